Context: an optimization exercise on an open-source flow, tuned for small area. The choices shown serve that exercise and are no tape-out recipe. Function was checked by simulation only, so behaviour that the tests miss may differ from the original. Runs are listed by start time; runs that overlapped did not see each other's results, and the first one shown may already differ from the original design. The series may have gaps, and a smaller design here may also do less where the tests do not look. No activity file was given, so power comes from the tool's default toggle rates.

==> design.v <==
`timescale 1ns / 1ps
module ADD(
    input [7:0] A,
    input [7:0] B,
    output reg [7:0] Y
    );
	always @(*) begin
		Y <= A + B;
	end
endmodule
`timescale 1ns / 1ps
module ALU(
    input [7:0] A,
    input [7:0] B,
    input ALUOP,
    output [7:0] Y
    );
	assign Y = (ALUOP == 1) ? A + B : 8'b00000000;
endmodule
`timescale 1ns / 1ps
module BCD7(
    input [3:0] A,
    output [6:0] Y
    );
	assign Y = (A == 4'b0000) ? 7'b0111111 :
				  (A == 4'b0001) ? 7'b0000110 :
				  (A == 4'b0010) ? 7'b1011011 :
				  (A == 4'b0011) ? 7'b1001111 :
				  (A == 4'b0100) ? 7'b1100110 :
				  (A == 4'b0101) ? 7'b1101101 :
				  (A == 4'b0110) ? 7'b1111101 :
				  (A == 4'b0111) ? 7'b0000111 :
				  (A == 4'b1000) ? 7'b1111111 :
				  (A == 4'b1001) ? 7'b1101111 :
				  (A == 4'b1010) ? 7'b1110111 :
				  (A == 4'b1011) ? 7'b1111100 :
				  (A == 4'b1100) ? 7'b0111001 :
				  (A == 4'b1101) ? 7'b1011110 :
				  (A == 4'b1110) ? 7'b1111001 : 7'b1110001;
endmodule
`timescale 1ns / 1ps
module CTRL(
    input [1:0] A,
    output RegDst,
    output RegWrite,
    output ALUSrc,
    output Branch,
    output MemRead,
    output MemWrite,
    output MemtoReg,
    output ALUOP
    );
	reg [7:0] out;
	always @(A) begin
		case(A)
			4'b00 : out <= 8'b11000001;
			4'b01 : out <= 8'b01101011;
			4'b10 : out <= 8'b00100101;
			4'b11 : out <= 8'b00010000;
		endcase
	end
	assign RegDst = out[7];
	assign RegWrite = out[6];
   assign ALUSrc = out[5];
   assign Branch = out[4];
   assign MemRead = out[3];
   assign MemWrite = out[2];
   assign MemtoReg = out[1];
	assign ALUOP = out[0];
endmodule
`timescale 1ns / 1ps
module MEM(
    input [7:0] AD,
    input [7:0] WD,
	 input MW,
	 input MR,
	 input RESET,
	 input CLK,
    output [7:0] RD
    );
	reg [7:0] mem [0:31];
	integer i;
	always @(posedge CLK or posedge RESET) begin
		if(RESET == 1) begin
			for(i = 0; i < 32; i = i + 1) begin
				if(i < 16) mem[i] <= i;
				else mem[i] <= 16 - i;
			end
		end
		else if(MW == 1) begin
			mem[AD[4:0]] <= WD;
		end
	end
	assign RD = (MR == 0) ? 8'b00000000 : mem[AD[4:0]];
endmodule
`timescale 1ns / 1ps
module MUX2(
    input [1:0] A,
    input [1:0] B,
    input S,
    output [1:0] Y
    );
	assign Y = (S == 0) ? A : B;
endmodule
`timescale 1ns / 1ps
module MUX8(
    input [7:0] A,
    input [7:0] B,
    input S,
    output [7:0] Y
    );
	assign Y = (S == 0) ? A : B;
endmodule
`timescale 1ns / 1ps
module Output(
    input [7:0] WD,
    input [1:0] Ins,
    output reg [6:0] Seg1,
    output reg [6:0] Seg2,
    output reg [6:0] Seg3,
    output reg [6:0] Seg4,
    output reg [6:0] Seg5
    );
	wire [6:0] tmp1, tmp2;
	BCD7 B1(WD[7:4], tmp1);
	BCD7 B2(WD[3:0], tmp2);
	always @(*) begin
		if(Ins == 2'b10) begin
			Seg1 <= 7'b1101101;
			Seg2 <= 7'b1111000;
			Seg3 <= 7'b0111111;
			Seg4 <= 7'b1110000;
			Seg5 <= 7'b1111001;
		end
		else if(Ins == 2'b11) begin
			Seg1 <= 7'b0001110;
			Seg2 <= 7'b0111110;
			Seg3 <= 7'b0110111;
			Seg4 <= 7'b0110111;
			Seg5 <= 7'b1110011;
		end
		else begin
			Seg1 <= tmp1;
			Seg2 <= tmp2;
			Seg3 <= 7'b0000000;
			Seg4 <= 7'b0000000;
			Seg5 <= 7'b0000000;
		end
	end		  
endmodule
`timescale 1ns / 1ps
module PC(
    input [7:0] A,
	 input RESET,
	 input CLK,
    output reg [7:0] Y
    );
	always @(posedge CLK or posedge RESET) begin
		if(RESET == 1) Y <= 8'b00000000;
		else Y <= A;
	end
endmodule
`timescale 1ns / 1ps
module Register(
    input [1:0] R1,
    input [1:0] R2,
    input [1:0] W,
	 input [7:0] WD,
	 input RW,
    input CLK,
	 input RESET,
    output [7:0] RD1,
    output [7:0] RD2,
    output [7:0] Y
    );
	integer i;
	reg [7:0] mem [0:3];
	always @(posedge CLK or posedge RESET) begin
		if(RESET == 1) begin
			for(i = 0; i < 4; i = i + 1) mem[i] <= 8'b00000000;
		end
		else if(RW == 1) begin
			mem[W] <= WD;
		end
	end
	assign RD1 = mem[R1];
	assign RD2 = mem[R2];
	assign Y = WD;
endmodule
`timescale 1ns / 1ps
module SignEx(
    input [1:0] A,
    output [7:0] Y
    );
	assign Y = {{6{A[1]}}, A};
endmodule
`timescale 1ns / 1ps
module CPU(
    input [7:0] Ins,
	 input RESET,
	 input sCLK,
    output [6:0] SEG1,
    output [6:0] SEG2,
    output [6:0] SEG3,
    output [6:0] SEG4,
    output [6:0] SEG5,
    output [7:0] ADD
    );
	wire CLK;
	wire RegDst, RegWrite, ALUSrc, Branch, MemRead, MemWrite, MemtoReg, ALUOP;
	wire [1:0] WriteReg;
	wire [7:0] ReadData1;
	wire [7:0] ReadData2;
	wire [7:0] WriteData;
	wire [7:0] Data3;
	wire [7:0] Out;
	wire [7:0] SignExtend;
	wire [7:0] ALUResult;
	wire [7:0] MemoryRead;
	wire [7:0] PPC, OPC, JPC, NPC;
	assign ADD = PPC;
	assign CLK = sCLK;
	CTRL C(Ins[7:6], RegDst, RegWrite, ALUSrc, Branch, MemRead, MemWrite, MemtoReg, ALUOP);
	MUX2 M1(Ins[3:2], Ins[1:0], RegDst, WriteReg);
	Register R(Ins[5:4], Ins[3:2], WriteReg, WriteData, RegWrite, CLK, RESET, ReadData1, ReadData2, Out);
	SignEx S(Ins[1:0], SignExtend);
	MUX8 M2(ReadData2, SignExtend, ALUSrc, Data3);
	ALU A1(ReadData1, Data3, ALUOP, ALUResult);
	MEM M3(ALUResult, ReadData2, MemWrite, MemRead, RESET, CLK, MemoryRead);
	MUX8 M4(ALUResult, MemoryRead, MemtoReg, WriteData);
	PC P(NPC, RESET, CLK, PPC);
	ADD A2(PPC, 8'b00000001, OPC);
	ADD A3(OPC, SignExtend, JPC);
	MUX8 M5(OPC, JPC, Branch, NPC);
	Output O(Out, Ins[7:6], SEG1, SEG2, SEG3, SEG4, SEG5);
endmodule
==> run.sh <==
#!/bin/bash
# synth_recipe.tcl (not shown) runs the flow's synth.tcl, then flattens the netlist and writes it again
# the make line also repeats each setting of config.mk as NAME=value (left out here)
make -C /OpenROAD-flow-scripts/flow DESIGN_CONFIG=/design/flow/config.mk WORK_HOME=/design/flow/orfs CLKGATE_MAP_FILE= SYNTH_SCRIPT=/design/flow/synth_recipe.tcl finish
==> config.mk <==
export PLATFORM = sky130hd
export DESIGN_NAME = CPU
export DESIGN_NICKNAME = CPU
export VERILOG_FILES = /design/flow/design.v
export SDC_FILE = /design/flow/constraint.sdc
export NUM_CORES = 4
export LEC_CHECK = 0
export CAP_MARGIN = 20
export CORE_MARGIN = 2
export CORE_UTILIZATION = 40
export SLEW_MARGIN = 20
==> constraint.sdc <==
create_clock -name core_clock -period 11.0 [get_ports {sCLK}]
set_input_delay 2.2000 -clock core_clock [delete_from_list [all_inputs] [get_ports {sCLK}]]
set_output_delay 2.2000 -clock core_clock [all_outputs]
set_load 0.01 [all_outputs]
==> results.txt, run 1 <==
# TYPE chip_impl_metric gauge
chip_impl_metric{name="cts_inserted_buffers",unit=""} 35
chip_impl_metric{name="synth.ff_latch_count",unit=""} 296
chip_impl_metric{name="worst_slack",unit="ns"} 0.227
chip_impl_metric{name="overall_fraction_of_global_route_tracks_in_use",unit="%"} 27.5
chip_impl_metric{name="routed_wirelength",unit="mm"} 55.7
chip_impl_metric{name="gp_congestion",unit=""} 0.995
chip_impl_info{name="critical_path.cell_chain",value="clkdlybuf4s50_1 > inv_1 > ha_1 > o21ai_0 > ha_1 > inv_1 > fa_2 > buf_12 > and3b_1 > a22oi_1 > nor4_1 > o22ai_1 > o211ai_1 > nor4_2 > nand4_1 > o22a_1 > nand2_1 > o21ai_0 > a211oi_1 > clkdlybuf4s50_1"} 1
chip_impl_metric{name="max_slew.worst_pin.slew",unit="ns"} 0.999
chip_impl_info{name="timing.setup.critical_path_class",value="in -> out"} 1
chip_impl_metric{name="final_hold_viol_count",unit=""} 0
chip_impl_metric{name="maxSlewViolCount",unit=""} 0
chip_impl_info{name="cp_top_family",value="compound AO/OA/AOI/OAI gates"} 1
chip_impl_metric{name="cells_after_synthesis",unit=""} 1688
chip_impl_metric{name="synth-edff-count",unit=""} 0
chip_impl_metric{name="utilization_after_layout",unit="%"} 46.2
chip_impl_metric{name="antennaDiodeCount",unit=""} 0
chip_impl_metric{name="holdBufCountCts",unit=""} 0
chip_impl_metric{name="clock_tree.buffer_depth",unit=""} 3
chip_impl_metric{name="clkSlewWorstSetupHoldPaths",unit="ns"} 0.05
chip_impl_metric{name="synth_largest_type_area_fraction",unit="%"} 27.4
chip_impl_metric{name="hold_path_depth",unit=""} 2
chip_impl_info{name="netlist.top_cell.by_area",value="sky130_fd_sc_hd__dfrtp_1"} 1
chip_impl_metric{name="cp_data_arrival_time",unit="ns"} 8.57
chip_impl_metric{name="syn_area_cell",unit="um^2"} 9.30
chip_impl_metric{name="max-slew-margin-rel",unit="%"} 33.4
chip_impl_info{name="min_path_type",value="reg -> reg"} 1
chip_impl_metric{name="placement.cell_area",unit="um^2"} 16700
chip_impl_metric{name="reg2reg_depth",unit=""} 18
chip_impl_info{name="dominantRegCellSynth",value="sky130_fd_sc_hd__dfrtp_1"} 1
chip_impl_metric{name="htree_num_levels",unit=""} 2
chip_impl_info{name="netlist_top_cells_area",value="sky130_fd_sc_hd__dfrtp_1, sky130_fd_sc_hd__dfstp_2, sky130_fd_sc_hd__o21ai_0, sky130_fd_sc_hd__nand2_1, sky130_fd_sc_hd__clkbuf_1"} 1
chip_impl_metric{name="start_util",unit="%"} 40.5
chip_impl_metric{name="synth.yosys.warnings",unit=""} 8
chip_impl_metric{name="grt_antenna_before_repair",unit=""} 0
chip_impl_metric{name="crit_path_max_fanout",unit=""} 13
chip_impl_info{name="outcome",value="complete, no violations"} 1
chip_impl_info{name="critical_path.slowest_cell",value="sky130_fd_sc_hd__fa_2"} 1
chip_impl_info{name="crit_path_end_kind",value="output port"} 1
chip_impl_metric{name="sequential_cell_area_fraction_in_the_yosys_report",unit="%"} 48.2
chip_impl_metric{name="setup_viol",unit=""} 0
chip_impl_metric{name="pre_cts_ws",unit="ns"} 0.181
chip_impl_metric{name="count_of_buffering_cells_on_the_critical_path_with_inverters_included",unit=""} 5
chip_impl_metric{name="via_count_of_the_first_global_routing_pass",unit=""} 13000
chip_impl_metric{name="layout_cell_share_with_drive_strength_beyond_1",unit="%"} 20.6
chip_impl_info{name="ctsRootBufferMaster",value="sky130_fd_sc_hd__clkbuf_16"} 1
chip_impl_metric{name="core.rowCount",unit=""} 72
chip_impl_metric{name="detailedRoute.firstPassIterationCount",unit=""} 7
chip_impl_info{name="setup_repair_after_global_routing_missed_its_margin",value="no"} 1
chip_impl_metric{name="post_drt_via_cell_ratio",unit=""} 5.92
chip_impl_info{name="start_kind",value="primary input"} 1
chip_impl_metric{name="finish.net_count",unit=""} 1737
chip_impl_info{name="tritoncts_clock_tree",value="built"} 1
chip_impl_metric{name="clkLatencyLatePin",unit="ns"} 0.57
chip_impl_metric{name="routed_via_count",unit=""} 13300
chip_impl_metric{name="wire_per_inst",unit="um"} 24.8
chip_impl_metric{name="antenna_violating_nets_left",unit=""} 0
chip_impl_metric{name="placement.io_buffers",unit=""} 49
chip_impl_metric{name="worst_path_largest_cell_delay",unit="ns"} 0.64
chip_impl_metric{name="grt_max_degree",unit=""} 84
chip_impl_metric{name="clock-skew-final",unit="ns"} 0.0232
chip_impl_metric{name="post-route-drc-count",unit=""} 0
chip_impl_metric{name="layout_area_overhead",unit="%"} 13.9
chip_impl_metric{name="layout_worst_path_cycle_share",unit="%"} 97.9
chip_impl_metric{name="finish.instance_area",unit="um^2"} 17900
chip_impl_metric{name="grt_pass1_wl",unit="mm"} 84.6
chip_impl_metric{name="critPathRequiredTime",unit="ns"} 8.80
chip_impl_metric{name="distinct_cells_synth",unit=""} 107
chip_impl_metric{name="fmax",unit="MHz"} 92.8
chip_impl_metric{name="clock_sinks",unit=""} 296
chip_impl_metric{name="globalRoute.totalOverflow",unit=""} 0
chip_impl_metric{name="fp.dieW",unit="um"} 202
chip_impl_metric{name="min_period",unit="ns"} 10.77
chip_impl_metric{name="totalNegativeSetupSlack",unit="ns"} 0
chip_impl_metric{name="num_io_pins",unit=""} 53
chip_impl_metric{name="max-cap-violations",unit=""} 0
chip_impl_metric{name="die_h",unit="um"} 202
chip_impl_metric{name="detail_route.iter0.violations",unit=""} 1385
chip_impl_metric{name="synth_async_sr_flop_share",unit="%"} 100
chip_impl_metric{name="syn_area",unit="um^2"} 15700
chip_impl_metric{name="worst-path-stages",unit=""} 20
chip_impl_metric{name="die_area",unit="um^2"} 40900
chip_impl_metric{name="slack_of_the_worst_reg_to_reg_path",unit="ns"} 5.74
chip_impl_metric{name="core_area",unit="um^2"} 38700
chip_impl_metric{name="detailedPlacementHpwl",unit="mm"} 38.4
## kinds of logic (layout without fill, tap and decap cells)
| group | after synthesis | count (layout) | synth area share, % |
|---|---|---|---|
| simple gates | 587 | 588 | 17.1 |
| mux | 59 | 59 | 4.73 |
| compound gates | 527 | 527 | 20.9 |
| other cells | 1 | 3 | 0.0239 |
| flops | 296 | 296 | 48.2 |
| fa+ha+maj | 23 | 23 | 1.93 |
| xor+xnor | 25 | 25 | 1.61 |
| buf+inv | 170 | 209 | 5.45 |
## state kept, by name (all words and copies together) (netlist names)
register	flops
R.mem	32
M3.mem	256
P.Y	8
## worst reg2reg max path, stage by stage, from the launching register on
cell and delay [ns]:
sky130_fd_sc_hd__dfrtp_1 0.35, sky130_fd_sc_hd__inv_1 0.06, sky130_fd_sc_hd__o21ai_0 0.21, sky130_fd_sc_hd__o21ai_2 0.09
sky130_fd_sc_hd__o21ai_0 0.17, sky130_fd_sc_hd__ha_1 0.27, sky130_fd_sc_hd__inv_1 0.09, sky130_fd_sc_hd__fa_2 0.64
sky130_fd_sc_hd__buf_12 0.23, sky130_fd_sc_hd__and3b_1 0.44, sky130_fd_sc_hd__a22oi_1 0.34, sky130_fd_sc_hd__nor4_1 0.08
sky130_fd_sc_hd__o22ai_1 0.36, sky130_fd_sc_hd__o211ai_1 0.22, sky130_fd_sc_hd__nor4_2 0.32, sky130_fd_sc_hd__nand4_1 0.32
sky130_fd_sc_hd__o22a_1 0.44, sky130_fd_sc_hd__buf_4 0.23, sky130_fd_sc_hd__mux2_2 0.27
## final timing paths
path,from,end
setup reg to reg,R.mem[0][0],R.mem[0][6]
hold reg to reg,M3.mem[2][4],M3.mem[2][4]
setup / recovery,Ins[6],SEG1[0]
hold / removal,M3.mem[2][4],M3.mem[2][4]
min in group asynchronous,RESET,M3.mem[7][3]
max in group asynchronous,RESET,M3.mem[31][3]
## Yosys cell counts, types with 11 or more instances
| master | instances |
|---|---|
| sky130_fd_sc_hd__buf_6 | 12 |
| sky130_fd_sc_hd__nor2_1 | 55 |
| sky130_fd_sc_hd__a211oi_1 | 12 |
| sky130_fd_sc_hd__xnor2_1 | 17 |
| sky130_fd_sc_hd__inv_1 | 21 |
| sky130_fd_sc_hd__buf_2 | 18 |
| sky130_fd_sc_hd__a22oi_1 | 20 |
| sky130_fd_sc_hd__a22o_1 | 12 |
| sky130_fd_sc_hd__o21ai_0 | 300 |
| sky130_fd_sc_hd__nand2_1 | 355 |
| sky130_fd_sc_hd__ha_1 | 21 |
| sky130_fd_sc_hd__mux2_2 | 28 |
| sky130_fd_sc_hd__dfrtp_1 | 172 |
| sky130_fd_sc_hd__nand3_1 | 47 |
| sky130_fd_sc_hd__a32oi_1 | 20 |
| sky130_fd_sc_hd__and3_1 | 12 |
| sky130_fd_sc_hd__nand4_1 | 19 |
| sky130_fd_sc_hd__clkbuf_1 | 84 |
| sky130_fd_sc_hd__dfstp_2 | 124 |
| sky130_fd_sc_hd__nor3_1 | 17 |
| sky130_fd_sc_hd__a21oi_1 | 51 |
| sky130_fd_sc_hd__buf_4 | 28 |
| sky130_fd_sc_hd__mux2i_1 | 21 |
| sky130_fd_sc_hd__nor4_1 | 11 |
## cells in the final DEF, fill, tap and decap left out, types with 10 or more instances in the layout
master	n
sky130_fd_sc_hd__dfrtp_1	172
sky130_fd_sc_hd__o21ai_0	292
sky130_fd_sc_hd__a211oi_1	12
sky130_fd_sc_hd__nand3_1	47
sky130_fd_sc_hd__and3_1	12
sky130_fd_sc_hd__ha_1	19
sky130_fd_sc_hd__nand2_1	355
sky130_fd_sc_hd__nand4_1	19
sky130_fd_sc_hd__mux2i_1	21
sky130_fd_sc_hd__inv_1	20
sky130_fd_sc_hd__a21oi_1	51
sky130_fd_sc_hd__buf_4	73
sky130_fd_sc_hd__xnor2_1	17
sky130_fd_sc_hd__nor2_1	55
sky130_fd_sc_hd__a22oi_1	20
sky130_fd_sc_hd__nor4_1	10
sky130_fd_sc_hd__a32oi_1	20
sky130_fd_sc_hd__nor3_1	16
sky130_fd_sc_hd__a22o_1	12
sky130_fd_sc_hd__clkbuf_16	35
sky130_fd_sc_hd__dfstp_2	124
sky130_fd_sc_hd__a32o_1	10
sky130_fd_sc_hd__clkdlybuf4s50_1	49
sky130_fd_sc_hd__mux2_2	28
## cell type report
| type | count | area [um^2] |
|---|---|---|
| Timing Repair Buffer | 124 | 1070 |
| Multi-Input combinational cell | 1225 | 7360 |
| Clock inverter | 14 | 166 |
| Tap cell | 518 | 648 |
| Clock buffer | 49 | 988 |
| Fill cell | 3731 | 20900 |
| Inverter | 22 | 90.1 |
| Sequential cell | 296 | 7560 |
## stage by stage
stage,std cells,hold WS (ns)
after floorplan,1690,0.441
after global placement,2184,0.458
after detailed placement,2184,0.467
after CTS,2247,0.480
after global routing,2248,0.495
final,2248,0.475
## metal layers
layer | GRT usage, % | vias up | part of all wire [%]
met3 | 6.09 | 143 | 8.3
met1 | 39.1 | 6581 | 44
li1 | - | 6015 | -
met5 | 0 | - | 0
met4 | 10.7 | 0 | 3.8
met2 | 40.8 | 577 | 43
## what timing repair did
item | 4_1_cts | 5_1_grt
setup buffers | 0 | 0
resized for setup | 0 | 3
setup endpoints to repair | 0 | 13
Power of run 1 is not shown: the default activity estimate is doubtful for this run.
==> inputs of run 2 (changes only) <==
==> design.v (replaced) <==
`timescale 1ns / 1ps
module CPU(
    input [7:0] Ins,
    input RESET,
    input sCLK,
    output [6:0] SEG1,
    output [6:0] SEG2,
    output [6:0] SEG3,
    output [6:0] SEG4,
    output [6:0] SEG5,
    output [7:0] ADD
    );
	wire [1:0] op = Ins[7:6];
	wire [1:0] rs = Ins[5:4];
	wire [1:0] rt = Ins[3:2];
	wire [1:0] rd = Ins[1:0];
	wire [7:0] imm = {{6{Ins[1]}}, Ins[1:0]};
	wire is_add   = (op == 2'b00);
	wire is_load  = (op == 2'b01);
	wire is_store = (op == 2'b10);
	wire is_jump  = (op == 2'b11);
	reg [7:0] pc;
	wire [7:0] off = is_jump ? {{6{Ins[1] & ~Ins[0]}}, Ins[1] ^ Ins[0], ~Ins[0]} : 8'd1;
	always @(posedge sCLK or posedge RESET)
		if (RESET) pc <= 8'd0;
		else pc <= pc + off;
	assign ADD = pc;
	reg [7:0] r [0:3];
	wire [7:0] A = r[rs];
	wire [7:0] B = r[rt];
	wire [7:0] sum = A + (is_add ? B : imm);
	wire [4:0] addr = sum[4:0];
	reg [7:0] m [0:31];
	reg [31:0] mv;
	wire [7:0] init = addr[4] ? (8'd0 - {4'd0, addr[3:0]}) : {4'd0, addr[3:0]};
	wire [31:0] dec = 32'd1 << addr;
	wire [31:0] sv = dec & mv;
	wire hit = |sv;
	reg [7:0] md;
	integer k;
	always @(*) begin
		md = 8'd0;
		for (k = 0; k < 32; k = k + 1)
			md = md | ({8{sv[k]}} & m[k]);
	end
	wire [7:0] mrd = hit ? md : init;
	always @(posedge sCLK)
		for (k = 0; k < 32; k = k + 1)
			if (is_store & dec[k]) m[k] <= B;
	integer i;
	always @(posedge sCLK or posedge RESET)
		if (RESET) mv <= 32'd0;
		else if (is_store) mv <= mv | dec;
	wire [7:0] W = is_load ? mrd : sum;
	wire [1:0] wr = is_load ? rt : rd;
	always @(posedge sCLK or posedge RESET)
		if (RESET) begin
			r[0] <= 8'd0; r[1] <= 8'd0; r[2] <= 8'd0; r[3] <= 8'd0;
		end else if (is_add | is_load)
			r[wr] <= W;
	function [6:0] hex7(input [3:0] h);
		case (h)
			4'h0: hex7 = 7'b0111111; 4'h1: hex7 = 7'b0000110;
			4'h2: hex7 = 7'b1011011; 4'h3: hex7 = 7'b1001111;
			4'h4: hex7 = 7'b1100110; 4'h5: hex7 = 7'b1101101;
			4'h6: hex7 = 7'b1111101; 4'h7: hex7 = 7'b0000111;
			4'h8: hex7 = 7'b1111111; 4'h9: hex7 = 7'b1101111;
			4'hA: hex7 = 7'b1110111; 4'hB: hex7 = 7'b1111100;
			4'hC: hex7 = 7'b0111001; 4'hD: hex7 = 7'b1011110;
			4'hE: hex7 = 7'b1111001; default: hex7 = 7'b1110001;
		endcase
	endfunction
	assign SEG1 = is_store ? 7'b1101101 : is_jump ? 7'b0001110 : hex7(W[7:4]);
	assign SEG2 = is_store ? 7'b1111000 : is_jump ? 7'b0111110 : hex7(W[3:0]);
	assign SEG3 = is_store ? 7'b0111111 : is_jump ? 7'b0110111 : 7'b0000000;
	assign SEG4 = is_store ? 7'b1110000 : is_jump ? 7'b0110111 : 7'b0000000;
	assign SEG5 = is_store ? 7'b1111001 : is_jump ? 7'b1110011 : 7'b0000000;
endmodule
==> run 2 against run 1 <==
Compared with the run above: still clean; synthesized cell count is 29% lower; critical path depth up 3; synthesized area down 3.7%; sequential cell count is 32 higher; worst setup slack better by 0.056 ns.
==> results.txt, run 2 <==
# TYPE chip_impl_metric gauge
chip_impl_metric{name="routedLengthMet1",unit="mm"} 20.1
chip_impl_metric{name="start_util",unit="%"} 40.3
chip_impl_metric{name="cells_after_synthesis",unit=""} 1201
chip_impl_metric{name="worst_path_largest_cell_delay",unit="ns"} 0.63
chip_impl_info{name="cpMostUsedCell",value="sky130_fd_sc_hd__nand2_1"} 1
chip_impl_metric{name="detail_route.iter0.violations",unit=""} 1476
chip_impl_info{name="min_path_type",value="reg -> reg"} 1
chip_impl_metric{name="die_area",unit="um^2"} 39400
chip_impl_metric{name="clock_tree.buffer_depth",unit=""} 3
chip_impl_metric{name="min_period",unit="ns"} 10.72
chip_impl_metric{name="clkLatencyLatePin",unit="ns"} 0.54
chip_impl_metric{name="via_count_of_the_first_global_routing_pass",unit=""} 11000
chip_impl_metric{name="grt_antenna_before_repair",unit=""} 0
chip_impl_info{name="dominantRegCellSynth",value="sky130_fd_sc_hd__edfxtp_1"} 1
chip_impl_metric{name="synth-edff-count",unit=""} 256
chip_impl_metric{name="htree_num_levels",unit=""} 2
chip_impl_metric{name="cts_inserted_buffers",unit=""} 36
chip_impl_metric{name="final_hold_viol_count",unit=""} 0
chip_impl_info{name="outcome",value="complete, no violations"} 1
chip_impl_metric{name="distinct_cells_synth",unit=""} 89
chip_impl_metric{name="grt_max_degree",unit=""} 51
chip_impl_metric{name="layout_cell_share_with_drive_strength_beyond_1",unit="%"} 15.6
chip_impl_metric{name="synth.ff_latch_count",unit=""} 328
chip_impl_metric{name="area.sequential",unit="um^2"} 9490
chip_impl_metric{name="core.rowCount",unit=""} 71
chip_impl_info{name="setup_repair_after_global_routing_missed_its_margin",value="no"} 1
chip_impl_metric{name="layout_area_overhead",unit="%"} 17.2
chip_impl_metric{name="detailroute.wirelength.met3",unit="mm"} 5.68
chip_impl_info{name="critical_path.cell_chain",value="clkdlybuf4s50_1 > buf_4 > mux4_2 > nand2_1 > nand2_1 > ha_1 > xor2_2 > buf_4 > ha_1 > buf_4 > nand2_1 > mux2i_1 > and3_1 > a32oi_1 > and3_1 > and4_1 > a31oi_4 > inv_2 > ha_1 > nand2_1 > nor2_1 > a211oi_1 > clkdlybuf4s50_1"} 1
chip_impl_metric{name="max-slew-margin-rel",unit="%"} 21.0
chip_impl_metric{name="syn_area",unit="um^2"} 15100
chip_impl_info{name="reg.largest.list",value="m: 256 flops, mv: 32 flops, r: 32 flops"} 1
chip_impl_metric{name="count_of_buffering_cells_on_the_critical_path_with_inverters_included",unit=""} 6
chip_impl_info{name="cp_top_family",value="buffers and inverters"} 1
chip_impl_metric{name="detailedPlacementHpwl",unit="mm"} 33.9
chip_impl_metric{name="met2_wirelength",unit="mm"} 22.2
chip_impl_metric{name="sequential_cell_area_fraction_in_the_yosys_report",unit="%"} 62.8
chip_impl_metric{name="routed_via_count",unit=""} 11200
chip_impl_metric{name="num-fill-cells",unit=""} 3432
chip_impl_info{name="crit_path_end_kind",value="output port"} 1
chip_impl_info{name="layout_common_cells",value="sky130_fd_sc_hd__edfxtp_1, sky130_fd_sc_hd__nand2_1, sky130_fd_sc_hd__dfrtp_1"} 1
chip_impl_metric{name="max-cap-violations",unit=""} 0
chip_impl_metric{name="synth.yosys.warnings",unit=""} 3
chip_impl_metric{name="crit_path_max_fanout",unit=""} 13
chip_impl_metric{name="multi_input_comb_area",unit="um^2"} 5120
chip_impl_info{name="ctsRootBufferMaster",value="sky130_fd_sc_hd__clkbuf_16"} 1
chip_impl_metric{name="maxSlewViolCount",unit=""} 0
chip_impl_metric{name="finish.net_count",unit=""} 1317
chip_impl_metric{name="largest_reg_flops",unit=""} 256
chip_impl_metric{name="totalNegativeSetupSlack",unit="ns"} 0
chip_impl_metric{name="synth_async_sr_flop_share",unit="%"} 22.0
chip_impl_metric{name="die_h",unit="um"} 198
chip_impl_metric{name="syn_area_cell",unit="um^2"} 12.6
chip_impl_info{name="maxUsedRoutingLayer",value="met4"} 1
chip_impl_metric{name="layout_worst_path_cycle_share",unit="%"} 97.4
chip_impl_info{name="yosys.cell_count.top_type",value="sky130_fd_sc_hd__edfxtp_1"} 1
chip_impl_metric{name="fmax",unit="MHz"} 93.3
chip_impl_metric{name="wire_per_inst",unit="um"} 27.5
chip_impl_metric{name="detailedRoute.firstPassIterationCount",unit=""} 6
chip_impl_metric{name="setup_viol",unit=""} 0
chip_impl_metric{name="holdBufCountCts",unit=""} 0
chip_impl_info{name="synth_commonest_cells",value="sky130_fd_sc_hd__edfxtp_1, sky130_fd_sc_hd__nand2_1, sky130_fd_sc_hd__dfrtp_1, sky130_fd_sc_hd__nor2_1, sky130_fd_sc_hd__o21ai_0"} 1
chip_impl_metric{name="globalRoute.totalOverflow",unit=""} 0
chip_impl_metric{name="routed_wirelength",unit="mm"} 50.0
chip_impl_metric{name="clkSlewWorstSetupHoldPaths",unit="ns"} 0.05
chip_impl_metric{name="core_area",unit="um^2"} 37500
chip_impl_metric{name="grt_pass1_wl",unit="mm"} 73.7
chip_impl_info{name="register_containing_the_most_flip_flops_in_the_final_layout",value="m"} 1
chip_impl_metric{name="critPathRequiredTime",unit="ns"} 8.80
chip_impl_metric{name="fp.dieW",unit="um"} 198
chip_impl_metric{name="antennaDiodeCount",unit=""} 0
chip_impl_metric{name="gp_congestion",unit=""} 0.975
chip_impl_info{name="timing.setup.critical_path_class",value="in -> out"} 1
chip_impl_metric{name="cp_data_arrival_time",unit="ns"} 8.52
chip_impl_info{name="tritoncts_clock_tree",value="built"} 1
chip_impl_info{name="start_kind",value="primary input"} 1
chip_impl_info{name="mostFrequentLayoutCell",value="sky130_fd_sc_hd__edfxtp_1"} 1
chip_impl_metric{name="placement.io_buffers",unit=""} 49
chip_impl_metric{name="clock-skew-final",unit="ns"} 0.0242
chip_impl_metric{name="post-route-drc-count",unit=""} 0
chip_impl_metric{name="num_io_pins",unit=""} 53
chip_impl_metric{name="synth_largest_type_area_fraction",unit="%"} 50.8
chip_impl_info{name="netlist_top_cells_area",value="sky130_fd_sc_hd__edfxtp_1, sky130_fd_sc_hd__dfrtp_1, sky130_fd_sc_hd__nand2_1, sky130_fd_sc_hd__ha_1, sky130_fd_sc_hd__mux4_2"} 1
chip_impl_metric{name="max_slew.worst_pin.slew",unit="ns"} 1.18
chip_impl_metric{name="overall_fraction_of_global_route_tracks_in_use",unit="%"} 25.8
chip_impl_info{name="netlist.top_cell.by_area",value="sky130_fd_sc_hd__edfxtp_1"} 1
chip_impl_metric{name="antenna_violating_nets_left",unit=""} 0
chip_impl_metric{name="post_drt_via_cell_ratio",unit=""} 6.18
chip_impl_metric{name="clock_sinks",unit=""} 328
chip_impl_info{name="critical_path.slowest_cell",value="sky130_fd_sc_hd__clkdlybuf4s50_1"} 1
==> run 2: cell count changes in the layout (fill, tap and decap cells not counted), sizes merged, moves of 100 or more <==
cell / before / now
o21ai: 305 / 55
dfrtp: 172 / 72
edfxtp: 0 / 256
nand2: 358 / 130
dfstp: 124 / 0
==> run 2: stage by stage <==
| stage | hold WS (ns) | worst slack [ns] | utilization (%) | instance area (um^2) | instances |
|---|---|---|---|---|---|
| 2_1_floorplan | 0.430 | 0.987 | - | 15100 | 1203 |
| 3_3_place_gp | 0.444 | 0.167 | 43.7 | 16400 | 1743 |
| 3_5_place_dp | 0.445 | 0.181 | 43.7 | 16400 | 1743 |
| 4_1_cts | 0.458 | 0.156 | 47.1 | 17600 | 1809 |
| 5_1_grt | 0.465 | 0.0277 | 47.3 | 17700 | 1815 |
| 6_report | 0.459 | 0.283 | 47.3 | 17700 | 1815 |
==> run 2: area by class of cell <==
cell class,instances,area share [%]
sequential,328,53.5
multi-input combinational,752,28.9
timing repair buffer,124,6.23
clock buffer,56,5.97
tap,511,3.61
clock inverter,10,1.08
inverter,34,0.727
==> run 2: metal layers <==
| layer | up-vias | GRT usage [%] |
|---|---|---|
| li1 | 4727 | - |
| met1 | 5596 | 36.0 |
| met2 | 742 | 39.3 |
| met3 | 150 | 6.27 |
| met4 | 0 | 9.62 |
| met5 | - | 0 |
==> run 2: worst paths after layout <==
path,endpoint,slack (ns),from,depth (start not counted)
worst max-delay path,SEG1[4],0.28,Ins[2],23
worst min-delay path,mv[29],0.46,mv[29],1
worst max register to register,r[3][7],5.57,r[3][0],19
worst min register to register,mv[29],0.46,mv[29],1
max in group asynchronous,r[1][1],7.85,RESET,3
min in group asynchronous,pc[7],2.06,RESET,2
==> run 2: cell families (layout without fill, tap and decap cells) <==
logic type                 Yosys count  in the layout  share of synthesized area (%)
adders and majority gates           31             31                           2.66
xor gates and xnor gates            17             17                           1.03
buffers and inverters              123            224                           3.68
other                                1              3                         0.0248
muxes                               25             25                           2.98
and+or+nand+nor                    398            398                           13.1
DFF                                328            328                           62.8
AOI/OAI and AO/OA                  278            278                           13.7
==> run 2: what timing repair did <==
action / in CTS / in global routing
endpoints found under the setup margin: 0 / 13
gates resized for setup: 0 / 4
setup buffers: 0 / 5
Power of run 2 is not shown: the default activity estimate is doubtful for this run.
==> inputs of run 3 (changes only) <==
--- a/config.mk
+++ b/config.mk
@@ -9,3 +9,4 @@
 export CORE_MARGIN = 2
 export CORE_UTILIZATION = 40
+export CTS_BUF_LIST = sky130_fd_sc_hd__clkbuf_4
 export SLEW_MARGIN = 20
==> run 3 against run 2 <==
Compared with the run above: still clean on timing, DRC and antenna; register-to-register slack lost 0.09 ns; via count up 3.3%; sequential share of layout area is 0.13 points higher.
==> results.txt, run 3 <==
# TYPE chip_impl_metric gauge
chip_impl_metric{name="layout_area_overhead",unit="%"} 17.0
chip_impl_metric{name="clock-skew-final",unit="ns"} 0.0709
chip_impl_metric{name="sequential_cell_area_fraction_in_the_yosys_report",unit="%"} 62.8
chip_impl_info{name="crit_path_end_kind",value="output port"} 1
chip_impl_metric{name="detailedPlacementHpwl",unit="mm"} 33.9
chip_impl_metric{name="cts_inserted_buffers",unit=""} 87
chip_impl_metric{name="grt_max_degree",unit=""} 51
chip_impl_metric{name="post-route-drc-count",unit=""} 0
chip_impl_info{name="min_path_type",value="reg -> reg"} 1
chip_impl_metric{name="max-cap-violations",unit=""} 0
chip_impl_metric{name="wire_per_inst",unit="um"} 26.4
chip_impl_metric{name="die_area",unit="um^2"} 39400
chip_impl_metric{name="detailedRoute.firstPassIterationCount",unit=""} 6
chip_impl_metric{name="globalRoute.totalOverflow",unit=""} 0
chip_impl_metric{name="hold_path_depth",unit=""} 1
chip_impl_metric{name="clkSlewWorstSetupHoldPaths",unit="ns"} 0.06
chip_impl_metric{name="core.rowCount",unit=""} 71
chip_impl_metric{name="antenna_violating_nets_left",unit=""} 0
chip_impl_metric{name="largest_reg_flops",unit=""} 256
chip_impl_info{name="outcome",value="complete, no violations"} 1
chip_impl_metric{name="critPathRequiredTime",unit="ns"} 8.80
chip_impl_metric{name="overall_fraction_of_global_route_tracks_in_use",unit="%"} 26.1
chip_impl_info{name="reg.largest.list",value="m: 256 flops, mv: 32 flops, r: 32 flops"} 1
chip_impl_metric{name="via_count_of_the_first_global_routing_pass",unit=""} 11400
chip_impl_metric{name="synth-edff-count",unit=""} 256
chip_impl_metric{name="synth_async_sr_flop_share",unit="%"} 22.0
chip_impl_metric{name="grt_pass1_wl",unit="mm"} 74.4
chip_impl_metric{name="slack_of_the_worst_reg_to_reg_path",unit="ns"} 5.48
chip_impl_metric{name="totalNegativeSetupSlack",unit="ns"} 0
chip_impl_info{name="dominantRegCellSynth",value="sky130_fd_sc_hd__edfxtp_1"} 1
chip_impl_metric{name="worst_hold_slack",unit="ns"} 0.459
chip_impl_metric{name="fp.dieW",unit="um"} 198
chip_impl_metric{name="layout_worst_path_cycle_share",unit="%"} 97.4
chip_impl_metric{name="max-slew-margin-rel",unit="%"} 22.0
chip_impl_info{name="yosys.cell_count.top_type",value="sky130_fd_sc_hd__edfxtp_1"} 1
chip_impl_metric{name="grt_antenna_before_repair",unit=""} 2
chip_impl_metric{name="syn_area",unit="um^2"} 15100
chip_impl_metric{name="synth.ff_latch_count",unit=""} 328
chip_impl_metric{name="start_util",unit="%"} 40.3
chip_impl_metric{name="routed_via_count",unit=""} 11600
chip_impl_metric{name="crit_path_max_fanout",unit=""} 11
chip_impl_metric{name="clkLatencyLatePin",unit="ns"} 0.80
chip_impl_info{name="layout_common_cells",value="sky130_fd_sc_hd__edfxtp_1, sky130_fd_sc_hd__clkbuf_4, sky130_fd_sc_hd__nand2_1"} 1
chip_impl_metric{name="max_slew.worst_pin.slew",unit="ns"} 1.17
chip_impl_metric{name="clock_sinks",unit=""} 328
chip_impl_metric{name="final_hold_viol_count",unit=""} 0
chip_impl_info{name="synth_commonest_cells",value="sky130_fd_sc_hd__edfxtp_1, sky130_fd_sc_hd__nand2_1, sky130_fd_sc_hd__dfrtp_1, sky130_fd_sc_hd__nor2_1, sky130_fd_sc_hd__o21ai_0"} 1
chip_impl_info{name="mostFrequentLayoutCell",value="sky130_fd_sc_hd__edfxtp_1"} 1
chip_impl_metric{name="setup_viol",unit=""} 0
chip_impl_info{name="timing.setup.critical_path_class",value="in -> out"} 1
chip_impl_metric{name="placement.io_buffers",unit=""} 49
chip_impl_metric{name="maxSlewViolCount",unit=""} 0
chip_impl_metric{name="num_io_pins",unit=""} 53
chip_impl_metric{name="detail_route.iter0.violations",unit=""} 1577
chip_impl_metric{name="htree_num_levels",unit=""} 3
chip_impl_metric{name="synth.yosys.warnings",unit=""} 3
chip_impl_metric{name="fmax",unit="MHz"} 93.3
chip_impl_metric{name="pre_cts_ws",unit="ns"} 0.181
chip_impl_metric{name="syn_area_cell",unit="um^2"} 12.6
chip_impl_info{name="netlist.top_cell.by_area",value="sky130_fd_sc_hd__edfxtp_1"} 1
chip_impl_metric{name="finish.net_count",unit=""} 1368
chip_impl_metric{name="reg2reg_depth",unit=""} 20
chip_impl_metric{name="utilization_after_layout",unit="%"} 47.2
chip_impl_metric{name="worst_slack",unit="ns"} 0.282
chip_impl_metric{name="routed_wirelength",unit="mm"} 50.5
chip_impl_metric{name="distinct_cells_synth",unit=""} 89
chip_impl_metric{name="min_period",unit="ns"} 10.72
chip_impl_metric{name="synth_largest_type_area_fraction",unit="%"} 50.8
chip_impl_metric{name="num-fill-cells",unit=""} 3510
chip_impl_info{name="register_containing_the_most_flip_flops_in_the_final_layout",value="m"} 1
chip_impl_info{name="setup_repair_after_global_routing_missed_its_margin",value="no"} 1
chip_impl_metric{name="die_h",unit="um"} 198
chip_impl_metric{name="core_area",unit="um^2"} 37500
chip_impl_info{name="ctsRootBufferMaster",value="sky130_fd_sc_hd__clkbuf_4"} 1
chip_impl_info{name="netlist_top_cells_area",value="sky130_fd_sc_hd__edfxtp_1, sky130_fd_sc_hd__dfrtp_1, sky130_fd_sc_hd__nand2_1, sky130_fd_sc_hd__ha_1, sky130_fd_sc_hd__mux4_2"} 1
chip_impl_metric{name="clock_tree.buffer_depth",unit=""} 3
chip_impl_info{name="start_kind",value="primary input"} 1
chip_impl_info{name="tritoncts_clock_tree",value="built"} 1
chip_impl_metric{name="gp_congestion",unit=""} 0.975
chip_impl_metric{name="layout_cell_share_with_drive_strength_beyond_1",unit="%"} 21.6
chip_impl_metric{name="cells_after_synthesis",unit=""} 1201
chip_impl_metric{name="cp_data_arrival_time",unit="ns"} 8.52
chip_impl_metric{name="post_drt_via_cell_ratio",unit=""} 6.06
-- run 3: cell counts after synthesis --
No cell type changed its count.
-- run 3: layout make-up --
| type | instances | area [um^2] | share of cell area, % |
|---|---|---|---|
| Sequential cell | 328 | 9490 | 53.7 |
| Timing Repair Buffer | 124 | 1100 | 6.24 |
| Clock inverter | 21 | 149 | 0.842 |
| Clock buffer | 141 | 1060 | 5.99 |
| Inverter | 34 | 129 | 0.729 |
| Tap cell | 511 | 639 | 3.62 |
| Multi-Input combinational cell | 752 | 5110 | 28.9 |
| Antenna cell | 1 | 2.50 | 0.0142 |
-- run 3: cell families (layout without fill, tap and decap cells) --
family                     after synthesis  after routing  share of synthesized area [%]
AOI/OAI and AO/OA                      278            278                           13.7
muxes                                   25             25                           2.98
DFF                                    328            328                           62.8
and+or+nand+nor                        398            398                           13.1
buffers and inverters                  123            320                           3.68
xor gates and xnor gates                17             17                           1.03
other                                    1              4                         0.0248
adders and majority gates               31             31                           2.66
-- run 3: path summary, 6_finish.rpt --
path                          from       to
setup / recovery            Ins[2]  SEG1[4]
hold / removal              mv[29]   mv[29]
setup reg to reg           r[0][0]  r[3][7]
hold reg to reg             mv[29]   mv[29]
max in group asynchronous    RESET   mv[24]
min in group asynchronous    RESET    mv[2]
-- run 3: routing by layer --
| metal | part of all wire, % | GRT usage, % |
|---|---|---|
| met2 | 45 | 39.3 |
| met4 | 4.3 | 11.2 |
| met3 | 12 | 6.60 |
| met1 | 39 | 36.1 |
| met5 | 0 | 0 |
-- run 3: what timing repair did --
action | 4_1_cts | 5_1_grt
endpoints found under the setup margin | 0 | 13
gates resized for setup | 0 | 3
buffers inserted | 0 | 5
hold buffers | 0 | 0
-- run 3: metrics by stage --
step	std cells	area [um^2]
2_1_floorplan	1203	15100
6_report	1912	17700
5_1_grt	1912	17700
4_1_cts	1905	17600
3_3_place_gp	1743	16400
3_5_place_dp	1743	16400
-- run 3: worst max-delay path, cell delays in order --
cell and delay (ns):
sky130_fd_sc_hd__clkdlybuf4s50_1 0.50, sky130_fd_sc_hd__mux4_2 0.52, sky130_fd_sc_hd__nand2_1 0.07, sky130_fd_sc_hd__o21ai_0 0.08, sky130_fd_sc_hd__ha_1 0.26, sky130_fd_sc_hd__inv_1 0.10, sky130_fd_sc_hd__fa_1 0.48, sky130_fd_sc_hd__inv_1 0.12
sky130_fd_sc_hd__ha_1 0.49, sky130_fd_sc_hd__buf_4 0.25, sky130_fd_sc_hd__and2_1 0.34, sky130_fd_sc_hd__nand2_1 0.11, sky130_fd_sc_hd__a2111oi_0 0.47, sky130_fd_sc_hd__buf_4 0.21, sky130_fd_sc_hd__a31oi_1 0.04, sky130_fd_sc_hd__o311ai_0 0.14
sky130_fd_sc_hd__a211oi_1 0.17, sky130_fd_sc_hd__o211a_1 0.19, sky130_fd_sc_hd__o221ai_2 0.37, sky130_fd_sc_hd__nand2_1 0.36, sky130_fd_sc_hd__a211oi_1 0.39, sky130_fd_sc_hd__clkdlybuf4s50_1 0.64
Power of run 3 is not shown: the default activity estimate is doubtful for this run.
==> inputs of run 4 (changes only) <==
==> flow/run.sh (new file) <==
#!/bin/bash
# Standard ORFS flow with: no CTS dummy loads and smaller clock buffers,
# smallest buffer on the ports, and power (size) recovery after global route.
set -euo pipefail
CTSBUF=${CTSBUF:-sky130_fd_sc_hd__clkbuf_4}
bash standard.sh \
  "CTS_ARGS=-sink_clustering_enable -repair_clock_nets -dont_use_dummy_load -buf_list $CTSBUF" \
  "BUFFER_PORTS_ARGS=-buffer_cell sky130_fd_sc_hd__buf_1" \
  RECOVER_POWER=100 \
  finish > make_finish.log 2>&1
==> standard.sh (new file) <==
#!/bin/bash
# synth_recipe.tcl (not shown) runs the flow's synth.tcl, then flattens the netlist and writes it again
# the make line also repeats each setting of config.mk as NAME=value (left out here)
make -C /OpenROAD-flow-scripts/flow DESIGN_CONFIG=/design/flow/config.mk WORK_HOME=/design/flow/orfs CLKGATE_MAP_FILE= SYNTH_SCRIPT=/design/flow/synth_recipe.tcl "${@:-finish}"
--- a/config.mk
+++ b/config.mk
@@ -6,7 +6,6 @@
 export NUM_CORES = 4
 export LEC_CHECK = 0
-export CAP_MARGIN = 20
+export CAP_MARGIN = 0
 export CORE_MARGIN = 2
 export CORE_UTILIZATION = 40
-export CTS_BUF_LIST = sky130_fd_sc_hd__clkbuf_4
-export SLEW_MARGIN = 20
+export SLEW_MARGIN = 0
removed: run.sh
==> run 4 against run 3 <==
Compared with the run above: the layout now fails its checks (max-capacitance violations, max-slew violations); sequential share of layout area up 3.8 points; synthesized cell count unchanged; sequential cell count did not move; count of clock-buffer cells in the layout decreased by 56; via count decreased by 4.2%; critical endpoint is now SEG1[0].
==> results.txt, run 4 <==
# TYPE chip_impl_metric gauge
chip_impl_info{name="outcome",value="complete, but fails checks"} 1
chip_impl_info{name="so_faults",value="max-capacitance violations, max-slew violations"} 1
chip_impl_info{name="timing.setup.critical_path_class",value="in -> out"} 1
chip_impl_info{name="min_path_type",value="reg -> reg"} 1
chip_impl_metric{name="grt_pass1_wl",unit="mm"} 72.6
chip_impl_metric{name="layout_worst_path_cycle_share",unit="%"} 96.7
chip_impl_metric{name="grt_max_degree",unit=""} 54
chip_impl_metric{name="syn_area_cell",unit="um^2"} 12.6
chip_impl_metric{name="pre_cts_ws",unit="ns"} 0.444
chip_impl_metric{name="num_io_pins",unit=""} 53
chip_impl_info{name="dominantRegCellSynth",value="sky130_fd_sc_hd__edfxtp_1"} 1
chip_impl_metric{name="placement.io_buffers",unit=""} 49
chip_impl_metric{name="synth.ff_latch_count",unit=""} 328
chip_impl_info{name="layout_common_cells",value="sky130_fd_sc_hd__edfxtp_1, sky130_fd_sc_hd__nand2_1, sky130_fd_sc_hd__clkbuf_4"} 1
chip_impl_metric{name="grt_antenna_before_repair",unit=""} 2
chip_impl_info{name="setup_repair_after_global_routing_missed_its_margin",value="no"} 1
chip_impl_metric{name="layout_cell_share_with_drive_strength_beyond_1",unit="%"} 14.8
chip_impl_metric{name="clkSlewWorstSetupHoldPaths",unit="ns"} 0.06
chip_impl_metric{name="cp_data_arrival_time",unit="ns"} 8.44
chip_impl_metric{name="max-cap-violations",unit=""} 7
chip_impl_info{name="start_kind",value="primary input"} 1
chip_impl_metric{name="synth_async_sr_flop_share",unit="%"} 22.0
chip_impl_metric{name="worst_slack",unit="ns"} 0.362
chip_impl_metric{name="slack_of_the_worst_reg_to_reg_path",unit="ns"} 5.15
chip_impl_info{name="ctsRootBufferMaster",value="sky130_fd_sc_hd__clkbuf_4"} 1
chip_impl_metric{name="num-fill-cells",unit=""} 3551
chip_impl_metric{name="globalRoute.totalOverflow",unit=""} 0
chip_impl_metric{name="detailedRoute.firstPassIterationCount",unit=""} 8
chip_impl_metric{name="synth_largest_type_area_fraction",unit="%"} 50.8
chip_impl_metric{name="clock_sinks",unit=""} 328
chip_impl_info{name="combinational_family_with_the_most_area_after_synthesis",value="compound AO/OA/AOI/OAI gates"} 1
chip_impl_info{name="reg.largest.list",value="m: 256 flops, mv: 32 flops, r: 32 flops"} 1
chip_impl_info{name="register_containing_the_most_flip_flops_in_the_final_layout",value="m"} 1
chip_impl_info{name="synth_commonest_cells",value="sky130_fd_sc_hd__edfxtp_1, sky130_fd_sc_hd__nand2_1, sky130_fd_sc_hd__dfrtp_1, sky130_fd_sc_hd__nor2_1, sky130_fd_sc_hd__o21ai_0"} 1
chip_impl_info{name="crit_path_end_kind",value="output port"} 1
chip_impl_metric{name="cells_after_synthesis",unit=""} 1201
chip_impl_metric{name="finish.net_count",unit=""} 1344
chip_impl_metric{name="crit_path_max_fanout",unit=""} 10
chip_impl_metric{name="syn_area",unit="um^2"} 15100
chip_impl_metric{name="synth.yosys.warnings",unit=""} 3
chip_impl_info{name="worst_hold_path.endpoint",value="mv[22]"} 1
chip_impl_metric{name="synth-edff-count",unit=""} 256
chip_impl_metric{name="die_area",unit="um^2"} 39400
chip_impl_info{name="worst_r2r_startpoint",value="r[3][3]"} 1
chip_impl_metric{name="core_area",unit="um^2"} 37500
chip_impl_info{name="hold_path.startpoint",value="mv[22]"} 1
chip_impl_info{name="tritoncts_clock_tree",value="built"} 1
chip_impl_info{name="yosys.cell_count.top_type",value="sky130_fd_sc_hd__edfxtp_1"} 1
chip_impl_metric{name="max-slew-margin-rel",unit="%"} -98.6
chip_impl_metric{name="critPathRequiredTime",unit="ns"} 8.80
chip_impl_metric{name="layout_area_overhead",unit="%"} 9.18
chip_impl_metric{name="post-route-drc-count",unit=""} 0
chip_impl_info{name="worst_r2r_endpoint",value="r[2][7]"} 1
chip_impl_metric{name="largest_reg_flops",unit=""} 256
chip_impl_metric{name="distinct_cells_synth",unit=""} 89
chip_impl_info{name="netlist_top_cells_area",value="sky130_fd_sc_hd__edfxtp_1, sky130_fd_sc_hd__dfrtp_1, sky130_fd_sc_hd__nand2_1, sky130_fd_sc_hd__ha_1, sky130_fd_sc_hd__mux4_2"} 1
chip_impl_metric{name="hold_path_depth",unit=""} 1
chip_impl_metric{name="routed_wirelength",unit="mm"} 49.7
chip_impl_metric{name="synth-xor-area-share",unit="%"} 1.03
chip_impl_metric{name="multi_input_comb_area",unit="um^2"} 5070
chip_impl_metric{name="clkLatencyLatePin",unit="ns"} 0.75
chip_impl_metric{name="area.sequential",unit="um^2"} 9490
chip_impl_metric{name="synth_compound_area_share",unit="%"} 13.7
chip_impl_metric{name="die_h",unit="um"} 198
chip_impl_metric{name="fmax",unit="MHz"} 94.0
chip_impl_metric{name="core.rowCount",unit=""} 71
chip_impl_metric{name="overall_fraction_of_global_route_tracks_in_use",unit="%"} 25.7
chip_impl_metric{name="reg2reg_depth",unit=""} 14
chip_impl_metric{name="max_slew.worst_pin.slew",unit="ns"} 2.98
chip_impl_metric{name="gp_congestion",unit=""} 0.956
chip_impl_metric{name="post_drt_via_cell_ratio",unit=""} 6.12
chip_impl_metric{name="final_hold_viol_count",unit=""} 0
chip_impl_metric{name="detailedPlacementHpwl",unit="mm"} 34.0
chip_impl_metric{name="min_period",unit="ns"} 10.64
chip_impl_metric{name="sequential_cell_area_fraction_in_the_yosys_report",unit="%"} 62.8
chip_impl_info{name="mostFrequentLayoutCell",value="sky130_fd_sc_hd__edfxtp_1"} 1
chip_impl_metric{name="synth_simple_gate_area_share",unit="%"} 13.1
chip_impl_metric{name="detail_route.iter0.violations",unit=""} 1256
chip_impl_metric{name="htree_num_levels",unit=""} 3
chip_impl_metric{name="clock_tree.buffer_depth",unit=""} 3
chip_impl_metric{name="clock-skew-final",unit="ns"} 0.0823
chip_impl_metric{name="totalNegativeSetupSlack",unit="ns"} 0
chip_impl_metric{name="start_util",unit="%"} 40.3
chip_impl_metric{name="fp.dieW",unit="um"} 198
chip_impl_info{name="netlist.top_cell.by_area",value="sky130_fd_sc_hd__edfxtp_1"} 1
chip_impl_metric{name="synth_mux_area_share",unit="%"} 2.98
chip_impl_metric{name="wire_per_inst",unit="um"} 27.4
chip_impl_metric{name="routed_via_count",unit=""} 11100
chip_impl_metric{name="maxSlewViolCount",unit=""} 240
chip_impl_metric{name="setup_viol",unit=""} 0
chip_impl_metric{name="via_count_of_the_first_global_routing_pass",unit=""} 11000
chip_impl_metric{name="antenna_violating_nets_left",unit=""} 0
chip_impl_metric{name="cts_setup_buffers",unit=""} 0
chip_impl_metric{name="cts_inserted_buffers",unit=""} 85
chip_impl_metric{name="synth-adder-area-share",unit="%"} 2.66
[run 4: cell counts after synthesis]
Identical to the previous run, type by type.
[run 4: final cells by class]
type / count / share of cell area [%]
Tap cell: 511 / 3.87
Sequential cell: 328 / 57.5
Clock buffer: 85 / 3.87
Timing Repair Buffer: 102 / 3.28
Inverter: 34 / 0.781
Antenna cell: 1 / 0.0152
Multi-Input combinational cell: 752 / 30.7
[run 4: through the flow]
step | util (%) | cells | instance area [um^2] | hold slack, ns
after floorplan | - | 1203 | 15100 | 0.430
after global placement | 42.5 | 1727 | 15900 | 0.445
after detailed placement | 42.5 | 1727 | 15900 | 0.447
after CTS | 44.2 | 1812 | 16600 | 0.462
after global routing | 44.0 | 1813 | 16500 | 0.475
final | 44.0 | 1813 | 16500 | 0.461
[run 4: what timing repair did]
action                     4_1_cts  5_1_grt
gates resized for setup          0        1
setup endpoints to repair        0        1
hold buffers                     0        0
[run 4: logic make-up after synthesis]
kind of cell / count (synthesis)
flip-flops: 328
multiplexers: 25
AND/OR/NAND/NOR: 398
other: 1
adder cells (fa/ha/maj): 31
XOR/XNOR: 17
buffers and inverters: 123
AO/OA/AOI/OAI: 278
[run 4: layer usage]
metal	global-route usage (%)	vias up	wire (um)
li1	-	4790	-
met4	12.1	0	2270
met1	34.0	5498	20000
met2	39.3	668	22600
met5	0	-	0
met3	7.07	137	4850
[run 4: worst max-delay path by stage]
stage	from	endpoint	slack [ns]	cells after the start
after floorplan	Ins[2]	SEG2[2]	0.99	25
after global placement	Ins[2]	SEG1[0]	0.41	20
after detailed placement	Ins[2]	SEG2[6]	0.44	25
after CTS	Ins[2]	SEG2[6]	0.42	25
after global routing	Ins[7]	SEG2[6]	0.09	26
final	Ins[3]	SEG1[0]	0.36	21
[run 4: worst max-delay path, stage by stage]
cell                        delay (ns)
sky130_fd_sc_hd__clkbuf_1         0.35
sky130_fd_sc_hd__clkbuf_1         0.32
sky130_fd_sc_hd__mux4_2           0.27
sky130_fd_sc_hd__nand2_1          0.05
sky130_fd_sc_hd__nand2_1          0.09
sky130_fd_sc_hd__ha_1             0.34
sky130_fd_sc_hd__a21oi_1          0.19
sky130_fd_sc_hd__xnor2_1          1.10
sky130_fd_sc_hd__nor3_1           0.43
sky130_fd_sc_hd__a32oi_1          0.38
sky130_fd_sc_hd__a31oi_1          0.18
sky130_fd_sc_hd__nor4_1           0.69
sky130_fd_sc_hd__and4_1           0.46
sky130_fd_sc_hd__a31oi_4          0.16
sky130_fd_sc_hd__inv_1            0.29
sky130_fd_sc_hd__ha_1             0.24
sky130_fd_sc_hd__inv_1            0.04
sky130_fd_sc_hd__o21ai_0          0.24
sky130_fd_sc_hd__o2bb2ai_1        0.15
sky130_fd_sc_hd__a21oi_1          0.10
sky130_fd_sc_hd__buf_1            0.14
Power of run 4 is not shown: the default activity estimate is doubtful for this run.
==> inputs of run 5 (changes only) <==
--- a/flow/run.sh
+++ b/flow/run.sh
@@ -3,5 +3,5 @@
 # smallest buffer on the ports, and power (size) recovery after global route.
 set -euo pipefail
-CTSBUF=${CTSBUF:-sky130_fd_sc_hd__clkbuf_4}
+CTSBUF=${CTSBUF:-sky130_fd_sc_hd__clkbuf_8}
 bash standard.sh \
   "CTS_ARGS=-sink_clustering_enable -repair_clock_nets -dont_use_dummy_load -buf_list $CTSBUF" \
--- a/config.mk
+++ b/config.mk
@@ -6,6 +6,6 @@
 export NUM_CORES = 4
 export LEC_CHECK = 0
-export CAP_MARGIN = 0
+export CAP_MARGIN = 20
 export CORE_MARGIN = 2
 export CORE_UTILIZATION = 40
-export SLEW_MARGIN = 0
+export SLEW_MARGIN = 20
==> run 5 against run 4 <==
Compared with the run above: still fails the layout checks on max-capacitance violations, max-slew violations; maximum frequency down 1.1%; synthesized cell count unchanged; first-iteration DRC count up 9.6%; non-clock buffer count up 1; synthesized area unchanged; core utilization up 0.36 points; sequential cell count unchanged; cell count down 1.7%; count of clock-buffer cells in the layout down 30; hold slack about the same; clock skew down 0.035 ns; critical path depth down 3.
==> results.txt, run 5 <==
# TYPE chip_impl_metric gauge
chip_impl_metric{name="cp_data_arrival_time",unit="ns"} 8.56
chip_impl_metric{name="finish.net_count",unit=""} 1315
chip_impl_metric{name="layout_cell_share_with_drive_strength_beyond_1",unit="%"} 13.0
chip_impl_metric{name="htree_num_levels",unit=""} 2
chip_impl_metric{name="via_count_of_the_first_global_routing_pass",unit=""} 10700
chip_impl_metric{name="holdBufCountCts",unit=""} 0
chip_impl_metric{name="clkLatencyLatePin",unit="ns"} 0.61
chip_impl_metric{name="overall_fraction_of_global_route_tracks_in_use",unit="%"} 25.6
chip_impl_metric{name="final_hold_viol_count",unit=""} 0
chip_impl_metric{name="gp_congestion",unit=""} 0.956
chip_impl_metric{name="max-slew-margin-rel",unit="%"} -98.9
chip_impl_metric{name="max_slew.worst_pin.slew",unit="ns"} 2.98
chip_impl_metric{name="syn_area_cell",unit="um^2"} 12.6
chip_impl_metric{name="detailedPlacementHpwl",unit="mm"} 34.1
chip_impl_info{name="outcome",value="complete, but fails checks"} 1
chip_impl_metric{name="cts_setup_buffers",unit=""} 0
chip_impl_metric{name="synth.ff_latch_count",unit=""} 328
chip_impl_info{name="reg.largest.list",value="m: 256 flops, mv: 32 flops, r: 32 flops"} 1
chip_impl_info{name="ctsRootBufferMaster",value="sky130_fd_sc_hd__clkbuf_8"} 1
chip_impl_metric{name="antenna_violating_nets_left",unit=""} 0
chip_impl_metric{name="worst_path_largest_cell_delay",unit="ns"} 0.77
chip_impl_metric{name="globalRoute.totalOverflow",unit=""} 0
chip_impl_metric{name="area.sequential",unit="um^2"} 9490
chip_impl_metric{name="core.rowCount",unit=""} 71
chip_impl_metric{name="num-fill-cells",unit=""} 3547
chip_impl_metric{name="cts_repair_resize_count",unit=""} 0
chip_impl_metric{name="grt_antenna_before_repair",unit=""} 0
chip_impl_info{name="register_containing_the_most_flip_flops_in_the_final_layout",value="m"} 1
chip_impl_info{name="timing.setup.critical_path_class",value="in -> out"} 1
chip_impl_metric{name="synth.yosys.warnings",unit=""} 3
chip_impl_info{name="cpMostUsedCell",value="sky130_fd_sc_hd__nand2_1"} 1
chip_impl_metric{name="critPathRequiredTime",unit="ns"} 8.80
chip_impl_info{name="netlist.top_cell.by_area",value="sky130_fd_sc_hd__edfxtp_1"} 1
chip_impl_info{name="so_faults",value="max-capacitance violations, max-slew violations"} 1
chip_impl_metric{name="start_util",unit="%"} 40.3
chip_impl_metric{name="clock-skew-final",unit="ns"} 0.0469
chip_impl_info{name="tritoncts_clock_tree",value="built"} 1
chip_impl_metric{name="core_area",unit="um^2"} 37500
chip_impl_info{name="cp_top_family",value="compound AO/OA/AOI/OAI gates"} 1
chip_impl_metric{name="synth_async_sr_flop_share",unit="%"} 22.0
chip_impl_metric{name="totalNegativeSetupSlack",unit="ns"} 0
chip_impl_metric{name="setup_viol",unit=""} 0
chip_impl_metric{name="min_period",unit="ns"} 10.76
chip_impl_metric{name="fp.dieW",unit="um"} 198
chip_impl_info{name="layout_common_cells",value="sky130_fd_sc_hd__edfxtp_1, sky130_fd_sc_hd__nand2_1, sky130_fd_sc_hd__dfrtp_1"} 1
chip_impl_metric{name="routed_via_count",unit=""} 10900
chip_impl_metric{name="max-cap-violations",unit=""} 7
chip_impl_metric{name="clock_tree.buffer_depth",unit=""} 3
chip_impl_info{name="mostFrequentLayoutCell",value="sky130_fd_sc_hd__edfxtp_1"} 1
chip_impl_info{name="critical_path.slowest_cell",value="sky130_fd_sc_hd__nor4b_1"} 1
chip_impl_metric{name="maxSlewViolCount",unit=""} 240
chip_impl_metric{name="crit_path_max_fanout",unit=""} 22
chip_impl_metric{name="post-route-drc-count",unit=""} 0
chip_impl_metric{name="distinct_cells_synth",unit=""} 89
chip_impl_metric{name="num_io_pins",unit=""} 53
chip_impl_metric{name="layout_area_overhead",unit="%"} 10.1
chip_impl_info{name="critical_path.cell_chain",value="clkbuf_1 > buf_4 > mux4_2 > nand2_1 > nand2_1 > ha_1 > nor2_1 > o21ba_1 > nor2_4 > o21ai_0 > a22o_1 > nor4b_1 > o211ai_1 > a22oi_1 > clkbuf_2 > a21oi_1 > a211oi_1 > buf_1"} 1
chip_impl_info{name="crit_path_end_kind",value="output port"} 1
chip_impl_metric{name="die_area",unit="um^2"} 39400
chip_impl_metric{name="cts_inserted_buffers",unit=""} 55
chip_impl_metric{name="fmax",unit="MHz"} 92.9
chip_impl_info{name="min_path_type",value="reg -> reg"} 1
chip_impl_metric{name="multi_input_comb_area",unit="um^2"} 5090
chip_impl_metric{name="cells_after_synthesis",unit=""} 1201
chip_impl_metric{name="placement.io_buffers",unit=""} 49
chip_impl_metric{name="grt_max_degree",unit=""} 54
chip_impl_metric{name="sequential_cell_area_fraction_in_the_yosys_report",unit="%"} 62.8
chip_impl_metric{name="detail_route.iter0.violations",unit=""} 1377
chip_impl_info{name="synth_commonest_cells",value="sky130_fd_sc_hd__edfxtp_1, sky130_fd_sc_hd__nand2_1, sky130_fd_sc_hd__dfrtp_1, sky130_fd_sc_hd__nor2_1, sky130_fd_sc_hd__o21ai_0"} 1
chip_impl_metric{name="routed_wirelength",unit="mm"} 49.6
chip_impl_metric{name="clock_sinks",unit=""} 328
chip_impl_metric{name="synth-edff-count",unit=""} 256
chip_impl_info{name="setup_repair_after_global_routing_missed_its_margin",value="no"} 1
chip_impl_info{name="yosys.cell_count.top_type",value="sky130_fd_sc_hd__edfxtp_1"} 1
chip_impl_metric{name="grt_pass1_wl",unit="mm"} 72.4
chip_impl_metric{name="die_h",unit="um"} 198
chip_impl_metric{name="synth_largest_type_area_fraction",unit="%"} 50.8
chip_impl_info{name="start_kind",value="primary input"} 1
chip_impl_metric{name="layout_worst_path_cycle_share",unit="%"} 97.8
chip_impl_metric{name="wire_per_inst",unit="um"} 27.8
chip_impl_metric{name="count_of_buffering_cells_on_the_critical_path_with_inverters_included",unit=""} 4
chip_impl_metric{name="post_drt_via_cell_ratio",unit=""} 6.13
chip_impl_metric{name="largest_reg_flops",unit=""} 256
chip_impl_metric{name="syn_area",unit="um^2"} 15100
chip_impl_info{name="dominantRegCellSynth",value="sky130_fd_sc_hd__edfxtp_1"} 1
chip_impl_metric{name="clkSlewWorstSetupHoldPaths",unit="ns"} 0.06
chip_impl_metric{name="detailedRoute.firstPassIterationCount",unit=""} 8
chip_impl_metric{name="antennaDiodeCount",unit=""} 0
chip_impl_info{name="netlist_top_cells_area",value="sky130_fd_sc_hd__edfxtp_1, sky130_fd_sc_hd__dfrtp_1, sky130_fd_sc_hd__nand2_1, sky130_fd_sc_hd__ha_1, sky130_fd_sc_hd__mux4_2"} 1
[run 5: cell counts after synthesis]
No cell type changed its count.
[run 5: final cells by class]
class	count	share of cell area, %
Multi-Input combinational cell	752	30.6
Sequential cell	328	57.0
Timing Repair Buffer	103	3.23
Tap cell	511	3.84
Clock buffer	55	4.55
Inverter	34	0.774
[run 5: worst register-to-register path: cells and delay by family, from the launching register on]
kind	cells	cell delay (ns)
AO/OA/AOI/OAI	7	1.91
adder cells (fa/ha/maj)	3	1.16
AND/OR/NAND/NOR	3	0.97
buffers and inverters	3	0.74
multiplexers	1	0.48
flip-flops	1	0.39
[run 5: logic make-up (layout without fill, tap and decap cells)]
group / after synthesis / count (layout) / share of synthesized area [%]
buffers and inverters: 123 / 192 / 3.68
XOR/XNOR: 17 / 17 / 1.03
AND/OR/NAND/NOR: 398 / 398 / 13.1
adder cells (fa/ha/maj): 31 / 31 / 2.66
AO/OA/AOI/OAI: 278 / 278 / 13.7
multiplexers: 25 / 25 / 2.98
flip-flops: 328 / 328 / 62.8
other: 1 / 3 / 0.0248
[run 5: worst paths after layout]
path,slack (ns),endpoint,cells after the start,start
setup / recovery,0.24,SEG1[4],18,Ins[2]
hold / removal,0.46,mv[9],1,mv[9]
setup reg to reg,5.26,r[3][7],17,r[3][0]
hold reg to reg,0.46,mv[9],1,mv[9]
max in group asynchronous,5.60,pc[2],3,RESET
min in group asynchronous,1.96,mv[29],2,RESET
[run 5: layer usage]
layer | GRT usage (%) | vias up | wire length, um
met1 | 34.8 | 5500 | 20000
met3 | 5.29 | 118 | 4650
met4 | 10.3 | 0 | 2290
met5 | 0 | - | 0
met2 | 40.3 | 619 | 22700
li1 | - | 4696 | -
[run 5: stage by stage]
| stage | cell area, um^2 | setup slack, ns | std cells | hold slack (ns) | utilization, % |
|---|---|---|---|---|---|
| 5_1_grt | 16600 | 0.0202 | 1783 | 0.464 | 44.4 |
| 4_1_cts | 16700 | 0.449 | 1783 | 0.458 | 44.6 |
| 3_5_place_dp | 16000 | 0.443 | 1728 | 0.445 | 42.6 |
| 3_3_place_gp | 15900 | 0.408 | 1727 | 0.445 | 42.5 |
| 2_1_floorplan | 15100 | 0.987 | 1203 | 0.430 | - |
| 6_report | 16600 | 0.241 | 1783 | 0.460 | 44.4 |
Power of run 5 is not shown: the default activity estimate is doubtful for this run.
==> inputs of run 6 (changes only) <==
==> flow/run.sh (replaced) <==
#!/bin/bash
# Standard ORFS flow with: no CTS dummy loads and smaller clock buffers,
# smallest buffer on the ports, and power (size) recovery after global route.
set -euo pipefail
EXTRA_ARGS=""
HERE=$(pwd)
CTSBUF=${CTSBUF:-sky130_fd_sc_hd__clkbuf_8}
bash standard.sh \
  "CTS_ARGS=-sink_clustering_enable -repair_clock_nets -dont_use_dummy_load -buf_list $CTSBUF" \
  "PRE_RESIZE_TCL=$HERE/flow/pre_resize.tcl" \
  RECOVER_POWER=100 \
  $EXTRA_ARGS finish > make_finish.log 2>&1
==> flow/pre_resize.tcl (new file) <==
# Shrink the port buffers that buffer_ports inserted to the smallest buffer.
foreach inst [get_cells -quiet {input* output*}] {
  set name [get_full_name $inst]
  set master [get_property $inst ref_name]
  if {[string match "sky130_fd_sc_hd__*buf*" $master] && $master ne "sky130_fd_sc_hd__buf_1"} {
    replace_cell $name sky130_fd_sc_hd__buf_1
  }
}
==> run 6 against run 5 <==
Compared with the run above: still fails the layout checks on max-capacitance violations, max-slew violations; global-route usage is 0.30 points higher; die area stayed put; highest routed layer is now met5; maximum frequency is 2.4% higher; sequential cell count stayed put; critical path type unchanged; sequential share of layout area is 0.43 points lower; cell count is 0.95% higher; routed wire length is 0.97% higher; count of clock-buffer cells in the layout stayed put.
==> results.txt, run 6 <==
# TYPE chip_impl_metric gauge
chip_impl_metric{name="max_slew.worst_pin.slew",unit="ns"} 2.85
chip_impl_metric{name="clock_tree.buffer_depth",unit=""} 3
chip_impl_info{name="dominantRegCellSynth",value="sky130_fd_sc_hd__edfxtp_1"} 1
chip_impl_metric{name="core_area",unit="um^2"} 37500
chip_impl_info{name="tritoncts_clock_tree",value="built"} 1
chip_impl_metric{name="antenna_violating_nets_left",unit=""} 0
chip_impl_metric{name="setup_viol",unit=""} 0
chip_impl_metric{name="synth_largest_type_area_fraction",unit="%"} 50.8
chip_impl_metric{name="detailedRoute.firstPassIterationCount",unit=""} 6
chip_impl_metric{name="crit_path_max_fanout",unit=""} 15
chip_impl_info{name="crit_path_end_kind",value="output port"} 1
chip_impl_metric{name="syn_area_cell",unit="um^2"} 12.6
chip_impl_metric{name="grt_antenna_before_repair",unit=""} 1
chip_impl_metric{name="distinct_cells_synth",unit=""} 89
chip_impl_metric{name="antennaDiodeCount",unit=""} 0
chip_impl_metric{name="detailedPlacementHpwl",unit="mm"} 33.8
chip_impl_metric{name="gp_congestion",unit=""} 0.975
chip_impl_metric{name="synth.ff_latch_count",unit=""} 328
chip_impl_metric{name="num_io_pins",unit=""} 53
chip_impl_metric{name="die_h",unit="um"} 198
chip_impl_metric{name="synth-edff-count",unit=""} 256
chip_impl_metric{name="critPathRequiredTime",unit="ns"} 8.80
chip_impl_info{name="worst_hold_path.endpoint",value="mv[29]"} 1
chip_impl_info{name="reg.largest.list",value="m: 256 flops, mv: 32 flops, r: 32 flops"} 1
chip_impl_metric{name="sequential_cell_area_fraction_in_the_yosys_report",unit="%"} 62.8
chip_impl_metric{name="fp.dieW",unit="um"} 198
chip_impl_metric{name="final-instance-count-excl-fill",unit=""} 1800
chip_impl_metric{name="cells_after_synthesis",unit=""} 1201
chip_impl_metric{name="grt_pass1_wl",unit="mm"} 73.2
chip_impl_metric{name="clock_sinks",unit=""} 328
chip_impl_info{name="worst_r2r_startpoint",value="r[3][0]"} 1
chip_impl_metric{name="worst_hold_slack",unit="ns"} 0.456
chip_impl_metric{name="start_util",unit="%"} 40.3
chip_impl_metric{name="num-fill-cells",unit=""} 3533
chip_impl_metric{name="hold_path_depth",unit=""} 1
chip_impl_metric{name="clock-skew-final",unit="ns"} 0.0851
chip_impl_metric{name="reg2reg_depth",unit=""} 15
chip_impl_metric{name="post-route-drc-count",unit=""} 0
chip_impl_metric{name="synth.yosys.warnings",unit=""} 3
chip_impl_info{name="timing.setup.critical_path_class",value="in -> out"} 1
chip_impl_metric{name="final_hold_viol_count",unit=""} 0
chip_impl_metric{name="globalRoute.totalOverflow",unit=""} 0
chip_impl_info{name="worst_r2r_endpoint",value="r[2][2]"} 1
chip_impl_info{name="setup_repair_after_global_routing_missed_its_margin",value="no"} 1
chip_impl_metric{name="largest_reg_flops",unit=""} 256
chip_impl_metric{name="holdBufCountCts",unit=""} 0
chip_impl_metric{name="cts_setup_buffers",unit=""} 0
chip_impl_info{name="yosys.cell_count.top_type",value="sky130_fd_sc_hd__edfxtp_1"} 1
chip_impl_metric{name="cts_inserted_buffers",unit=""} 55
chip_impl_metric{name="max-slew-margin-rel",unit="%"} -90.1
chip_impl_info{name="outcome",value="complete, but fails checks"} 1
chip_impl_metric{name="overall_fraction_of_global_route_tracks_in_use",unit="%"} 25.9
chip_impl_metric{name="utilization_after_layout",unit="%"} 44.7
chip_impl_metric{name="synth_async_sr_flop_share",unit="%"} 22.0
chip_impl_info{name="ctsRootBufferMaster",value="sky130_fd_sc_hd__clkbuf_8"} 1
chip_impl_metric{name="routed_via_count",unit=""} 11200
chip_impl_info{name="start_kind",value="primary input"} 1
chip_impl_info{name="min_path_type",value="reg -> reg"} 1
chip_impl_metric{name="dp_cells",unit=""} 1743
chip_impl_metric{name="detail_route.iter0.violations",unit=""} 1463
chip_impl_info{name="layout_common_cells",value="sky130_fd_sc_hd__edfxtp_1, sky130_fd_sc_hd__nand2_1, sky130_fd_sc_hd__dfrtp_1"} 1
chip_impl_metric{name="grt_max_degree",unit=""} 51
chip_impl_metric{name="clkLatencyLatePin",unit="ns"} 0.63
chip_impl_metric{name="placement.io_buffers",unit=""} 49
chip_impl_metric{name="min_period",unit="ns"} 10.51
chip_impl_metric{name="cts_repair_resize_count",unit=""} 0
chip_impl_metric{name="totalNegativeSetupSlack",unit="ns"} 0
chip_impl_metric{name="layout_worst_path_cycle_share",unit="%"} 95.6
chip_impl_metric{name="maxSlewViolCount",unit=""} 240
chip_impl_metric{name="fmax",unit="MHz"} 95.1
chip_impl_info{name="netlist_top_cells_area",value="sky130_fd_sc_hd__edfxtp_1, sky130_fd_sc_hd__dfrtp_1, sky130_fd_sc_hd__nand2_1, sky130_fd_sc_hd__ha_1, sky130_fd_sc_hd__mux4_2"} 1
chip_impl_metric{name="htree_num_levels",unit=""} 2
chip_impl_metric{name="finish.net_count",unit=""} 1332
chip_impl_metric{name="clkSlewWorstSetupHoldPaths",unit="ns"} 0.05
chip_impl_info{name="register_containing_the_most_flip_flops_in_the_final_layout",value="m"} 1
chip_impl_metric{name="cp_data_arrival_time",unit="ns"} 8.31
chip_impl_metric{name="syn_area",unit="um^2"} 15100
chip_impl_info{name="mostFrequentLayoutCell",value="sky130_fd_sc_hd__edfxtp_1"} 1
chip_impl_info{name="synth_commonest_cells",value="sky130_fd_sc_hd__edfxtp_1, sky130_fd_sc_hd__nand2_1, sky130_fd_sc_hd__dfrtp_1, sky130_fd_sc_hd__nor2_1, sky130_fd_sc_hd__o21ai_0"} 1
chip_impl_metric{name="via_count_of_the_first_global_routing_pass",unit=""} 11000
chip_impl_info{name="hold_path.startpoint",value="mv[29]"} 1
chip_impl_info{name="so_faults",value="max-capacitance violations, max-slew violations"} 1
chip_impl_metric{name="wire_per_inst",unit="um"} 27.8
chip_impl_metric{name="core.rowCount",unit=""} 71
chip_impl_metric{name="routed_wirelength",unit="mm"} 50.1
chip_impl_info{name="netlist.top_cell.by_area",value="sky130_fd_sc_hd__edfxtp_1"} 1
chip_impl_metric{name="layout_cell_share_with_drive_strength_beyond_1",unit="%"} 13.6
chip_impl_metric{name="post_drt_via_cell_ratio",unit=""} 6.23
chip_impl_info{name="launching_element_of_the_worst_setup_path",value="Ins[3]"} 1
chip_impl_metric{name="layout_area_overhead",unit="%"} 10.9
chip_impl_metric{name="slack_of_the_worst_reg_to_reg_path",unit="ns"} 5.30
chip_impl_metric{name="max-cap-violations",unit=""} 7
chip_impl_metric{name="die_area",unit="um^2"} 39400
-- run 6: cell count changes in the layout (fill, tap and decap cells not counted), sizes merged --
| cell | before | now |
|---|---|---|
| buf | 87 | 103 |
| clkbuf | 71 | 72 |
-- run 6: routing by layer --
layer  global-route usage, %  up-vias  share of wire, %
met5                   0.128        -             0.026
met4                    11.4        2               4.3
met3                    6.82      152                12
met2                    39.0      734                44
met1                    35.3     5594                40
li1                        -     4726                 -
-- run 6: how the worst max path moves through the flow --
stage / to / slack, ns / cells after the start
2_1_floorplan: SEG2[2] / 0.99 / 25
3_3_place_gp: SEG2[0] / 0.17 / 24
3_5_place_dp: SEG2[0] / 0.91 / 24
4_1_cts: SEG2[0] / 0.89 / 24
5_1_grt: SEG2[6] / 0.26 / 26
6_report: SEG2[2] / 0.49 / 20
-- run 6: layout make-up --
cell class | count | area, um^2 | share of cell area, %
flip-flops and latches | 328 | 9490 | 56.6
multi-input cells | 752 | 5070 | 30.2
clock buffers | 55 | 757 | 4.51
repair buffers | 120 | 691 | 4.12
well taps | 511 | 639 | 3.81
inverters | 34 | 129 | 0.768
-- run 6: critical path, stage by stage --
cell	delay, ns
sky130_fd_sc_hd__buf_1	0.10
sky130_fd_sc_hd__clkbuf_1	0.51
sky130_fd_sc_hd__mux4_2	0.41
sky130_fd_sc_hd__nand2_1	0.08
sky130_fd_sc_hd__nand2_1	0.06
sky130_fd_sc_hd__ha_1	0.32
sky130_fd_sc_hd__a211oi_1	0.34
sky130_fd_sc_hd__o21ba_1	0.59
sky130_fd_sc_hd__nor2_1	0.38
sky130_fd_sc_hd__buf_4	0.32
sky130_fd_sc_hd__and3_1	0.25
sky130_fd_sc_hd__a22o_1	0.25
sky130_fd_sc_hd__a211oi_1	0.57
sky130_fd_sc_hd__a41oi_1	0.32
sky130_fd_sc_hd__a211oi_2	0.29
sky130_fd_sc_hd__clkbuf_1	0.52
sky130_fd_sc_hd__or2_2	0.26
sky130_fd_sc_hd__nor2_1	0.04
sky130_fd_sc_hd__or3_1	0.32
sky130_fd_sc_hd__buf_1	0.14
-- run 6: cells by family (layout without fill, tap and decap cells) --
group	Yosys count	after routing	share of synthesized area, %
compound gates	278	278	13.7
other cells	1	3	0.0248
flops	328	328	62.8
simple gates	398	398	13.1
fa+ha+maj	31	31	2.66
mux	25	25	2.98
xor+xnor	17	17	1.03
buf+inv	123	209	3.68
-- run 6: per-stage QoR --
step	area, um^2	setup WS (ns)
floorplan	15100	0.987
global placement	16400	0.167
detailed placement	16100	0.913
CTS	16800	0.894
global route	16800	0.258
finish	16800	0.489
Power of run 6 is not shown: the default activity estimate is doubtful for this run.
==> inputs of run 7 (changes only) <==
==> flow/run.sh (replaced) <==
#!/bin/bash
# Own layout flow: the standard synthesis, then the logic between the
# flip-flops re-mapped for area (flow/resynth.tcl, flip-flops untouched), then
# the standard ORFS flow with smaller port and clock buffers.
# Each tool's output goes to a log file of its own in this folder.
set -euo pipefail
HERE=$(pwd)
R=$HERE/orfs/results/sky130hd/CPU/base
CTSBUF=${CTSBUF:-sky130_fd_sc_hd__clkbuf_8}
VARS=(
  "CTS_ARGS=-sink_clustering_enable -repair_clock_nets -dont_use_dummy_load -buf_list $CTSBUF"
  "PRE_RESIZE_TCL=$HERE/flow/pre_resize.tcl"
)
bash standard.sh "${VARS[@]}" synth > make_synth.log 2>&1
cp $R/1_2_yosys.v $HERE/standard_synth.v
printf 'set_driving_cell sky130_fd_sc_hd__buf_1\nset_load 5\n' > $HERE/abc.constr
LIB=$FLOW_HOME/platforms/sky130hd/lib/sky130_fd_sc_hd__tt_025C_1v80.lib \
IN=$HERE/standard_synth.v OUT=$R/1_2_yosys.v TOP=$FLOW_TOP \
ABC_SCRIPT=$HERE/flow/area.abc ABC_CONSTR=$HERE/abc.constr STAT=$HERE/resynth_stat.txt \
  yosys -c $HERE/flow/resynth.tcl > resynth.log 2>&1
rm -f $R/1_synth.odb $R/1_synth.sdc
bash standard.sh "${VARS[@]}" finish > make_finish.log 2>&1
==> flow/area.abc (new file) <==
strash
dch
&get -n
&st
&dch
&nf -R 1000 -p
&st
&syn2
&dch
&nf -R 1000 -p
&put
topo
stime -c
==> flow/resynth.tcl (new file) <==
# Re-map the combinational logic of the standard synthesis netlist for area.
# The flip-flops (and their instance names) are kept as they are: every
# sequential cell is a black box here, so only the logic between them changes.
yosys -import
set lib $::env(LIB)
read_liberty -ignore_miss_func $lib
read_verilog $::env(IN)
hierarchy -top $::env(TOP)
set f [open $lib r]; set txt [read $f]; close $f
foreach {- m} [regexp -all -inline {cell\s*\(\s*"?(sky130_fd_sc_hd__\w+)"?\s*\)} $txt] {
  if {[regexp {__(s?e?df|dl|sdl)} $m]} { blackbox $m }
}
flatten
opt_clean -purge
techmap
opt -fast
set dont_use {}
foreach c {sky130_fd_sc_hd__lpflow_bleeder_1 sky130_fd_sc_hd__lpflow_clkbufkapwr_1 sky130_fd_sc_hd__lpflow_clkbufkapwr_16 sky130_fd_sc_hd__lpflow_clkbufkapwr_2 sky130_fd_sc_hd__lpflow_clkbufkapwr_4 sky130_fd_sc_hd__lpflow_clkbufkapwr_8 sky130_fd_sc_hd__lpflow_clkinvkapwr_1 sky130_fd_sc_hd__lpflow_clkinvkapwr_16 sky130_fd_sc_hd__lpflow_clkinvkapwr_2 sky130_fd_sc_hd__lpflow_clkinvkapwr_4 sky130_fd_sc_hd__lpflow_clkinvkapwr_8 sky130_fd_sc_hd__lpflow_decapkapwr_12 sky130_fd_sc_hd__lpflow_decapkapwr_3 sky130_fd_sc_hd__lpflow_decapkapwr_4 sky130_fd_sc_hd__lpflow_decapkapwr_6 sky130_fd_sc_hd__lpflow_decapkapwr_8 sky130_fd_sc_hd__lpflow_inputiso0n_1 sky130_fd_sc_hd__lpflow_inputiso0p_1 sky130_fd_sc_hd__lpflow_inputiso1n_1 sky130_fd_sc_hd__lpflow_inputiso1p_1 sky130_fd_sc_hd__lpflow_inputisolatch_1 sky130_fd_sc_hd__lpflow_isobufsrc_1 sky130_fd_sc_hd__lpflow_isobufsrc_16 sky130_fd_sc_hd__lpflow_isobufsrc_2 sky130_fd_sc_hd__lpflow_isobufsrc_4 sky130_fd_sc_hd__lpflow_isobufsrc_8 sky130_fd_sc_hd__lpflow_isobufsrckapwr_16 sky130_fd_sc_hd__lpflow_lsbuf_lh_hl_isowell_tap_1 sky130_fd_sc_hd__lpflow_lsbuf_lh_hl_isowell_tap_2 sky130_fd_sc_hd__lpflow_lsbuf_lh_hl_isowell_tap_4 sky130_fd_sc_hd__lpflow_lsbuf_lh_isowell_4 sky130_fd_sc_hd__lpflow_lsbuf_lh_isowell_tap_1 sky130_fd_sc_hd__lpflow_lsbuf_lh_isowell_tap_2 sky130_fd_sc_hd__lpflow_lsbuf_lh_isowell_tap_4 sky130_fd_sc_hd__probe_p_8 sky130_fd_sc_hd__probec_p_8} { lappend dont_use -dont_use $c }
abc -liberty $lib {*}$dont_use -script $::env(ABC_SCRIPT) -constr $::env(ABC_CONSTR)
read_liberty -lib -overwrite $lib
opt_clean -purge
hilomap -singleton -hicell sky130_fd_sc_hd__conb_1 HI -locell sky130_fd_sc_hd__conb_1 LO
insbuf -buf sky130_fd_sc_hd__buf_1 A X
opt_clean -purge
check -assert
tee -o $::env(STAT) stat -liberty $lib
write_verilog -noattr -nohex -nodec $::env(OUT)
==> run 7 against run 6 <==
Compared with the run above: the run now finishes clean; hold slack improved by 0.013 ns; count of clock-buffer cells in the layout fell by 3; clock skew fell by 0.0075 ns; sequential cell count did not move; core utilization rose by 1.5 points; synthesized area fell by 8.9%; routed wire length fell by 17%; global-route usage fell by 2.6 points; non-clock buffer count fell by 9; cell count fell by 9.6%; critical path type unchanged; largest cell class unchanged.
==> results.txt, run 7 <==
# TYPE chip_impl_metric gauge
chip_impl_metric{name="comb_power_share",unit="%"} 46.1
chip_impl_metric{name="totalNegativeSetupSlack",unit="ns"} 0
chip_impl_metric{name="cts_repair_resize_count",unit=""} 0
chip_impl_metric{name="grt_antenna_before_repair",unit=""} 0
chip_impl_metric{name="core_area",unit="um^2"} 33700
chip_impl_info{name="launching_element_of_the_worst_setup_path",value="Ins[2]"} 1
chip_impl_metric{name="placement.io_buffers",unit=""} 49
chip_impl_metric{name="placement.cell_area",unit="um^2"} 14900
chip_impl_metric{name="gp_congestion",unit=""} 0.910
chip_impl_metric{name="clock_tree.buffer_depth",unit=""} 3
chip_impl_metric{name="critPathRequiredTime",unit="ns"} 8.80
chip_impl_metric{name="max-slew-margin-rel",unit="%"} 27.2
chip_impl_metric{name="overall_fraction_of_global_route_tracks_in_use",unit="%"} 23.2
chip_impl_metric{name="max_slew.worst_pin.slew",unit="ns"} 1.09
chip_impl_metric{name="clkSlewWorstSetupHoldPaths",unit="ns"} 0.05
chip_impl_metric{name="share_seq_of_total_power",unit="%"} 36.3
chip_impl_metric{name="die_area",unit="um^2"} 35900
chip_impl_metric{name="detail_route.iter0.violations",unit=""} 1184
chip_impl_info{name="outcome",value="complete, no violations"} 1
chip_impl_metric{name="start_util",unit="%"} 40.9
chip_impl_metric{name="grt_max_degree",unit=""} 73
chip_impl_metric{name="max-cap-violations",unit=""} 0
chip_impl_info{name="min_path_type",value="reg -> reg"} 1
chip_impl_metric{name="die_h",unit="um"} 190
chip_impl_metric{name="count_of_buffering_cells_on_the_critical_path_with_inverters_included",unit=""} 6
chip_impl_metric{name="crit_path_max_fanout",unit=""} 14
chip_impl_metric{name="largest_reg_flops",unit=""} 256
chip_impl_metric{name="ir_worst_vdd",unit="V"} 0.000156
chip_impl_metric{name="cellPowerDensity",unit="nW/um^2"} 310
chip_impl_metric{name="routed_wirelength",unit="mm"} 41.6
chip_impl_info{name="reg.largest.list",value="m: 256 flops, mv: 32 flops, r: 32 flops"} 1
chip_impl_metric{name="layout_cell_share_with_drive_strength_beyond_1",unit="%"} 11.4
chip_impl_metric{name="routed_via_count",unit=""} 9759
chip_impl_metric{name="antenna_violating_nets_left",unit=""} 0
chip_impl_info{name="setup_repair_after_global_routing_missed_its_margin",value="no"} 1
chip_impl_metric{name="num_io_pins",unit=""} 53
chip_impl_metric{name="setup_viol",unit=""} 0
chip_impl_metric{name="swShare",unit="%"} 42.8
chip_impl_info{name="worst_r2r_startpoint",value="r[1][0]"} 1
chip_impl_info{name="layout_common_cells",value="sky130_fd_sc_hd__edfxtp_1, sky130_fd_sc_hd__nand2_1, sky130_fd_sc_hd__nor2_1"} 1
chip_impl_metric{name="netSwitchingPower",unit="mW"} 2.07
chip_impl_metric{name="layout_worst_path_cycle_share",unit="%"} 92.4
chip_impl_metric{name="htree_num_levels",unit=""} 2
chip_impl_metric{name="syn_area",unit="um^2"} 13800
chip_impl_metric{name="wire_per_inst",unit="um"} 25.6
chip_impl_metric{name="clock-skew-final",unit="ns"} 0.0776
chip_impl_metric{name="holdBufCountCts",unit=""} 0
chip_impl_info{name="critical_path.slowest_cell",value="sky130_fd_sc_hd__or3_1"} 1
chip_impl_metric{name="cp_data_arrival_time",unit="ns"} 7.97
chip_impl_metric{name="syn_area_cell",unit="um^2"} 13.0
chip_impl_metric{name="fp.dieW",unit="um"} 190
chip_impl_info{name="start_kind",value="primary input"} 1
chip_impl_info{name="tritoncts_clock_tree",value="built"} 1
chip_impl_metric{name="globalRoute.totalOverflow",unit=""} 0
chip_impl_metric{name="core.rowCount",unit=""} 67
chip_impl_metric{name="synth.yosys.warnings",unit=""} 3
chip_impl_metric{name="antennaDiodeCount",unit=""} 0
chip_impl_metric{name="cts_setup_buffers",unit=""} 0
chip_impl_metric{name="post-route-drc-count",unit=""} 0
chip_impl_metric{name="worst_path_largest_cell_delay",unit="ns"} 0.45
chip_impl_metric{name="detailedRoute.firstPassIterationCount",unit=""} 5
chip_impl_info{name="crit_path_end_kind",value="output port"} 1
chip_impl_metric{name="maxSlewViolCount",unit=""} 0
chip_impl_metric{name="grt_pass1_wl",unit="mm"} 61.1
chip_impl_metric{name="utilization_after_layout",unit="%"} 46.3
chip_impl_info{name="mostFrequentLayoutCell",value="sky130_fd_sc_hd__edfxtp_1"} 1
chip_impl_metric{name="power_frac_clock",unit="%"} 17.5
chip_impl_metric{name="final_hold_viol_count",unit=""} 0
chip_impl_metric{name="cts_inserted_buffers",unit=""} 52
chip_impl_info{name="cp_top_family",value="simple AND/OR/NAND/NOR gates"} 1
chip_impl_metric{name="clkLatencyLatePin",unit="ns"} 0.63
chip_impl_metric{name="post_drt_via_cell_ratio",unit=""} 6.00
chip_impl_metric{name="leakagePower",unit="nW"} 5.28
chip_impl_metric{name="finish.net_count",unit=""} 1191
chip_impl_metric{name="cells_after_synthesis",unit=""} 1057
chip_impl_info{name="hold_path.startpoint",value="mv[25]"} 1
chip_impl_metric{name="layout_area_overhead",unit="%"} 13.2
chip_impl_metric{name="fmax",unit="MHz"} 98.3
chip_impl_info{name="register_containing_the_most_flip_flops_in_the_final_layout",value="m"} 1
chip_impl_metric{name="finish.instance_area",unit="um^2"} 15600
chip_impl_metric{name="power_report.internal_total",unit="mW"} 2.76
chip_impl_metric{name="clock_sinks",unit=""} 328
chip_impl_metric{name="min_period",unit="ns"} 10.17
chip_impl_metric{name="detailedPlacementHpwl",unit="mm"} 28.4
chip_impl_info{name="timing.setup.critical_path_class",value="in -> out"} 1
chip_impl_info{name="ctsRootBufferMaster",value="sky130_fd_sc_hd__clkbuf_8"} 1
chip_impl_metric{name="via_count_of_the_first_global_routing_pass",unit=""} 9476
## run 7: final cells by class
class | count | area (um^2)
flip-flops and latches | 328 | 9490
multi-input cells | 675 | 4120
fillers | 3043 | 18100
inverters | 13 | 50.0
repair buffers | 111 | 657
well taps | 448 | 561
clock buffers | 52 | 716
## run 7: final timing paths
check | slack [ns] | to | cells past startpoint
min | 0.47 | mv[25] | 1
max reg2reg | 5.63 | r[3][0] | 22
min reg2reg | 0.47 | mv[25] | 1
max in group asynchronous | 8.65 | r[0][6] | 3
max | 0.83 | SEG2[3] | 28
min in group asynchronous | 1.76 | mv[26] | 3
## run 7: metal layers
| layer | vias to the layer above | share of wire (%) | global-route usage (%) | wire length, um |
|---|---|---|---|---|
| li1 | 4278 | - | - | - |
| met1 | 4863 | 41 | 32.4 | 17100 |
| met2 | 541 | 45 | 36.0 | 18900 |
| met3 | 77 | 11 | 5.77 | 4450 |
| met4 | 0 | 2.9 | 7.45 | 1220 |
| met5 | - | 0 | 0 | 0 |
## run 7: metrics by stage
| step | cells | setup slack [ns] | power (mW) | hold WS [ns] |
|---|---|---|---|---|
| after floorplan | 1059 | 0.221 | 3.03 | 0.435 |
| after global placement | 1574 | 0.335 | 4.04 | 0.451 |
| after detailed placement | 1575 | 0.961 | 3.96 | 0.458 |
| after CTS | 1627 | 0.908 | 4.80 | 0.471 |
| after global routing | 1627 | 0.424 | 5.08 | 0.476 |
| final | 1627 | 0.832 | 4.83 | 0.469 |
## run 7: power by group through the flow
stage          combinational (mW)  sequential, mW  clock (mW)
2_1_floorplan                1.29            1.74           0
3_3_place_gp                 2.26            1.78           0
3_5_place_dp                 2.18            1.78           0
4_1_cts                      2.19            1.76       0.857
5_1_grt                      2.40            1.78       0.903
6_report                     2.23            1.76       0.848
==> inputs of run 8 (changes only) <==
--- a/flow/run.sh
+++ b/flow/run.sh
@@ -8,6 +8,7 @@
 R=$HERE/orfs/results/sky130hd/CPU/base
 CTSBUF=${CTSBUF:-sky130_fd_sc_hd__clkbuf_8}
+CTSCL=${CTSCL:--sink_clustering_max_diameter 80 -sink_clustering_size 15}
 VARS=(
-  "CTS_ARGS=-sink_clustering_enable -repair_clock_nets -dont_use_dummy_load -buf_list $CTSBUF"
+  "CTS_ARGS=-sink_clustering_enable -repair_clock_nets -dont_use_dummy_load -buf_list $CTSBUF $CTSCL"
   "PRE_RESIZE_TCL=$HERE/flow/pre_resize.tcl"
 )
--- a/config.mk
+++ b/config.mk
@@ -8,4 +8,6 @@
 export CAP_MARGIN = 20
 export CORE_MARGIN = 2
-export CORE_UTILIZATION = 40
+export CORE_UTILIZATION = 55
+export GPL_TIMING_DRIVEN = 0
+export PLACE_DENSITY = 0.7
 export SLEW_MARGIN = 20
==> run 8 against run 7 <==
Compared with the run above: still clean; routed wire length decreased by 6.2%; cell count shrank 9.1%; register-to-register slack lost 0.35 ns; hold slack better by 0.011 ns; global-route usage rose by 6.7 points; maximum frequency is 5.5% lower; core utilization up 17 points; die area shrank 27%; sequential share of layout area rose by 0.76 points; synthesized cell count unchanged; clock skew is 0.036 ns lower; critical endpoint unchanged.
==> results.txt, run 8 <==
# TYPE chip_impl_metric gauge
chip_impl_metric{name="fmax",unit="MHz"} 93.0
chip_impl_metric{name="via_count_of_the_first_global_routing_pass",unit=""} 9138
chip_impl_metric{name="routedLengthMet1",unit="mm"} 15.2
chip_impl_info{name="ctsRootBufferMaster",value="sky130_fd_sc_hd__clkbuf_8"} 1
chip_impl_metric{name="clkSlewWorstSetupHoldPaths",unit="ns"} 0.09
chip_impl_metric{name="antenna_violating_nets_left",unit=""} 0
chip_impl_info{name="critical_path.slowest_cell",value="sky130_fd_sc_hd__o31a_1"} 1
chip_impl_metric{name="final_hold_viol_count",unit=""} 0
chip_impl_metric{name="grt_pass1_wl",unit="mm"} 58.0
chip_impl_metric{name="dp_cells",unit=""} 1445
chip_impl_metric{name="fp.dieW",unit="um"} 162
chip_impl_metric{name="finish.net_count",unit=""} 1167
chip_impl_metric{name="die_h",unit="um"} 162
chip_impl_metric{name="worst_slack",unit="ns"} 0.245
chip_impl_metric{name="routed_via_count",unit=""} 9666
chip_impl_metric{name="clock_sinks",unit=""} 328
chip_impl_info{name="outcome",value="complete, no violations"} 1
chip_impl_metric{name="grt_antenna_before_repair",unit=""} 0
chip_impl_metric{name="count_of_buffering_cells_on_the_critical_path_with_inverters_included",unit=""} 4
chip_impl_metric{name="synth.yosys.warnings",unit=""} 3
chip_impl_metric{name="worst-path-stages",unit=""} 25
chip_impl_metric{name="syn_area_cell",unit="um^2"} 13.0
chip_impl_info{name="timing.setup.critical_path_class",value="in -> out"} 1
chip_impl_info{name="start_kind",value="primary input"} 1
chip_impl_metric{name="final-instance-count-excl-fill",unit=""} 1479
chip_impl_metric{name="critPathRequiredTime",unit="ns"} 8.80
chip_impl_metric{name="die_area",unit="um^2"} 26300
chip_impl_metric{name="reg2reg_depth",unit=""} 21
chip_impl_metric{name="layout_worst_path_cycle_share",unit="%"} 97.8
chip_impl_metric{name="layout_area_overhead",unit="%"} 11.8
chip_impl_info{name="cpMostUsedCell",value="sky130_fd_sc_hd__buf_1"} 1
chip_impl_metric{name="num-fill-cells",unit=""} 1806
chip_impl_metric{name="cells_after_synthesis",unit=""} 1057
chip_impl_metric{name="met2_wirelength",unit="mm"} 18.3
chip_impl_metric{name="setup_viol",unit=""} 0
chip_impl_metric{name="grt_max_degree",unit=""} 73
chip_impl_metric{name="wire_per_inst",unit="um"} 26.4
chip_impl_metric{name="max-cap-violations",unit=""} 0
chip_impl_metric{name="clock_tree.buffer_depth",unit=""} 3
chip_impl_info{name="register_containing_the_most_flip_flops_in_the_final_layout",value="m"} 1
chip_impl_metric{name="clkLatencyLatePin",unit="ns"} 0.60
chip_impl_metric{name="largest_reg_flops",unit=""} 256
chip_impl_metric{name="clock-skew-final",unit="ns"} 0.0417
chip_impl_metric{name="crit_path_max_fanout",unit=""} 29
chip_impl_metric{name="routed_wirelength",unit="mm"} 39.1
chip_impl_info{name="tritoncts_clock_tree",value="built"} 1
chip_impl_metric{name="detail_route.iter0.violations",unit=""} 1412
chip_impl_metric{name="utilization_after_layout",unit="%"} 63.0
chip_impl_metric{name="cts_inserted_buffers",unit=""} 25
chip_impl_metric{name="gp_congestion",unit=""} 0.903
chip_impl_metric{name="max_slew.worst_pin.slew",unit="ns"} 1.17
chip_impl_metric{name="max-slew-margin-rel",unit="%"} 21.9
chip_impl_info{name="reg.largest.list",value="m: 256 flops, mv: 32 flops, r: 32 flops"} 1
chip_impl_metric{name="post_drt_via_cell_ratio",unit=""} 6.54
chip_impl_metric{name="core.rowCount",unit=""} 57
chip_impl_metric{name="hold_path_depth",unit=""} 1
chip_impl_info{name="layout_common_cells",value="sky130_fd_sc_hd__edfxtp_1, sky130_fd_sc_hd__nand2_1, sky130_fd_sc_hd__buf_1"} 1
chip_impl_metric{name="syn_area",unit="um^2"} 13800
chip_impl_metric{name="antennaDiodeCount",unit=""} 0
chip_impl_metric{name="worst_hold_slack",unit="ns"} 0.480
chip_impl_metric{name="detailedPlacementHpwl",unit="mm"} 26.0
chip_impl_metric{name="num_io_pins",unit=""} 53
chip_impl_metric{name="maxSlewViolCount",unit=""} 0
chip_impl_info{name="maxUsedRoutingLayer",value="met4"} 1
chip_impl_metric{name="min_period",unit="ns"} 10.76
chip_impl_metric{name="pre_cts_ws",unit="ns"} -1.65
chip_impl_info{name="cp_top_family",value="simple AND/OR/NAND/NOR gates"} 1
chip_impl_metric{name="placement.io_buffers",unit=""} 49
chip_impl_metric{name="post-route-drc-count",unit=""} 0
chip_impl_metric{name="core_area",unit="um^2"} 24500
chip_impl_metric{name="cp_data_arrival_time",unit="ns"} 8.56
chip_impl_metric{name="globalRoute.totalOverflow",unit=""} 0
chip_impl_info{name="min_path_type",value="reg -> reg"} 1
chip_impl_metric{name="worst_path_largest_cell_delay",unit="ns"} 0.60
chip_impl_metric{name="start_util",unit="%"} 56.3
chip_impl_metric{name="htree_num_levels",unit=""} 1
chip_impl_metric{name="detailroute.wirelength.met3",unit="mm"} 3.88
chip_impl_info{name="mostFrequentLayoutCell",value="sky130_fd_sc_hd__edfxtp_1"} 1
chip_impl_info{name="crit_path_end_kind",value="output port"} 1
chip_impl_metric{name="detailedRoute.firstPassIterationCount",unit=""} 5
chip_impl_metric{name="layout_cell_share_with_drive_strength_beyond_1",unit="%"} 9.35
chip_impl_metric{name="overall_fraction_of_global_route_tracks_in_use",unit="%"} 30.0
-- run 8: area by class of cell --
type                            instances  area [um^2]  area share, %
Inverter                               13         53.8          0.349
Multi-Input combinational cell        677         4460           28.9
Buffer                                 43          161           1.05
Timing Repair Buffer                   69          490           3.18
Clock buffer                           25          344           2.23
Sequential cell                       328         9490           61.6
Tap cell                              324          405           2.63
-- run 8: through the flow --
stage	TNS, ns	area, um^2
after detailed placement	-18.12	14800
after global routing	-0.293	15400
after floorplan	0	13800
after CTS	0	15300
final	0	15400
after global placement	-52.50	14700
-- run 8: final timing paths --
check | startpoint | end | slack, ns
worst max register to register | r[1][2] | r[3][7] | 5.28
worst min-delay path | mv[18] | mv[18] | 0.48
min in group asynchronous | RESET | mv[6] | 1.73
max in group asynchronous | RESET | r[2][5] | 8.78
worst min register to register | mv[18] | mv[18] | 0.48
worst max-delay path | Ins[3] | SEG2[3] | 0.24
-- run 8: timing repair --
action	in CTS	in global routing
gates cloned	2	0
endpoints found under the setup margin	14	14
gates resized for setup	25	19
pin swaps	3	2
hold buffers	0	0
buffers inserted	6	1
-- run 8: routing by layer --
layer	track usage, %	vias up
li1	-	4231
met1	42.4	4736
met4	9.81	0
met3	4.60	94
met2	48.4	605
met5	0	-
-- run 8: worst register-to-register path: cells and delay by family, from the launching register on --
family	cells	cell delay, ns
buf+inv	1	0.22
compound gates	5	0.95
mux	1	0.33
simple gates	13	3.57
flops	1	0.38
xor+xnor	1	0.15
Power of run 8 is not shown: the default activity estimate is doubtful for this run.
==> inputs of run 9 (changes only) <==
--- a/flow/run.sh
+++ b/flow/run.sh
@@ -12,4 +12,5 @@
   "CTS_ARGS=-sink_clustering_enable -repair_clock_nets -dont_use_dummy_load -buf_list $CTSBUF $CTSCL"
   "PRE_RESIZE_TCL=$HERE/flow/pre_resize.tcl"
+  "PRE_GLOBAL_PLACE_TCL=$HERE/flow/pre_gpl.tcl"
 )
 bash standard.sh "${VARS[@]}" synth > make_synth.log 2>&1
==> flow/pre_gpl.tcl (new file) <==
# Remove the buffers synthesis put on pass-through and port nets; buffer_ports
# then gives every port its own buffer, as in the standard flow.
remove_buffers
--- a/flow/pre_resize.tcl
+++ b/flow/pre_resize.tcl
@@ -7,2 +7,4 @@
   }
 }
+# Keep repair_design from reaching for the largest buffers.
+set_dont_use {sky130_fd_sc_hd__buf_16 sky130_fd_sc_hd__buf_12 sky130_fd_sc_hd__bufbuf_16 sky130_fd_sc_hd__bufbuf_8 sky130_fd_sc_hd__bufinv_16 sky130_fd_sc_hd__bufinv_8}
--- a/config.mk
+++ b/config.mk
@@ -9,5 +9,5 @@
 export CORE_MARGIN = 2
 export CORE_UTILIZATION = 55
-export GPL_TIMING_DRIVEN = 0
+export GPL_TIMING_DRIVEN = 1
 export PLACE_DENSITY = 0.7
 export SLEW_MARGIN = 20
==> run 9 against run 8 <==
Compared with the run above: maximum frequency increased by 4.7%; global-route usage grew 0.63 points; non-clock buffer count is 8 higher; still clean; critical path type unchanged; synthesized cell count unchanged; worst setup slack improved by 0.48 ns; routed wire length rose by 1.9%; sequential cell count did not move.
==> results.txt, run 9 <==
# TYPE chip_impl_metric gauge
chip_impl_metric{name="synth.yosys.warnings",unit=""} 3
chip_impl_info{name="layout_common_cells",value="sky130_fd_sc_hd__edfxtp_1, sky130_fd_sc_hd__nand2_1, sky130_fd_sc_hd__nor2_1"} 1
chip_impl_metric{name="placement.cell_area",unit="um^2"} 14800
chip_impl_metric{name="clock-skew-final",unit="ns"} 0.0280
chip_impl_metric{name="worst_hold_slack",unit="ns"} 0.474
chip_impl_info{name="register_containing_the_most_flip_flops_in_the_final_layout",value="m"} 1
chip_impl_info{name="hold_path.startpoint",value="mv[10]"} 1
chip_impl_metric{name="clock_sinks",unit=""} 328
chip_impl_info{name="outcome",value="complete, no violations"} 1
chip_impl_metric{name="grt_max_degree",unit=""} 73
chip_impl_metric{name="cts_setup_buffers",unit=""} 0
chip_impl_metric{name="cells_after_synthesis",unit=""} 1057
chip_impl_metric{name="multi_input_comb_area",unit="um^2"} 4120
chip_impl_metric{name="die_area",unit="um^2"} 26300
chip_impl_metric{name="layout_cell_share_with_drive_strength_beyond_1",unit="%"} 10.1
chip_impl_info{name="setup_repair_after_global_routing_missed_its_margin",value="no"} 1
chip_impl_metric{name="slack_of_the_worst_reg_to_reg_path",unit="ns"} 5.52
chip_impl_metric{name="post_drt_via_cell_ratio",unit=""} 6.59
chip_impl_info{name="crit_path_end_kind",value="output port"} 1
chip_impl_metric{name="detailedPlacementHpwl",unit="mm"} 27.4
chip_impl_metric{name="detail_route.iter0.violations",unit=""} 1342
chip_impl_metric{name="overall_fraction_of_global_route_tracks_in_use",unit="%"} 30.6
chip_impl_metric{name="grt_pass1_wl",unit="mm"} 59.3
chip_impl_metric{name="fmax",unit="MHz"} 97.3
chip_impl_info{name="reg.largest.list",value="m: 256 flops, mv: 32 flops, r: 32 flops"} 1
chip_impl_info{name="timing.setup.critical_path_class",value="in -> out"} 1
chip_impl_metric{name="worst_path_largest_cell_delay",unit="ns"} 0.89
chip_impl_metric{name="clkLatencyLatePin",unit="ns"} 0.57
chip_impl_metric{name="via_count_of_the_first_global_routing_pass",unit=""} 9223
chip_impl_metric{name="min_period",unit="ns"} 10.27
chip_impl_metric{name="gp_congestion",unit=""} 0.968
chip_impl_metric{name="critPathRequiredTime",unit="ns"} 8.80
chip_impl_metric{name="reg2reg_depth",unit=""} 24
chip_impl_info{name="min_path_type",value="reg -> reg"} 1
chip_impl_metric{name="crit_path_max_fanout",unit=""} 8
chip_impl_metric{name="clkSlewWorstSetupHoldPaths",unit="ns"} 0.09
chip_impl_info{name="cp_top_family",value="simple AND/OR/NAND/NOR gates"} 1
chip_impl_info{name="critical_path.slowest_cell",value="sky130_fd_sc_hd__nor2b_1"} 1
chip_impl_metric{name="cp_data_arrival_time",unit="ns"} 8.07
chip_impl_metric{name="syn_area_cell",unit="um^2"} 13.0
chip_impl_metric{name="holdBufCountCts",unit=""} 0
chip_impl_metric{name="fp.dieW",unit="um"} 162
chip_impl_metric{name="max-cap-violations",unit=""} 0
chip_impl_metric{name="layout_area_overhead",unit="%"} 9.86
chip_impl_info{name="worst_hold_path.endpoint",value="mv[10]"} 1
chip_impl_metric{name="grt_antenna_before_repair",unit=""} 0
chip_impl_metric{name="max_slew.worst_pin.slew",unit="ns"} 1.09
chip_impl_metric{name="globalRoute.totalOverflow",unit=""} 0
chip_impl_metric{name="post-route-drc-count",unit=""} 0
chip_impl_info{name="tritoncts_clock_tree",value="built"} 1
chip_impl_metric{name="core.rowCount",unit=""} 57
chip_impl_metric{name="cts_repair_resize_count",unit=""} 0
chip_impl_metric{name="cts_inserted_buffers",unit=""} 25
chip_impl_metric{name="num-fill-cells",unit=""} 1893
chip_impl_metric{name="totalNegativeSetupSlack",unit="ns"} 0
chip_impl_metric{name="antennaDiodeCount",unit=""} 0
chip_impl_metric{name="hold_path_depth",unit=""} 1
chip_impl_metric{name="routed_via_count",unit=""} 9789
chip_impl_metric{name="count_of_buffering_cells_on_the_critical_path_with_inverters_included",unit=""} 5
chip_impl_info{name="mostFrequentLayoutCell",value="sky130_fd_sc_hd__edfxtp_1"} 1
chip_impl_info{name="start_kind",value="primary input"} 1
chip_impl_metric{name="start_util",unit="%"} 56.3
chip_impl_metric{name="detailedRoute.firstPassIterationCount",unit=""} 5
chip_impl_metric{name="setup_viol",unit=""} 0
chip_impl_metric{name="final_hold_viol_count",unit=""} 0
chip_impl_metric{name="core_area",unit="um^2"} 24500
chip_impl_metric{name="num_io_pins",unit=""} 53
chip_impl_metric{name="antenna_violating_nets_left",unit=""} 0
chip_impl_metric{name="wire_per_inst",unit="um"} 26.8
chip_impl_metric{name="clock_tree.buffer_depth",unit=""} 3
chip_impl_metric{name="syn_area",unit="um^2"} 13800
chip_impl_metric{name="maxSlewViolCount",unit=""} 0
chip_impl_info{name="ctsRootBufferMaster",value="sky130_fd_sc_hd__clkbuf_8"} 1
chip_impl_metric{name="layout_worst_path_cycle_share",unit="%"} 93.4
chip_impl_metric{name="finish.instance_area",unit="um^2"} 15100
chip_impl_metric{name="utilization_after_layout",unit="%"} 61.9
chip_impl_info{name="worst_r2r_startpoint",value="r[1][0]"} 1
chip_impl_info{name="worst_r2r_endpoint",value="r[3][7]"} 1
chip_impl_metric{name="max-slew-margin-rel",unit="%"} 27.2
chip_impl_metric{name="area.sequential",unit="um^2"} 9490
chip_impl_metric{name="die_h",unit="um"} 162
chip_impl_metric{name="routed_wirelength",unit="mm"} 39.8
chip_impl_metric{name="placement.io_buffers",unit=""} 49
chip_impl_metric{name="finish.net_count",unit=""} 1173
chip_impl_metric{name="htree_num_levels",unit=""} 1
chip_impl_metric{name="largest_reg_flops",unit=""} 256
[run 9: worst max path at each step]
stage	endpoint	cells after the start	start	slack [ns]
final	SEG1[3]	25	Ins[2]	0.73
after detailed placement	SEG1[3]	25	Ins[2]	0.91
after floorplan	SEG2[3]	23	Ins[3]	0.22
after global routing	SEG1[3]	25	Ins[2]	0.19
after CTS	SEG1[3]	25	Ins[2]	0.90
after global placement	SEG2[0]	23	Ins[2]	0.34
[run 9: through the flow]
step,worst slack (ns),instances
CTS,0.904,1484
floorplan,0.221,1059
detailed placement,0.911,1459
global route,0.192,1485
finish,0.728,1485
global placement,0.337,1459
[run 9: area by class of cell]
cell class                      instances  area share (%)
Clock buffer                           25            2.27
Inverter                               13           0.331
Multi-Input combinational cell        675            27.2
Sequential cell                       328            62.7
Tap cell                              324            2.68
Timing Repair Buffer                  120            4.76
[run 9: routing by layer]
layer | GRT usage (%) | up-vias | part of all wire [%]
li1 | - | 4238 | -
met1 | 45.0 | 4880 | 39
met2 | 48.0 | 599 | 47
met3 | 5.23 | 72 | 11
met4 | 8.21 | 0 | 2.9
met5 | 0 | - | 0
[run 9: worst register-to-register path, cell delays in order, from the launching register on]
cell and delay (ns):
sky130_fd_sc_hd__dfrtp_1 0.41, sky130_fd_sc_hd__o22ai_1 0.23, sky130_fd_sc_hd__o21ai_0 0.12, sky130_fd_sc_hd__o21ai_0 0.13
sky130_fd_sc_hd__nand2b_1 0.21, sky130_fd_sc_hd__clkinv_1 0.10, sky130_fd_sc_hd__maj3_1 0.44, sky130_fd_sc_hd__xnor2_1 0.23
sky130_fd_sc_hd__buf_4 0.16, sky130_fd_sc_hd__nand2b_1 0.07, sky130_fd_sc_hd__nand2b_1 0.26, sky130_fd_sc_hd__nor2b_1 0.90
sky130_fd_sc_hd__o21ai_0 0.17, sky130_fd_sc_hd__o2111ai_1 0.17, sky130_fd_sc_hd__nor2_1 0.08, sky130_fd_sc_hd__nand2_1 0.11
sky130_fd_sc_hd__nor4_1 0.08, sky130_fd_sc_hd__buf_4 0.22, sky130_fd_sc_hd__nor4_1 0.29, sky130_fd_sc_hd__nor3b_1 0.10
sky130_fd_sc_hd__nor3_1 0.17, sky130_fd_sc_hd__buf_4 0.18, sky130_fd_sc_hd__a21oi_1 0.05, sky130_fd_sc_hd__buf_4 0.19
sky130_fd_sc_hd__mux2_1 0.29
Power of run 9 is not shown: the default activity estimate is doubtful for this run.
==> inputs of run 10 (changes only) <==
--- a/config.mk
+++ b/config.mk
@@ -9,5 +9,5 @@
 export CORE_MARGIN = 2
 export CORE_UTILIZATION = 55
-export GPL_TIMING_DRIVEN = 1
+export GPL_TIMING_DRIVEN = 0
 export PLACE_DENSITY = 0.7
 export SLEW_MARGIN = 20
==> run 10 against run 9 <==
Compared with the run above: critical path depth increased by 1; die area stayed put; synthesized cell count unchanged; global-route usage fell by 1.4 points; via count is 2.8% lower; count of clock-buffer cells in the layout stayed put; maximum frequency decreased by 4.9%; sequential share of layout area decreased by 0.067 points; routed wire length decreased by 3.3%; core utilization is 0.067 points higher; sequential cell count unchanged; critical path type unchanged.
==> results.txt, run 10 <==
# TYPE chip_impl_metric gauge
chip_impl_metric{name="core.rowCount",unit=""} 57
chip_impl_metric{name="clock_sinks",unit=""} 328
chip_impl_metric{name="max-cap-violations",unit=""} 0
chip_impl_info{name="reg.largest.list",value="m: 256 flops, mv: 32 flops, r: 32 flops"} 1
chip_impl_info{name="ctsRootBufferMaster",value="sky130_fd_sc_hd__clkbuf_8"} 1
chip_impl_metric{name="max-slew-margin-rel",unit="%"} 24.0
chip_impl_metric{name="worst_path_largest_cell_delay",unit="ns"} 0.70
chip_impl_metric{name="fp.dieW",unit="um"} 162
chip_impl_metric{name="layout_worst_path_cycle_share",unit="%"} 98.2
chip_impl_metric{name="critPathRequiredTime",unit="ns"} 8.80
chip_impl_metric{name="detail_route.iter0.violations",unit=""} 1576
chip_impl_metric{name="detailedPlacementHpwl",unit="mm"} 25.7
chip_impl_metric{name="post-route-drc-count",unit=""} 0
chip_impl_metric{name="layout_area_overhead",unit="%"} 9.97
chip_impl_metric{name="grt_max_degree",unit=""} 53
chip_impl_metric{name="layout_cell_share_with_drive_strength_beyond_1",unit="%"} 9.55
chip_impl_metric{name="globalRoute.totalOverflow",unit=""} 0
chip_impl_metric{name="cp_data_arrival_time",unit="ns"} 8.61
chip_impl_info{name="grt-busiest-layer",value="met2"} 1
chip_impl_metric{name="setup_viol",unit=""} 0
chip_impl_metric{name="routed_wirelength",unit="mm"} 38.5
chip_impl_info{name="cp_top_family",value="simple AND/OR/NAND/NOR gates"} 1
chip_impl_metric{name="clkLatencyLatePin",unit="ns"} 0.60
chip_impl_metric{name="synth.yosys.warnings",unit=""} 3
chip_impl_metric{name="finish.instance_area",unit="um^2"} 15100
chip_impl_metric{name="finish.net_count",unit=""} 1132
chip_impl_metric{name="antennaDiodeCount",unit=""} 0
chip_impl_info{name="register_containing_the_most_flip_flops_in_the_final_layout",value="m"} 1
chip_impl_metric{name="htree_num_levels",unit=""} 1
chip_impl_metric{name="antenna_violating_nets_left",unit=""} 0
chip_impl_metric{name="core_area",unit="um^2"} 24500
chip_impl_metric{name="clock_tree.buffer_depth",unit=""} 3
chip_impl_metric{name="met1_usage",unit="%"} 42.7
chip_impl_metric{name="final_hold_viol_count",unit=""} 0
chip_impl_info{name="layout_common_cells",value="sky130_fd_sc_hd__edfxtp_1, sky130_fd_sc_hd__nand2_1, sky130_fd_sc_hd__nor2_1"} 1
chip_impl_metric{name="utilization_after_layout",unit="%"} 61.9
chip_impl_metric{name="cts_inserted_buffers",unit=""} 25
chip_impl_metric{name="clock-skew-final",unit="ns"} 0.0586
chip_impl_metric{name="wire_per_inst",unit="um"} 26.7
chip_impl_metric{name="max_slew.worst_pin.slew",unit="ns"} 1.14
chip_impl_info{name="mostFrequentLayoutCell",value="sky130_fd_sc_hd__edfxtp_1"} 1
chip_impl_metric{name="num_io_pins",unit=""} 53
chip_impl_metric{name="grt_pass1_wl",unit="mm"} 56.5
chip_impl_info{name="timing.setup.critical_path_class",value="in -> out"} 1
chip_impl_metric{name="crit_path_max_fanout",unit=""} 10
chip_impl_info{name="critical_path.slowest_cell",value="sky130_fd_sc_hd__o22ai_1"} 1
chip_impl_metric{name="die_area",unit="um^2"} 26300
chip_impl_info{name="outcome",value="complete, no violations"} 1
chip_impl_metric{name="clkSlewWorstSetupHoldPaths",unit="ns"} 0.09
chip_impl_metric{name="placement.cell_area",unit="um^2"} 14500
chip_impl_metric{name="die_h",unit="um"} 162
chip_impl_metric{name="overall_fraction_of_global_route_tracks_in_use",unit="%"} 29.2
chip_impl_metric{name="global_route.usage.met2",unit="%"} 46.2
chip_impl_metric{name="min_period",unit="ns"} 10.81
chip_impl_metric{name="placement.io_buffers",unit=""} 49
chip_impl_info{name="tritoncts_clock_tree",value="built"} 1
chip_impl_metric{name="maxSlewViolCount",unit=""} 0
chip_impl_metric{name="post_drt_via_cell_ratio",unit=""} 6.59
chip_impl_metric{name="routed_via_count",unit=""} 9515
chip_impl_metric{name="syn_area_cell",unit="um^2"} 13.0
chip_impl_info{name="start_kind",value="primary input"} 1
chip_impl_metric{name="start_util",unit="%"} 56.3
chip_impl_metric{name="grt_antenna_before_repair",unit=""} 0
chip_impl_metric{name="cells_after_synthesis",unit=""} 1057
chip_impl_metric{name="num-fill-cells",unit=""} 1858
chip_impl_metric{name="largest_reg_flops",unit=""} 256
chip_impl_metric{name="grt_use_met3",unit="%"} 4.11
chip_impl_metric{name="detailedRoute.firstPassIterationCount",unit=""} 6
chip_impl_metric{name="gp_congestion",unit=""} 0.893
chip_impl_metric{name="count_of_buffering_cells_on_the_critical_path_with_inverters_included",unit=""} 4
chip_impl_metric{name="fmax",unit="MHz"} 92.5
chip_impl_metric{name="syn_area",unit="um^2"} 13800
chip_impl_info{name="crit_path_end_kind",value="output port"} 1
chip_impl_metric{name="via_count_of_the_first_global_routing_pass",unit=""} 8867
chip_impl_info{name="min_path_type",value="reg -> reg"} 1
chip_impl_metric{name="slack_of_the_worst_reg_to_reg_path",unit="ns"} 5.10
## run 10: per-stage QoR
stage	setup WS (ns)	hold WS, ns	setup TNS, ns	instances
6_report	0.193	0.477	0	1444
5_1_grt	-0.0533	0.489	-0.103	1444
4_1_cts	0.0115	0.481	0	1431
3_5_place_dp	-1.71	0.457	-18.00	1400
3_3_place_gp	-3.91	0.451	-57.60	1389
2_1_floorplan	0.221	0.435	0	1059
## run 10: path summary, 6_finish.rpt
kind,startpoint,to,depth (start not counted)
min in group asynchronous,RESET,mv[5],2
hold / removal,mv[9],mv[9],1
setup reg to reg,r[0][0],r[3][7],20
max in group asynchronous,RESET,r[0][4],3
setup / recovery,Ins[2],SEG2[3],26
hold reg to reg,mv[9],mv[9],1
## run 10: layout make-up
cell class	instances	area (um^2)	area share [%]
Sequential cell	328	9490	62.6
Multi-Input combinational cell	677	4370	28.9
Timing Repair Buffer	77	480	3.17
Tap cell	324	405	2.68
Clock buffer	25	344	2.27
Inverter	13	53.8	0.355
## run 10: timing repair
item                       in CTS  in global routing
buffers inserted                4                 12
gates cloned                    2                  0
gates resized for setup        21                 14
hold buffers                    0                  0
pin swaps                       3                  4
setup endpoints to repair      14                 14
## run 10: metal layers
metal	vias up	part of all wire [%]	routed length [um]
li1	4169	-	-
met1	4689	39	15100
met2	572	47	18200
met3	85	10	3940
met4	0	3.4	1300
met5	-	0	0
Power of run 10 is not shown: the default activity estimate is doubtful for this run.
==> inputs of run 11 (changes only) <==
--- a/design.v
+++ b/design.v
@@ -34,22 +34,11 @@
 	reg [31:0] mv;
 	wire [7:0] init = addr[4] ? (8'd0 - {4'd0, addr[3:0]}) : {4'd0, addr[3:0]};
-	wire [31:0] dec = 32'd1 << addr;
-	wire [31:0] sv = dec & mv;
-	wire hit = |sv;
-	reg [7:0] md;
-	integer k;
-	always @(*) begin
-		md = 8'd0;
-		for (k = 0; k < 32; k = k + 1)
-			md = md | ({8{sv[k]}} & m[k]);
-	end
-	wire [7:0] mrd = hit ? md : init;
+	wire [7:0] mrd = mv[addr] ? m[addr] : init;
 	always @(posedge sCLK)
-		for (k = 0; k < 32; k = k + 1)
-			if (is_store & dec[k]) m[k] <= B;
+		if (is_store) m[addr] <= B;
 	integer i;
 	always @(posedge sCLK or posedge RESET)
 		if (RESET) mv <= 32'd0;
-		else if (is_store) mv <= mv | dec;
+		else if (is_store) mv[addr] <= 1'b1;
 	wire [7:0] W = is_load ? mrd : sum;
 	wire [1:0] wr = is_load ? rt : rd;
==> flow/area.abc (replaced) <==
strash
dch
&get -n
&st
&dch
&nf -R 1000 -p
&put
mfs2 -a
strash
&get -n
&st
&dch
&nf -R 1000 -p
&put
topo
stime -c
--- a/config.mk
+++ b/config.mk
@@ -9,5 +9,5 @@
 export CORE_MARGIN = 2
 export CORE_UTILIZATION = 55
-export GPL_TIMING_DRIVEN = 0
+export GPL_TIMING_DRIVEN = 1
 export PLACE_DENSITY = 0.7
 export SLEW_MARGIN = 20
==> run 11 against run 10 <==
Compared with the run above: synthesized area fell by 0.96%; core utilization is 0.39 points lower; critical path depth decreased by 3; first-iteration DRC count is 21% lower; design area decreased by 1.2%; routed wire length is 6.5% lower; hold slack better by 0.0029 ns; die area decreased by 0.93%; worst setup slack better by 0.37 ns; sequential cell count unchanged.
==> results.txt, run 11 <==
# TYPE chip_impl_metric gauge
chip_impl_metric{name="detailedRoute.firstPassIterationCount",unit=""} 6
chip_impl_info{name="tritoncts_clock_tree",value="built"} 1
chip_impl_info{name="mostFrequentLayoutCell",value="sky130_fd_sc_hd__edfxtp_1"} 1
chip_impl_metric{name="cts_setup_buffers",unit=""} 0
chip_impl_metric{name="htree_num_levels",unit=""} 1
chip_impl_info{name="setup_repair_after_global_routing_missed_its_margin",value="no"} 1
chip_impl_metric{name="antenna_violating_nets_left",unit=""} 0
chip_impl_info{name="min_path_type",value="reg -> reg"} 1
chip_impl_metric{name="layout_area_overhead",unit="%"} 9.70
chip_impl_metric{name="layout_worst_path_cycle_share",unit="%"} 94.9
chip_impl_metric{name="final_hold_viol_count",unit=""} 0
chip_impl_metric{name="totalNegativeSetupSlack",unit="ns"} 0
chip_impl_metric{name="min_period",unit="ns"} 10.44
chip_impl_info{name="layout_common_cells",value="sky130_fd_sc_hd__edfxtp_1, sky130_fd_sc_hd__nand2_1, sky130_fd_sc_hd__nor2_1, sky130_fd_sc_hd__a21oi_1, sky130_fd_sc_hd__dfrtp_1"} 1
chip_impl_metric{name="grt_antenna_before_repair",unit=""} 0
chip_impl_metric{name="die_h",unit="um"} 161
chip_impl_metric{name="layout_cell_share_with_drive_strength_beyond_1",unit="%"} 9.36
chip_impl_metric{name="cts_repair_resize_count",unit=""} 0
chip_impl_info{name="ctsRootBufferMaster",value="sky130_fd_sc_hd__clkbuf_8"} 1
chip_impl_metric{name="cts_inserted_buffers",unit=""} 25
chip_impl_metric{name="maxSlewViolCount",unit=""} 0
chip_impl_metric{name="fp.dieW",unit="um"} 161
chip_impl_metric{name="clkLatencyLatePin",unit="ns"} 0.59
chip_impl_metric{name="clkSlewWorstSetupHoldPaths",unit="ns"} 0.09
chip_impl_info{name="critical_path.cell_chain",value="buf_1 > nor2_1 > a22oi_1 > a31oi_1 > nand2_1 > a21oi_1 > clkinv_1 > a21oi_1 > clkinv_1 > a21o_1 > xnor2_2 > buf_4 > nand2_1 > a21oi_1 > nor3_1 > a31oi_1 > o21ai_0 > mux2i_1 > a21oi_1 > nor2b_1 > a21oi_1 > or3_1 > buf_1"} 1
chip_impl_info{name="timing.setup.critical_path_class",value="in -> out"} 1
chip_impl_metric{name="via_count_of_the_first_global_routing_pass",unit=""} 9005
chip_impl_metric{name="clock_tree.buffer_depth",unit=""} 3
chip_impl_metric{name="cp_data_arrival_time",unit="ns"} 8.24
chip_impl_metric{name="placement.io_buffers",unit=""} 49
chip_impl_metric{name="antennaDiodeCount",unit=""} 0
chip_impl_metric{name="count_of_buffering_cells_on_the_critical_path_with_inverters_included",unit=""} 5
chip_impl_metric{name="wire_per_inst",unit="um"} 24.9
chip_impl_metric{name="finish.net_count",unit=""} 1134
chip_impl_metric{name="max-slew-margin-rel",unit="%"} 28.2
chip_impl_metric{name="cells_after_synthesis",unit=""} 1032
chip_impl_metric{name="routed_wirelength",unit="mm"} 36.0
chip_impl_metric{name="detailedPlacementHpwl",unit="mm"} 23.8
chip_impl_metric{name="holdBufCountCts",unit=""} 0
chip_impl_info{name="register_containing_the_most_flip_flops_in_the_final_layout",value="m"} 1
chip_impl_metric{name="worst_path_largest_cell_delay",unit="ns"} 0.67
chip_impl_metric{name="clock-skew-final",unit="ns"} 0.0246
chip_impl_metric{name="globalRoute.totalOverflow",unit=""} 0
chip_impl_metric{name="max_slew.worst_pin.slew",unit="ns"} 1.08
chip_impl_metric{name="core.rowCount",unit=""} 57
chip_impl_metric{name="post-route-drc-count",unit=""} 0
chip_impl_metric{name="crit_path_max_fanout",unit=""} 24
chip_impl_metric{name="max-cap-violations",unit=""} 0
chip_impl_metric{name="routed_via_count",unit=""} 9366
chip_impl_metric{name="overall_fraction_of_global_route_tracks_in_use",unit="%"} 28.1
chip_impl_metric{name="largest_reg_flops",unit=""} 256
chip_impl_metric{name="critPathRequiredTime",unit="ns"} 8.80
chip_impl_info{name="crit_path_end_kind",value="output port"} 1
chip_impl_metric{name="num_io_pins",unit=""} 53
chip_impl_metric{name="start_util",unit="%"} 56.1
chip_impl_info{name="outcome",value="complete, no violations"} 1
chip_impl_metric{name="core_area",unit="um^2"} 24300
chip_impl_info{name="cp_top_family",value="compound AO/OA/AOI/OAI gates"} 1
chip_impl_metric{name="worst_hold_slack",unit="ns"} 0.480
chip_impl_metric{name="detail_route.iter0.violations",unit=""} 1252
chip_impl_metric{name="post_drt_via_cell_ratio",unit=""} 6.48
chip_impl_metric{name="grt_pass1_wl",unit="mm"} 55.3
chip_impl_info{name="start_kind",value="primary input"} 1
chip_impl_info{name="critical_path.slowest_cell",value="sky130_fd_sc_hd__mux2i_1"} 1
chip_impl_metric{name="die_area",unit="um^2"} 26100
chip_impl_metric{name="syn_area_cell",unit="um^2"} 13.2
chip_impl_metric{name="synth.yosys.warnings",unit=""} 2
chip_impl_info{name="reg.largest.list",value="m: 256 flops, mv: 32 flops, r: 32 flops"} 1
chip_impl_metric{name="grt_max_degree",unit=""} 73
chip_impl_metric{name="fmax",unit="MHz"} 95.8
chip_impl_metric{name="gp_congestion",unit=""} 0.942
chip_impl_metric{name="syn_area",unit="um^2"} 13600
chip_impl_metric{name="clock_sinks",unit=""} 328
chip_impl_info{name="cpMostUsedCell",value="sky130_fd_sc_hd__a21oi_1"} 1
chip_impl_metric{name="setup_viol",unit=""} 0
run 11: per-stage QoR:
stage          std cells  setup WS [ns]  util [%]  instance area (um^2)
2_1_floorplan       1034          0.782         -                 13600
3_3_place_gp        1420          0.184      61.3                 14900
3_5_place_dp        1421          0.753      60.1                 14600
4_1_cts             1446          0.738      61.5                 15000
5_1_grt             1446          0.121      61.5                 15000
6_report            1446          0.562      61.5                 15000
run 11: final timing paths:
kind                            startpoint      end  slack, ns  depth (start not counted)
worst max-delay path                Ins[3]  SEG2[5]       0.56                         23
worst min-delay path                 pc[7]    pc[7]       0.48                          1
worst max register to register     r[2][0]  r[1][0]       5.91                         17
worst min register to register       pc[7]    pc[7]       0.48                          1
max in group asynchronous            RESET  r[1][4]       8.45                          3
min in group asynchronous            RESET   mv[20]       1.91                          3
run 11: layer usage:
| layer | GRT usage [%] | routed length, um | vias up |
|---|---|---|---|
| li1 | - | - | 4136 |
| met1 | 40.9 | 14400 | 4578 |
| met5 | 0 | 0 | - |
| met3 | 6.03 | 3940 | 104 |
| met2 | 42.2 | 16100 | 548 |
| met4 | 10.4 | 1510 | 0 |
run 11: layout make-up:
cell class                 count  area, um^2
sequential                   328        9490
timing repair buffer         106         649
fill                        1928        9360
multi-input combinational    650        4030
inverter                      13        48.8
clock buffer                  25         344
tap                          324         405
Power of run 11 is not shown: the default activity estimate is doubtful for this run.
==> inputs of run 12 (changes only) <==
--- a/config.mk
+++ b/config.mk
@@ -8,6 +8,6 @@
 export CAP_MARGIN = 20
 export CORE_MARGIN = 2
-export CORE_UTILIZATION = 55
+export CORE_UTILIZATION = 70
 export GPL_TIMING_DRIVEN = 1
-export PLACE_DENSITY = 0.7
+export PLACE_DENSITY = 0.8
 export SLEW_MARGIN = 20
==> run 12 against run 11 <==
Compared with the run above: via count is essentially flat; first-iteration DRC count grew 16%; critical path type unchanged; cell count shrank 4.6%; synthesized cell count is the same; design area shrank 1.1%.
==> results.txt, run 12 <==
# TYPE chip_impl_metric gauge
chip_impl_metric{name="largest_reg_flops",unit=""} 256
chip_impl_metric{name="htree_num_levels",unit=""} 1
chip_impl_metric{name="post_drt_via_cell_ratio",unit=""} 6.79
chip_impl_metric{name="post-route-drc-count",unit=""} 0
chip_impl_metric{name="cells_after_synthesis",unit=""} 1032
chip_impl_info{name="ctsRootBufferMaster",value="sky130_fd_sc_hd__clkbuf_8"} 1
chip_impl_metric{name="slack_of_the_worst_reg_to_reg_path",unit="ns"} 6.04
chip_impl_metric{name="critPathRequiredTime",unit="ns"} 8.80
chip_impl_metric{name="fmax",unit="MHz"} 100
chip_impl_metric{name="cts_setup_buffers",unit=""} 0
chip_impl_metric{name="maxSlewViolCount",unit=""} 0
chip_impl_info{name="setup.worst_path.end",value="SEG2[5]"} 1
chip_impl_metric{name="worst_path_largest_cell_delay",unit="ns"} 0.67
chip_impl_info{name="setup_repair_after_global_routing_missed_its_margin",value="no"} 1
chip_impl_metric{name="layout_cell_share_with_drive_strength_beyond_1",unit="%"} 8.70
chip_impl_info{name="register_containing_the_most_flip_flops_in_the_final_layout",value="m"} 1
chip_impl_metric{name="synth.yosys.warnings",unit=""} 2
chip_impl_metric{name="grt_max_degree",unit=""} 73
chip_impl_metric{name="clock_sinks",unit=""} 328
chip_impl_metric{name="detail_route.iter0.violations",unit=""} 1447
chip_impl_metric{name="fp.dieW",unit="um"} 144
chip_impl_metric{name="detailedPlacementHpwl",unit="mm"} 22.8
chip_impl_metric{name="via_count_of_the_first_global_routing_pass",unit=""} 9198
chip_impl_metric{name="antennaDiodeCount",unit=""} 0
chip_impl_metric{name="clock-skew-final",unit="ns"} 0.0467
chip_impl_metric{name="layout_worst_path_cycle_share",unit="%"} 90.7
chip_impl_info{name="outcome",value="complete, no violations"} 1
chip_impl_info{name="critical_path.slowest_cell",value="sky130_fd_sc_hd__mux2i_1"} 1
chip_impl_metric{name="syn_area",unit="um^2"} 13600
chip_impl_metric{name="multi_input_comb_area",unit="um^2"} 4020
chip_impl_metric{name="final_hold_viol_count",unit=""} 0
chip_impl_metric{name="finish.net_count",unit=""} 1127
chip_impl_metric{name="cts_repair_resize_count",unit=""} 0
chip_impl_info{name="mostFrequentLayoutCell",value="sky130_fd_sc_hd__edfxtp_1"} 1
chip_impl_info{name="crit_path_end_kind",value="output port"} 1
chip_impl_info{name="critical_path.cell_chain",value="buf_1 > nor2b_1 > a22oi_1 > a31oi_1 > or2_0 > nand2_1 > buf_4 > nor2_4 > buf_4 > a222oi_1 > a21oi_1 > nor3_1 > a31oi_1 > o21ai_0 > mux2i_1 > a21oi_1 > nor2b_1 > a21oi_1 > or3_1 > buf_1"} 1
chip_impl_metric{name="setup_viol",unit=""} 0
chip_impl_info{name="reg.largest.list",value="m: 256 flops, mv: 32 flops, r: 32 flops"} 1
chip_impl_metric{name="totalNegativeSetupSlack",unit="ns"} 0
chip_impl_metric{name="area.sequential",unit="um^2"} 9490
chip_impl_metric{name="syn_area_cell",unit="um^2"} 13.2
chip_impl_metric{name="gp_congestion",unit=""} 0.966
chip_impl_metric{name="clock_tree.buffer_depth",unit=""} 3
chip_impl_metric{name="placement.io_buffers",unit=""} 49
chip_impl_metric{name="grt_antenna_before_repair",unit=""} 0
chip_impl_info{name="min_path_type",value="reg -> reg"} 1
chip_impl_metric{name="clkSlewWorstSetupHoldPaths",unit="ns"} 0.09
chip_impl_metric{name="count_of_buffering_cells_on_the_critical_path_with_inverters_included",unit=""} 4
chip_impl_metric{name="die_area",unit="um^2"} 20600
chip_impl_info{name="tritoncts_clock_tree",value="built"} 1
chip_impl_metric{name="start_util",unit="%"} 70.8
chip_impl_metric{name="max_slew.worst_pin.slew",unit="ns"} 1.10
chip_impl_metric{name="max-cap-violations",unit=""} 0
chip_impl_metric{name="grt_pass1_wl",unit="mm"} 53.3
chip_impl_metric{name="detailedRoute.firstPassIterationCount",unit=""} 9
chip_impl_metric{name="core.rowCount",unit=""} 51
chip_impl_metric{name="worst-path-stages",unit=""} 20
chip_impl_info{name="worst_r2r_endpoint",value="m[24][1]"} 1
chip_impl_metric{name="routed_wirelength",unit="mm"} 34.6
chip_impl_metric{name="antenna_violating_nets_left",unit=""} 0
chip_impl_metric{name="crit_path_max_fanout",unit=""} 24
chip_impl_info{name="layout_common_cells",value="sky130_fd_sc_hd__edfxtp_1, sky130_fd_sc_hd__nand2_1, sky130_fd_sc_hd__nor2_1, sky130_fd_sc_hd__a21oi_1, sky130_fd_sc_hd__dfrtp_1"} 1
chip_impl_metric{name="cts_inserted_buffers",unit=""} 25
chip_impl_metric{name="holdBufCountCts",unit=""} 0
chip_impl_info{name="launching_element_of_the_worst_setup_path",value="Ins[3]"} 1
chip_impl_metric{name="die_h",unit="um"} 144
chip_impl_info{name="cpMostUsedCell",value="sky130_fd_sc_hd__a21oi_1"} 1
chip_impl_info{name="worst_r2r_startpoint",value="r[1][0]"} 1
chip_impl_metric{name="clkLatencyLatePin",unit="ns"} 0.57
chip_impl_info{name="start_kind",value="primary input"} 1
chip_impl_metric{name="max-slew-margin-rel",unit="%"} 26.6
chip_impl_metric{name="routed_via_count",unit=""} 9371
chip_impl_metric{name="reg2reg_depth",unit=""} 14
chip_impl_metric{name="core_area",unit="um^2"} 19300
chip_impl_metric{name="min_period",unit="ns"} 9.97
chip_impl_metric{name="overall_fraction_of_global_route_tracks_in_use",unit="%"} 34.8
chip_impl_metric{name="cp_data_arrival_time",unit="ns"} 7.77
chip_impl_metric{name="layout_area_overhead",unit="%"} 8.44
chip_impl_info{name="timing.setup.critical_path_class",value="in -> out"} 1
chip_impl_info{name="cp_top_family",value="simple AND/OR/NAND/NOR gates"} 1
chip_impl_metric{name="globalRoute.totalOverflow",unit=""} 0
chip_impl_metric{name="num-fill-cells",unit=""} 1291
chip_impl_metric{name="wire_per_inst",unit="um"} 25.1
chip_impl_metric{name="num_io_pins",unit=""} 53
run 12: changes by cell type in the layout (fill, tap and decap cells not counted), sizes merged:
cell	previous run	this run
buf	106	99
run 12: per-layer routing:
metal  up-vias  routed length [um]  global-route usage [%]
met2       626               16000                    54.0
li1       4105                   -                       -
met3        86                4020                    5.63
met5         -                   0                       0
met1      4554               13300                    51.2
met4         0                1320                    12.0
run 12: layout make-up:
type,instances,share of cell area (%)
Inverter,13,0.330
Tap cell,265,2.24
Clock buffer,25,2.33
Multi-Input combinational cell,650,27.2
Timing Repair Buffer,99,3.76
Sequential cell,328,64.2
run 12: worst min path at each step:
stage | from | endpoint | slack (ns) | depth (start not counted)
5_1_grt | mv[0] | mv[0] | 0.50 | 1
3_5_place_dp | mv[20] | mv[20] | 0.46 | 1
3_3_place_gp | mv[20] | mv[20] | 0.45 | 1
2_1_floorplan | mv[8] | mv[8] | 0.43 | 1
6_report | mv[20] | mv[20] | 0.48 | 1
4_1_cts | mv[20] | mv[20] | 0.48 | 1
run 12: per-stage QoR:
stage	worst slack, ns	utilization, %	hold slack (ns)	std cells	instance area, um^2
floorplan	0.782	-	0.429	1034	13600
global placement	0.648	76.5	0.451	1354	14700
detailed placement	1.20	74.9	0.460	1354	14400
CTS	1.20	76.7	0.481	1379	14800
global route	0.560	76.8	0.497	1380	14800
finish	1.03	76.8	0.480	1380	14800
run 12: worst reg2reg max path, delay by kind of cell (launching register included):
| family | cells | cell delay (ns) |
|---|---|---|
| flip-flops | 1 | 0.42 |
| buffers and inverters | 3 | 0.55 |
| multiplexers | 1 | 0.48 |
| AND/OR/NAND/NOR | 6 | 1.90 |
| XOR/XNOR | 1 | 0.59 |
| AO/OA/AOI/OAI | 3 | 0.63 |
Power of run 12 is not shown: the default activity estimate is doubtful for this run.
==> inputs of run 13 (changes only) <==
--- a/config.mk
+++ b/config.mk
@@ -8,6 +8,6 @@
 export CAP_MARGIN = 20
 export CORE_MARGIN = 2
-export CORE_UTILIZATION = 70
+export CORE_UTILIZATION = 80
 export GPL_TIMING_DRIVEN = 1
-export PLACE_DENSITY = 0.8
+export PLACE_DENSITY = 0.88
 export SLEW_MARGIN = 20
==> run 13 against run 12 <==
Compared with the run above: sequential share of layout area about the same; core utilization increased by 12 points; die area decreased by 12%; critical path depth increased by 4; routed wire length increased by 12%; critical endpoint is now SEG2[6].
==> results.txt, run 13 <==
# TYPE chip_impl_metric gauge
chip_impl_metric{name="routed_wirelength",unit="mm"} 38.8
chip_impl_metric{name="cts_repair_resize_count",unit=""} 0
chip_impl_metric{name="syn_area_cell",unit="um^2"} 13.2
chip_impl_metric{name="layout_area_overhead",unit="%"} 8.37
chip_impl_metric{name="detailedRoute.firstPassIterationCount",unit=""} 11
chip_impl_info{name="outcome",value="complete, no violations"} 1
chip_impl_info{name="maxUsedRoutingLayer",value="met5"} 1
chip_impl_metric{name="die_area",unit="um^2"} 18100
chip_impl_metric{name="die_h",unit="um"} 135
chip_impl_info{name="setup_repair_after_global_routing_missed_its_margin",value="no"} 1
chip_impl_info{name="reg.largest.list",value="m: 256 flops, mv: 32 flops, r: 32 flops"} 1
chip_impl_metric{name="finish.net_count",unit=""} 1127
chip_impl_metric{name="count_of_buffering_cells_on_the_critical_path_with_inverters_included",unit=""} 7
chip_impl_info{name="crit_path_end_kind",value="output port"} 1
chip_impl_metric{name="detailroute.wirelength.met3",unit="mm"} 6.43
chip_impl_metric{name="via_count_of_the_first_global_routing_pass",unit=""} 9780
chip_impl_metric{name="max_slew.worst_pin.slew",unit="ns"} 1.13
chip_impl_metric{name="detail_route.iter0.violations",unit=""} 2137
chip_impl_metric{name="clkLatencyLatePin",unit="ns"} 0.58
chip_impl_info{name="start_kind",value="primary input"} 1
chip_impl_metric{name="min_period",unit="ns"} 10.57
chip_impl_metric{name="cts_setup_buffers",unit=""} 0
chip_impl_metric{name="maxSlewViolCount",unit=""} 0
chip_impl_metric{name="fp.dieW",unit="um"} 135
chip_impl_metric{name="htree_num_levels",unit=""} 1
chip_impl_info{name="cp_top_family",value="compound AO/OA/AOI/OAI gates"} 1
chip_impl_metric{name="routed_via_count",unit=""} 10200
chip_impl_info{name="mostFrequentLayoutCell",value="sky130_fd_sc_hd__edfxtp_1"} 1
chip_impl_metric{name="antennaDiodeCount",unit=""} 0
chip_impl_metric{name="met2_wirelength",unit="mm"} 17.6
chip_impl_metric{name="clkSlewWorstSetupHoldPaths",unit="ns"} 0.09
chip_impl_info{name="tritoncts_clock_tree",value="built"} 1
chip_impl_metric{name="grt_max_degree",unit=""} 73
chip_impl_metric{name="core.rowCount",unit=""} 47
chip_impl_info{name="timing.setup.critical_path_class",value="in -> out"} 1
chip_impl_metric{name="worst-path-stages",unit=""} 24
chip_impl_metric{name="max-cap-violations",unit=""} 0
chip_impl_metric{name="max-slew-margin-rel",unit="%"} 24.7
chip_impl_metric{name="clock_sinks",unit=""} 328
chip_impl_metric{name="overall_fraction_of_global_route_tracks_in_use",unit="%"} 44.1
chip_impl_metric{name="largest_reg_flops",unit=""} 256
chip_impl_metric{name="hold_path_depth",unit=""} 1
chip_impl_metric{name="grt_pass1_wl",unit="mm"} 58.2
chip_impl_info{name="critical_path.cell_chain",value="buf_1 > nor2b_1 > a22oi_1 > a31oi_1 > nand2_1 > a21oi_1 > clkinv_1 > a21oi_1 > clkinv_1 > a21o_1 > xnor2_2 > buf_4 > nand2_1 > a21oi_1 > or4_1 > a21oi_1 > a31oi_1 > o21ai_0 > buf_4 > a21boi_0 > clkinv_1 > o21ai_0 > nand2_1 > buf_1"} 1
chip_impl_info{name="layout_common_cells",value="sky130_fd_sc_hd__edfxtp_1, sky130_fd_sc_hd__nand2_1, sky130_fd_sc_hd__nor2_1, sky130_fd_sc_hd__a21oi_1, sky130_fd_sc_hd__dfrtp_1"} 1
chip_impl_metric{name="post-route-drc-count",unit=""} 0
chip_impl_metric{name="cts_inserted_buffers",unit=""} 25
chip_impl_metric{name="reg2reg_depth",unit=""} 14
chip_impl_metric{name="cells_after_synthesis",unit=""} 1032
chip_impl_metric{name="layout_cell_share_with_drive_strength_beyond_1",unit="%"} 8.61
chip_impl_info{name="ctsRootBufferMaster",value="sky130_fd_sc_hd__clkbuf_8"} 1
chip_impl_metric{name="dp_cells",unit=""} 1309
chip_impl_metric{name="final_hold_viol_count",unit=""} 0
chip_impl_info{name="cpMostUsedCell",value="sky130_fd_sc_hd__a21oi_1"} 1
chip_impl_info{name="min_path_type",value="reg -> reg"} 1
chip_impl_metric{name="layout_worst_path_cycle_share",unit="%"} 96.1
chip_impl_metric{name="grt_antenna_before_repair",unit=""} 1
chip_impl_metric{name="wire_per_inst",unit="um"} 29.1
chip_impl_metric{name="cp_data_arrival_time",unit="ns"} 8.37
chip_impl_metric{name="syn_area",unit="um^2"} 13600
chip_impl_metric{name="fmax",unit="MHz"} 94.6
chip_impl_metric{name="clock-skew-final",unit="ns"} 0.0335
chip_impl_metric{name="clock_tree.buffer_depth",unit=""} 3
chip_impl_metric{name="gp_congestion",unit=""} 0.976
chip_impl_metric{name="routedLengthMet1",unit="mm"} 12.3
chip_impl_metric{name="holdBufCountCts",unit=""} 0
chip_impl_metric{name="final-instance-count-excl-fill",unit=""} 1335
chip_impl_info{name="critical_path.slowest_cell",value="sky130_fd_sc_hd__nor2b_1"} 1
chip_impl_metric{name="worst_path_largest_cell_delay",unit="ns"} 0.61
chip_impl_metric{name="post_drt_via_cell_ratio",unit=""} 7.66
chip_impl_metric{name="start_util",unit="%"} 82.0
chip_impl_metric{name="critPathRequiredTime",unit="ns"} 8.80
chip_impl_metric{name="antenna_violating_nets_left",unit=""} 0
chip_impl_metric{name="num_io_pins",unit=""} 53
chip_impl_metric{name="detailedPlacementHpwl",unit="mm"} 25.5
chip_impl_metric{name="crit_path_max_fanout",unit=""} 12
chip_impl_metric{name="synth.yosys.warnings",unit=""} 2
chip_impl_metric{name="globalRoute.totalOverflow",unit=""} 0
chip_impl_metric{name="totalNegativeSetupSlack",unit="ns"} 0
chip_impl_metric{name="placement.io_buffers",unit=""} 49
chip_impl_metric{name="setup_viol",unit=""} 0
chip_impl_info{name="register_containing_the_most_flip_flops_in_the_final_layout",value="m"} 1
chip_impl_metric{name="core_area",unit="um^2"} 16600
## run 13: cell type report
cell class	count	area, um^2
inverters	13	48.8
well taps	220	275
flip-flops and latches	328	9490
clock buffers	25	344
repair buffers	99	601
multi-input cells	650	4030
fillers	633	1860
## run 13: through the flow
step,cell area [um^2],hold slack (ns),util [%],setup slack (ns)
3_5_place_dp,14400,0.467,86.7,0.869
5_1_grt,14800,0.507,88.8,0.142
3_3_place_gp,14700,0.440,88.4,0.433
4_1_cts,14800,0.486,88.8,0.834
2_1_floorplan,13600,0.429,-,0.782
6_report,14800,0.491,88.8,0.427
## run 13: per-layer routing
| layer | global-route usage [%] | up-vias |
|---|---|---|
| li1 | - | 4111 |
| met1 | 60.7 | 4723 |
| met2 | 67.2 | 1115 |
| met3 | 12.9 | 270 |
| met4 | 19.7 | 2 |
| met5 | 0 | - |
## run 13: worst paths after layout
kind | start | to | slack (ns)
max | Ins[3] | SEG2[6] | 0.43
min | pc[7] | pc[7] | 0.49
max reg2reg | r[2][0] | m[24][6] | 5.65
min reg2reg | pc[7] | pc[7] | 0.49
max in group asynchronous | RESET | mv[13] | 8.47
min in group asynchronous | RESET | mv[17] | 1.90
## run 13: worst register-to-register path, stage by stage (launching register included)
cell and delay [ns]:
sky130_fd_sc_hd__dfrtp_1 0.41, sky130_fd_sc_hd__a22oi_1 0.12, sky130_fd_sc_hd__a31oi_1 0.24, sky130_fd_sc_hd__nand2_1 0.21, sky130_fd_sc_hd__a21oi_1 0.51, sky130_fd_sc_hd__clkinv_1 0.13, sky130_fd_sc_hd__a21oi_1 0.36, sky130_fd_sc_hd__xnor2_2 0.23
sky130_fd_sc_hd__buf_4 0.35, sky130_fd_sc_hd__and2_0 0.45, sky130_fd_sc_hd__nand2_1 0.21, sky130_fd_sc_hd__o21ai_0 0.49, sky130_fd_sc_hd__and2_0 0.34, sky130_fd_sc_hd__nand2_1 0.17, sky130_fd_sc_hd__nor2_1 0.75
Power of run 13 is not shown: the default activity estimate is doubtful for this run.
==> inputs of run 14 (changes only) <==
--- a/flow/pre_gpl.tcl
+++ b/flow/pre_gpl.tcl
@@ -2,2 +2,4 @@
 # then gives every port its own buffer, as in the standard flow.
 remove_buffers
+# Let the timing-driven placement's repairs use only the small buffers.
+set_dont_use {sky130_fd_sc_hd__buf_4 sky130_fd_sc_hd__buf_6 sky130_fd_sc_hd__buf_8 sky130_fd_sc_hd__buf_12 sky130_fd_sc_hd__buf_16 sky130_fd_sc_hd__bufbuf_8 sky130_fd_sc_hd__bufbuf_16 sky130_fd_sc_hd__clkbuf_4 sky130_fd_sc_hd__clkbuf_8 sky130_fd_sc_hd__clkbuf_16}
--- a/config.mk
+++ b/config.mk
@@ -8,6 +8,6 @@
 export CAP_MARGIN = 20
 export CORE_MARGIN = 2
-export CORE_UTILIZATION = 80
+export CORE_UTILIZATION = 70
 export GPL_TIMING_DRIVEN = 1
-export PLACE_DENSITY = 0.88
+export PLACE_DENSITY = 0.8
 export SLEW_MARGIN = 20
==> run 14 against run 13 <==
Compared with the run above: worst setup slack improved by 0.18 ns; core utilization decreased by 13 points; synthesized cell count unchanged; die area increased by 14%; synthesized area unchanged.
==> results.txt, run 14 <==
# TYPE chip_impl_metric gauge
chip_impl_info{name="register_containing_the_most_flip_flops_in_the_final_layout",value="m"} 1
chip_impl_info{name="outcome",value="complete, no violations"} 1
chip_impl_metric{name="maxSlewViolCount",unit=""} 0
chip_impl_metric{name="grt_pass1_wl",unit="mm"} 54.9
chip_impl_info{name="ctsRootBufferMaster",value="sky130_fd_sc_hd__clkbuf_8"} 1
chip_impl_metric{name="detailedPlacementHpwl",unit="mm"} 24.4
chip_impl_info{name="min_path_type",value="reg -> reg"} 1
chip_impl_metric{name="crit_path_max_fanout",unit=""} 11
chip_impl_info{name="layout_common_cells",value="sky130_fd_sc_hd__edfxtp_1, sky130_fd_sc_hd__nand2_1, sky130_fd_sc_hd__buf_1"} 1
chip_impl_metric{name="overall_fraction_of_global_route_tracks_in_use",unit="%"} 36.6
chip_impl_info{name="setup_repair_after_global_routing_missed_its_margin",value="no"} 1
chip_impl_metric{name="routed_via_count",unit=""} 9639
chip_impl_metric{name="setup_viol",unit=""} 0
chip_impl_metric{name="die_area",unit="um^2"} 20600
chip_impl_metric{name="critPathRequiredTime",unit="ns"} 8.80
chip_impl_metric{name="via_count_of_the_first_global_routing_pass",unit=""} 9103
chip_impl_metric{name="start_util",unit="%"} 70.8
chip_impl_metric{name="finish.net_count",unit=""} 1126
chip_impl_metric{name="final_hold_viol_count",unit=""} 0
chip_impl_metric{name="slack_of_the_worst_reg_to_reg_path",unit="ns"} 5.20
chip_impl_metric{name="gp_congestion",unit=""} 1.07
chip_impl_metric{name="largest_reg_flops",unit=""} 256
chip_impl_metric{name="clkLatencyLatePin",unit="ns"} 0.60
chip_impl_info{name="start_kind",value="primary input"} 1
chip_impl_metric{name="max-cap-violations",unit=""} 0
chip_impl_metric{name="holdBufCountCts",unit=""} 0
chip_impl_metric{name="cp_data_arrival_time",unit="ns"} 8.19
chip_impl_metric{name="core.rowCount",unit=""} 51
chip_impl_metric{name="post_drt_via_cell_ratio",unit=""} 6.98
chip_impl_metric{name="cts_setup_buffers",unit=""} 0
chip_impl_info{name="mostFrequentLayoutCell",value="sky130_fd_sc_hd__edfxtp_1"} 1
chip_impl_metric{name="synth.yosys.warnings",unit=""} 2
chip_impl_metric{name="fp.dieW",unit="um"} 144
chip_impl_metric{name="wire_per_inst",unit="um"} 26.7
chip_impl_metric{name="die_h",unit="um"} 144
chip_impl_metric{name="clkSlewWorstSetupHoldPaths",unit="ns"} 0.10
chip_impl_metric{name="min_period",unit="ns"} 10.39
chip_impl_metric{name="grt_max_degree",unit=""} 43
chip_impl_info{name="reg.largest.list",value="m: 256 flops, mv: 32 flops, r: 32 flops"} 1
chip_impl_metric{name="detailedRoute.firstPassIterationCount",unit=""} 9
chip_impl_metric{name="clock_tree.buffer_depth",unit=""} 3
chip_impl_metric{name="routed_wirelength",unit="mm"} 36.9
chip_impl_metric{name="syn_area_cell",unit="um^2"} 13.2
chip_impl_metric{name="max_slew.worst_pin.slew",unit="ns"} 1.09
chip_impl_metric{name="utilization_after_layout",unit="%"} 76.0
chip_impl_metric{name="clock-skew-final",unit="ns"} 0.0545
chip_impl_metric{name="num_io_pins",unit=""} 53
chip_impl_metric{name="layout_worst_path_cycle_share",unit="%"} 94.4
chip_impl_metric{name="layout_cell_share_with_drive_strength_beyond_1",unit="%"} 5.66
chip_impl_metric{name="worst_hold_slack",unit="ns"} 0.482
chip_impl_metric{name="num-fill-cells",unit=""} 1305
chip_impl_metric{name="htree_num_levels",unit=""} 1
chip_impl_metric{name="placement.io_buffers",unit=""} 49
chip_impl_info{name="crit_path_end_kind",value="output port"} 1
chip_impl_info{name="tritoncts_clock_tree",value="built"} 1
chip_impl_metric{name="fmax",unit="MHz"} 96.3
chip_impl_metric{name="max-slew-margin-rel",unit="%"} 27.0
chip_impl_metric{name="totalNegativeSetupSlack",unit="ns"} 0
chip_impl_metric{name="layout_area_overhead",unit="%"} 7.35
chip_impl_metric{name="detail_route.iter0.violations",unit=""} 1709
chip_impl_metric{name="globalRoute.totalOverflow",unit=""} 0
chip_impl_metric{name="core_area",unit="um^2"} 19300
chip_impl_metric{name="post-route-drc-count",unit=""} 0
chip_impl_metric{name="antenna_violating_nets_left",unit=""} 0
chip_impl_metric{name="clock_sinks",unit=""} 328
chip_impl_metric{name="syn_area",unit="um^2"} 13600
chip_impl_metric{name="cells_after_synthesis",unit=""} 1032
chip_impl_metric{name="grt_antenna_before_repair",unit=""} 1
chip_impl_info{name="timing.setup.critical_path_class",value="in -> out"} 1
chip_impl_metric{name="cts_inserted_buffers",unit=""} 25
[run 14: cell types whose count changed in the layout (fill, tap and decap cells not counted), sizes merged]
cell           previous run  this run
clkdlybuf4s15             1         0
diode                     0         1
[run 14: worst max-delay path: stages]
cell and delay, ns:
sky130_fd_sc_hd__buf_1 0.16, sky130_fd_sc_hd__and2_0 0.48, sky130_fd_sc_hd__a22oi_1 0.21, sky130_fd_sc_hd__a31oi_1 0.22, sky130_fd_sc_hd__nand2_1 0.18, sky130_fd_sc_hd__a21oi_1 0.49, sky130_fd_sc_hd__clkinv_1 0.12, sky130_fd_sc_hd__a21oi_1 0.32
sky130_fd_sc_hd__clkinv_1 0.11, sky130_fd_sc_hd__a21o_1 0.24, sky130_fd_sc_hd__xnor2_2 0.60, sky130_fd_sc_hd__nand2_1 0.51, sky130_fd_sc_hd__a21oi_1 0.31, sky130_fd_sc_hd__nor3_1 0.17, sky130_fd_sc_hd__a31oi_1 0.23, sky130_fd_sc_hd__o21ai_0 0.22
sky130_fd_sc_hd__mux2i_2 0.51, sky130_fd_sc_hd__a21oi_1 0.21, sky130_fd_sc_hd__nor2b_1 0.17, sky130_fd_sc_hd__a21oi_1 0.05, sky130_fd_sc_hd__or3_1 0.33, sky130_fd_sc_hd__buf_1 0.14
[run 14: path summary, 6_finish.rpt]
path | start | end | depth (start not counted)
min in group asynchronous | RESET | mv[20] | 2
min | pc[7] | pc[7] | 1
max | Ins[2] | SEG2[5] | 22
max reg2reg | r[0][3] | m[24][2] | 13
min reg2reg | pc[7] | pc[7] | 1
max in group asynchronous | RESET | pc[5] | 3
[run 14: cell type report]
cell class / count / area [um^2] / area share (%)
flip-flops and latches: 328 / 9490 / 64.8
multi-input cells: 650 / 4040 / 27.6
repair buffers: 98 / 383 / 2.61
clock buffers: 25 / 344 / 2.35
well taps: 265 / 332 / 2.26
inverters: 13 / 48.8 / 0.333
diodes: 1 / 2.50 / 0.0171
[run 14: what timing repair did]
action | 4_1_cts | 5_1_grt
setup endpoints to repair | 0 | 13
hold endpoints to repair | 0 | 0
gates resized for setup | 0 | 5
[run 14: metrics by stage]
step / area, um^2 / instances / setup slack, ns
5_1_grt: 14600 / 1379 / 0.102
6_report: 14600 / 1380 / 0.612
3_5_place_dp: 14300 / 1353 / 0.352
2_1_floorplan: 13600 / 1034 / 0.782
3_3_place_gp: 14300 / 1353 / 0.178
4_1_cts: 14600 / 1378 / 0.293
[run 14: routing by layer]
| layer | track usage (%) | wire, um | vias to the layer above |
|---|---|---|---|
| li1 | - | - | 4107 |
| met2 | 56.8 | 17100 | 679 |
| met3 | 6.86 | 4410 | 105 |
| met5 | 0 | 0 | - |
| met1 | 52.6 | 13800 | 4748 |
| met4 | 14.1 | 1520 | 0 |
Power of run 14 is not shown: the default activity estimate is doubtful for this run.
==> inputs of run 15 (changes only) <==
--- a/flow/run.sh
+++ b/flow/run.sh
@@ -7,6 +7,6 @@
 HERE=$(pwd)
 R=$HERE/orfs/results/sky130hd/CPU/base
-CTSBUF=${CTSBUF:-sky130_fd_sc_hd__clkbuf_8}
-CTSCL=${CTSCL:--sink_clustering_max_diameter 80 -sink_clustering_size 15}
+CTSBUF=${CTSBUF:-sky130_fd_sc_hd__clkbuf_4}
+CTSCL=${CTSCL:--sink_clustering_max_diameter 50 -sink_clustering_size 10}
 VARS=(
   "CTS_ARGS=-sink_clustering_enable -repair_clock_nets -dont_use_dummy_load -buf_list $CTSBUF $CTSCL"
==> run 15 against run 14 <==
Compared with the run above: count of clock-buffer cells in the layout is 14 higher; via count is 1.3% higher; synthesized area stayed put; critical path type unchanged; core utilization is 0.27 points lower; non-clock buffer count stayed put.
==> results.txt, run 15 <==
# TYPE chip_impl_metric gauge
chip_impl_info{name="launching_element_of_the_worst_setup_path",value="Ins[2]"} 1
chip_impl_metric{name="final-instance-count-excl-fill",unit=""} 1394
chip_impl_metric{name="cp_data_arrival_time",unit="ns"} 8.20
chip_impl_metric{name="cells_after_synthesis",unit=""} 1032
chip_impl_metric{name="detailedPlacementHpwl",unit="mm"} 24.4
chip_impl_metric{name="detail_route.iter0.violations",unit=""} 1620
chip_impl_info{name="crit_path_end_kind",value="output port"} 1
chip_impl_metric{name="clock_sinks",unit=""} 328
chip_impl_metric{name="cts_setup_buffers",unit=""} 0
chip_impl_metric{name="min_period",unit="ns"} 10.40
chip_impl_metric{name="slack_of_the_worst_reg_to_reg_path",unit="ns"} 5.13
chip_impl_metric{name="detailedRoute.firstPassIterationCount",unit=""} 9
chip_impl_metric{name="overall_fraction_of_global_route_tracks_in_use",unit="%"} 37.0
chip_impl_metric{name="via_count_of_the_first_global_routing_pass",unit=""} 9240
chip_impl_metric{name="dp_cells",unit=""} 1353
chip_impl_metric{name="htree_num_levels",unit=""} 2
chip_impl_metric{name="layout_area_overhead",unit="%"} 6.97
chip_impl_info{name="layout_common_cells",value="sky130_fd_sc_hd__edfxtp_1, sky130_fd_sc_hd__nand2_1, sky130_fd_sc_hd__buf_1"} 1
chip_impl_metric{name="core.rowCount",unit=""} 51
chip_impl_info{name="worst_r2r_endpoint",value="m[24][7]"} 1
chip_impl_metric{name="grt_pass1_wl",unit="mm"} 55.4
chip_impl_metric{name="setup_viol",unit=""} 0
chip_impl_metric{name="largest_reg_flops",unit=""} 256
chip_impl_metric{name="maxSlewViolCount",unit=""} 0
chip_impl_metric{name="cts_inserted_buffers",unit=""} 39
chip_impl_metric{name="routed_via_count",unit=""} 9767
chip_impl_metric{name="max-slew-margin-rel",unit="%"} 25.9
chip_impl_metric{name="clock_tree.buffer_depth",unit=""} 3
chip_impl_metric{name="clock-skew-final",unit="ns"} 0.0810
chip_impl_metric{name="max_slew.worst_pin.slew",unit="ns"} 1.11
chip_impl_info{name="worst_r2r_startpoint",value="r[0][3]"} 1
chip_impl_info{name="reg.largest.list",value="m: 256 flops, mv: 32 flops, r: 32 flops"} 1
chip_impl_metric{name="die_area",unit="um^2"} 20600
chip_impl_metric{name="globalRoute.totalOverflow",unit=""} 0
chip_impl_info{name="register_containing_the_most_flip_flops_in_the_final_layout",value="m"} 1
chip_impl_metric{name="clkSlewWorstSetupHoldPaths",unit="ns"} 0.11
chip_impl_metric{name="fmax",unit="MHz"} 96.1
chip_impl_metric{name="post-route-drc-count",unit=""} 0
chip_impl_info{name="setup.worst_path.end",value="SEG2[5]"} 1
chip_impl_metric{name="gp_congestion",unit=""} 1.07
chip_impl_metric{name="clkLatencyLatePin",unit="ns"} 0.70
chip_impl_metric{name="placement.io_buffers",unit=""} 49
chip_impl_metric{name="start_util",unit="%"} 70.8
chip_impl_metric{name="routed_wirelength",unit="mm"} 37.0
chip_impl_info{name="start_kind",value="primary input"} 1
chip_impl_metric{name="finish.net_count",unit=""} 1140
chip_impl_info{name="tritoncts_clock_tree",value="built"} 1
chip_impl_metric{name="max-cap-violations",unit=""} 0
chip_impl_metric{name="post_drt_via_cell_ratio",unit=""} 7.01
chip_impl_metric{name="critPathRequiredTime",unit="ns"} 8.80
chip_impl_metric{name="final_hold_viol_count",unit=""} 0
chip_impl_info{name="outcome",value="complete, no violations"} 1
chip_impl_info{name="min_path_type",value="reg -> reg"} 1
chip_impl_metric{name="syn_area",unit="um^2"} 13600
chip_impl_info{name="timing.setup.critical_path_class",value="in -> out"} 1
chip_impl_metric{name="synth.yosys.warnings",unit=""} 2
chip_impl_metric{name="crit_path_max_fanout",unit=""} 11
chip_impl_metric{name="syn_area_cell",unit="um^2"} 13.2
chip_impl_metric{name="die_h",unit="um"} 144
chip_impl_metric{name="reg2reg_depth",unit=""} 13
chip_impl_metric{name="wire_per_inst",unit="um"} 26.5
chip_impl_metric{name="cts_repair_resize_count",unit=""} 0
chip_impl_info{name="ctsRootBufferMaster",value="sky130_fd_sc_hd__clkbuf_4"} 1
chip_impl_metric{name="placement.cell_area",unit="um^2"} 14300
chip_impl_metric{name="holdBufCountCts",unit=""} 0
chip_impl_metric{name="grt_max_degree",unit=""} 43
chip_impl_metric{name="core_area",unit="um^2"} 19300
chip_impl_metric{name="layout_worst_path_cycle_share",unit="%"} 94.6
chip_impl_metric{name="finish.instance_area",unit="um^2"} 14600
chip_impl_info{name="mostFrequentLayoutCell",value="sky130_fd_sc_hd__edfxtp_1"} 1
chip_impl_metric{name="fp.dieW",unit="um"} 144
chip_impl_metric{name="antenna_violating_nets_left",unit=""} 0
chip_impl_info{name="setup_repair_after_global_routing_missed_its_margin",value="no"} 1
chip_impl_metric{name="totalNegativeSetupSlack",unit="ns"} 0
chip_impl_metric{name="layout_cell_share_with_drive_strength_beyond_1",unit="%"} 6.83
chip_impl_metric{name="num_io_pins",unit=""} 53
chip_impl_metric{name="grt_antenna_before_repair",unit=""} 2
[run 15: how the worst min path moves through the flow]
stage | start | to | slack (ns) | cells past startpoint
global placement | mv[23] | mv[23] | 0.46 | 1
finish | pc[7] | pc[7] | 0.48 | 1
global route | mv[31] | mv[31] | 0.51 | 1
CTS | pc[7] | pc[7] | 0.49 | 1
detailed placement | mv[27] | mv[27] | 0.46 | 1
floorplan | mv[8] | mv[8] | 0.43 | 1
[run 15: critical path, cell delays in order]
cell and delay [ns]:
sky130_fd_sc_hd__buf_1 0.15, sky130_fd_sc_hd__and2_0 0.47, sky130_fd_sc_hd__a22oi_1 0.21, sky130_fd_sc_hd__a31oi_1 0.22
sky130_fd_sc_hd__nand2_1 0.18, sky130_fd_sc_hd__a21oi_1 0.49, sky130_fd_sc_hd__clkinv_1 0.12, sky130_fd_sc_hd__a21oi_1 0.32
sky130_fd_sc_hd__clkinv_1 0.11, sky130_fd_sc_hd__a21o_1 0.25, sky130_fd_sc_hd__xnor2_2 0.61, sky130_fd_sc_hd__nand2_1 0.50
sky130_fd_sc_hd__a21oi_1 0.33, sky130_fd_sc_hd__nor3_1 0.18, sky130_fd_sc_hd__a31oi_1 0.22, sky130_fd_sc_hd__o21ai_0 0.22
sky130_fd_sc_hd__mux2i_2 0.51, sky130_fd_sc_hd__a21oi_1 0.21, sky130_fd_sc_hd__nor2b_1 0.17, sky130_fd_sc_hd__a21oi_1 0.05
sky130_fd_sc_hd__or3_1 0.33, sky130_fd_sc_hd__buf_1 0.14
[run 15: per-layer routing]
metal	share of wire (%)	wire length, um	GRT usage (%)
met2	46	17200	56.3
met3	12	4430	7.46
met5	0	0	0
met4	3.9	1440	15.3
met1	38	14000	53.3
[run 15: cell type report]
class,count,area (um^2)
multi-input combinational,650,4040
sequential,328,9490
antenna,1,2.50
clock buffer,39,293
fill,1322,4680
timing repair buffer,98,383
tap,265,332
inverter,13,48.8
[run 15: metrics by stage]
step / hold slack (ns) / utilization, % / worst slack [ns]
floorplan: 0.429 / - / 0.782
detailed placement: 0.464 / 74.0 / 0.352
finish: 0.484 / 75.7 / 0.599
CTS: 0.489 / 75.5 / 0.320
global placement: 0.462 / 74.0 / 0.178
global route: 0.513 / 75.7 / 0.0855
Power of run 15 is not shown: the default activity estimate is doubtful for this run.
==> inputs of run 16 (changes only) <==
--- a/flow/run.sh
+++ b/flow/run.sh
@@ -7,6 +7,6 @@
 HERE=$(pwd)
 R=$HERE/orfs/results/sky130hd/CPU/base
-CTSBUF=${CTSBUF:-sky130_fd_sc_hd__clkbuf_4}
-CTSCL=${CTSCL:--sink_clustering_max_diameter 50 -sink_clustering_size 10}
+CTSBUF=${CTSBUF:-sky130_fd_sc_hd__clkbuf_8}
+CTSCL=${CTSCL:--sink_clustering_max_diameter 80 -sink_clustering_size 15}
 VARS=(
   "CTS_ARGS=-sink_clustering_enable -repair_clock_nets -dont_use_dummy_load -buf_list $CTSBUF $CTSCL"
@@ -19,5 +19,5 @@
 LIB=$FLOW_HOME/platforms/sky130hd/lib/sky130_fd_sc_hd__tt_025C_1v80.lib \
 IN=$HERE/standard_synth.v OUT=$R/1_2_yosys.v TOP=$FLOW_TOP \
-ABC_SCRIPT=$HERE/flow/area.abc ABC_CONSTR=$HERE/abc.constr STAT=$HERE/resynth_stat.txt \
+ABC_SCRIPTS="$HERE/flow/area1.abc $HERE/flow/area2.abc $HERE/flow/area3.abc $HERE/flow/area4.abc" ABC_CONSTR=$HERE/abc.constr STAT=$HERE/resynth_stat.txt \
   yosys -c $HERE/flow/resynth.tcl > resynth.log 2>&1
 rm -f $R/1_synth.odb $R/1_synth.sdc
==> flow/area1.abc (new file) <==
strash
dch
&get -n
&st
&dch
&nf -R 1000 -p
&put
mfs2 -a
strash
&get -n
&st
&dch
&nf -R 1000 -p
&put
topo
stime -c
==> flow/area2.abc (new file) <==
strash
dc2
dch
&get -n
&st
&dch
&nf -R 1000 -p
&put
mfs2 -a
strash
&get -n
&st
&dch
&nf -R 1000 -p
&put
topo
stime -c
==> flow/area3.abc (new file) <==
strash
dch
&get -n
&st
&dch
&nf -R 1000 -p
&put
mfs2 -a
strash
&get -n
&st
&dch
&nf -R 1000 -p
&put
mfs2 -a
strash
&get -n
&st
&dch
&nf -R 1000 -p
&put
topo
stime -c
==> flow/area4.abc (new file) <==
strash
&get -n
&st
&syn2
&dch
&nf -R 1000 -p
&put
mfs2 -a
strash
&get -n
&st
&dch
&nf -R 1000 -p
&put
topo
stime -c
--- a/flow/resynth.tcl
+++ b/flow/resynth.tcl
@@ -17,7 +17,24 @@
 set dont_use {}
 foreach c {sky130_fd_sc_hd__lpflow_bleeder_1 sky130_fd_sc_hd__lpflow_clkbufkapwr_1 sky130_fd_sc_hd__lpflow_clkbufkapwr_16 sky130_fd_sc_hd__lpflow_clkbufkapwr_2 sky130_fd_sc_hd__lpflow_clkbufkapwr_4 sky130_fd_sc_hd__lpflow_clkbufkapwr_8 sky130_fd_sc_hd__lpflow_clkinvkapwr_1 sky130_fd_sc_hd__lpflow_clkinvkapwr_16 sky130_fd_sc_hd__lpflow_clkinvkapwr_2 sky130_fd_sc_hd__lpflow_clkinvkapwr_4 sky130_fd_sc_hd__lpflow_clkinvkapwr_8 sky130_fd_sc_hd__lpflow_decapkapwr_12 sky130_fd_sc_hd__lpflow_decapkapwr_3 sky130_fd_sc_hd__lpflow_decapkapwr_4 sky130_fd_sc_hd__lpflow_decapkapwr_6 sky130_fd_sc_hd__lpflow_decapkapwr_8 sky130_fd_sc_hd__lpflow_inputiso0n_1 sky130_fd_sc_hd__lpflow_inputiso0p_1 sky130_fd_sc_hd__lpflow_inputiso1n_1 sky130_fd_sc_hd__lpflow_inputiso1p_1 sky130_fd_sc_hd__lpflow_inputisolatch_1 sky130_fd_sc_hd__lpflow_isobufsrc_1 sky130_fd_sc_hd__lpflow_isobufsrc_16 sky130_fd_sc_hd__lpflow_isobufsrc_2 sky130_fd_sc_hd__lpflow_isobufsrc_4 sky130_fd_sc_hd__lpflow_isobufsrc_8 sky130_fd_sc_hd__lpflow_isobufsrckapwr_16 sky130_fd_sc_hd__lpflow_lsbuf_lh_hl_isowell_tap_1 sky130_fd_sc_hd__lpflow_lsbuf_lh_hl_isowell_tap_2 sky130_fd_sc_hd__lpflow_lsbuf_lh_hl_isowell_tap_4 sky130_fd_sc_hd__lpflow_lsbuf_lh_isowell_4 sky130_fd_sc_hd__lpflow_lsbuf_lh_isowell_tap_1 sky130_fd_sc_hd__lpflow_lsbuf_lh_isowell_tap_2 sky130_fd_sc_hd__lpflow_lsbuf_lh_isowell_tap_4 sky130_fd_sc_hd__probe_p_8 sky130_fd_sc_hd__probec_p_8} { lappend dont_use -dont_use $c }
-abc -liberty $lib {*}$dont_use -script $::env(ABC_SCRIPT) -constr $::env(ABC_CONSTR)
-read_liberty -lib -overwrite $lib
-opt_clean -purge
+# Map with each of the ABC scripts given and keep the smallest result.
+design -save unmapped
+set best_area -1
+set best_script ""
+foreach script $::env(ABC_SCRIPTS) {
+  design -load unmapped
+  abc -liberty $lib {*}$dont_use -script $script -constr $::env(ABC_CONSTR)
+  opt_clean -purge
+  read_liberty -lib -overwrite $lib
+  set st [tee -q -s result.string stat -liberty $lib]
+  regexp {Chip area for module '[^']*': ([0-9.]+)} $st -> area
+  puts "RESYNTH $script area $area"
+  if {$best_area < 0 || $area < $best_area} {
+    set best_area $area
+    set best_script $script
+    design -save best
+  }
+}
+puts "RESYNTH best $best_script area $best_area"
+design -load best
 hilomap -singleton -hicell sky130_fd_sc_hd__conb_1 HI -locell sky130_fd_sc_hd__conb_1 LO
 insbuf -buf sky130_fd_sc_hd__buf_1 A X
removed: flow/area.abc
==> run 16 against run 15 <==
Compared with the run above: still clean; critical path depth up 1; design area down 0.15%; clock skew down 0.042 ns; routed wire length down 4.0%; core utilization up 1.7 points; first-iteration DRC count up 2.9%; synthesized area down 0.84%; critical endpoint is now SEG1[0].
==> results.txt, run 16 <==
# TYPE chip_impl_metric gauge
chip_impl_metric{name="htree_num_levels",unit=""} 1
chip_impl_metric{name="antennaDiodeCount",unit=""} 0
chip_impl_info{name="launching_element_of_the_worst_setup_path",value="Ins[3]"} 1
chip_impl_metric{name="syn_area",unit="um^2"} 13500
chip_impl_metric{name="clock_tree.buffer_depth",unit=""} 3
chip_impl_metric{name="finish.instance_area",unit="um^2"} 14600
chip_impl_metric{name="grt_pass1_wl",unit="mm"} 53.4
chip_impl_metric{name="antenna_violating_nets_left",unit=""} 0
chip_impl_metric{name="max-cap-violations",unit=""} 0
chip_impl_metric{name="gp_congestion",unit=""} 1.08
chip_impl_metric{name="cts_setup_buffers",unit=""} 0
chip_impl_metric{name="finish.net_count",unit=""} 1115
chip_impl_metric{name="post_drt_via_cell_ratio",unit=""} 7.06
chip_impl_info{name="reg.largest.list",value="m: 256 flops, mv: 32 flops, r: 32 flops"} 1
chip_impl_metric{name="layout_worst_path_cycle_share",unit="%"} 95.1
chip_impl_info{name="hold_path.startpoint",value="mv[29]"} 1
chip_impl_info{name="ctsRootBufferMaster",value="sky130_fd_sc_hd__clkbuf_8"} 1
chip_impl_metric{name="detail_route.iter0.violations",unit=""} 1667
chip_impl_metric{name="wire_per_inst",unit="um"} 26.1
chip_impl_metric{name="synth.yosys.warnings",unit=""} 2
chip_impl_info{name="layout_common_cells",value="sky130_fd_sc_hd__edfxtp_1, sky130_fd_sc_hd__nand2_1, sky130_fd_sc_hd__buf_1"} 1
chip_impl_metric{name="grt_max_degree",unit=""} 43
chip_impl_info{name="mostFrequentLayoutCell",value="sky130_fd_sc_hd__edfxtp_1"} 1
chip_impl_metric{name="num_io_pins",unit=""} 53
chip_impl_metric{name="max-slew-margin-rel",unit="%"} 24.8
chip_impl_metric{name="largest_reg_flops",unit=""} 256
chip_impl_info{name="register_containing_the_most_flip_flops_in_the_final_layout",value="m"} 1
chip_impl_info{name="worst_r2r_startpoint",value="r[2][2]"} 1
chip_impl_metric{name="final_hold_viol_count",unit=""} 0
chip_impl_metric{name="syn_area_cell",unit="um^2"} 13.5
chip_impl_metric{name="cells_after_synthesis",unit=""} 1005
chip_impl_metric{name="num-fill-cells",unit=""} 1207
chip_impl_info{name="setup_repair_after_global_routing_missed_its_margin",value="no"} 1
chip_impl_metric{name="clock_sinks",unit=""} 328
chip_impl_metric{name="holdBufCountCts",unit=""} 0
chip_impl_metric{name="core.rowCount",unit=""} 50
chip_impl_metric{name="cts_repair_resize_count",unit=""} 0
chip_impl_metric{name="critPathRequiredTime",unit="ns"} 8.80
chip_impl_metric{name="clkLatencyLatePin",unit="ns"} 0.58
chip_impl_info{name="tritoncts_clock_tree",value="built"} 1
chip_impl_metric{name="cp_data_arrival_time",unit="ns"} 8.26
chip_impl_metric{name="detailedRoute.firstPassIterationCount",unit=""} 7
chip_impl_metric{name="cts_inserted_buffers",unit=""} 25
chip_impl_info{name="crit_path_end_kind",value="output port"} 1
chip_impl_metric{name="slack_of_the_worst_reg_to_reg_path",unit="ns"} 5.57
chip_impl_info{name="outcome",value="complete, no violations"} 1
chip_impl_info{name="start_kind",value="primary input"} 1
chip_impl_info{name="timing.setup.critical_path_class",value="in -> out"} 1
chip_impl_metric{name="die_h",unit="um"} 143
chip_impl_metric{name="globalRoute.totalOverflow",unit=""} 0
chip_impl_metric{name="core_area",unit="um^2"} 18800
chip_impl_metric{name="start_util",unit="%"} 71.8
chip_impl_metric{name="min_period",unit="ns"} 10.46
chip_impl_metric{name="placement.cell_area",unit="um^2"} 14200
chip_impl_metric{name="routed_wirelength",unit="mm"} 35.5
chip_impl_metric{name="totalNegativeSetupSlack",unit="ns"} 0
chip_impl_metric{name="layout_cell_share_with_drive_strength_beyond_1",unit="%"} 5.44
chip_impl_metric{name="maxSlewViolCount",unit=""} 0
chip_impl_metric{name="fmax",unit="MHz"} 95.6
chip_impl_metric{name="layout_area_overhead",unit="%"} 7.72
chip_impl_metric{name="post-route-drc-count",unit=""} 0
chip_impl_metric{name="overall_fraction_of_global_route_tracks_in_use",unit="%"} 35.6
chip_impl_metric{name="grt_antenna_before_repair",unit=""} 0
chip_impl_metric{name="clock-skew-final",unit="ns"} 0.0389
chip_impl_metric{name="routed_via_count",unit=""} 9616
chip_impl_metric{name="crit_path_max_fanout",unit=""} 19
chip_impl_metric{name="placement.io_buffers",unit=""} 49
chip_impl_metric{name="setup_viol",unit=""} 0
chip_impl_metric{name="max_slew.worst_pin.slew",unit="ns"} 1.12
chip_impl_metric{name="fp.dieW",unit="um"} 143
chip_impl_metric{name="die_area",unit="um^2"} 20500
chip_impl_info{name="min_path_type",value="reg -> reg"} 1
chip_impl_metric{name="clkSlewWorstSetupHoldPaths",unit="ns"} 0.08
chip_impl_metric{name="via_count_of_the_first_global_routing_pass",unit=""} 9125
chip_impl_metric{name="detailedPlacementHpwl",unit="mm"} 23.9
run 16: routing by layer:
layer	vias to the layer above	wire, um	global-route usage, %
met3	135	4710	8.22
li1	4102	-	-
met4	0	1470	13.1
met1	4650	13400	52.8
met5	-	0	0
met2	729	15900	52.9
run 16: critical path: stages:
cell	delay [ns]
sky130_fd_sc_hd__buf_1	0.15
sky130_fd_sc_hd__nor2b_1	0.55
sky130_fd_sc_hd__a222oi_1	0.23
sky130_fd_sc_hd__nand2_1	0.43
sky130_fd_sc_hd__a21o_1	0.20
sky130_fd_sc_hd__nor2_1	0.05
sky130_fd_sc_hd__nand2b_1	0.21
sky130_fd_sc_hd__xnor2_2	0.88
sky130_fd_sc_hd__nand2_1	0.20
sky130_fd_sc_hd__a221oi_1	0.33
sky130_fd_sc_hd__o211ai_1	0.14
sky130_fd_sc_hd__o21ai_0	0.11
sky130_fd_sc_hd__a21oi_1	0.06
sky130_fd_sc_hd__a211o_1	0.30
sky130_fd_sc_hd__and2_0	0.24
sky130_fd_sc_hd__nand2b_1	0.29
sky130_fd_sc_hd__o221ai_1	0.60
sky130_fd_sc_hd__buf_1	0.36
sky130_fd_sc_hd__nor2_1	0.07
sky130_fd_sc_hd__a31oi_1	0.18
sky130_fd_sc_hd__o21ai_0	0.10
sky130_fd_sc_hd__o21ai_0	0.19
sky130_fd_sc_hd__buf_1	0.18
run 16: per-stage QoR:
step | worst slack (ns) | util [%] | hold WS [ns] | instances
after floorplan | 0.382 | - | 0.436 | 1007
after global placement | 0.804 | 75.4 | 0.455 | 1336
after detailed placement | 0.655 | 75.4 | 0.463 | 1336
after CTS | 0.664 | 77.2 | 0.485 | 1361
after global routing | 0.105 | 77.4 | 0.497 | 1363
final | 0.543 | 77.4 | 0.483 | 1363
run 16: layout make-up:
cell class                      instances  area [um^2]  area share [%]
Tap cell                              260          325            2.23
Clock buffer                           25          344            2.36
Multi-Input combinational cell        641         3970            27.3
Sequential cell                       328         9490            65.1
Timing Repair Buffer                   98          398            2.73
Inverter                               11         41.3           0.283
run 16: final timing paths:
| kind | endpoint | cells after the start |
|---|---|---|
| min in group asynchronous | mv[1] | 2 |
| worst min register to register | mv[29] | 1 |
| worst min-delay path | mv[29] | 1 |
| worst max-delay path | SEG1[0] | 23 |
| max in group asynchronous | mv[30] | 3 |
| worst max register to register | r[0][6] | 17 |
Power of run 16 is not shown: the default activity estimate is doubtful for this run.
==> inputs of run 17 (changes only) <==
--- a/design.v
+++ b/design.v
@@ -24,5 +24,5 @@
 	always @(posedge sCLK or posedge RESET)
 		if (RESET) pc <= 8'd0;
-		else pc <= pc + off;
+		else pc <= pc + 8'd1 + (is_jump ? imm : 8'd0);
 	assign ADD = pc;
 	reg [7:0] r [0:3];
--- a/flow/run.sh
+++ b/flow/run.sh
@@ -19,5 +19,5 @@
 LIB=$FLOW_HOME/platforms/sky130hd/lib/sky130_fd_sc_hd__tt_025C_1v80.lib \
 IN=$HERE/standard_synth.v OUT=$R/1_2_yosys.v TOP=$FLOW_TOP \
-ABC_SCRIPTS="$HERE/flow/area1.abc $HERE/flow/area2.abc $HERE/flow/area3.abc $HERE/flow/area4.abc" ABC_CONSTR=$HERE/abc.constr STAT=$HERE/resynth_stat.txt \
+ABC_SCRIPTS="$(ls $HERE/flow/area*.abc | tr "\n" " ")" ABC_CONSTR=$HERE/abc.constr STAT=$HERE/resynth_stat.txt \
   yosys -c $HERE/flow/resynth.tcl > resynth.log 2>&1
 rm -f $R/1_synth.odb $R/1_synth.sdc
==> flow/area5.abc (new file) <==
strash
dch
&get -n
&st
&dch
&nf -R 1000 -p
&st
&syn2
&dch
&nf -R 1000 -p
&put
topo
stime -c
==> flow/area6.abc (new file) <==
strash
dch -f
&get -n
&st
&dch -f
&nf -R 1000 -p -F 6 -A 6
&put
mfs2 -a
strash
&get -n
&st
&dch -f
&nf -R 1000 -p -F 6 -A 6
&put
topo
stime -c
==> flow/area7.abc (new file) <==
strash
dch
&get -n
&st
&dch
&nf -R 1000 -p -E 50
&put
mfs2 -a
strash
&get -n
&st
&dch
&nf -R 1000 -p -E 50
&put
topo
stime -c
==> run 17 against run 16 <==
Compared with the run above: count of clock-buffer cells in the layout is the same; critical path depth rose by 1; largest cell class unchanged; core utilization is 0.97 points lower; synthesized cell count fell by 1.3%; cell count is 3.4% lower; routed wire length is 2.3% lower; synthesized area fell by 1.7%; clock skew increased by 0.0039 ns; global-route usage decreased by 0.50 points; register-to-register slack worse by 0.18 ns; critical endpoint is now SEG2[1]; design area down 2.2%.
==> results.txt, run 17 <==
# TYPE chip_impl_metric gauge
chip_impl_info{name="outcome",value="complete, no violations"} 1
chip_impl_info{name="tritoncts_clock_tree",value="built"} 1
chip_impl_metric{name="grt_antenna_before_repair",unit=""} 0
chip_impl_metric{name="antenna_violating_nets_left",unit=""} 0
chip_impl_metric{name="post_drt_via_cell_ratio",unit=""} 7.05
chip_impl_metric{name="slack_of_the_worst_reg_to_reg_path",unit="ns"} 5.39
chip_impl_metric{name="fmax",unit="MHz"} 96.0
chip_impl_info{name="critical_path.slowest_cell",value="sky130_fd_sc_hd__or4_1"} 1
chip_impl_info{name="mostFrequentLayoutCell",value="sky130_fd_sc_hd__edfxtp_1"} 1
chip_impl_metric{name="htree_num_levels",unit=""} 1
chip_impl_metric{name="syn_area",unit="um^2"} 13300
chip_impl_metric{name="clock_tree.buffer_depth",unit=""} 3
chip_impl_metric{name="routed_via_count",unit=""} 9286
chip_impl_metric{name="count_of_buffering_cells_on_the_critical_path_with_inverters_included",unit=""} 2
chip_impl_metric{name="placement.io_buffers",unit=""} 49
chip_impl_metric{name="cts_setup_buffers",unit=""} 0
chip_impl_metric{name="detailedRoute.firstPassIterationCount",unit=""} 6
chip_impl_metric{name="max-slew-margin-rel",unit="%"} 31.0
chip_impl_metric{name="synth.yosys.warnings",unit=""} 2
chip_impl_metric{name="largest_reg_flops",unit=""} 256
chip_impl_metric{name="grt_pass1_wl",unit="mm"} 52.1
chip_impl_info{name="hold_path.startpoint",value="mv[17]"} 1
chip_impl_metric{name="layout_area_overhead",unit="%"} 7.12
chip_impl_metric{name="reg2reg_depth",unit=""} 18
chip_impl_metric{name="detailedPlacementHpwl",unit="mm"} 23.2
chip_impl_metric{name="layout_worst_path_cycle_share",unit="%"} 94.7
chip_impl_info{name="cp_top_family",value="simple AND/OR/NAND/NOR gates"} 1
chip_impl_metric{name="cts_repair_resize_count",unit=""} 0
chip_impl_metric{name="detail_route.iter0.violations",unit=""} 1264
chip_impl_metric{name="clock-skew-final",unit="ns"} 0.0428
chip_impl_metric{name="critPathRequiredTime",unit="ns"} 8.80
chip_impl_metric{name="core_area",unit="um^2"} 18600
chip_impl_info{name="start_kind",value="primary input"} 1
chip_impl_metric{name="overall_fraction_of_global_route_tracks_in_use",unit="%"} 35.1
chip_impl_info{name="register_containing_the_most_flip_flops_in_the_final_layout",value="m"} 1
chip_impl_metric{name="clkSlewWorstSetupHoldPaths",unit="ns"} 0.11
chip_impl_metric{name="gp_congestion",unit=""} 1.05
chip_impl_metric{name="core.rowCount",unit=""} 50
chip_impl_metric{name="crit_path_max_fanout",unit=""} 11
chip_impl_info{name="reg.largest.list",value="m: 256 flops, mv: 32 flops, r: 32 flops"} 1
chip_impl_metric{name="min_period",unit="ns"} 10.42
chip_impl_metric{name="num_io_pins",unit=""} 53
chip_impl_metric{name="clkLatencyLatePin",unit="ns"} 0.58
chip_impl_info{name="setup.worst_path.end",value="SEG2[1]"} 1
chip_impl_info{name="min_path_type",value="reg -> reg"} 1
chip_impl_metric{name="cells_after_synthesis",unit=""} 992
chip_impl_metric{name="die_h",unit="um"} 142
chip_impl_metric{name="clock_sinks",unit=""} 328
chip_impl_metric{name="max-cap-violations",unit=""} 0
chip_impl_metric{name="holdBufCountCts",unit=""} 0
chip_impl_info{name="crit_path_end_kind",value="output port"} 1
chip_impl_metric{name="totalNegativeSetupSlack",unit="ns"} 0
chip_impl_info{name="timing.setup.critical_path_class",value="in -> out"} 1
chip_impl_metric{name="setup_viol",unit=""} 0
chip_impl_info{name="ctsRootBufferMaster",value="sky130_fd_sc_hd__clkbuf_8"} 1
chip_impl_metric{name="syn_area_cell",unit="um^2"} 13.4
chip_impl_info{name="setup_repair_after_global_routing_missed_its_margin",value="no"} 1
chip_impl_metric{name="antennaDiodeCount",unit=""} 0
chip_impl_metric{name="cts_inserted_buffers",unit=""} 25
chip_impl_metric{name="fp.dieW",unit="um"} 142
chip_impl_metric{name="layout_cell_share_with_drive_strength_beyond_1",unit="%"} 6.00
chip_impl_metric{name="worst_path_largest_cell_delay",unit="ns"} 0.64
chip_impl_info{name="worst_r2r_endpoint",value="r[2][3]"} 1
chip_impl_metric{name="die_area",unit="um^2"} 20100
chip_impl_info{name="cpMostUsedCell",value="sky130_fd_sc_hd__a21oi_1"} 1
chip_impl_metric{name="cp_data_arrival_time",unit="ns"} 8.22
chip_impl_metric{name="worst-path-stages",unit=""} 24
chip_impl_info{name="launching_element_of_the_worst_setup_path",value="Ins[2]"} 1
chip_impl_metric{name="post-route-drc-count",unit=""} 0
chip_impl_metric{name="globalRoute.totalOverflow",unit=""} 0
chip_impl_info{name="worst_r2r_startpoint",value="r[3][0]"} 1
chip_impl_info{name="layout_common_cells",value="sky130_fd_sc_hd__edfxtp_1, sky130_fd_sc_hd__o22ai_1, sky130_fd_sc_hd__nor2_1"} 1
chip_impl_metric{name="finish.net_count",unit=""} 1095
chip_impl_metric{name="wire_per_inst",unit="um"} 26.3
chip_impl_metric{name="pre_cts_ws",unit="ns"} 0.706
chip_impl_metric{name="worst_slack",unit="ns"} 0.581
chip_impl_info{name="critical_path.cell_chain",value="buf_1 > or2_0 > o22ai_1 > nor2_2 > mux2_1 > nand2_1 > a21oi_1 > maj3_1 > a22oi_1 > xnor2_1 > xnor2_1 > nor2_1 > nand2_1 > nor3_1 > or4_1 > and2_0 > nand4_1 > o21ai_0 > a21oi_1 > nor2b_1 > nand2b_1 > a21oi_1 > o31ai_1 > buf_1"} 1
chip_impl_metric{name="worst_hold_slack",unit="ns"} 0.468
chip_impl_metric{name="via_count_of_the_first_global_routing_pass",unit=""} 8896
chip_impl_metric{name="maxSlewViolCount",unit=""} 0
chip_impl_metric{name="routed_wirelength",unit="mm"} 34.7
chip_impl_metric{name="grt_max_degree",unit=""} 38
chip_impl_metric{name="start_util",unit="%"} 71.3
chip_impl_metric{name="max_slew.worst_pin.slew",unit="ns"} 1.03
chip_impl_metric{name="final_hold_viol_count",unit=""} 0
## run 17: changes by cell type in the layout (fill, tap and decap cells not counted), moves of 10 or more
cell and delta:
sky130_fd_sc_hd__o22ai_1 +112, sky130_fd_sc_hd__nand2_1 -61, sky130_fd_sc_hd__a222oi_1 -42, sky130_fd_sc_hd__nor3_1 +31, sky130_fd_sc_hd__a21oi_1 -28, sky130_fd_sc_hd__nor2_1 +16
sky130_fd_sc_hd__mux2_1 -11, sky130_fd_sc_hd__buf_1 -10
## run 17: layer usage
| layer | track usage, % | routed length, um | up-vias |
|---|---|---|---|
| met5 | 0 | 0 | - |
| met1 | 52.0 | 13400 | 4508 |
| met4 | 12.8 | 1420 | 0 |
| met3 | 7.22 | 4100 | 112 |
| li1 | - | - | 4036 |
| met2 | 53.2 | 15800 | 630 |
## run 17: worst min path at each step
stage / slack [ns] / cells after the start / to
finish: 0.47 / 1 / mv[17]
global route: 0.49 / 1 / pc[7]
CTS: 0.47 / 1 / mv[17]
detailed placement: 0.45 / 1 / mv[17]
global placement: 0.44 / 1 / mv[17]
floorplan: 0.43 / 1 / mv[19]
## run 17: area by class of cell
type                       instances  area, um^2
sequential                       328        9490
fill                            1176        4400
multi-input combinational        632        3730
timing repair buffer              91         363
clock buffer                      25         344
tap                              234         293
inverter                           7        27.5
## run 17: per-stage QoR
| stage | instances | cell area, um^2 | util [%] |
|---|---|---|---|
| after floorplan | 994 | 13300 | - |
| after global placement | 1292 | 13900 | 74.5 |
| after detailed placement | 1292 | 13900 | 74.5 |
| after CTS | 1317 | 14200 | 76.4 |
| after global routing | 1317 | 14200 | 76.4 |
| final | 1317 | 14200 | 76.4 |
Power of run 17 is not shown: the default activity estimate is doubtful for this run.
==> inputs of run 18 (changes only) <==
--- a/flow/run.sh
+++ b/flow/run.sh
@@ -7,6 +7,6 @@
 HERE=$(pwd)
 R=$HERE/orfs/results/sky130hd/CPU/base
-CTSBUF=${CTSBUF:-sky130_fd_sc_hd__clkbuf_8}
-CTSCL=${CTSCL:--sink_clustering_max_diameter 80 -sink_clustering_size 15}
+CTSBUF=${CTSBUF:-sky130_fd_sc_hd__clkbuf_4}
+CTSCL=${CTSCL:--sink_clustering_max_diameter 50 -sink_clustering_size 10}
 VARS=(
   "CTS_ARGS=-sink_clustering_enable -repair_clock_nets -dont_use_dummy_load -buf_list $CTSBUF $CTSCL"
==> run 18 against run 17 <==
Compared with the run above: core utilization shrank 0.22 points; first-iteration DRC count grew 5.7%; register-to-register slack is essentially flat; design area shrank 0.29%; non-clock buffer count grew 1; worst setup slack lost 0.028 ns; clock skew grew 0.011 ns; global-route usage grew 0.34 points; maximum frequency shrank 0.27%; die area is the same; critical path type unchanged; critical endpoint unchanged.
==> results.txt, run 18 <==
# TYPE chip_impl_metric gauge
chip_impl_metric{name="largest_reg_flops",unit=""} 256
chip_impl_info{name="start_kind",value="primary input"} 1
chip_impl_metric{name="finish.net_count",unit=""} 1110
chip_impl_metric{name="cts_inserted_buffers",unit=""} 39
chip_impl_metric{name="clock_tree.buffer_depth",unit=""} 3
chip_impl_metric{name="cts_setup_buffers",unit=""} 0
chip_impl_info{name="outcome",value="complete, no violations"} 1
chip_impl_metric{name="start_util",unit="%"} 71.3
chip_impl_metric{name="detail_route.iter0.violations",unit=""} 1336
chip_impl_metric{name="cts_repair_resize_count",unit=""} 0
chip_impl_info{name="tritoncts_clock_tree",value="built"} 1
chip_impl_metric{name="routed_via_count",unit=""} 9387
chip_impl_metric{name="wire_per_inst",unit="um"} 26.2
chip_impl_metric{name="core_area",unit="um^2"} 18600
chip_impl_metric{name="grt_max_degree",unit=""} 38
chip_impl_metric{name="syn_area_cell",unit="um^2"} 13.4
chip_impl_metric{name="fmax",unit="MHz"} 95.7
chip_impl_metric{name="finish.instance_area",unit="um^2"} 14200
chip_impl_metric{name="slack_of_the_worst_reg_to_reg_path",unit="ns"} 5.39
chip_impl_info{name="min_path_type",value="reg -> reg"} 1
chip_impl_metric{name="detailedPlacementHpwl",unit="mm"} 23.2
chip_impl_metric{name="setup_viol",unit=""} 0
chip_impl_info{name="crit_path_end_kind",value="output port"} 1
chip_impl_metric{name="core.rowCount",unit=""} 50
chip_impl_metric{name="via_count_of_the_first_global_routing_pass",unit=""} 9024
chip_impl_metric{name="grt_pass1_wl",unit="mm"} 52.3
chip_impl_metric{name="htree_num_levels",unit=""} 2
chip_impl_metric{name="placement.io_buffers",unit=""} 49
chip_impl_metric{name="die_h",unit="um"} 142
chip_impl_info{name="layout_common_cells",value="sky130_fd_sc_hd__edfxtp_1, sky130_fd_sc_hd__o22ai_1, sky130_fd_sc_hd__nor2_1"} 1
chip_impl_info{name="setup_repair_after_global_routing_missed_its_margin",value="no"} 1
chip_impl_metric{name="cells_after_synthesis",unit=""} 992
chip_impl_metric{name="globalRoute.totalOverflow",unit=""} 0
chip_impl_info{name="setup.worst_path.end",value="SEG2[1]"} 1
chip_impl_metric{name="num-fill-cells",unit=""} 1211
chip_impl_info{name="mostFrequentLayoutCell",value="sky130_fd_sc_hd__edfxtp_1"} 1
chip_impl_metric{name="post-route-drc-count",unit=""} 0
chip_impl_metric{name="clkSlewWorstSetupHoldPaths",unit="ns"} 0.08
chip_impl_metric{name="critPathRequiredTime",unit="ns"} 8.80
chip_impl_metric{name="holdBufCountCts",unit=""} 0
chip_impl_metric{name="fp.dieW",unit="um"} 142
chip_impl_metric{name="cp_data_arrival_time",unit="ns"} 8.25
chip_impl_metric{name="post_drt_via_cell_ratio",unit=""} 7.04
chip_impl_metric{name="detailedRoute.firstPassIterationCount",unit=""} 7
chip_impl_metric{name="crit_path_max_fanout",unit=""} 11
chip_impl_metric{name="antenna_violating_nets_left",unit=""} 0
chip_impl_metric{name="clock_sinks",unit=""} 328
chip_impl_metric{name="syn_area",unit="um^2"} 13300
chip_impl_metric{name="maxSlewViolCount",unit=""} 0
chip_impl_info{name="reg.largest.list",value="m: 256 flops, mv: 32 flops, r: 32 flops"} 1
chip_impl_info{name="ctsRootBufferMaster",value="sky130_fd_sc_hd__clkbuf_4"} 1
chip_impl_metric{name="max-slew-margin-rel",unit="%"} 35.1
chip_impl_metric{name="final_hold_viol_count",unit=""} 0
chip_impl_metric{name="layout_cell_share_with_drive_strength_beyond_1",unit="%"} 7.29
chip_impl_info{name="worst_r2r_startpoint",value="r[3][0]"} 1
chip_impl_info{name="launching_element_of_the_worst_setup_path",value="Ins[2]"} 1
chip_impl_metric{name="die_area",unit="um^2"} 20100
chip_impl_info{name="worst_r2r_endpoint",value="r[2][3]"} 1
chip_impl_metric{name="layout_area_overhead",unit="%"} 6.81
chip_impl_metric{name="totalNegativeSetupSlack",unit="ns"} 0
chip_impl_metric{name="reg2reg_depth",unit=""} 18
chip_impl_metric{name="layout_worst_path_cycle_share",unit="%"} 95.0
chip_impl_metric{name="routed_wirelength",unit="mm"} 34.9
chip_impl_metric{name="grt_antenna_before_repair",unit=""} 1
chip_impl_metric{name="max_slew.worst_pin.slew",unit="ns"} 0.973
chip_impl_metric{name="overall_fraction_of_global_route_tracks_in_use",unit="%"} 35.5
chip_impl_metric{name="clock-skew-final",unit="ns"} 0.0534
chip_impl_metric{name="num_io_pins",unit=""} 53
chip_impl_metric{name="clkLatencyLatePin",unit="ns"} 0.67
chip_impl_metric{name="max-cap-violations",unit=""} 0
chip_impl_info{name="register_containing_the_most_flip_flops_in_the_final_layout",value="m"} 1
chip_impl_info{name="timing.setup.critical_path_class",value="in -> out"} 1
chip_impl_metric{name="synth.yosys.warnings",unit=""} 2
chip_impl_metric{name="placement.cell_area",unit="um^2"} 13900
chip_impl_metric{name="gp_congestion",unit=""} 1.05
chip_impl_metric{name="min_period",unit="ns"} 10.45
[run 18: cell types whose count changed in the layout (fill, tap and decap cells not counted)]
cell / delta
sky130_fd_sc_hd__clkbuf_8: -25
sky130_fd_sc_hd__diode_2: +1
sky130_fd_sc_hd__clkbuf_4: +39
sky130_fd_sc_hd__buf_4: +1
[run 18: through the flow]
step | hold slack [ns] | utilization (%) | cells | setup WS (ns)
final | 0.461 | 76.2 | 1333 | 0.553
after floorplan | 0.428 | - | 994 | 0.705
after CTS | 0.463 | 76.1 | 1331 | 0.696
after detailed placement | 0.446 | 74.5 | 1292 | 0.706
after global placement | 0.440 | 74.5 | 1292 | 0.844
after global routing | 0.482 | 76.2 | 1333 | 0.135
[run 18: area by class of cell]
cell class	instances	area, um^2	area share [%]
multi-input cells	632	3730	26.2
clock buffers	39	293	2.06
well taps	234	293	2.06
repair buffers	92	370	2.61
flip-flops and latches	328	9490	66.8
diodes	1	2.50	0.0176
inverters	7	27.5	0.194
[run 18: critical path, stage by stage]
cell                       delay, ns
sky130_fd_sc_hd__buf_1          0.11
sky130_fd_sc_hd__or2_0          0.43
sky130_fd_sc_hd__o22ai_1        0.24
sky130_fd_sc_hd__nor2_2         0.05
sky130_fd_sc_hd__mux2_1         0.36
sky130_fd_sc_hd__nand2_1        0.16
sky130_fd_sc_hd__a21oi_1        0.16
sky130_fd_sc_hd__maj3_1         0.44
sky130_fd_sc_hd__a22oi_1        0.26
sky130_fd_sc_hd__xnor2_1        0.16
sky130_fd_sc_hd__xnor2_1        0.54
sky130_fd_sc_hd__nor2_1         0.13
sky130_fd_sc_hd__nand2_1        0.31
sky130_fd_sc_hd__nor3_1         0.07
sky130_fd_sc_hd__or4_1          0.64
sky130_fd_sc_hd__and2_0         0.31
sky130_fd_sc_hd__nand4_1        0.11
sky130_fd_sc_hd__o21ai_0        0.09
sky130_fd_sc_hd__a21oi_1        0.68
sky130_fd_sc_hd__nor2b_1        0.29
sky130_fd_sc_hd__nand2b_1       0.10
sky130_fd_sc_hd__a21oi_1        0.16
sky130_fd_sc_hd__o31ai_1        0.09
sky130_fd_sc_hd__buf_1          0.15
[run 18: worst min path at each step]
stage,slack [ns],end,from,cells after the start
global placement,0.44,mv[17],mv[17],1
global route,0.48,mv[17],mv[17],1
CTS,0.46,mv[17],mv[17],1
floorplan,0.43,mv[19],mv[19],1
detailed placement,0.45,mv[17],mv[17],1
finish,0.46,mv[17],mv[17],1
[run 18: metal layers]
metal | global-route usage (%) | vias to the layer above | share of wire, %
li1 | - | 4076 | -
met1 | 51.7 | 4498 | 37
met2 | 53.0 | 703 | 45
met3 | 8.30 | 110 | 13
met4 | 14.3 | 0 | 4.2
met5 | 0 | - | 0
Power of run 18 is not shown: the default activity estimate is doubtful for this run.
==> inputs of run 19 (changes only) <==
--- a/flow/run.sh
+++ b/flow/run.sh
@@ -17,8 +17,23 @@
 cp $R/1_2_yosys.v $HERE/standard_synth.v
 printf 'set_driving_cell sky130_fd_sc_hd__buf_1\nset_load 5\n' > $HERE/abc.constr
-LIB=$FLOW_HOME/platforms/sky130hd/lib/sky130_fd_sc_hd__tt_025C_1v80.lib \
-IN=$HERE/standard_synth.v OUT=$R/1_2_yosys.v TOP=$FLOW_TOP \
-ABC_SCRIPTS="$(ls $HERE/flow/area*.abc | tr "\n" " ")" ABC_CONSTR=$HERE/abc.constr STAT=$HERE/resynth_stat.txt \
-  yosys -c $HERE/flow/resynth.tcl > resynth.log 2>&1
+# Re-map in rounds: each round maps the previous round's netlist with every
+# script in flow/area*.abc and keeps the smallest; stop when a round gains nothing.
+SCRIPTS="$(ls $HERE/flow/area*.abc | tr '\n' ' ')"
+LIB=$FLOW_HOME/platforms/sky130hd/lib/sky130_fd_sc_hd__tt_025C_1v80.lib
+prev=$HERE/standard_synth.v
+prev_area=1e12
+for round in 1 2 3 4; do
+  LIB=$LIB IN=$prev OUT=$HERE/resynth_$round.v TOP=$FLOW_TOP \
+  ABC_SCRIPTS="$SCRIPTS" ABC_CONSTR=$HERE/abc.constr STAT=$HERE/resynth_stat_$round.txt \
+    yosys -c $HERE/flow/resynth.tcl > resynth_$round.log 2>&1
+  area=$(sed -n "s/.*Chip area for module '[^']*': *\([0-9.]*\).*/\1/p" $HERE/resynth_stat_$round.txt | tail -1)
+  echo "round $round area $area (previous $prev_area)" >> resynth_rounds.log
+  if awk -v a="$area" -v b="$prev_area" 'BEGIN{exit !(a < b - 1)}'; then
+    prev=$HERE/resynth_$round.v; prev_area=$area
+  else
+    break
+  fi
+done
+cp $prev $R/1_2_yosys.v
 rm -f $R/1_synth.odb $R/1_synth.sdc
 bash standard.sh "${VARS[@]}" finish > make_finish.log 2>&1
==> flow/area8.abc (new file) <==
strash
&get -n
&st
&syn3
&dch
&nf -R 1000 -p
&put
mfs2 -a
strash
&get -n
&st
&dch
&nf -R 1000 -p
&put
topo
stime -c
==> flow/area9.abc (new file) <==
strash
&get -n
&st
&synch2
&dch
&nf -R 1000 -p
&put
mfs2 -a
strash
&get -n
&st
&dch
&nf -R 1000 -p
&put
topo
stime -c
--- a/config.mk
+++ b/config.mk
@@ -8,6 +8,6 @@
 export CAP_MARGIN = 20
 export CORE_MARGIN = 2
-export CORE_UTILIZATION = 70
+export CORE_UTILIZATION = 75
 export GPL_TIMING_DRIVEN = 1
-export PLACE_DENSITY = 0.8
+export PLACE_DENSITY = 0.85
 export SLEW_MARGIN = 20
==> run 19 against run 18 <==
Compared with the run above: design area fell by 0.17%; critical path type unchanged; still clean; worst setup slack got worse by 0.071 ns; maximum frequency fell by 0.67%; first-iteration DRC count rose by 18%; count of clock-buffer cells in the layout did not move.
==> results.txt, run 19 <==
# TYPE chip_impl_metric gauge
chip_impl_metric{name="die_h",unit="um"} 137
chip_impl_metric{name="routed_via_count",unit=""} 9799
chip_impl_info{name="worst_r2r_endpoint",value="r[2][5]"} 1
chip_impl_metric{name="crit_path_max_fanout",unit=""} 14
chip_impl_info{name="setup.worst_path.end",value="SEG1[1]"} 1
chip_impl_metric{name="clock-skew-final",unit="ns"} 0.0647
chip_impl_metric{name="overall_fraction_of_global_route_tracks_in_use",unit="%"} 40.0
chip_impl_metric{name="clkLatencyLatePin",unit="ns"} 0.67
chip_impl_metric{name="setup_viol",unit=""} 0
chip_impl_metric{name="grt_pass1_wl",unit="mm"} 54.3
chip_impl_metric{name="layout_area_overhead",unit="%"} 7.12
chip_impl_metric{name="max-cap-violations",unit=""} 0
chip_impl_metric{name="slack_of_the_worst_reg_to_reg_path",unit="ns"} 5.31
chip_impl_metric{name="grt_max_degree",unit=""} 34
chip_impl_metric{name="routed_wirelength",unit="mm"} 36.0
chip_impl_metric{name="gp_congestion",unit=""} 0.996
chip_impl_metric{name="die_area",unit="um^2"} 18700
chip_impl_info{name="ctsRootBufferMaster",value="sky130_fd_sc_hd__clkbuf_4"} 1
chip_impl_info{name="crit_path_end_kind",value="output port"} 1
chip_impl_metric{name="clkSlewWorstSetupHoldPaths",unit="ns"} 0.11
chip_impl_metric{name="totalNegativeSetupSlack",unit="ns"} 0
chip_impl_metric{name="antenna_violating_nets_left",unit=""} 0
chip_impl_metric{name="start_util",unit="%"} 76.5
chip_impl_metric{name="min_period",unit="ns"} 10.52
chip_impl_info{name="mostFrequentLayoutCell",value="sky130_fd_sc_hd__edfxtp_1"} 1
chip_impl_metric{name="fp.dieW",unit="um"} 137
chip_impl_metric{name="reg2reg_depth",unit=""} 20
chip_impl_info{name="worst_r2r_startpoint",value="r[2][1]"} 1
chip_impl_metric{name="grt_antenna_before_repair",unit=""} 2
chip_impl_metric{name="final_hold_viol_count",unit=""} 0
chip_impl_metric{name="core.rowCount",unit=""} 48
chip_impl_metric{name="detail_route.iter0.violations",unit=""} 1575
chip_impl_metric{name="detailedRoute.firstPassIterationCount",unit=""} 11
chip_impl_info{name="launching_element_of_the_worst_setup_path",value="Ins[2]"} 1
chip_impl_metric{name="synth.yosys.warnings",unit=""} 2
chip_impl_metric{name="wire_per_inst",unit="um"} 26.9
chip_impl_metric{name="max_slew.worst_pin.slew",unit="ns"} 1.09
chip_impl_info{name="outcome",value="complete, no violations"} 1
chip_impl_metric{name="layout_cell_share_with_drive_strength_beyond_1",unit="%"} 7.01
chip_impl_info{name="tritoncts_clock_tree",value="built"} 1
chip_impl_metric{name="maxSlewViolCount",unit=""} 0
chip_impl_metric{name="cells_after_synthesis",unit=""} 996
chip_impl_info{name="start_kind",value="primary input"} 1
chip_impl_info{name="register_containing_the_most_flip_flops_in_the_final_layout",value="m"} 1
chip_impl_metric{name="placement.io_buffers",unit=""} 49
chip_impl_info{name="min_path_type",value="reg -> reg"} 1
chip_impl_metric{name="core_area",unit="um^2"} 17300
chip_impl_info{name="timing.setup.critical_path_class",value="in -> out"} 1
chip_impl_metric{name="critPathRequiredTime",unit="ns"} 8.80
chip_impl_metric{name="finish.net_count",unit=""} 1124
chip_impl_metric{name="post-route-drc-count",unit=""} 0
chip_impl_metric{name="syn_area",unit="um^2"} 13200
chip_impl_metric{name="syn_area_cell",unit="um^2"} 13.3
chip_impl_metric{name="clock_sinks",unit=""} 328
chip_impl_info{name="layout_common_cells",value="sky130_fd_sc_hd__edfxtp_1, sky130_fd_sc_hd__o22ai_1, sky130_fd_sc_hd__nor2_1"} 1
chip_impl_metric{name="layout_worst_path_cycle_share",unit="%"} 95.6
chip_impl_info{name="reg.largest.list",value="m: 256 flops, mv: 32 flops, r: 32 flops"} 1
chip_impl_metric{name="fmax",unit="MHz"} 95.1
chip_impl_metric{name="via_count_of_the_first_global_routing_pass",unit=""} 9295
chip_impl_info{name="setup_repair_after_global_routing_missed_its_margin",value="no"} 1
chip_impl_metric{name="cp_data_arrival_time",unit="ns"} 8.32
chip_impl_metric{name="cts_inserted_buffers",unit=""} 39
chip_impl_metric{name="max-slew-margin-rel",unit="%"} 26.9
chip_impl_metric{name="largest_reg_flops",unit=""} 256
chip_impl_metric{name="post_drt_via_cell_ratio",unit=""} 7.32
chip_impl_metric{name="clock_tree.buffer_depth",unit=""} 3
chip_impl_metric{name="detailedPlacementHpwl",unit="mm"} 24.3
chip_impl_metric{name="num_io_pins",unit=""} 53
chip_impl_metric{name="globalRoute.totalOverflow",unit=""} 0
chip_impl_metric{name="worst_hold_slack",unit="ns"} 0.485
chip_impl_metric{name="htree_num_levels",unit=""} 2
## run 19: worst min path at each step
| stage | slack [ns] | end | startpoint | depth (start not counted) |
|---|---|---|---|---|
| floorplan | 0.44 | mv[26] | mv[26] | 1 |
| global placement | 0.46 | mv[18] | mv[18] | 1 |
| detailed placement | 0.46 | pc[7] | pc[7] | 1 |
| CTS | 0.49 | pc[7] | pc[7] | 1 |
| global route | 0.49 | pc[7] | pc[7] | 1 |
| finish | 0.48 | pc[7] | pc[7] | 1 |
## run 19: repair_timing
| action | in CTS | in global routing |
|---|---|---|
| setup buffers | 0 | 0 |
| endpoints found under the setup margin | 0 | 14 |
| gates resized for setup | 0 | 3 |
| hold buffers | 0 | 0 |
## run 19: layer usage
metal  GRT usage [%]  part of all wire (%)
met1            57.1                    36
met2            58.0                    45
met3            11.0                    14
met4            19.4                   5.6
met5               0                     0
## run 19: stage by stage
| stage | cells | setup slack (ns) | cell area (um^2) | utilization [%] |
|---|---|---|---|---|
| 6_report | 1338 | 0.482 | 14200 | 82.0 |
| 5_1_grt | 1338 | 0.144 | 14200 | 82.0 |
| 4_1_cts | 1337 | 0.123 | 14200 | 81.8 |
| 3_5_place_dp | 1298 | 0.138 | 13900 | 80.1 |
| 3_3_place_gp | 1298 | 0.396 | 13900 | 80.1 |
| 2_1_floorplan | 998 | 0.0810 | 13200 | - |
## run 19: worst max-delay path, stage by stage
cell,delay [ns]
sky130_fd_sc_hd__buf_1,0.13
sky130_fd_sc_hd__or2_0,0.21
sky130_fd_sc_hd__buf_1,0.30
sky130_fd_sc_hd__o22ai_1,0.15
sky130_fd_sc_hd__nor2_2,0.66
sky130_fd_sc_hd__nand2_1,0.11
sky130_fd_sc_hd__nand2_1,0.13
sky130_fd_sc_hd__xor2_1,0.36
sky130_fd_sc_hd__xor2_2,0.63
sky130_fd_sc_hd__nand3_1,0.59
sky130_fd_sc_hd__nor3_1,0.60
sky130_fd_sc_hd__nor4_1,0.11
sky130_fd_sc_hd__buf_1,0.22
sky130_fd_sc_hd__nor4_1,0.39
sky130_fd_sc_hd__a2bb2oi_1,0.20
sky130_fd_sc_hd__nand2_1,0.30
sky130_fd_sc_hd__and2_0,0.33
sky130_fd_sc_hd__o21ai_0,0.18
sky130_fd_sc_hd__a21oi_1,0.06
sky130_fd_sc_hd__o31ai_1,0.26
sky130_fd_sc_hd__buf_1,0.18
## run 19: cell type report
class | instances | area (um^2)
multi-input cells | 635 | 3680
inverters | 8 | 31.3
well taps | 225 | 282
fillers | 950 | 3120
repair buffers | 102 | 399
diodes | 1 | 2.50
clock buffers | 39 | 293
flip-flops and latches | 328 | 9490
Power of run 19 is not shown: the default activity estimate is doubtful for this run.
==> inputs of run 20 (changes only) <==
--- a/config.mk
+++ b/config.mk
@@ -8,6 +8,6 @@
 export CAP_MARGIN = 20
 export CORE_MARGIN = 2
-export CORE_UTILIZATION = 75
+export CORE_UTILIZATION = 70
 export GPL_TIMING_DRIVEN = 1
-export PLACE_DENSITY = 0.85
+export PLACE_DENSITY = 0.8
 export SLEW_MARGIN = 20
==> run 20 against run 19 <==
Compared with the run above: die area is 6.9% higher; core utilization decreased by 6.0 points; synthesized area unchanged; non-clock buffer count decreased by 7; via count down 4.3%; register-to-register slack improved by 0.15 ns; sequential cell count did not move; largest cell class unchanged.
==> results.txt, run 20 <==
# TYPE chip_impl_metric gauge
chip_impl_metric{name="routed_wirelength",unit="mm"} 34.3
chip_impl_metric{name="worst_path_largest_cell_delay",unit="ns"} 0.47
chip_impl_info{name="timing.setup.critical_path_class",value="in -> out"} 1
chip_impl_metric{name="clock_tree.buffer_depth",unit=""} 3
chip_impl_metric{name="grt_use_met3",unit="%"} 6.45
chip_impl_info{name="reg.largest.list",value="m: 256 flops, mv: 32 flops, r: 32 flops"} 1
chip_impl_metric{name="clock_sinks",unit=""} 328
chip_impl_metric{name="core.rowCount",unit=""} 50
chip_impl_metric{name="fmax",unit="MHz"} 96.9
chip_impl_info{name="grt-busiest-layer",value="met2"} 1
chip_impl_info{name="layout_common_cells",value="sky130_fd_sc_hd__edfxtp_1, sky130_fd_sc_hd__o22ai_1, sky130_fd_sc_hd__nor2_1"} 1
chip_impl_metric{name="slack_of_the_worst_reg_to_reg_path",unit="ns"} 5.46
chip_impl_metric{name="via_count_of_the_first_global_routing_pass",unit=""} 8762
chip_impl_metric{name="crit_path_max_fanout",unit=""} 13
chip_impl_metric{name="synth.yosys.warnings",unit=""} 2
chip_impl_info{name="outcome",value="complete, no violations"} 1
chip_impl_metric{name="met1_usage",unit="%"} 51.2
chip_impl_info{name="setup_repair_after_global_routing_missed_its_margin",value="no"} 1
chip_impl_metric{name="final_hold_viol_count",unit=""} 0
chip_impl_metric{name="cp_data_arrival_time",unit="ns"} 8.12
chip_impl_metric{name="layout_area_overhead",unit="%"} 6.97
chip_impl_info{name="start_kind",value="primary input"} 1
chip_impl_metric{name="maxSlewViolCount",unit=""} 0
chip_impl_metric{name="cts_inserted_buffers",unit=""} 39
chip_impl_metric{name="area.sequential",unit="um^2"} 9490
chip_impl_info{name="critical_path.slowest_cell",value="sky130_fd_sc_hd__nor4_1"} 1
chip_impl_metric{name="detail_route.iter0.violations",unit=""} 1326
chip_impl_metric{name="critPathRequiredTime",unit="ns"} 8.80
chip_impl_metric{name="core_area",unit="um^2"} 18600
chip_impl_metric{name="grt_max_degree",unit=""} 38
chip_impl_metric{name="min_period",unit="ns"} 10.32
chip_impl_metric{name="globalRoute.totalOverflow",unit=""} 0
chip_impl_metric{name="clkSlewWorstSetupHoldPaths",unit="ns"} 0.10
chip_impl_metric{name="clkLatencyLatePin",unit="ns"} 0.69
chip_impl_info{name="crit_path_end_kind",value="output port"} 1
chip_impl_metric{name="post-route-drc-count",unit=""} 0
chip_impl_metric{name="overall_fraction_of_global_route_tracks_in_use",unit="%"} 34.8
chip_impl_info{name="critical_path.cell_chain",value="buf_1 > or2_0 > o22ai_1 > nor2_2 > mux2_1 > nand2_1 > o21ai_0 > buf_1 > maj3_1 > mux2i_1 > xnor2_1 > buf_1 > nand3_1 > nor3_1 > nor4_2 > buf_1 > nor4_1 > a2bb2oi_1 > nand2_1 > and2_0 > o21ai_0 > a21oi_1 > o31ai_1 > buf_1"} 1
chip_impl_metric{name="cells_after_synthesis",unit=""} 996
chip_impl_metric{name="die_h",unit="um"} 142
chip_impl_metric{name="placement.io_buffers",unit=""} 49
chip_impl_metric{name="max-slew-margin-rel",unit="%"} 23.0
chip_impl_info{name="ctsRootBufferMaster",value="sky130_fd_sc_hd__clkbuf_4"} 1
chip_impl_metric{name="grt_antenna_before_repair",unit=""} 1
chip_impl_metric{name="antenna_violating_nets_left",unit=""} 0
chip_impl_metric{name="totalNegativeSetupSlack",unit="ns"} 0
chip_impl_metric{name="detailedPlacementHpwl",unit="mm"} 22.7
chip_impl_metric{name="wire_per_inst",unit="um"} 25.6
chip_impl_metric{name="start_util",unit="%"} 71.0
chip_impl_metric{name="post_drt_via_cell_ratio",unit=""} 6.99
chip_impl_metric{name="layout_cell_share_with_drive_strength_beyond_1",unit="%"} 6.97
chip_impl_metric{name="cts_setup_buffers",unit=""} 0
chip_impl_metric{name="syn_area",unit="um^2"} 13200
chip_impl_metric{name="htree_num_levels",unit=""} 2
chip_impl_info{name="mostFrequentLayoutCell",value="sky130_fd_sc_hd__edfxtp_1"} 1
chip_impl_metric{name="clock-skew-final",unit="ns"} 0.124
chip_impl_metric{name="layout_worst_path_cycle_share",unit="%"} 93.8
chip_impl_info{name="register_containing_the_most_flip_flops_in_the_final_layout",value="m"} 1
chip_impl_metric{name="multi_input_comb_area",unit="um^2"} 3680
chip_impl_metric{name="gp_congestion",unit=""} 1.02
chip_impl_metric{name="detailedRoute.firstPassIterationCount",unit=""} 9
chip_impl_info{name="tritoncts_clock_tree",value="built"} 1
chip_impl_metric{name="die_area",unit="um^2"} 20000
chip_impl_metric{name="fp.dieW",unit="um"} 142
chip_impl_metric{name="max-cap-violations",unit=""} 0
chip_impl_metric{name="syn_area_cell",unit="um^2"} 13.3
chip_impl_metric{name="count_of_buffering_cells_on_the_critical_path_with_inverters_included",unit=""} 5
chip_impl_metric{name="setup_viol",unit=""} 0
chip_impl_metric{name="max_slew.worst_pin.slew",unit="ns"} 1.16
chip_impl_metric{name="largest_reg_flops",unit=""} 256
chip_impl_info{name="cp_top_family",value="simple AND/OR/NAND/NOR gates"} 1
chip_impl_metric{name="num-fill-cells",unit=""} 1221
chip_impl_metric{name="global_route.usage.met2",unit="%"} 52.7
chip_impl_info{name="cpMostUsedCell",value="sky130_fd_sc_hd__buf_1"} 1
chip_impl_metric{name="finish.net_count",unit=""} 1117
chip_impl_metric{name="routed_via_count",unit=""} 9373
chip_impl_metric{name="num_io_pins",unit=""} 53
chip_impl_info{name="min_path_type",value="reg -> reg"} 1
chip_impl_metric{name="grt_pass1_wl",unit="mm"} 51.7
## run 20: metal layers
| layer | up-vias | share of wire (%) |
|---|---|---|
| li1 | 4113 | - |
| met1 | 4471 | 38 |
| met2 | 677 | 46 |
| met3 | 112 | 12 |
| met4 | 0 | 4.2 |
| met5 | - | 0 |
## run 20: worst paths after layout
kind                              start  endpoint  depth (start not counted)
worst min register to register   mv[28]    mv[28]                          1
max in group asynchronous         RESET   r[0][5]                          3
worst min-delay path             mv[28]    mv[28]                          1
min in group asynchronous         RESET     pc[5]                          2
worst max register to register  r[1][0]   r[0][5]                         19
worst max-delay path             Ins[2]   SEG1[1]                         24
## run 20: worst reg2reg max path: stages, from the launching register on
cell and delay, ns:
sky130_fd_sc_hd__dfrtp_1 0.42, sky130_fd_sc_hd__o22ai_1 0.20, sky130_fd_sc_hd__nor2_2 0.07, sky130_fd_sc_hd__mux2_1 0.35, sky130_fd_sc_hd__nand2_1 0.15, sky130_fd_sc_hd__o21ai_0 0.09, sky130_fd_sc_hd__buf_1 0.16, sky130_fd_sc_hd__maj3_1 0.43
sky130_fd_sc_hd__mux2i_1 0.23, sky130_fd_sc_hd__xnor2_1 0.12, sky130_fd_sc_hd__buf_1 0.28, sky130_fd_sc_hd__nand3_1 0.26, sky130_fd_sc_hd__nor3_1 0.09, sky130_fd_sc_hd__or3_1 0.39, sky130_fd_sc_hd__nor4_2 0.55, sky130_fd_sc_hd__nor2_1 0.27
sky130_fd_sc_hd__and3_1 0.25, sky130_fd_sc_hd__nor3_1 0.50, sky130_fd_sc_hd__buf_1 0.32, sky130_fd_sc_hd__o21ai_0 0.15
## run 20: per-stage QoR
stage,util [%],worst slack (ns),hold slack (ns),std cells,cell area [um^2]
floorplan,-,0.0810,0.438,998,13200
global placement,74.3,0.711,0.455,1300,13800
detailed placement,74.3,0.464,0.461,1300,13900
CTS,75.9,0.380,0.487,1339,14100
global route,75.9,0.174,0.511,1340,14200
finish,75.9,0.677,0.485,1340,14200
## run 20: final cells by class
| type | instances | area share [%] |
|---|---|---|
| timing repair buffer | 95 | 2.63 |
| multi-input combinational | 635 | 26.0 |
| clock buffer | 39 | 2.07 |
| tap | 234 | 2.07 |
| antenna | 1 | 0.0177 |
| inverter | 8 | 0.221 |
| sequential | 328 | 67.0 |
## run 20: timing repair
item	4_1_cts	5_1_grt
endpoints found under the hold margin	0	0
gates resized for setup	0	1
hold buffers	0	0
endpoints found under the setup margin	0	7
Power of run 20 is not shown: the default activity estimate is doubtful for this run.
==> inputs of run 21 (changes only) <==
--- a/config.mk
+++ b/config.mk
@@ -8,6 +8,6 @@
 export CAP_MARGIN = 20
 export CORE_MARGIN = 2
-export CORE_UTILIZATION = 70
+export CORE_UTILIZATION = 65
 export GPL_TIMING_DRIVEN = 1
-export PLACE_DENSITY = 0.8
+export PLACE_DENSITY = 0.75
 export SLEW_MARGIN = 20
==> run 21 against run 20 <==
Compared with the run above: first-iteration DRC count decreased by 19%; maximum frequency decreased by 2.4%; core utilization decreased by 5.3 points; worst setup slack got worse by 0.25 ns; hold slack got worse by 0.0066 ns; die area increased by 7.5%; design area increased by 0.35%; critical path type unchanged.
==> results.txt, run 21 <==
# TYPE chip_impl_metric gauge
chip_impl_metric{name="fmax",unit="MHz"} 94.5
chip_impl_metric{name="grt_pass1_wl",unit="mm"} 52.2
chip_impl_metric{name="placement.cell_area",unit="um^2"} 13900
chip_impl_metric{name="clock_sinks",unit=""} 328
chip_impl_metric{name="largest_reg_flops",unit=""} 256
chip_impl_metric{name="max-cap-violations",unit=""} 0
chip_impl_metric{name="detail_route.iter0.violations",unit=""} 1080
chip_impl_info{name="setup.worst_path.end",value="SEG1[1]"} 1
chip_impl_metric{name="clock_tree.buffer_depth",unit=""} 3
chip_impl_info{name="setup_repair_after_global_routing_missed_its_margin",value="no"} 1
chip_impl_metric{name="antenna_violating_nets_left",unit=""} 0
chip_impl_metric{name="worst-path-stages",unit=""} 21
chip_impl_metric{name="clock-skew-final",unit="ns"} 0.0460
chip_impl_info{name="start_kind",value="primary input"} 1
chip_impl_info{name="launching_element_of_the_worst_setup_path",value="Ins[3]"} 1
chip_impl_metric{name="routed_via_count",unit=""} 9305
chip_impl_metric{name="worst_path_largest_cell_delay",unit="ns"} 0.61
chip_impl_metric{name="globalRoute.totalOverflow",unit=""} 0
chip_impl_info{name="critical_path.slowest_cell",value="sky130_fd_sc_hd__xnor2_1"} 1
chip_impl_metric{name="totalNegativeSetupSlack",unit="ns"} 0
chip_impl_metric{name="die_h",unit="um"} 147
chip_impl_metric{name="min_period",unit="ns"} 10.58
chip_impl_info{name="worst_r2r_endpoint",value="r[2][5]"} 1
chip_impl_info{name="mostFrequentLayoutCell",value="sky130_fd_sc_hd__edfxtp_1"} 1
chip_impl_metric{name="finish.net_count",unit=""} 1122
chip_impl_metric{name="layout_worst_path_cycle_share",unit="%"} 96.2
chip_impl_metric{name="reg2reg_depth",unit=""} 20
chip_impl_metric{name="cts_inserted_buffers",unit=""} 39
chip_impl_metric{name="cts_repair_resize_count",unit=""} 0
chip_impl_metric{name="pre_cts_ws",unit="ns"} 0.613
chip_impl_metric{name="wire_per_inst",unit="um"} 24.7
chip_impl_metric{name="layout_cell_share_with_drive_strength_beyond_1",unit="%"} 6.49
chip_impl_metric{name="grt_antenna_before_repair",unit=""} 1
chip_impl_metric{name="max_slew.worst_pin.slew",unit="ns"} 1.09
chip_impl_metric{name="htree_num_levels",unit=""} 2
chip_impl_metric{name="finish.instance_area",unit="um^2"} 14200
chip_impl_metric{name="worst_slack",unit="ns"} 0.423
chip_impl_info{name="outcome",value="complete, no violations"} 1
chip_impl_info{name="timing.setup.critical_path_class",value="in -> out"} 1
chip_impl_metric{name="placement.io_buffers",unit=""} 49
chip_impl_metric{name="start_util",unit="%"} 65.8
chip_impl_info{name="worst_r2r_startpoint",value="r[1][0]"} 1
chip_impl_info{name="reg.largest.list",value="m: 256 flops, mv: 32 flops, r: 32 flops"} 1
chip_impl_info{name="crit_path_end_kind",value="output port"} 1
chip_impl_metric{name="cells_after_synthesis",unit=""} 996
chip_impl_metric{name="fp.dieW",unit="um"} 147
chip_impl_info{name="ctsRootBufferMaster",value="sky130_fd_sc_hd__clkbuf_4"} 1
chip_impl_metric{name="synth.yosys.warnings",unit=""} 2
chip_impl_metric{name="detailedRoute.firstPassIterationCount",unit=""} 8
chip_impl_metric{name="slack_of_the_worst_reg_to_reg_path",unit="ns"} 5.26
chip_impl_metric{name="grt_max_degree",unit=""} 46
chip_impl_info{name="layout_common_cells",value="sky130_fd_sc_hd__edfxtp_1, sky130_fd_sc_hd__o22ai_1, sky130_fd_sc_hd__nor2_1"} 1
chip_impl_metric{name="routed_wirelength",unit="mm"} 34.2
chip_impl_metric{name="post-route-drc-count",unit=""} 0
chip_impl_metric{name="die_area",unit="um^2"} 21500
chip_impl_metric{name="syn_area",unit="um^2"} 13200
chip_impl_metric{name="num_io_pins",unit=""} 53
chip_impl_metric{name="core.rowCount",unit=""} 52
chip_impl_metric{name="final_hold_viol_count",unit=""} 0
chip_impl_metric{name="via_count_of_the_first_global_routing_pass",unit=""} 8805
chip_impl_metric{name="utilization_after_layout",unit="%"} 70.7
chip_impl_metric{name="setup_viol",unit=""} 0
chip_impl_metric{name="critPathRequiredTime",unit="ns"} 8.80
chip_impl_metric{name="layout_area_overhead",unit="%"} 7.35
chip_impl_info{name="critical_path.cell_chain",value="buf_1 > nand2b_1 > o22ai_1 > nor2_2 > a21oi_1 > xnor2_1 > mux2i_1 > xnor2_1 > nand3_1 > nor3_1 > or3_1 > nor4_1 > buf_1 > nor4_1 > a2bb2oi_1 > nand2_1 > and2_0 > o21ai_0 > a21oi_1 > o31ai_1 > buf_1"} 1
chip_impl_metric{name="syn_area_cell",unit="um^2"} 13.3
chip_impl_info{name="register_containing_the_most_flip_flops_in_the_final_layout",value="m"} 1
chip_impl_metric{name="max-slew-margin-rel",unit="%"} 27.0
chip_impl_metric{name="maxSlewViolCount",unit=""} 0
chip_impl_metric{name="holdBufCountCts",unit=""} 0
chip_impl_metric{name="core_area",unit="um^2"} 20100
chip_impl_metric{name="gp_congestion",unit=""} 1.01
chip_impl_info{name="tritoncts_clock_tree",value="built"} 1
chip_impl_metric{name="post_drt_via_cell_ratio",unit=""} 6.74
chip_impl_metric{name="clkLatencyLatePin",unit="ns"} 0.66
chip_impl_metric{name="cts_setup_buffers",unit=""} 0
chip_impl_metric{name="detailedPlacementHpwl",unit="mm"} 22.5
chip_impl_metric{name="cp_data_arrival_time",unit="ns"} 8.38
chip_impl_info{name="hold_path.startpoint",value="pc[7]"} 1
chip_impl_info{name="min_path_type",value="reg -> reg"} 1
chip_impl_info{name="cp_top_family",value="simple AND/OR/NAND/NOR gates"} 1
chip_impl_metric{name="count_of_buffering_cells_on_the_critical_path_with_inverters_included",unit=""} 3
chip_impl_metric{name="clkSlewWorstSetupHoldPaths",unit="ns"} 0.10
chip_impl_info{name="cpMostUsedCell",value="sky130_fd_sc_hd__buf_1"} 1
chip_impl_metric{name="crit_path_max_fanout",unit=""} 14
chip_impl_metric{name="overall_fraction_of_global_route_tracks_in_use",unit="%"} 32.3
==> run 21: per-layer routing <==
metal  part of all wire (%)  up-vias  track usage (%)  wire length (um)
met2                     44      585             47.3             15200
met3                     12       94             7.05              3980
met4                    3.8        0             11.7              1300
li1                       -     4117                -                 -
met1                     40     4509             49.0             13700
met5                      0        -                0                 0
==> run 21: worst reg2reg max path, stage by stage (launching register included) <==
cell,delay (ns)
sky130_fd_sc_hd__dfrtp_1,0.43
sky130_fd_sc_hd__o22ai_1,0.20
sky130_fd_sc_hd__nor2_2,0.07
sky130_fd_sc_hd__mux2_1,0.35
sky130_fd_sc_hd__nand2_1,0.16
sky130_fd_sc_hd__o21ai_0,0.10
sky130_fd_sc_hd__buf_1,0.17
sky130_fd_sc_hd__maj3_1,0.43
sky130_fd_sc_hd__mux2i_1,0.23
sky130_fd_sc_hd__xnor2_1,0.37
sky130_fd_sc_hd__nor2_1,0.18
sky130_fd_sc_hd__nand2_1,0.36
sky130_fd_sc_hd__o22ai_1,0.14
sky130_fd_sc_hd__or3_1,0.42
sky130_fd_sc_hd__nor4_1,0.38
sky130_fd_sc_hd__nor2_1,0.14
sky130_fd_sc_hd__buf_1,0.21
sky130_fd_sc_hd__and3_1,0.20
sky130_fd_sc_hd__nor3_1,0.58
sky130_fd_sc_hd__buf_1,0.32
sky130_fd_sc_hd__o21ai_0,0.15
==> run 21: worst min-delay path by stage <==
stage	end	slack (ns)	cells past startpoint
detailed placement	mv[28]	0.46	1
finish	pc[7]	0.48	1
floorplan	mv[26]	0.44	1
CTS	pc[7]	0.48	1
global placement	mv[26]	0.45	1
global route	mv[4]	0.51	1
==> run 21: layout make-up <==
type                            count  area, um^2
Multi-Input combinational cell    635        3660
Fill cell                        1392        5900
Sequential cell                   328        9490
Inverter                            8        31.3
Timing Repair Buffer              100         390
Clock buffer                       39         293
Tap cell                          270         338
Antenna cell                        1        2.50
==> run 21: stage by stage <==
step	std cells	hold WS (ns)
2_1_floorplan	998	0.438
3_3_place_gp	1341	0.453
3_5_place_dp	1341	0.463
4_1_cts	1380	0.483
5_1_grt	1381	0.509
6_report	1381	0.478
Power of run 21 is not shown: the default activity estimate is doubtful for this run.
==> inputs of run 22 (changes only) <==
--- a/flow/run.sh
+++ b/flow/run.sh
@@ -7,6 +7,6 @@
 HERE=$(pwd)
 R=$HERE/orfs/results/sky130hd/CPU/base
-CTSBUF=${CTSBUF:-sky130_fd_sc_hd__clkbuf_4}
-CTSCL=${CTSCL:--sink_clustering_max_diameter 50 -sink_clustering_size 10}
+CTSBUF=${CTSBUF:-sky130_fd_sc_hd__clkbuf_8}
+CTSCL=${CTSCL:--sink_clustering_max_diameter 80 -sink_clustering_size 15}
 VARS=(
   "CTS_ARGS=-sink_clustering_enable -repair_clock_nets -dont_use_dummy_load -buf_list $CTSBUF $CTSCL"
--- a/config.mk
+++ b/config.mk
@@ -8,6 +8,6 @@
 export CAP_MARGIN = 20
 export CORE_MARGIN = 2
-export CORE_UTILIZATION = 65
+export CORE_UTILIZATION = 70
 export GPL_TIMING_DRIVEN = 1
-export PLACE_DENSITY = 0.75
+export PLACE_DENSITY = 0.8
 export SLEW_MARGIN = 20
==> run 22 against run 21 <==
Compared with the run above: global-route usage increased by 2.2 points; via count rose by 0.57%; still clean on timing, DRC and antenna; critical path type unchanged; non-clock buffer count is 5 lower; routed wire length up 0.55%; hold slack improved by 0.0093 ns; critical endpoint is now SEG1[5].
==> results.txt, run 22 <==
# TYPE chip_impl_metric gauge
chip_impl_info{name="tritoncts_clock_tree",value="built"} 1
chip_impl_metric{name="overall_fraction_of_global_route_tracks_in_use",unit="%"} 34.5
chip_impl_metric{name="clkLatencyLatePin",unit="ns"} 0.58
chip_impl_metric{name="core.rowCount",unit=""} 50
chip_impl_metric{name="globalRoute.totalOverflow",unit=""} 0
chip_impl_metric{name="detailedRoute.firstPassIterationCount",unit=""} 6
chip_impl_info{name="min_path_type",value="reg -> reg"} 1
chip_impl_metric{name="placement.io_buffers",unit=""} 49
chip_impl_info{name="reg.largest.list",value="m: 256 flops, mv: 32 flops, r: 32 flops"} 1
chip_impl_metric{name="largest_reg_flops",unit=""} 256
chip_impl_metric{name="dp_cells",unit=""} 1300
chip_impl_metric{name="syn_area_cell",unit="um^2"} 13.3
chip_impl_metric{name="maxSlewViolCount",unit=""} 0
chip_impl_info{name="crit_path_end_kind",value="output port"} 1
chip_impl_metric{name="antenna_violating_nets_left",unit=""} 0
chip_impl_metric{name="crit_path_max_fanout",unit=""} 13
chip_impl_metric{name="detailedPlacementHpwl",unit="mm"} 22.7
chip_impl_metric{name="post-route-drc-count",unit=""} 0
chip_impl_metric{name="synth.yosys.warnings",unit=""} 2
chip_impl_metric{name="fmax",unit="MHz"} 95.8
chip_impl_metric{name="antennaDiodeCount",unit=""} 0
chip_impl_metric{name="max_slew.worst_pin.slew",unit="ns"} 1.12
chip_impl_metric{name="placement.cell_area",unit="um^2"} 13900
chip_impl_metric{name="die_h",unit="um"} 142
chip_impl_metric{name="finish.instance_area",unit="um^2"} 14200
chip_impl_metric{name="layout_cell_share_with_drive_strength_beyond_1",unit="%"} 5.77
chip_impl_metric{name="finish.net_count",unit=""} 1103
chip_impl_metric{name="clock_tree.buffer_depth",unit=""} 3
chip_impl_metric{name="num_io_pins",unit=""} 53
chip_impl_metric{name="routed_wirelength",unit="mm"} 34.4
chip_impl_metric{name="final_hold_viol_count",unit=""} 0
chip_impl_metric{name="core_area",unit="um^2"} 18600
chip_impl_metric{name="grt_pass1_wl",unit="mm"} 51.5
chip_impl_metric{name="gp_congestion",unit=""} 1.02
chip_impl_metric{name="routed_via_count",unit=""} 9358
chip_impl_metric{name="max-slew-margin-rel",unit="%"} 25.3
chip_impl_metric{name="clkSlewWorstSetupHoldPaths",unit="ns"} 0.09
chip_impl_metric{name="layout_worst_path_cycle_share",unit="%"} 94.9
chip_impl_metric{name="totalNegativeSetupSlack",unit="ns"} 0
chip_impl_metric{name="final-instance-count-excl-fill",unit=""} 1325
chip_impl_metric{name="clock-skew-final",unit="ns"} 0.0549
chip_impl_metric{name="cp_data_arrival_time",unit="ns"} 8.24
chip_impl_metric{name="max-cap-violations",unit=""} 0
chip_impl_metric{name="setup_viol",unit=""} 0
chip_impl_metric{name="clock_sinks",unit=""} 328
chip_impl_info{name="start_kind",value="primary input"} 1
chip_impl_metric{name="cells_after_synthesis",unit=""} 996
chip_impl_info{name="mostFrequentLayoutCell",value="sky130_fd_sc_hd__edfxtp_1"} 1
chip_impl_info{name="setup_repair_after_global_routing_missed_its_margin",value="no"} 1
chip_impl_metric{name="fp.dieW",unit="um"} 142
chip_impl_metric{name="syn_area",unit="um^2"} 13200
chip_impl_metric{name="via_count_of_the_first_global_routing_pass",unit=""} 8693
chip_impl_metric{name="start_util",unit="%"} 71.0
chip_impl_info{name="timing.setup.critical_path_class",value="in -> out"} 1
chip_impl_metric{name="grt_antenna_before_repair",unit=""} 0
chip_impl_metric{name="cts_inserted_buffers",unit=""} 25
chip_impl_metric{name="wire_per_inst",unit="um"} 25.9
chip_impl_metric{name="die_area",unit="um^2"} 20000
chip_impl_metric{name="critPathRequiredTime",unit="ns"} 8.80
chip_impl_metric{name="layout_area_overhead",unit="%"} 7.34
chip_impl_metric{name="min_period",unit="ns"} 10.44
chip_impl_info{name="outcome",value="complete, no violations"} 1
chip_impl_metric{name="post_drt_via_cell_ratio",unit=""} 7.06
chip_impl_metric{name="detail_route.iter0.violations",unit=""} 1234
chip_impl_metric{name="htree_num_levels",unit=""} 1
chip_impl_info{name="layout_common_cells",value="sky130_fd_sc_hd__edfxtp_1, sky130_fd_sc_hd__o22ai_1, sky130_fd_sc_hd__nor2_1"} 1
chip_impl_info{name="ctsRootBufferMaster",value="sky130_fd_sc_hd__clkbuf_8"} 1
chip_impl_metric{name="grt_max_degree",unit=""} 38
chip_impl_metric{name="holdBufCountCts",unit=""} 0
chip_impl_info{name="register_containing_the_most_flip_flops_in_the_final_layout",value="m"} 1
[run 22: path summary, 6_finish.rpt]
check	start	to	slack, ns	cells after the start
worst min register to register	mv[15]	mv[15]	0.49	1
min in group asynchronous	RESET	pc[7]	1.67	2
worst max register to register	r[1][0]	r[0][5]	5.40	19
worst max-delay path	Ins[2]	SEG1[5]	0.56	24
max in group asynchronous	RESET	r[1][1]	8.02	3
worst min-delay path	mv[15]	mv[15]	0.49	1
[run 22: layout make-up]
class	count	area [um^2]
Tap cell	234	293
Sequential cell	328	9490
Fill cell	1200	4440
Clock buffer	25	344
Inverter	8	31.3
Timing Repair Buffer	95	373
Multi-Input combinational cell	635	3680
[run 22: stage by stage]
stage | utilization [%] | hold slack [ns] | setup slack [ns]
floorplan | - | 0.438 | 0.0810
global route | 76.2 | 0.509 | 0.134
CTS | 76.1 | 0.486 | 0.435
finish | 76.2 | 0.487 | 0.563
detailed placement | 74.3 | 0.461 | 0.464
global placement | 74.3 | 0.455 | 0.711
[run 22: critical path, cell delays in order]
cell                      delay [ns]
sky130_fd_sc_hd__buf_1          0.10
sky130_fd_sc_hd__or2_0          0.40
sky130_fd_sc_hd__o22ai_1        0.23
sky130_fd_sc_hd__nor2_2         0.05
sky130_fd_sc_hd__mux2_1         0.36
sky130_fd_sc_hd__nand2_1        0.15
sky130_fd_sc_hd__o21ai_0        0.09
sky130_fd_sc_hd__buf_1          0.16
sky130_fd_sc_hd__maj3_1         0.43
sky130_fd_sc_hd__mux2i_1        0.25
sky130_fd_sc_hd__xnor2_1        0.12
sky130_fd_sc_hd__buf_1          0.29
sky130_fd_sc_hd__nand3_1        0.27
sky130_fd_sc_hd__nor3_1         0.09
sky130_fd_sc_hd__or3_1          0.40
sky130_fd_sc_hd__nor4_2         0.59
sky130_fd_sc_hd__nor2_1         0.28
sky130_fd_sc_hd__and3_1         0.25
sky130_fd_sc_hd__nor3_1         0.53
sky130_fd_sc_hd__buf_1          0.32
sky130_fd_sc_hd__maj3_1         0.20
sky130_fd_sc_hd__o21ai_0        0.07
sky130_fd_sc_hd__o21ai_0        0.20
sky130_fd_sc_hd__buf_1          0.18
[run 22: timing repair]
item                       4_1_cts  5_1_grt
buffers inserted                 0        0
setup endpoints to repair        0       10
resized for setup                0        1
[run 22: routing by layer]
metal / routed length (um) / vias to the layer above / part of all wire (%) / global-route usage [%]
met5: 0 / - / 0 / 0
met4: 1560 / 0 / 4.5 / 13.8
met3: 3970 / 124 / 12 / 5.77
met2: 15600 / 681 / 46 / 52.4
met1: 13200 / 4499 / 38 / 51.4
li1: - / 4054 / - / -
Power of run 22 is not shown: the default activity estimate is doubtful for this run.
==> inputs of run 23 (changes only) <==
--- a/design.v
+++ b/design.v
@@ -21,5 +21,4 @@
 	wire is_jump  = (op == 2'b11);
 	reg [7:0] pc;
-	wire [7:0] off = is_jump ? {{6{Ins[1] & ~Ins[0]}}, Ins[1] ^ Ins[0], ~Ins[0]} : 8'd1;
 	always @(posedge sCLK or posedge RESET)
 		if (RESET) pc <= 8'd0;
@@ -37,5 +36,4 @@
 	always @(posedge sCLK)
 		if (is_store) m[addr] <= B;
-	integer i;
 	always @(posedge sCLK or posedge RESET)
 		if (RESET) mv <= 32'd0;
--- a/flow/run.sh
+++ b/flow/run.sh
@@ -7,6 +7,6 @@
 HERE=$(pwd)
 R=$HERE/orfs/results/sky130hd/CPU/base
-CTSBUF=${CTSBUF:-sky130_fd_sc_hd__clkbuf_8}
-CTSCL=${CTSCL:--sink_clustering_max_diameter 80 -sink_clustering_size 15}
+CTSBUF=${CTSBUF:-sky130_fd_sc_hd__clkbuf_4}
+CTSCL=${CTSCL:--sink_clustering_max_diameter 50 -sink_clustering_size 10}
 VARS=(
   "CTS_ARGS=-sink_clustering_enable -repair_clock_nets -dont_use_dummy_load -buf_list $CTSBUF $CTSCL"
==> run 23 against run 22 <==
Compared with the run above: cell count is 2.0% higher; synthesized area rose by 0.16%; critical endpoint is now SEG2[0]; clock skew rose by 0.0083 ns; die area increased by 0.16%.
==> results.txt, run 23 <==
# TYPE chip_impl_metric gauge
chip_impl_info{name="layout_common_cells",value="sky130_fd_sc_hd__edfxtp_1, sky130_fd_sc_hd__o22ai_1, sky130_fd_sc_hd__nor2_1"} 1
chip_impl_info{name="ctsRootBufferMaster",value="sky130_fd_sc_hd__clkbuf_4"} 1
chip_impl_info{name="timing.setup.critical_path_class",value="in -> out"} 1
chip_impl_metric{name="cts_setup_buffers",unit=""} 0
chip_impl_metric{name="routed_via_count",unit=""} 9599
chip_impl_metric{name="cts_inserted_buffers",unit=""} 39
chip_impl_metric{name="wire_per_inst",unit="um"} 26.5
chip_impl_metric{name="reg2reg_depth",unit=""} 20
chip_impl_metric{name="holdBufCountCts",unit=""} 0
chip_impl_metric{name="num_io_pins",unit=""} 53
chip_impl_metric{name="syn_area",unit="um^2"} 13300
chip_impl_metric{name="start_util",unit="%"} 71.1
chip_impl_metric{name="min_period",unit="ns"} 10.44
chip_impl_metric{name="syn_area_cell",unit="um^2"} 13.3
chip_impl_metric{name="grt_max_degree",unit=""} 33
chip_impl_metric{name="synth.yosys.warnings",unit=""} 2
chip_impl_metric{name="grt_antenna_before_repair",unit=""} 2
chip_impl_metric{name="antenna_violating_nets_left",unit=""} 0
chip_impl_metric{name="count_of_buffering_cells_on_the_critical_path_with_inverters_included",unit=""} 3
chip_impl_metric{name="layout_cell_share_with_drive_strength_beyond_1",unit="%"} 6.45
chip_impl_info{name="start_kind",value="primary input"} 1
chip_impl_info{name="mostFrequentLayoutCell",value="sky130_fd_sc_hd__edfxtp_1"} 1
chip_impl_info{name="critical_path.slowest_cell",value="sky130_fd_sc_hd__and2_0"} 1
chip_impl_info{name="critical_path.cell_chain",value="buf_1 > nand2_1 > o22ai_1 > o21ai_0 > o21ai_0 > nand2b_1 > clkinv_1 > maj3_1 > maj3_1 > a21o_1 > o21ai_0 > xor2_1 > and2_0 > nand2_1 > o22ai_1 > nor2_1 > and2_0 > nand2_1 > mux2i_1 > or2_0 > and2_0 > nor2_1 > nor4_1 > buf_1"} 1
chip_impl_metric{name="die_h",unit="um"} 142
chip_impl_metric{name="dp_cells",unit=""} 1311
chip_impl_metric{name="cells_after_synthesis",unit=""} 999
chip_impl_metric{name="critPathRequiredTime",unit="ns"} 8.80
chip_impl_metric{name="detail_route.iter0.violations",unit=""} 1532
chip_impl_metric{name="slack_of_the_worst_reg_to_reg_path",unit="ns"} 5.29
chip_impl_metric{name="clock-skew-final",unit="ns"} 0.0633
chip_impl_metric{name="final_hold_viol_count",unit=""} 0
chip_impl_metric{name="clkLatencyLatePin",unit="ns"} 0.70
chip_impl_metric{name="area.sequential",unit="um^2"} 9490
chip_impl_metric{name="worst_path_largest_cell_delay",unit="ns"} 0.51
chip_impl_metric{name="max_slew.worst_pin.slew",unit="ns"} 1.15
chip_impl_metric{name="crit_path_max_fanout",unit=""} 9
chip_impl_metric{name="htree_num_levels",unit=""} 2
chip_impl_metric{name="totalNegativeSetupSlack",unit="ns"} 0
chip_impl_metric{name="max-cap-violations",unit=""} 0
chip_impl_metric{name="core.rowCount",unit=""} 50
chip_impl_metric{name="post_drt_via_cell_ratio",unit=""} 7.11
chip_impl_metric{name="die_area",unit="um^2"} 20100
chip_impl_info{name="tritoncts_clock_tree",value="built"} 1
chip_impl_metric{name="setup_viol",unit=""} 0
chip_impl_metric{name="clock_sinks",unit=""} 328
chip_impl_info{name="reg.largest.list",value="m: 256 flops, mv: 32 flops, r: 32 flops"} 1
chip_impl_info{name="setup_repair_after_global_routing_missed_its_margin",value="no"} 1
chip_impl_metric{name="detailedPlacementHpwl",unit="mm"} 23.8
chip_impl_metric{name="hold_path_depth",unit=""} 1
chip_impl_metric{name="overall_fraction_of_global_route_tracks_in_use",unit="%"} 36.4
chip_impl_metric{name="placement.io_buffers",unit=""} 49
chip_impl_metric{name="layout_worst_path_cycle_share",unit="%"} 94.9
chip_impl_metric{name="num-fill-cells",unit=""} 1207
chip_impl_metric{name="core_area",unit="um^2"} 18600
chip_impl_info{name="worst_r2r_startpoint",value="r[2][0]"} 1
chip_impl_info{name="min_path_type",value="reg -> reg"} 1
chip_impl_metric{name="largest_reg_flops",unit=""} 256
chip_impl_info{name="worst_r2r_endpoint",value="r[0][4]"} 1
chip_impl_metric{name="grt_pass1_wl",unit="mm"} 53.6
chip_impl_metric{name="final-instance-count-excl-fill",unit=""} 1351
chip_impl_metric{name="multi_input_comb_area",unit="um^2"} 3660
chip_impl_metric{name="gp_congestion",unit=""} 0.966
chip_impl_metric{name="finish.net_count",unit=""} 1128
chip_impl_info{name="crit_path_end_kind",value="output port"} 1
chip_impl_info{name="outcome",value="complete, no violations"} 1
chip_impl_metric{name="layout_area_overhead",unit="%"} 6.96
chip_impl_metric{name="fp.dieW",unit="um"} 142
chip_impl_metric{name="cts_repair_resize_count",unit=""} 0
chip_impl_info{name="cp_top_family",value="simple AND/OR/NAND/NOR gates"} 1
chip_impl_metric{name="max-slew-margin-rel",unit="%"} 23.4
chip_impl_info{name="worst_hold_path.endpoint",value="pc[7]"} 1
chip_impl_metric{name="globalRoute.totalOverflow",unit=""} 0
chip_impl_metric{name="fmax",unit="MHz"} 95.8
chip_impl_info{name="hold_path.startpoint",value="pc[7]"} 1
chip_impl_metric{name="via_count_of_the_first_global_routing_pass",unit=""} 9174
chip_impl_metric{name="post-route-drc-count",unit=""} 0
chip_impl_metric{name="detailedRoute.firstPassIterationCount",unit=""} 7
chip_impl_info{name="register_containing_the_most_flip_flops_in_the_final_layout",value="m"} 1
chip_impl_metric{name="maxSlewViolCount",unit=""} 0
chip_impl_metric{name="routed_wirelength",unit="mm"} 35.8
chip_impl_metric{name="clkSlewWorstSetupHoldPaths",unit="ns"} 0.11
chip_impl_metric{name="cp_data_arrival_time",unit="ns"} 8.24
chip_impl_metric{name="clock_tree.buffer_depth",unit=""} 3
==> run 23: layout make-up <==
type | count | share of cell area [%]
well taps | 234 | 2.06
diodes | 1 | 0.0176
inverters | 10 | 0.265
clock buffers | 39 | 2.06
multi-input cells | 636 | 25.8
flip-flops and latches | 328 | 66.9
repair buffers | 103 | 2.86
==> run 23: worst max-delay path by stage <==
stage | start | cells after the start | to
final | Ins[2] | 24 | SEG2[0]
after global routing | Ins[2] | 24 | SEG2[0]
after detailed placement | Ins[3] | 24 | SEG2[0]
after global placement | Ins[3] | 25 | SEG2[0]
after floorplan | Ins[3] | 20 | SEG2[0]
after CTS | Ins[3] | 24 | SEG2[0]
==> run 23: through the flow <==
| stage | cell area (um^2) | util [%] | setup slack, ns | hold slack [ns] |
|---|---|---|---|---|
| 3_3_place_gp | 13900 | 74.5 | 0.875 | 0.456 |
| 5_1_grt | 14200 | 76.1 | 0.0431 | 0.500 |
| 2_1_floorplan | 13300 | - | 1.22 | 0.440 |
| 4_1_cts | 14200 | 76.0 | 0.655 | 0.480 |
| 6_report | 14200 | 76.1 | 0.558 | 0.479 |
| 3_5_place_dp | 13900 | 74.5 | 0.675 | 0.462 |
==> run 23: metal layers <==
layer  vias up  track usage, %  wire length, um
met4         0            13.7             1510
met2       762            56.4            16300
li1       4089               -                -
met5         -               0                0
met1      4624            51.9            13400
met3       124            8.20             4520
Power of run 23 is not shown: the default activity estimate is doubtful for this run.
==> inputs of run 24 (changes only) <==
--- a/flow/run.sh
+++ b/flow/run.sh
@@ -7,6 +7,6 @@
 HERE=$(pwd)
 R=$HERE/orfs/results/sky130hd/CPU/base
-CTSBUF=${CTSBUF:-sky130_fd_sc_hd__clkbuf_4}
-CTSCL=${CTSCL:--sink_clustering_max_diameter 50 -sink_clustering_size 10}
+CTSBUF=${CTSBUF:-sky130_fd_sc_hd__clkbuf_8}
+CTSCL=${CTSCL:--sink_clustering_max_diameter 80 -sink_clustering_size 15}
 VARS=(
   "CTS_ARGS=-sink_clustering_enable -repair_clock_nets -dont_use_dummy_load -buf_list $CTSBUF $CTSCL"
==> run 24 against run 23 <==
Compared with the run above: synthesized cell count is the same; sequential cell count is the same; sequential share of layout area is 0.24 points lower; core utilization grew 0.28 points; worst setup slack got worse by 0.054 ns; cell count fell by 1.0%; count of clock-buffer cells in the layout decreased by 14; non-clock buffer count stayed put; maximum frequency is 0.51% lower; critical endpoint unchanged; largest cell class unchanged; highest routed layer unchanged.
==> results.txt, run 24 <==
# TYPE chip_impl_metric gauge
chip_impl_metric{name="detailedPlacementHpwl",unit="mm"} 23.8
chip_impl_metric{name="htree_num_levels",unit=""} 1
chip_impl_info{name="layout_common_cells",value="sky130_fd_sc_hd__edfxtp_1, sky130_fd_sc_hd__o22ai_1, sky130_fd_sc_hd__nor2_1"} 1
chip_impl_metric{name="cp_data_arrival_time",unit="ns"} 8.30
chip_impl_metric{name="gp_congestion",unit=""} 0.966
chip_impl_metric{name="cts_repair_resize_count",unit=""} 0
chip_impl_metric{name="area.sequential",unit="um^2"} 9490
chip_impl_metric{name="clkSlewWorstSetupHoldPaths",unit="ns"} 0.08
chip_impl_metric{name="cts_inserted_buffers",unit=""} 25
chip_impl_metric{name="fmax",unit="MHz"} 95.3
chip_impl_metric{name="cells_after_synthesis",unit=""} 999
chip_impl_metric{name="worst_slack",unit="ns"} 0.504
chip_impl_info{name="critical_path.cell_chain",value="buf_1 > nand2_1 > o22ai_1 > o21ai_0 > o21ai_0 > nand2b_1 > clkinv_1 > maj3_1 > maj3_1 > a21o_1 > o21ai_0 > xor2_1 > and2_0 > nand2_1 > o22ai_1 > nor2_1 > and2_0 > nand2_1 > mux2i_1 > or2_0 > and2_0 > nor2_1 > nor4_1 > buf_1"} 1
chip_impl_metric{name="die_area",unit="um^2"} 20100
chip_impl_metric{name="clock_tree.buffer_depth",unit=""} 3
chip_impl_info{name="timing.setup.critical_path_class",value="in -> out"} 1
chip_impl_metric{name="globalRoute.totalOverflow",unit=""} 0
chip_impl_metric{name="detail_route.iter0.violations",unit=""} 1459
chip_impl_metric{name="die_h",unit="um"} 142
chip_impl_info{name="min_path_type",value="reg -> reg"} 1
chip_impl_metric{name="syn_area",unit="um^2"} 13300
chip_impl_metric{name="totalNegativeSetupSlack",unit="ns"} 0
chip_impl_metric{name="grt_antenna_before_repair",unit=""} 1
chip_impl_metric{name="detailedRoute.firstPassIterationCount",unit=""} 6
chip_impl_metric{name="clkLatencyLatePin",unit="ns"} 0.59
chip_impl_metric{name="fp.dieW",unit="um"} 142
chip_impl_metric{name="holdBufCountCts",unit=""} 0
chip_impl_metric{name="routed_via_count",unit=""} 9518
chip_impl_metric{name="layout_worst_path_cycle_share",unit="%"} 95.4
chip_impl_metric{name="clock_sinks",unit=""} 328
chip_impl_metric{name="max_slew.worst_pin.slew",unit="ns"} 1.19
chip_impl_metric{name="post-route-drc-count",unit=""} 0
chip_impl_metric{name="pre_cts_ws",unit="ns"} 0.675
chip_impl_metric{name="clock-skew-final",unit="ns"} 0.0351
chip_impl_metric{name="crit_path_max_fanout",unit=""} 9
chip_impl_metric{name="antenna_violating_nets_left",unit=""} 0
chip_impl_metric{name="grt_pass1_wl",unit="mm"} 53.3
chip_impl_metric{name="max-cap-violations",unit=""} 0
chip_impl_info{name="critical_path.slowest_cell",value="sky130_fd_sc_hd__and2_0"} 1
chip_impl_metric{name="final_hold_viol_count",unit=""} 0
chip_impl_info{name="start_kind",value="primary input"} 1
chip_impl_metric{name="num-fill-cells",unit=""} 1181
chip_impl_metric{name="worst_hold_slack",unit="ns"} 0.476
chip_impl_metric{name="min_period",unit="ns"} 10.50
chip_impl_metric{name="grt_max_degree",unit=""} 33
chip_impl_metric{name="post_drt_via_cell_ratio",unit=""} 7.12
chip_impl_info{name="reg.largest.list",value="m: 256 flops, mv: 32 flops, r: 32 flops"} 1
chip_impl_info{name="ctsRootBufferMaster",value="sky130_fd_sc_hd__clkbuf_8"} 1
chip_impl_metric{name="core_area",unit="um^2"} 18600
chip_impl_metric{name="via_count_of_the_first_global_routing_pass",unit=""} 9046
chip_impl_metric{name="placement.cell_area",unit="um^2"} 13900
chip_impl_metric{name="num_io_pins",unit=""} 53
chip_impl_metric{name="critPathRequiredTime",unit="ns"} 8.80
chip_impl_metric{name="layout_area_overhead",unit="%"} 7.34
chip_impl_metric{name="core.rowCount",unit=""} 50
chip_impl_metric{name="overall_fraction_of_global_route_tracks_in_use",unit="%"} 36.0
chip_impl_metric{name="largest_reg_flops",unit=""} 256
chip_impl_metric{name="cts_setup_buffers",unit=""} 0
chip_impl_metric{name="maxSlewViolCount",unit=""} 0
chip_impl_metric{name="placement.io_buffers",unit=""} 49
chip_impl_info{name="mostFrequentLayoutCell",value="sky130_fd_sc_hd__edfxtp_1"} 1
chip_impl_info{name="outcome",value="complete, no violations"} 1
chip_impl_metric{name="count_of_buffering_cells_on_the_critical_path_with_inverters_included",unit=""} 3
chip_impl_metric{name="layout_cell_share_with_drive_strength_beyond_1",unit="%"} 5.26
chip_impl_info{name="tritoncts_clock_tree",value="built"} 1
chip_impl_metric{name="synth.yosys.warnings",unit=""} 2
chip_impl_info{name="setup_repair_after_global_routing_missed_its_margin",value="no"} 1
chip_impl_metric{name="wire_per_inst",unit="um"} 26.7
chip_impl_info{name="register_containing_the_most_flip_flops_in_the_final_layout",value="m"} 1
chip_impl_info{name="crit_path_end_kind",value="output port"} 1
chip_impl_info{name="cp_top_family",value="simple AND/OR/NAND/NOR gates"} 1
chip_impl_metric{name="multi_input_comb_area",unit="um^2"} 3660
chip_impl_metric{name="routed_wirelength",unit="mm"} 35.7
chip_impl_metric{name="max-slew-margin-rel",unit="%"} 20.4
chip_impl_metric{name="finish.net_count",unit=""} 1114
chip_impl_metric{name="worst_path_largest_cell_delay",unit="ns"} 0.52
chip_impl_metric{name="setup_viol",unit=""} 0
chip_impl_metric{name="syn_area_cell",unit="um^2"} 13.3
chip_impl_metric{name="start_util",unit="%"} 71.1
chip_impl_metric{name="finish.instance_area",unit="um^2"} 14200
==> run 24: layout make-up <==
| class | instances | area share, % |
|---|---|---|
| Clock buffer | 25 | 2.42 |
| Sequential cell | 328 | 66.7 |
| Timing Repair Buffer | 103 | 2.85 |
| Antenna cell | 1 | 0.0176 |
| Inverter | 10 | 0.264 |
| Multi-Input combinational cell | 636 | 25.7 |
| Tap cell | 234 | 2.06 |
==> run 24: final timing paths <==
path                              start       to  slack, ns  depth (start not counted)
max in group asynchronous         RESET   mv[19]       7.90                          3
worst max-delay path             Ins[3]  SEG2[0]       0.50                         24
worst min register to register    pc[7]    pc[7]       0.48                          1
min in group asynchronous         RESET  r[1][3]       1.70                          2
worst min-delay path              pc[7]    pc[7]       0.48                          1
worst max register to register  r[2][0]  r[0][4]       5.26                         20
==> run 24: metrics by stage <==
step	std cells	util [%]
2_1_floorplan	1001	-
4_1_cts	1336	76.3
3_5_place_dp	1311	74.5
6_report	1337	76.3
3_3_place_gp	1311	74.5
5_1_grt	1336	76.3
==> run 24: layer usage <==
layer / GRT usage, % / share of wire (%)
met5: 0 / 0
met4: 12.6 / 3.8
met3: 7.12 / 13
met2: 55.7 / 46
met1: 52.4 / 37
Power of run 24 is not shown: the default activity estimate is doubtful for this run.
==> inputs of run 25 (changes only) <==
--- a/flow/run.sh
+++ b/flow/run.sh
@@ -7,6 +7,6 @@
 HERE=$(pwd)
 R=$HERE/orfs/results/sky130hd/CPU/base
-CTSBUF=${CTSBUF:-sky130_fd_sc_hd__clkbuf_8}
-CTSCL=${CTSCL:--sink_clustering_max_diameter 80 -sink_clustering_size 15}
+CTSBUF=${CTSBUF:-sky130_fd_sc_hd__clkbuf_4}
+CTSCL=${CTSCL:--sink_clustering_max_diameter 50 -sink_clustering_size 10}
 VARS=(
   "CTS_ARGS=-sink_clustering_enable -repair_clock_nets -dont_use_dummy_load -buf_list $CTSBUF $CTSCL"
--- a/config.mk
+++ b/config.mk
@@ -6,8 +6,8 @@
 export NUM_CORES = 4
 export LEC_CHECK = 0
-export CAP_MARGIN = 20
+export CAP_MARGIN = 5
 export CORE_MARGIN = 2
 export CORE_UTILIZATION = 70
 export GPL_TIMING_DRIVEN = 1
 export PLACE_DENSITY = 0.8
-export SLEW_MARGIN = 20
+export SLEW_MARGIN = 5
==> run 25 against run 24 <==
Compared with the run above: critical endpoint unchanged; via count grew 0.85%; non-clock buffer count stayed put; register-to-register slack improved by 0.03 ns; clock skew rose by 0.028 ns; routed wire length increased by 0.26%; core utilization fell by 0.28 points; count of clock-buffer cells in the layout grew 14; worst setup slack gained 0.054 ns; still clean; synthesized area stayed put; global-route usage increased by 0.43 points.
==> results.txt, run 25 <==
# TYPE chip_impl_metric gauge
chip_impl_metric{name="critPathRequiredTime",unit="ns"} 8.80
chip_impl_info{name="setup_repair_after_global_routing_missed_its_margin",value="no"} 1
chip_impl_metric{name="max-cap-violations",unit=""} 0
chip_impl_metric{name="layout_cell_share_with_drive_strength_beyond_1",unit="%"} 6.45
chip_impl_metric{name="gp_congestion",unit=""} 0.966
chip_impl_metric{name="clkLatencyLatePin",unit="ns"} 0.70
chip_impl_info{name="outcome",value="complete, no violations"} 1
chip_impl_metric{name="layout_worst_path_cycle_share",unit="%"} 94.9
chip_impl_metric{name="fp.dieW",unit="um"} 142
chip_impl_info{name="crit_path_end_kind",value="output port"} 1
chip_impl_metric{name="placement.io_buffers",unit=""} 49
chip_impl_metric{name="antenna_violating_nets_left",unit=""} 0
chip_impl_metric{name="detail_route.iter0.violations",unit=""} 1532
chip_impl_info{name="register_containing_the_most_flip_flops_in_the_final_layout",value="m"} 1
chip_impl_metric{name="cp_data_arrival_time",unit="ns"} 8.24
chip_impl_metric{name="finish.net_count",unit=""} 1128
chip_impl_metric{name="core.rowCount",unit=""} 50
chip_impl_info{name="min_path_type",value="reg -> reg"} 1
chip_impl_info{name="layout_common_cells",value="sky130_fd_sc_hd__edfxtp_1, sky130_fd_sc_hd__o22ai_1, sky130_fd_sc_hd__nor2_1"} 1
chip_impl_metric{name="die_area",unit="um^2"} 20100
chip_impl_metric{name="setup_viol",unit=""} 0
chip_impl_metric{name="final_hold_viol_count",unit=""} 0
chip_impl_metric{name="via_count_of_the_first_global_routing_pass",unit=""} 9174
chip_impl_metric{name="grt_antenna_before_repair",unit=""} 2
chip_impl_metric{name="core_area",unit="um^2"} 18600
chip_impl_metric{name="fmax",unit="MHz"} 95.8
chip_impl_metric{name="routed_via_count",unit=""} 9599
chip_impl_metric{name="cts_setup_buffers",unit=""} 0
chip_impl_info{name="critical_path.slowest_cell",value="sky130_fd_sc_hd__and2_0"} 1
chip_impl_metric{name="worst_path_largest_cell_delay",unit="ns"} 0.51
chip_impl_metric{name="syn_area",unit="um^2"} 13300
chip_impl_metric{name="cts_repair_resize_count",unit=""} 0
chip_impl_metric{name="layout_area_overhead",unit="%"} 6.96
chip_impl_metric{name="start_util",unit="%"} 71.1
chip_impl_metric{name="grt_pass1_wl",unit="mm"} 53.6
chip_impl_metric{name="syn_area_cell",unit="um^2"} 13.3
chip_impl_metric{name="largest_reg_flops",unit=""} 256
chip_impl_info{name="timing.setup.critical_path_class",value="in -> out"} 1
chip_impl_metric{name="grt_max_degree",unit=""} 33
chip_impl_metric{name="holdBufCountCts",unit=""} 0
chip_impl_metric{name="count_of_buffering_cells_on_the_critical_path_with_inverters_included",unit=""} 3
chip_impl_metric{name="min_period",unit="ns"} 10.44
chip_impl_info{name="tritoncts_clock_tree",value="built"} 1
chip_impl_metric{name="detailedRoute.firstPassIterationCount",unit=""} 7
chip_impl_info{name="ctsRootBufferMaster",value="sky130_fd_sc_hd__clkbuf_4"} 1
chip_impl_info{name="reg.largest.list",value="m: 256 flops, mv: 32 flops, r: 32 flops"} 1
chip_impl_metric{name="synth.yosys.warnings",unit=""} 2
chip_impl_metric{name="cells_after_synthesis",unit=""} 999
chip_impl_metric{name="clock_tree.buffer_depth",unit=""} 3
chip_impl_info{name="cp_top_family",value="simple AND/OR/NAND/NOR gates"} 1
chip_impl_metric{name="htree_num_levels",unit=""} 2
chip_impl_metric{name="cts_inserted_buffers",unit=""} 39
chip_impl_metric{name="detailedPlacementHpwl",unit="mm"} 23.8
chip_impl_metric{name="num_io_pins",unit=""} 53
chip_impl_metric{name="wire_per_inst",unit="um"} 26.5
chip_impl_metric{name="max-slew-margin-rel",unit="%"} 23.4
chip_impl_metric{name="clock-skew-final",unit="ns"} 0.0633
chip_impl_metric{name="totalNegativeSetupSlack",unit="ns"} 0
chip_impl_metric{name="post_drt_via_cell_ratio",unit=""} 7.11
chip_impl_metric{name="clock_sinks",unit=""} 328
chip_impl_metric{name="crit_path_max_fanout",unit=""} 9
chip_impl_metric{name="clkSlewWorstSetupHoldPaths",unit="ns"} 0.11
chip_impl_metric{name="post-route-drc-count",unit=""} 0
chip_impl_info{name="critical_path.cell_chain",value="buf_1 > nand2_1 > o22ai_1 > o21ai_0 > o21ai_0 > nand2b_1 > clkinv_1 > maj3_1 > maj3_1 > a21o_1 > o21ai_0 > xor2_1 > and2_0 > nand2_1 > o22ai_1 > nor2_1 > and2_0 > nand2_1 > mux2i_1 > or2_0 > and2_0 > nor2_1 > nor4_1 > buf_1"} 1
chip_impl_metric{name="routed_wirelength",unit="mm"} 35.8
chip_impl_metric{name="die_h",unit="um"} 142
chip_impl_info{name="mostFrequentLayoutCell",value="sky130_fd_sc_hd__edfxtp_1"} 1
chip_impl_metric{name="overall_fraction_of_global_route_tracks_in_use",unit="%"} 36.4
chip_impl_metric{name="maxSlewViolCount",unit=""} 0
chip_impl_metric{name="globalRoute.totalOverflow",unit=""} 0
chip_impl_info{name="start_kind",value="primary input"} 1
chip_impl_metric{name="max_slew.worst_pin.slew",unit="ns"} 1.15
-- run 25: cell types whose count changed in the layout (fill, tap and decap cells not counted) --
cell and change:
sky130_fd_sc_hd__clkbuf_4 +39, sky130_fd_sc_hd__clkbuf_8 -25
-- run 25: stage by stage --
step | instances | utilization [%] | hold WS (ns) | area, um^2 | worst slack [ns]
floorplan | 1001 | - | 0.440 | 13300 | 1.22
global placement | 1311 | 74.5 | 0.456 | 13900 | 0.875
detailed placement | 1311 | 74.5 | 0.462 | 13900 | 0.675
CTS | 1350 | 76.0 | 0.480 | 14200 | 0.655
global route | 1351 | 76.1 | 0.500 | 14200 | 0.0431
finish | 1351 | 76.1 | 0.479 | 14200 | 0.558
-- run 25: routing by layer --
layer	global-route usage, %	wire length [um]	up-vias
met4	13.7	1510	0
met5	0	0	-
met2	56.4	16300	762
met1	51.9	13400	4624
met3	8.20	4520	124
li1	-	-	4089
-- run 25: cell type report --
class	count	area [um^2]
Multi-Input combinational cell	636	3660
Tap cell	234	293
Timing Repair Buffer	103	405
Antenna cell	1	2.50
Inverter	10	37.5
Clock buffer	39	293
Fill cell	1207	4460
Sequential cell	328	9490
-- run 25: final timing paths --
kind | end | cells after the start | slack, ns | from
setup / recovery | SEG2[0] | 24 | 0.56 | Ins[2]
hold / removal | pc[7] | 1 | 0.48 | pc[7]
setup reg to reg | r[0][4] | 20 | 5.29 | r[2][0]
hold reg to reg | pc[7] | 1 | 0.48 | pc[7]
max in group asynchronous | mv[18] | 3 | 7.98 | RESET
min in group asynchronous | pc[6] | 2 | 1.59 | RESET
Power of run 25 is not shown: the default activity estimate is doubtful for this run.
==> inputs of run 26 (changes only) <==
--- a/config.mk
+++ b/config.mk
@@ -6,8 +6,8 @@
 export NUM_CORES = 4
 export LEC_CHECK = 0
-export CAP_MARGIN = 5
+export CAP_MARGIN = 20
 export CORE_MARGIN = 2
 export CORE_UTILIZATION = 70
-export GPL_TIMING_DRIVEN = 1
+export GPL_TIMING_DRIVEN = 0
 export PLACE_DENSITY = 0.8
-export SLEW_MARGIN = 5
+export SLEW_MARGIN = 20
==> run 26 against run 25 <==
Compared with the run above: still clean on timing, DRC and antenna; routed wire length fell by 4.1%; worst setup slack got worse by 0.28 ns; core utilization up 1.1 points; critical path depth up 1; clock skew shrank 0.020 ns; critical path type unchanged; critical endpoint unchanged.
==> results.txt, run 26 <==
# TYPE chip_impl_metric gauge
chip_impl_info{name="outcome",value="complete, no violations"} 1
chip_impl_metric{name="gp_congestion",unit=""} 0.879
chip_impl_info{name="min_path_type",value="reg -> reg"} 1
chip_impl_info{name="mostFrequentLayoutCell",value="sky130_fd_sc_hd__edfxtp_1"} 1
chip_impl_info{name="ctsRootBufferMaster",value="sky130_fd_sc_hd__clkbuf_4"} 1
chip_impl_metric{name="maxSlewViolCount",unit=""} 0
chip_impl_metric{name="die_area",unit="um^2"} 20100
chip_impl_info{name="tritoncts_clock_tree",value="built"} 1
chip_impl_metric{name="layout_cell_share_with_drive_strength_beyond_1",unit="%"} 10.1
chip_impl_metric{name="post-route-drc-count",unit=""} 0
chip_impl_metric{name="syn_area",unit="um^2"} 13300
chip_impl_info{name="reg.largest.list",value="m: 256 flops, mv: 32 flops, r: 32 flops"} 1
chip_impl_metric{name="detail_route.iter0.violations",unit=""} 1371
chip_impl_metric{name="fmax",unit="MHz"} 93.2
chip_impl_metric{name="clock_sinks",unit=""} 328
chip_impl_metric{name="finish.net_count",unit=""} 1087
chip_impl_metric{name="wire_per_inst",unit="um"} 26.1
chip_impl_metric{name="clock_tree.buffer_depth",unit=""} 3
chip_impl_metric{name="placement.io_buffers",unit=""} 49
chip_impl_metric{name="largest_reg_flops",unit=""} 256
chip_impl_metric{name="syn_area_cell",unit="um^2"} 13.3
chip_impl_metric{name="antenna_violating_nets_left",unit=""} 0
chip_impl_metric{name="detailedRoute.firstPassIterationCount",unit=""} 6
chip_impl_metric{name="max-cap-violations",unit=""} 0
chip_impl_metric{name="grt_max_degree",unit=""} 73
chip_impl_metric{name="routed_wirelength",unit="mm"} 34.3
chip_impl_metric{name="start_util",unit="%"} 71.1
chip_impl_metric{name="core.rowCount",unit=""} 50
chip_impl_metric{name="num_io_pins",unit=""} 53
chip_impl_metric{name="overall_fraction_of_global_route_tracks_in_use",unit="%"} 34.6
chip_impl_metric{name="worst_path_largest_cell_delay",unit="ns"} 0.47
chip_impl_metric{name="post_drt_via_cell_ratio",unit=""} 7.06
chip_impl_info{name="layout_common_cells",value="sky130_fd_sc_hd__edfxtp_1, sky130_fd_sc_hd__o22ai_1, sky130_fd_sc_hd__nor2_1"} 1
chip_impl_metric{name="min_period",unit="ns"} 10.73
chip_impl_info{name="register_containing_the_most_flip_flops_in_the_final_layout",value="m"} 1
chip_impl_metric{name="synth.yosys.warnings",unit=""} 2
chip_impl_metric{name="max_slew.worst_pin.slew",unit="ns"} 1.14
chip_impl_metric{name="layout_worst_path_cycle_share",unit="%"} 97.5
chip_impl_metric{name="routed_via_count",unit=""} 9254
chip_impl_metric{name="layout_area_overhead",unit="%"} 8.45
chip_impl_metric{name="placement.cell_area",unit="um^2"} 13800
chip_impl_metric{name="clkSlewWorstSetupHoldPaths",unit="ns"} 0.04
chip_impl_metric{name="die_h",unit="um"} 142
chip_impl_metric{name="clkLatencyLatePin",unit="ns"} 0.68
chip_impl_info{name="crit_path_end_kind",value="output port"} 1
chip_impl_metric{name="htree_num_levels",unit=""} 2
chip_impl_metric{name="max-slew-margin-rel",unit="%"} 23.4
chip_impl_metric{name="finish.instance_area",unit="um^2"} 14400
chip_impl_metric{name="fp.dieW",unit="um"} 142
chip_impl_metric{name="clock-skew-final",unit="ns"} 0.0435
chip_impl_metric{name="crit_path_max_fanout",unit=""} 9
chip_impl_metric{name="core_area",unit="um^2"} 18600
chip_impl_info{name="start_kind",value="primary input"} 1
chip_impl_metric{name="critPathRequiredTime",unit="ns"} 8.80
chip_impl_info{name="timing.setup.critical_path_class",value="in -> out"} 1
chip_impl_metric{name="detailedPlacementHpwl",unit="mm"} 21.4
chip_impl_metric{name="setup_viol",unit=""} 0
chip_impl_metric{name="globalRoute.totalOverflow",unit=""} 0
chip_impl_metric{name="via_count_of_the_first_global_routing_pass",unit=""} 8894
chip_impl_metric{name="cp_data_arrival_time",unit="ns"} 8.53
chip_impl_metric{name="cts_inserted_buffers",unit=""} 39
chip_impl_metric{name="holdBufCountCts",unit=""} 0
chip_impl_metric{name="final_hold_viol_count",unit=""} 0
chip_impl_metric{name="grt_antenna_before_repair",unit=""} 1
chip_impl_info{name="cpMostUsedCell",value="sky130_fd_sc_hd__o21ai_0"} 1
chip_impl_metric{name="grt_pass1_wl",unit="mm"} 51.0
chip_impl_info{name="critical_path.slowest_cell",value="sky130_fd_sc_hd__maj3_1"} 1
chip_impl_metric{name="cells_after_synthesis",unit=""} 999
==> run 26: cell count changes in the layout (fill, tap and decap cells not counted), sizes merged <==
cell / delta
inv: -1
diode: +1
clkinvlp: +1
clkdlybuf4s15: +1
buf: -43
nor2: +1
==> run 26: repair_timing <==
action | 4_1_cts | 5_1_grt
gates cloned | 1 | 0
buffers inserted | 0 | 3
endpoints found under the hold margin | 0 | 0
endpoints found under the setup margin | 14 | 14
pin swaps | 3 | 2
gates resized for setup | 23 | 20
==> run 26: cell type report <==
class | count | area [um^2]
diodes | 2 | 5.00
clock buffers | 39 | 293
fillers | 1175 | 4270
inverters | 10 | 46.3
multi-input cells | 637 | 3920
flip-flops and latches | 328 | 9490
well taps | 234 | 293
repair buffers | 61 | 334
==> run 26: per-layer routing <==
| metal | GRT usage (%) | wire [um] | part of all wire [%] |
|---|---|---|---|
| met3 | 9.11 | 4240 | 12 |
| met2 | 51.5 | 15700 | 46 |
| met5 | 0 | 0 | 0 |
| met4 | 16.7 | 1600 | 4.7 |
| met1 | 48.7 | 12800 | 37 |
==> run 26: metrics by stage <==
step / setup TNS (ns) / instances / hold slack [ns] / setup slack, ns / util, %
floorplan: 0 / 1001 / 0.440 / 1.22 / -
finish: 0 / 1311 / 0.473 / 0.275 / 77.1
global route: -0.230 / 1311 / 0.490 / -0.0887 / 77.1
detailed placement: -9.15 / 1266 / 0.459 / -0.904 / 74.3
CTS: 0 / 1306 / 0.478 / 0.00374 / 76.5
global placement: -28.19 / 1257 / 0.454 / -2.23 / 73.2
==> run 26: final timing paths <==
path / endpoint / depth (start not counted) / start / slack (ns)
setup / recovery: SEG2[0] / 25 / Ins[3] / 0.27
hold / removal: mv[15] / 1 / mv[15] / 0.47
setup reg to reg: r[1][1] / 20 / r[3][0] / 5.17
hold reg to reg: mv[15] / 1 / mv[15] / 0.47
max in group asynchronous: mv[23] / 3 / RESET / 8.91
min in group asynchronous: mv[4] / 3 / RESET / 1.63
==> run 26: critical path, delay by kind of cell <==
| kind | cells | cell delay (ns) |
|---|---|---|
| AND/OR/NAND/NOR | 11 | 2.76 |
| AO/OA/AOI/OAI | 7 | 1.52 |
| XOR/XNOR | 1 | 0.41 |
| adder cells (fa/ha/maj) | 2 | 0.92 |
| buffers and inverters | 4 | 0.69 |
Power of run 26 is not shown: the default activity estimate is doubtful for this run.

## what the ideal ports hide
In the flow no input, the clock included, has a driving cell. The finished layouts below were timed again as built, in two steps.
Step 1, drivers: a clkbuf_16 drives sCLK and a buf_2 each remaining input, both assumed.
Step 2, shift: input delay + t, output delay - t, t = (earliest + latest rising clock arrival at the registers) / 2. This alone moves slack from input paths to output paths.
Slacks: no drivers / after step 1 / after step 2; pairs: no drivers / after step 1.
run | shift t [ns] | slack for setup (ns) | hold slack, ns | slew at the worst register clock pin (ns) | worst data-port slew with drivers (ns)
run 1 | 0.607 | 0.227 / 0.198 / 0.198 | 0.475 / 0.475 / 0.475 | 0.06 / 0.06 | 0.03
run 2 | 0.584 | 0.283 / 0.258 / 0.258 | 0.459 / 0.459 / 0.459 | 0.07 / 0.07 | 0.03
run 3 | 0.808 | 0.282 / 0.257 / 0.257 | 0.459 / 0.459 / 0.459 | 0.08 / 0.08 | 0.03
run 4 | 0.750 | 0.362 / 0.337 / 0.337 | 0.461 / 0.461 / 0.461 | 0.07 / 0.07 | 0.03
run 5 | 0.629 | 0.241 / 0.214 / 0.214 | 0.460 / 0.460 / 0.460 | 0.07 / 0.07 | 0.03
run 6 | 0.640 | 0.489 / 0.465 / 0.465 | 0.456 / 0.456 / 0.456 | 0.06 / 0.06 | 0.03
run 7 | 0.635 | 0.832 / 0.812 / 0.812 | 0.469 / 0.469 / 0.469 | 0.07 / 0.07 | 0.04
run 8 | 0.621 | 0.245 / 0.222 / 0.222 | 0.480 / 0.480 / 0.480 | 0.11 / 0.11 | 0.04
run 9 | 0.607 | 0.728 / 0.707 / 0.707 | 0.474 / 0.474 / 0.474 | 0.10 / 0.10 | 0.04
run 10 | 0.613 | 0.193 / 0.174 / 0.174 | 0.477 / 0.477 / 0.477 | 0.11 / 0.11 | 0.03
run 11 | 0.613 | 0.562 / 0.541 / 0.541 | 0.480 / 0.480 / 0.480 | 0.11 / 0.11 | 0.03
run 12 | 0.591 | 1.028 / 1.000 / 1.000 | 0.480 / 0.480 / 0.480 | 0.10 / 0.10 | 0.04
run 13 | 0.609 | 0.427 / 0.404 / 0.404 | 0.491 / 0.491 / 0.491 | 0.11 / 0.11 | 0.04
run 14 | 0.617 | 0.612 / 0.588 / 0.588 | 0.482 / 0.482 / 0.482 | 0.11 / 0.11 | 0.03
run 15 | 0.699 | 0.599 / 0.574 / 0.574 | 0.484 / 0.484 / 0.484 | 0.11 / 0.11 | 0.03
run 16 | 0.609 | 0.543 / 0.504 / 0.504 | 0.483 / 0.483 / 0.483 | 0.10 / 0.10 | 0.04
run 17 | 0.606 | 0.581 / 0.562 / 0.562 | 0.468 / 0.468 / 0.468 | 0.11 / 0.11 | 0.03
run 18 | 0.683 | 0.553 / 0.534 / 0.534 | 0.461 / 0.461 / 0.461 | 0.11 / 0.11 | 0.03
run 19 | 0.678 | 0.482 / 0.454 / 0.454 | 0.485 / 0.485 / 0.485 | 0.11 / 0.11 | 0.04
run 20 | 0.665 | 0.677 / 0.653 / 0.653 | 0.485 / 0.485 / 0.485 | 0.12 / 0.12 | 0.03
run 21 | 0.682 | 0.423 / 0.400 / 0.400 | 0.478 / 0.478 / 0.478 | 0.11 / 0.11 | 0.03
run 22 | 0.597 | 0.563 / 0.540 / 0.540 | 0.487 / 0.487 / 0.487 | 0.11 / 0.11 | 0.03
run 23 | 0.696 | 0.558 / 0.537 / 0.537 | 0.479 / 0.479 / 0.479 | 0.11 / 0.11 | 0.04
run 24 | 0.611 | 0.504 / 0.482 / 0.482 | 0.476 / 0.476 / 0.476 | 0.11 / 0.11 | 0.04
run 25 | 0.696 | 0.558 / 0.537 / 0.537 | 0.479 / 0.479 / 0.479 | 0.11 / 0.11 | 0.04
run 26 | 0.690 | 0.275 / 0.253 / 0.253 | 0.473 / 0.473 / 0.473 | 0.11 / 0.11 | 0.04
The setup slack of run 16, which loses most, moves by -0.039 ns with the drivers and by -0.039 ns with both steps.
